This is an optimization exercise on Yosys and OpenROAD, whose aim is small area, not a production implementation. RTL that was checked went through simulation tests only; none was proved equivalent to the original. The runs stand in the order in which they began. Some may have run side by side, so a run need not build on the results above it, and the first need not be the original design. Not every run is shown, and edits may drop behaviour that the tests do not exercise. No functional check of the RTL was part of runs 3 to 7. The clock cells of runs 11 to 15 and 17 to 20 come from the design's own scripts or RTL, not from TritonCTS. The clock input has no modelled driver; a real chip could not lean on it and would need a root buffer or a full tree. No activity file was given, so power comes from the tool's default toggle rates.

<file path="design.v">
module sevenseg(data, show);
input   [3:0]  data;
output  [6:0]  show;
reg     [6:0]  show;
always @ (*)
begin
  case (data)
  4'd0: show = 7'b100_0000;
  4'd1: show = 7'b111_1001;
  4'd2: show = 7'b010_0100;
  4'd3: show = 7'b011_0000;
  4'd4: show = 7'b001_1001;
  4'd5: show = 7'b001_0010;
  4'd6: show = 7'b000_0010;
  4'd7: show = 7'b111_1000;
  4'd8: show = 7'b000_0000;
  4'd9: show = 7'b001_0000;
  default: show = 7'b111_1111;
  endcase
end
endmodule
module debounce(clk, rst, button, pressed);
input   clk, rst, button;
output  pressed;
reg         pressed;
reg [31:0]  last;
parameter   DELAY=499;
always @ (posedge clk)
begin
  if (rst)
  last <= 32'd0;
  else if (button)
  last <= 32'd0;
  else 
  last <= (last == DELAY) ? 32'd0 : last + 32'd1;
end
always @ (posedge clk)
begin
    if (rst | button | last != DELAY)
    pressed <= 1'b0;
    else 
    pressed <= 1'b1;
end
endmodule
`timescale 1 ns/ 1 ns
module count(clk, rst, key_reset, key_start_pause, key_display, 
                    hex0, hex1, hex2, hex3, hex4, hex5, 
                    led0, led1, led2, led3                  );
input          clk, rst, key_reset, key_start_pause, key_display;
output  [6:0]  hex0, hex1, hex2, hex3, hex4, hex5;
output         led0, led1, led2, led3;
wire [6:0]  hex0, hex1, hex2, hex3, hex4, hex5;
reg         led0, led1, led2;
wire        led3;
reg [31:0] cnt;
reg        pulse;
reg [3:0]  ms_counter_low, ms_counter_high, sec_counter_low, sec_counter_high, min_counter_low, min_counter_high;  
reg [3:0]  ms_display_low, ms_display_high, sec_display_low, sec_display_high, min_display_low, min_display_high;  
reg     working;
reg     counting;
reg     display;
wire     reset_set;
wire     start_set;
wire     display_set;
parameter   COUNTS=24, DELAY=499;
assign led3 = 1'b0;
sevenseg    led8_ms_display_low(.data(ms_display_low), .show(hex0));
sevenseg    led8_ms_display_high(.data(ms_display_high), .show(hex1));
sevenseg    led8_sec_display_low(.data(sec_display_low), .show(hex2));
sevenseg    led8_sec_display_high(.data(sec_display_high), .show(hex3));
sevenseg    led8_min_display_low(.data(min_display_low), .show(hex4));
sevenseg    led8_min_display_high(.data(min_display_high), .show(hex5));
debounce    #(.DELAY(DELAY)) rst_key(.clk(clk), .rst(rst), .button(key_reset), .pressed(reset_set));
debounce    #(.DELAY(DELAY)) stt(.clk(clk), .rst(rst), .button(key_start_pause), .pressed(start_set));
debounce    #(.DELAY(DELAY)) dsp(.clk(clk), .rst(rst), .button(key_display), .pressed(display_set));
always @ (posedge clk)
begin
  if (rst | reset_set) 
  cnt <= 32'd0;
  else 
  begin
    if (working & counting)
	 begin
		cnt <= (cnt == COUNTS) ? 32'd0 : cnt + 1;
	 end
  end
end
always @ (posedge clk)
begin
  if (rst | reset_set)
  begin
    working <= 1'b0;
    led0 <= 1'b0;
  end
  else if (start_set)
  begin
    working <= 1'b1;
    led0 <= 1'b1;
  end
  else
    led0 <= working;
end
always @ (posedge clk)
begin
  if (rst | reset_set)
  begin
    counting <= 1'b0;
    led1 <= 1'b0;
  end
  else if (start_set)
  begin
    counting <= ~counting;
    led1 <= ~counting;
  end
  else
    led1 <= counting;
end
always @ (posedge clk)
begin
  if (rst | reset_set)
  begin
    display <= 1'b0;
    led2 <= 1'b0;
  end
  else if (display_set)
  begin
    display <= ~display;
    led2 <= ~display;
  end
  else 
    led2 <= display;
end
always @ (posedge clk)
begin
    if (rst | reset_set) pulse <= 1'b0;
    else if ((cnt == COUNTS) & working & counting) pulse <= 1'b1;
    else pulse <= 1'b0;
end
always @ (posedge clk)
begin
  if (rst | reset_set) ms_counter_low <= 4'd0;
  else 
  begin
    if (pulse) 
    ms_counter_low <= ((ms_counter_low == 4'd10) ? 4'd0 : ms_counter_low) + 4'd1;
    else if (ms_counter_low == 4'd10)
    ms_counter_low <= 4'd0;
  end
end
always @ (posedge clk)
begin
  if (rst | reset_set) ms_counter_high <= 4'd0;
  else 
  begin
    if (ms_counter_low == 4'd10)
    ms_counter_high <= ((ms_counter_high == 4'd10) ? 4'd0 : ms_counter_high) + 4'd1;
    else if (ms_counter_high == 4'd10)
    ms_counter_high <= 4'd0;
  end
end
always @ (posedge clk)
begin
  if (rst | reset_set) sec_counter_low <= 4'd0;
  else 
  begin
    if (ms_counter_high == 4'd10) 
    sec_counter_low <= ((sec_counter_low == 4'd10) ? 4'd0 : sec_counter_low) + 4'd1;
    else if (sec_counter_low == 4'd10)
    sec_counter_low <= 4'd0;
  end
end
always @ (posedge clk)
begin
  if (rst | reset_set) sec_counter_high <= 4'd0;
  else 
  begin
    if (sec_counter_low == 4'd10)
    sec_counter_high <= ((sec_counter_high == 4'd6) ? 4'd0 : sec_counter_high) + 4'd1;
    else if (sec_counter_high == 4'd6)
    sec_counter_high <= 4'd0;
  end
end
always @ (posedge clk)
begin
  if (rst | reset_set) min_counter_low <= 4'd0;
  else 
  begin
    if (sec_counter_high == 4'd6) 
    min_counter_low <= ((min_counter_low == 4'd10) ? 4'd0 : min_counter_low) + 4'd1;
    else if (min_counter_low == 4'd10)
    min_counter_low <= 4'd0;
  end
end
always @ (posedge clk)
begin
  if (rst | reset_set) min_counter_high <= 4'd0;
  else 
  begin
    if (min_counter_low == 4'd10)
    min_counter_high <= ((min_counter_high == 4'd6) ? 4'd0 : min_counter_high) + 4'd1;
    else if (min_counter_high == 4'd6)
    min_counter_high <= 4'd0;
  end
end
always @ (posedge clk)
begin
  if (rst)
  begin
    ms_display_low <= 4'd0;
    ms_display_high <= 4'd0;
    sec_display_low <= 4'd0;
    sec_display_high <= 4'd0;
    min_display_low <= 4'd0;
    min_display_high <= 4'd0;
  end
  else if (~display) 
  begin
    ms_display_low <= (ms_counter_low == 4'd10) ? 4'd0 : ms_counter_low;
    ms_display_high <= (ms_counter_high == 4'd10) ? 4'd0 : ms_counter_high;
    sec_display_low <= (sec_counter_low == 4'd10) ? 4'd0 : sec_counter_low;
    sec_display_high <= (sec_counter_high == 4'd6) ? 4'd0 : sec_counter_high;
    min_display_low <= (min_counter_low == 4'd10) ? 4'd0 : min_counter_low;
    min_display_high <= (min_counter_high == 4'd6) ? 4'd0 : min_counter_high;
  end
end
endmodule
</file>
<file path="run.sh">
#!/bin/bash
# synth_recipe.tcl (not shown) runs the flow's synth.tcl, then flattens the netlist and writes it again
# the make line also repeats each setting of config.mk as NAME=value (left out here)
make -C /OpenROAD-flow-scripts/flow DESIGN_CONFIG=/design/flow/config.mk WORK_HOME=/design/flow/orfs CLKGATE_MAP_FILE= SYNTH_SCRIPT=/design/flow/synth_recipe.tcl finish
</file>
<file path="config.mk">
export PLATFORM = sky130hd
export DESIGN_NAME = count
export DESIGN_NICKNAME = count
export VERILOG_FILES = /design/flow/design.v
export SDC_FILE = /design/flow/constraint.sdc
export NUM_CORES = 4
export LEC_CHECK = 0
export CAP_MARGIN = 20
export CORE_MARGIN = 2
export CORE_UTILIZATION = 40
export SLEW_MARGIN = 20
</file>
<file path="constraint.sdc">
create_clock -name core_clock -period 5.0 [get_ports {clk}]
set_input_delay 1.0000 -clock core_clock [delete_from_list [all_inputs] [get_ports {clk}]]
set_output_delay 1.0000 -clock core_clock [all_outputs]
set_load 0.01 [all_outputs]
</file>
==> results.toml, run 1 <==
[synthesis]
synth_top_area_cell = "dfxtp_1"
synth-warning-count = 3
syn-num-nets = 1288
ys_types = 58
synth-seq-cells = 225
synth_edf_count = 0
syn_area_um2 = 10750
synth_top_area_frac = 0.4191
synth-seq-area-share = 0.4191
ys_top_cells_by_area = "dfxtp_1 42%, ha_1 4.8%, a21oi_1 4.7%"
avgSynthCellArea_um2 = 8.654
async_flop_share = 0
synthCells = 1242
synth_flop_cell = "dfxtp_1"

[timing]
setup_tns_ps = 0
min_period_ps = 3028
slew_violations = 0
worstMarginPinSlew_ps = 931.8
max_freq_ghz = 0.3303
clock_skew_ps = 9.959
slew_headroom = 0.3771
finalCritPeriodShare = 0.6056
rsz0062_at_grt = "no"
hold_viol = 0
whs_ps = 461.0
setup_violations = 0

[placement]
portBuffers = 49
dp_hpwl_um = 15190
dp.cells = 1569
gp_congestion = 0.8066

[clock_network]
post_cts_resized = 0
cts.sink_count = 225
cts_made_buffers = 26
postCtsSetupRepairBufs = 0
cts_root_buf = "clkbuf_16"
cts_max_level = 1
clk-insertion-delay-late_ps = 530
cts_tree = "built"
clockBufferDepth = 3
clk_pin_slew_ps = 60
hold_buffers = 0

[route]
drt_wl_total_um = 22550
antenna_left = 0
drt_first_pass_iters = 4
vias = 8876
viasPerCell = 5.493
wl_per_cell_um = 13.95
drc = 0
drt_iter0_markers = 555

[global_route]
grt_max_degree = 44
grt_pass1_vias = 8183
track_usage = 0.1587
antenna_found_initial = 0
grt_pass1_wl_um = 38850
grt-ovfl-total = 0

[worst_hold_path]
worstHoldStart = "dsp.last[0]"
hold_class = "register to register"

[setup_path]
crit_path_end_kind = "primary output"
worstSetupPathType = "register to primary output"
cp_max_fo = 26
crit_start = "display"
critPathArrivalTime_ps = 2030
r2r_slack_ps = 2550
cp.required_ps = 4000
rr_startpoint = "display"
start_kind = "register"

[run]
maxCapViolations = 0

[status]
status = "timing/DRC/antenna clean"

[floorplan]
num_io_pins = 51
coreArea_um2 = 26650
rows = 60
die_w_um = 167.9
die_h_um = 167.9
start_util = 0.4033
die_area_um2 = 28200

[layout]
final_nets = 1302
drive_gt1_frac = 0.07137
fillers = 2521
area_growth_pct = 15.39
instances_no_fill = 1616
postLayoutCoreUtil = 0.4654
n_antenna_cell = 0
Yosys cell counts (3+ instances only):
library cell,instances
and3_1,9
ha_1,41
or4_1,44
or3b_2,5
nand2b_1,6
nor2b_1,5
o221ai_1,5
nand3b_1,6
nor4_1,38
or4b_2,4
nor3_1,14
a22oi_1,4
mux2_2,5
nand3_1,50
and4b_1,3
buf_2,5
o31ai_1,44
nor2_1,109
buf_1,5
xnor2_1,36
mux2i_1,34
nor4bb_1,7
xor2_1,29
or3_1,31
nor3b_1,5
o41ai_1,4
nand2_1,67
or2_2,12
and4_1,19
clkbuf_1,62
a21oi_1,102
and2_1,5
nand4_1,47
a21boi_0,6
o21ai_0,65
dfxtp_1,225
nor4b_1,3
inv_1,52
layout make-up:
| type | count | area, µm² | share of cell area |
|---|---|---|---|
| multi-input cells | 892 | 5809 | 0.4684 |
| flip-flops and latches | 225 | 4506 | 0.3633 |
| clock buffers | 38 | 807.0 | 0.06507 |
| repair buffers | 59 | 560.5 | 0.04520 |
| well taps | 341 | 426.7 | 0.03440 |
| inverters | 52 | 195.2 | 0.01574 |
| clock inverters | 9 | 97.59 | 0.007869 |
layout by cell type (no fill, tap or decap), types with 6 or more instances in the layout:
| master | count |
|---|---|
| ha_1 | 41 |
| nor4bb_1 | 7 |
| o31ai_1 | 41 |
| nand4_1 | 47 |
| inv_1 | 52 |
| clkbuf_16 | 27 |
| clkdlybuf4s50_1 | 48 |
| and3_1 | 9 |
| a21oi_1 | 102 |
| o21ai_0 | 64 |
| nor3_1 | 14 |
| or4_1 | 44 |
| a21boi_0 | 6 |
| nor2_1 | 109 |
| buf_4 | 10 |
| xor2_1 | 29 |
| nor4_1 | 38 |
| xnor2_1 | 36 |
| nand3_1 | 50 |
| mux2i_1 | 34 |
| clkinv_2 | 6 |
| nand3b_1 | 6 |
| dfxtp_1 | 224 |
| and4_1 | 19 |
| nand2_1 | 67 |
| clkbuf_8 | 9 |
| or3_1 | 31 |
| or2_2 | 12 |
| nand2b_1 | 6 |
metrics by stage:
stage	setup WS (ps)	instance area [µm²]
3_5_place_dp	2001	11500
5_1_grt	1856	12400
3_3_place_gp	2081	11500
2_1_floorplan	2092	10750
6_report	1972	12400
4_1_cts	1945	12400
sequential cells by signal, summed over array words and instances, names as in the netlist, 7 cells and up:
| register | flops |
|---|---|
| cnt | 32 |
| hex5 | 7 |
| hex3 | 7 |
| rst_key.last | 32 |
| hex4 | 7 |
| stt.last | 32 |
| hex2 | 7 |
| hex0 | 7 |
| hex1 | 7 |
| dsp.last | 32 |
cells by family after synthesis:
kind of cell / Yosys count / share of synthesized area
and+or+nand+nor: 493 / 0.2577
AOI/OAI and AO/OA: 253 / 0.1406
DFF: 225 / 0.4191
buffers and inverters: 125 / 0.04459
xor gates and xnor gates: 65 / 0.05297
adders and majority gates: 41 / 0.04773
muxes: 39 / 0.03690
other: 1 / 0.0003489
metal layers:
layer / GRT usage / vias to the layer above / wire [µm]
met5: 0 / - / 0
met1: 0.2188 / 4150 / 11260
met3: 0.02374 / 36 / 676
met4: 0.04310 / 0 / 493
met2: 0.2596 / 109 / 10120
li1: - / 4581 / -
worst max-delay path: stages (launching register included):
cell	delay [ps]
dfxtp_2	520
buf_4	370
clkdlybuf4s50_1	600
path summary, 6_finish.rpt:
path | end | cells after the start
setup / recovery | led2 | 2
hold / removal | dsp.last[0] | 1
setup reg to reg | hex2[5] | 8
hold reg to reg | dsp.last[0] | 1
Power of run 1 is not shown: the default activity estimate is doubtful for this run.
==> run 2: changes to the inputs <==
==> design.v (replaced) <==
module sevenseg(data, show);
input [3:0] data;
output [6:0] show;
assign show[0] = (data[2] & ~data[1] & ~data[0]) | (~data[3] & ~data[2] & ~data[1] & data[0]);
assign show[1] = (data[2] & data[1] & ~data[0]) | (data[2] & ~data[1] & data[0]);
assign show[2] = (~data[3] & ~data[2] & data[1] & ~data[0]);
assign show[3] = (data[2] & ~data[1] & ~data[0]) | (data[2] & data[1] & data[0]) | (~data[3] & ~data[2] & ~data[1] & data[0]);
assign show[4] = (data[0]) | (data[2] & ~data[1]);
assign show[5] = (data[1] & data[0]) | (~data[3] & ~data[2] & data[0]) | (~data[3] & ~data[2] & data[1]);
assign show[6] = (~data[3] & ~data[2] & ~data[1]) | (data[3] & data[1]) | (data[2] & data[1] & data[0]);
endmodule
module sevenseg6(data, show);
input [2:0] data;
output [6:0] show;
assign show[0] = (~data[2] & ~data[1] & data[0]) | (data[2] & ~data[1] & ~data[0]);
assign show[1] = (data[2] & data[0]);
assign show[2] = (~data[2] & data[1] & ~data[0]);
assign show[3] = (~data[2] & ~data[1] & data[0]) | (data[2] & ~data[1] & ~data[0]);
assign show[4] = (data[0]) | (data[2] & ~data[1]);
assign show[5] = (~data[2] & data[0]) | (~data[2] & data[1]);
assign show[6] = (~data[2] & ~data[1]) | (data[2] & data[1]);
endmodule
module debounce(clk, rst, button, pressed);
input   clk, rst, button;
output  pressed;
reg         pressed;
reg [8:0]   last;
parameter   TERM = 9'd33;    
wire term = (last == TERM);
wire clr  = rst | button | term;
always @ (posedge clk)
begin
  last    <= clr ? 9'd0 : {last[7:0], ~(last[8] ^ last[4])};
  pressed <= ~(rst | button) & term;
end
endmodule
`timescale 1 ns/ 1 ns
module count(clk, rst, key_reset, key_start_pause, key_display,
                    hex0, hex1, hex2, hex3, hex4, hex5,
                    led0, led1, led2, led3                  );
input          clk, rst, key_reset, key_start_pause, key_display;
output  [6:0]  hex0, hex1, hex2, hex3, hex4, hex5;
output         led0, led1, led2, led3;
reg         working, counting, display;
reg         pulse;
reg [4:0]   cnt;
reg [3:0]   d0, d1, d2, d4;
reg [2:0]   d3, d5;
reg [3:0]   s0, s1, s2, s4;
reg [2:0]   s3, s5;
wire reset_set, start_set, display_set;
assign led0 = working;
assign led1 = counting;
assign led2 = display;
assign led3 = 1'b0;
sevenseg led8_0(.data(s0), .show(hex0));
sevenseg led8_1(.data(s1), .show(hex1));
sevenseg led8_2(.data(s2), .show(hex2));
sevenseg6 led8_3(.data(s3), .show(hex3));
sevenseg led8_4(.data(s4), .show(hex4));
sevenseg6 led8_5(.data(s5), .show(hex5));
debounce rst_key(.clk(clk), .rst(rst), .button(key_reset), .pressed(reset_set));
debounce stt(.clk(clk), .rst(rst), .button(key_start_pause), .pressed(start_set));
debounce dsp(.clk(clk), .rst(rst), .button(key_display), .pressed(display_set));
wire clr = rst | reset_set;
wire tterm = (cnt == 5'd20);    
always @ (posedge clk)
begin
  working  <= ~clr & (start_set | working);
  counting <= ~clr & (start_set ^ counting);
  display  <= ~clr & (display_set ^ display);
  pulse    <= ~clr & counting & tterm;
  if (clr | (counting & tterm)) cnt <= 5'd0;
  else if (counting) cnt <= {cnt[3:0], ~(cnt[4] ^ cnt[2])};
end
wire c0 = pulse, c1 = (d0 == 4'd10), c2 = (d1 == 4'd10), c3 = (d2 == 4'd10),
     c4 = (d3 == 3'd6), c5 = (d4 == 4'd10), c6 = (d5 == 3'd6);
always @ (posedge clk)
begin
  if (clr) begin
    d0 <= 0; d1 <= 0; d2 <= 0; d3 <= 0; d4 <= 0; d5 <= 0;
  end else begin
    d0 <= c0 ? d0 + 4'd1 : c1 ? 4'd0 : d0;
    d1 <= c1 ? d1 + 4'd1 : c2 ? 4'd0 : d1;
    d2 <= c2 ? d2 + 4'd1 : c3 ? 4'd0 : d2;
    d3 <= c3 ? d3 + 3'd1 : c4 ? 3'd0 : d3;
    d4 <= c4 ? d4 + 4'd1 : c5 ? 4'd0 : d4;
    d5 <= c5 ? d5 + 3'd1 : c6 ? 3'd0 : d5;
  end
end
always @ (posedge clk)
begin
  if (rst) begin
    s0 <= 0; s1 <= 0; s2 <= 0; s3 <= 0; s4 <= 0; s5 <= 0;
  end else if (~display) begin
    s0 <= d0; s1 <= d1; s2 <= d2; s3 <= d3; s4 <= d4; s5 <= d5;
  end
end
endmodule
--- a/config.mk
+++ b/config.mk
@@ -5,6 +5,8 @@
 export SDC_FILE = /design/flow/constraint.sdc
 export NUM_CORES = 4
 export LEC_CHECK = 0
+export ABC_AREA = 1
+export ABC_CLOCK_PERIOD_IN_PS = 100000
 export CAP_MARGIN = 20
 export CORE_MARGIN = 2
 export CORE_UTILIZATION = 40
==> run 2 against run 1 <==
  * Still clean
  * Utilization up 2.9 points
  * Critical path depth up 3
  * Non-clock buffer count fell by 8
  * Worst hold slack lost 30 ps
  * Synthesized area fell by 65%
  * Sequential share of layout area up 0.20 points
  * Register-to-register slack better by 1200 ps
  * Cell count decreased by 60%
==> results.toml, run 2 <==
[status]
status = "timing/DRC/antenna clean"

[timing]
max_freq_ghz = 0.3549
rsz0062_at_grt = "no"
hold_viol = 0
setup_tns_ps = 0
slew_violations = 0
min_period_ps = 2818
clock_skew_ps = 7.624
setup_violations = 0
finalCritPeriodShare = 0.5635
setup_slack_ps = 2182

[synthesis]
synth_top_area_cell = "dfxtp_1"
synth_xor_xnor_area_share = 0.01860
ys_top_cells_by_count = "99 x nor2_1, 83 x dfxtp_1, 65 x inv_1, 60 x nand2_1, 34 x nand3_1"
synth_flop_cell = "dfxtp_1"
syn_area_um2 = 3766
synth_top_family_by_area = "simple AND/OR/NAND/NOR gates"
synth-adder-area-share = 0.05980
avgSynthCellArea_um2 = 7.717
ys_top_cells_by_area = "dfxtp_1 44%, nor2_1 9.9%, inv_1 6.5%"
ys_types = 32
synth-warning-count = 2
syn-num-nets = 511
async_flop_share = 0
synthCells = 488
synthSimpleGateAreaFrac = 0.2542
synth_edf_count = 0
synth-seq-area-share = 0.4412
synth_most_common_cell = "nor2_1"
synth-seq-cells = 83
synth_top_area_frac = 0.4412
synth_mux_area_frac = 0.007973
synth-compound-area-share = 0.1169

[worst_hold_path]
hold_class = "register to register"
worstHoldStart = "rst_key.last[5]"

[global_route]
grt-ovfl-total = 0
grt_pass1_wl_um = 11970
grtUsageMet3 = 0.02635
grt-busiest-layer = "met2"
use_met1 = 0.1908
antenna_found_initial = 0
grt_pass1_vias = 2814
grtUsageMet2 = 0.2267
track_usage = 0.1431
grt_max_degree = 33

[placement]
placed_area_um2 = 4299
portBuffers = 49
dp_slack_ps = 2552
gp_congestion = 0.8138
dp.cells = 636
dp_hpwl_um = 4959

[setup_path]
cpMaxStageDelayCell = "clkdlybuf4s50_1"
crit_start = "s3[1]"
cp.buffers_inverters = 2
path_delay_family = "buffers and inverters"
worstSetupPathType = "register to primary output"
slowest_delay_ps = 470
cp.required_ps = 4000
start_kind = "register"
cp_max_fo = 3
crit_path_end_kind = "primary output"
cp_cell_sequence = "inv_1 -> ha_1 -> or2_2 -> o21a_1 -> clkdlybuf4s50_1"
rr_startpoint = "d0[0]"
critPathArrivalTime_ps = 1820

[layout]
regArea_um2 = 1662
fin_area_um2 = 4548
top_regs = "dsp.last: 9 flops, rst_key.last: 9 flops, stt.last: 9 flops"
final_nets = 559
instances_no_fill = 652
mostFrequentLayoutCell = "nor2_1"
drive_gt1_frac = 0.07948
fillers = 937
multiInputGateArea_um2 = 1727
n_antenna_cell = 0
layout_common_cells = "99 x nor2_1, 83 x dfxtp_1, 65 x inv_1, 60 x nand2_1, 49 x clkdlybuf4s50_1"
area_growth_pct = 20.76

[floorplan]
die_h_um = 101.0
die_area_um2 = 10210
coreArea_um2 = 9196
num_io_pins = 51
die_w_um = 101.0
start_util = 0.4095
rows = 35

[route]
wl_per_cell_um = 10.38
viasPerCell = 4.626
antenna_left = 0
drt_wl_total_um = 6770
drt_first_pass_iters = 4
drt_iter0_markers = 91
drc = 0
vias = 3016

[power]
p_per_area_nw_per_um2 = 279.4
vdd_ir_drop_max_mv = 0.1690
leakage_nw = 1.828

[clock_network]
clk_pin_slew_ps = 90
cts_tree = "built"
cts_max_level = 3
cts_made_buffers = 9
post_cts_resized = 0
postCtsSetupRepairBufs = 0
clockBufferDepth = 2
cts_root_buf = "clkbuf_8"
cts.sink_count = 83
clk-insertion-delay-late_ps = 350
hold_buffers = 0

[run]
maxCapViolations = 0
[run 2: cell count changes in the layout (fill, tap and decap cells not counted), sizes merged, moves of 41 or more]
cell,change
o31ai,-44
dfxtp,-142
a21oi,-77
o21ai,-41
nand4,-46
or4,-44
[run 2: cell families (layout without fill, tap and decap cells)]
family,count (synthesis),count (layout)
simple gates,218,218
buf+inv,85,138
flops,83,83
compound gates,72,72
fa+ha+maj,18,18
xor+xnor,8,8
mux,3,3
other cells,1,1
[run 2: worst min-delay path: stages, from the launching register on]
cell	delay, ps
dfxtp_1	320
inv_1	50
nor2_1	30
[run 2: stage by stage]
| step | util | power [W] | hold WS [ps] |
|---|---|---|---|
| 6_report | 0.4946 | 0.001271 | 431.4 |
| 5_1_grt | 0.4946 | 0.001313 | 447.9 |
| 4_1_cts | 0.4946 | 0.001289 | 434.8 |
| 3_5_place_dp | 0.4675 | 0.0007019 | 421.1 |
| 3_3_place_gp | 0.4675 | 0.0007017 | 414.0 |
| 2_1_floorplan | - | 0.0006970 | 408.4 |
[run 2: cell type report]
cell class / count / area share
tap: 111 / 0.03054
clock inverter: 6 / 0.02448
timing repair buffer: 51 / 0.1111
inverter: 71 / 0.05860
multi-input combinational: 320 / 0.3796
clock buffer: 10 / 0.03026
sequential: 83 / 0.3653
[run 2: metal layers]
metal,vias to the layer above,wire length (µm)
met4,0,111
met5,-,0
met2,45,2837
li1,1641,-
met1,1318,3578
met3,12,243
[run 2: worst paths after layout]
path / endpoint / slack [ps] / depth (start not counted)
hold reg to reg: rst_key.last[6] / 430 / 2
hold / removal: rst_key.last[6] / 430 / 2
setup reg to reg: d0[1] / 3750 / 4
setup / recovery: hex3[3] / 2180 / 5
[run 2: where the power goes]
| part | total (W) | switching (W) | internal, W |
|---|---|---|---|
| clock network | 0.000585 | 0.000239 | 0.000346 |
| registers | 0.000663 | 0.000000803 | 0.000662 |
| logic | 0.0000223 | 0.0000154 | 0.00000686 |
| total | 0.00127 | 0.000255 | 0.00102 |
==> run 3: changes to the inputs <==
--- a/design.v
+++ b/design.v
@@ -23,15 +23,16 @@
 module debounce(clk, rst, button, pressed);
 input   clk, rst, button;
 output  pressed;
-reg         pressed;
-reg [8:0]   last;
-parameter   TERM = 9'd33;    
-wire term = (last == TERM);
-wire clr  = rst | button | term;
+reg  [8:0]  last;
+parameter   QSTATE = 9'd67;    
+wire q   = (last == QSTATE);
+wire clr = rst | button;
+wire fb  = ~(last[8] ^ last[4]);
+assign pressed = q;
 always @ (posedge clk)
 begin
-  last    <= clr ? 9'd0 : {last[7:0], ~(last[8] ^ last[4])};
-  pressed <= ~(rst | button) & term;
+  last[0]   <= ~clr & (q | fb);
+  last[8:1] <= (clr | q) ? 8'd0 : last[7:0];
 end
 endmodule
 `timescale 1 ns/ 1 ns
@@ -42,7 +43,6 @@
 output  [6:0]  hex0, hex1, hex2, hex3, hex4, hex5;
 output         led0, led1, led2, led3;
 reg         working, counting, display;
-reg         pulse;
 reg [4:0]   cnt;
 reg [3:0]   d0, d1, d2, d4;
 reg [2:0]   d3, d5;
@@ -53,47 +53,72 @@
 assign led1 = counting;
 assign led2 = display;
 assign led3 = 1'b0;
-sevenseg led8_0(.data(s0), .show(hex0));
-sevenseg led8_1(.data(s1), .show(hex1));
-sevenseg led8_2(.data(s2), .show(hex2));
+sevenseg  led8_0(.data(s0), .show(hex0));
+sevenseg  led8_1(.data(s1), .show(hex1));
+sevenseg  led8_2(.data(s2), .show(hex2));
 sevenseg6 led8_3(.data(s3), .show(hex3));
-sevenseg led8_4(.data(s4), .show(hex4));
+sevenseg  led8_4(.data(s4), .show(hex4));
 sevenseg6 led8_5(.data(s5), .show(hex5));
 debounce rst_key(.clk(clk), .rst(rst), .button(key_reset), .pressed(reset_set));
 debounce stt(.clk(clk), .rst(rst), .button(key_start_pause), .pressed(start_set));
 debounce dsp(.clk(clk), .rst(rst), .button(key_display), .pressed(display_set));
 wire clr = rst | reset_set;
-wire tterm = (cnt == 5'd20);    
 always @ (posedge clk)
 begin
   working  <= ~clr & (start_set | working);
   counting <= ~clr & (start_set ^ counting);
   display  <= ~clr & (display_set ^ display);
-  pulse    <= ~clr & counting & tterm;
-  if (clr | (counting & tterm)) cnt <= 5'd0;
-  else if (counting) cnt <= {cnt[3:0], ~(cnt[4] ^ cnt[2])};
 end
-wire c0 = pulse, c1 = (d0 == 4'd10), c2 = (d1 == 4'd10), c3 = (d2 == 4'd10),
-     c4 = (d3 == 3'd6), c5 = (d4 == 4'd10), c6 = (d5 == 3'd6);
+wire pulse = (cnt == 5'd9);
+wire run   = counting;
 always @ (posedge clk)
 begin
-  if (clr) begin
-    d0 <= 0; d1 <= 0; d2 <= 0; d3 <= 0; d4 <= 0; d5 <= 0;
-  end else begin
-    d0 <= c0 ? d0 + 4'd1 : c1 ? 4'd0 : d0;
-    d1 <= c1 ? d1 + 4'd1 : c2 ? 4'd0 : d1;
-    d2 <= c2 ? d2 + 4'd1 : c3 ? 4'd0 : d2;
-    d3 <= c3 ? d3 + 3'd1 : c4 ? 3'd0 : d3;
-    d4 <= c4 ? d4 + 4'd1 : c5 ? 4'd0 : d4;
-    d5 <= c5 ? d5 + 3'd1 : c6 ? 3'd0 : d5;
+  cnt[0]   <= ~clr & (pulse ? run : (run ? ~(cnt[4] ^ cnt[2]) : cnt[0]));
+  cnt[4:1] <= (clr | pulse) ? 4'd0 : (run ? cnt[3:0] : cnt[4:1]);
+end
+wire l0 = d0[3] & d0[1];
+wire l1 = d1[3] & d1[1];
+wire l2 = d2[3] & d2[1];
+wire l3 = d3[2] & d3[1];
+wire l4 = d4[3] & d4[1];
+wire l5 = d5[2] & d5[1];
+function [3:0] dec10;
+  input [3:0] d;
+  input       c, l;
+  begin
+    dec10[0] = d[0] ^ c;
+    dec10[1] = ~l & (d[1] ^ (c & d[0]));
+    dec10[2] = d[2] ^ (c & d[0] & d[1]);
+    dec10[3] = ~l & (d[3] ^ (c & d[0] & d[1] & d[2]));
   end
-end
+endfunction
+function [2:0] dec6;
+  input [2:0] d;
+  input       c, l;
+  begin
+    dec6[0] = d[0] ^ c;
+    dec6[1] = ~l & (d[1] ^ (c & d[0]));
+    dec6[2] = ~l & (d[2] ^ (c & d[0] & d[1]));
+  end
+endfunction
 always @ (posedge clk)
 begin
-  if (rst) begin
-    s0 <= 0; s1 <= 0; s2 <= 0; s3 <= 0; s4 <= 0; s5 <= 0;
-  end else if (~display) begin
-    s0 <= d0; s1 <= d1; s2 <= d2; s3 <= d3; s4 <= d4; s5 <= d5;
-  end
+  d0 <= {4{~clr}} & dec10(d0, pulse, l0);
+  d1 <= {4{~clr}} & dec10(d1, l0, l1);
+  d2 <= {4{~clr}} & dec10(d2, l1, l2);
+  d3 <= {3{~clr}} & dec6(d3, l2, l3);
+  d4 <= {4{~clr}} & dec10(d4, l3, l4);
+  d5 <= {3{~clr}} & dec6(d5, l4, l5);
+end
+wire hold = display & ~rst;
+wire load = ~display & ~rst;
+always @ (posedge clk)
+begin
+  s0 <= (s0 & {4{hold}}) | (d0 & {4{load}});
+  s1 <= (s1 & {4{hold}}) | (d1 & {4{load}});
+  s2 <= (s2 & {4{hold}}) | (d2 & {4{load}});
+  s3 <= (s3 & {3{hold}}) | (d3 & {3{load}});
+  s4 <= (s4 & {4{hold}}) | (d4 & {4{load}});
+  s5 <= (s5 & {3{hold}}) | (d5 & {3{load}});
 end
 endmodule
==> run 3 against run 2 <==
  * Clock skew is 6.9 ps higher
  * Cell area down 8.8%
  * Register-to-register slack got worse by 350 ps
  * Synthesized cell count down 6.4%
  * Clock power decreased by 28%
  * Clock-buffer cell count rose by 1
  * Combinational power down 14%
  * Cell count down 6.0%
==> results.toml, run 3 <==
[synthesis]
synth-seq-area-share = 0.4605
synth_top_area_frac = 0.4605
synth_xor_xnor_area_share = 0
syn-num-nets = 484
synth_mux_area_frac = 0.008743
synth_top_area_cell = "dfxtp_1"
synth-warning-count = 2
synth-adder-area-share = 0.08015
ys_top_cells_by_area = "dfxtp_1 46%, nor2_1 9.2%, ha_1 8.0%"
avgSynthCellArea_um2 = 7.515
synth-seq-cells = 79
synth_top_family_by_area = "simple AND/OR/NAND/NOR gates"
synth_most_common_cell = "nor2_1"
synth_edf_count = 0
synth-compound-area-share = 0.08015
ys_types = 24
ys_top_cells_by_count = "84 x nor2_1, 79 x dfxtp_1, 72 x inv_1, 66 x nand2_1, 54 x nand3_1"
async_flop_share = 0
synth_flop_cell = "dfxtp_1"
syn_area_um2 = 3435
synthCells = 457
synthSimpleGateAreaFrac = 0.2652

[setup_path]
reg2reg_depth = 9
rr_endpoint = "d0[3]"
critPathCapture = "hex3[3]"
cpMaxStageDelayCell = "clkdlybuf4s50_1"
cp_cell_sequence = "inv_1 -> ha_1 -> or2_2 -> o21a_1 -> clkdlybuf4s50_1"
slowest_delay_ps = 470
cp_max_fo = 3
crit_path_end_kind = "primary output"
path_delay_family = "buffers and inverters"
critPathArrivalTime_ps = 1800
r2r_slack_ps = 3400
worst-path-stages = 5
cp.required_ps = 4000
rr_startpoint = "cnt[2]"
start_kind = "register"
worstSetupPathType = "register to primary output"
crit_start = "s3[1]"
cp.buffers_inverters = 2

[route]
viasPerCell = 4.587
drt_wl_total_um = 6121
wl_per_cell_um = 9.985
drt_first_pass_iters = 4
drc = 0
antenna_left = 0
vias = 2812
drt_iter0_markers = 74

[global_route]
track_usage = 0.1365
grt-ovfl-total = 0
grt_pass1_vias = 2554
antenna_found_initial = 0
grt_pass1_wl_um = 10850
grt_max_degree = 34

[layout]
area_growth_pct = 20.73
postLayoutCoreUtil = 0.5021
layout_common_cells = "84 x nor2_1, 79 x dfxtp_1, 72 x inv_1, 66 x nand2_1, 54 x nand3_1"
fillers = 840
n_antenna_cell = 0
multiInputGateArea_um2 = 1495
regArea_um2 = 1582
drive_gt1_frac = 0.04331
top_regs = "dsp.last: 9 flops, rst_key.last: 9 flops, stt.last: 9 flops"
final_nets = 531
mostFrequentLayoutCell = "nor2_1"

[timing]
max_freq_ghz = 0.3569
finalCritPeriodShare = 0.5603
slew_headroom = 0.5266
rsz0062_at_grt = "no"
min_period_ps = 2802
worstMarginPinSlew_ps = 709.4
clock_skew_ps = 14.56
slew_violations = 0
hold_viol = 0
setup_violations = 0
setup_tns_ps = 0

[floorplan]
die_area_um2 = 9343
num_io_pins = 51
coreArea_um2 = 8258
die_w_um = 96.66
rows = 33
die_h_um = 96.66
start_util = 0.4159

[power]
vdd_ir_drop_max_mv = 0.1445
power_w = 0.001073
leakage_nw = 1.786
p_per_area_nw_per_um2 = 258.7

[clock_network]
cts_max_level = 3
hold_buffers = 0
cts.sink_count = 79
cts_tree = "built"
cts_made_buffers = 9
postCtsSetupRepairBufs = 0
clockBufferDepth = 2
cts_root_buf = "clkbuf_8"
post_cts_resized = 0
clk_pin_slew_ps = 80
clk-insertion-delay-late_ps = 340

[worst_hold_path]
hold_class = "register to register"

[placement]
gp_congestion = 0.8106
dp_hpwl_um = 4399
portBuffers = 49

[status]
status = "timing/DRC/antenna clean"

[run]
maxCapViolations = 0
## run 3: cell types whose count changed in the layout (fill, tap and decap cells not counted), sizes merged, moves of 4 or more
cell    before  now
a21oi       25    6
nor2       101   84
dfxtp       83   79
o21ai       24   34
nand3       38   54
a21o         0    5
xor2         5    0
ha          18   22
or2          8    4
a211oi      20    0
## run 3: final cells by class
| class | instances | share of cell area |
|---|---|---|
| well taps | 105 | 0.03168 |
| inverters | 73 | 0.06608 |
| clock inverters | 4 | 0.007845 |
| clock buffers | 11 | 0.03410 |
| multi-input cells | 292 | 0.3606 |
| repair buffers | 49 | 0.1183 |
| flip-flops and latches | 79 | 0.3814 |
## run 3: power by group
part           internal, W  leakage (nW)  total [W]  switching, W
combinational   0.00000572          1.07  0.0000191     0.0000133
clock             0.000193        0.0816   0.000422      0.000228
sequential        0.000631         0.637   0.000632    0.00000112
## run 3: worst min-delay path by stage
| stage | startpoint | endpoint | cells past startpoint |
|---|---|---|---|
| after floorplan | rst_key.last[5] | rst_key.last[6] | 2 |
| after global routing | dsp.last[0] | dsp.last[1] | 2 |
| after global placement | stt.last[2] | stt.last[3] | 2 |
| final | rst_key.last[0] | rst_key.last[1] | 2 |
| after detailed placement | stt.last[0] | stt.last[1] | 2 |
| after CTS | stt.last[0] | stt.last[1] | 2 |
## run 3: cells by family (layout without fill, tap and decap cells)
| group | count (synthesis) | after routing |
|---|---|---|
| and+or+nand+nor | 216 | 216 |
| buffers and inverters | 86 | 137 |
| DFF | 79 | 79 |
| AOI/OAI and AO/OA | 50 | 50 |
| adders and majority gates | 22 | 22 |
| muxes | 3 | 3 |
| other | 1 | 1 |
## run 3: stage by stage
| step | area, µm² | cells | hold slack (ps) | setup WS [ps] |
|---|---|---|---|---|
| 2_1_floorplan | 3435 | 457 | 408.3 | 2846 |
| 3_3_place_gp | 3973 | 598 | 416.0 | 2303 |
| 3_5_place_dp | 3973 | 598 | 417.8 | 2235 |
| 4_1_cts | 4146 | 613 | 425.1 | 2168 |
| 5_1_grt | 4146 | 613 | 445.6 | 2046 |
| 6_report | 4146 | 613 | 421.9 | 2198 |
## run 3: layer usage
layer | part of all wire | track usage | up-vias
met3 | 0.033 | 0.03396 | 6
met1 | 0.50 | 0.1730 | 1234
met2 | 0.45 | 0.2260 | 45
met4 | 0.013 | 0.04875 | 0
li1 | - | - | 1527
met5 | 0 | 0 | -
## run 3: worst register-to-register path, delay by kind of cell (launching register included)
kind                     cells  cell delay (ps)
AO/OA/AOI/OAI                2              260
adder cells (fa/ha/maj)      3              560
buffers and inverters        1               50
flip-flops                   1              380
AND/OR/NAND/NOR              3              220
==> run 4: changes to the inputs <==
--- a/config.mk
+++ b/config.mk
@@ -9,5 +9,8 @@
 export ABC_CLOCK_PERIOD_IN_PS = 100000
 export CAP_MARGIN = 20
 export CORE_MARGIN = 2
-export CORE_UTILIZATION = 40
+export CORE_UTILIZATION = 60
+export CTS_BUF_LIST = sky130_fd_sc_hd__clkbuf_2 sky130_fd_sc_hd__clkbuf_4
+export CTS_CLUSTER_DIAMETER = 100
+export CTS_CLUSTER_SIZE = 40
 export SLEW_MARGIN = 20
==> run 4 against run 3 <==
  * Total power rose by 8.6%
  * Worst hold slack improved by 14 ps
  * Still clean
  * Synthesized area did not move
  * Sequential power barely moved
  * Cell area fell by 0.30%
  * Clock skew fell by 4.0 ps
  * Register-to-register slack barely moved
  * Flip-flop and latch count did not move
==> results.toml, run 4 <==
[setup_path]
cp.buffers_inverters = 2
worst-path-stages = 5
cpMaxStageDelayCell = "clkdlybuf4s50_1"
r2r_slack_ps = 3400
slowest_delay_ps = 480
rr_endpoint = "d0[3]"
start_kind = "register"
worstSetupPathType = "register to primary output"
reg2reg_depth = 9
cp.required_ps = 4000
crit_path_end_kind = "primary output"
critPathArrivalTime_ps = 1950
cp_cell_sequence = "inv_1 -> ha_1 -> or2_2 -> o21a_1 -> clkdlybuf4s50_1"
cp_max_fo = 3
path_delay_family = "buffers and inverters"
rr_startpoint = "cnt[2]"

[synthesis]
synth-seq-cells = 79
synthCells = 457
synth_top_area_cell = "dfxtp_1"
syn-num-nets = 484
ys_types = 24
synth_most_common_cell = "nor2_1"
avgSynthCellArea_um2 = 7.515
syn_area_um2 = 3435
ys_top_cells_by_count = "84 x nor2_1, 79 x dfxtp_1, 72 x inv_1, 66 x nand2_1, 54 x nand3_1"
synth-warning-count = 2
synth_flop_cell = "dfxtp_1"
synth_top_area_frac = 0.4605
ys_top_cells_by_area = "dfxtp_1 46%, nor2_1 9.2%, ha_1 8.0%"
synth_edf_count = 0
synth-seq-area-share = 0.4605
async_flop_share = 0

[clock_network]
clk-insertion-delay-late_ps = 430
cts_tree = "built"
post_cts_resized = 0
hold_buffers = 0
postCtsSetupRepairBufs = 0
cts_root_buf = "clkbuf_4"
cts_made_buffers = 9
clockBufferDepth = 2
cts_max_level = 3
cts.sink_count = 79
clk_pin_slew_ps = 120

[timing]
clock_skew_ps = 10.54
finalCritPeriodShare = 0.5896
hold_viol = 0
setup_violations = 0
slew_violations = 0
rsz0062_at_grt = "no"
setup_tns_ps = 0
worstMarginPinSlew_ps = 659.1
slew_headroom = 0.5601
max_freq_ghz = 0.3392
min_period_ps = 2948

[route]
antenna_left = 0
drc = 0
drt_first_pass_iters = 5
vias = 2893
drt_wl_total_um = 6369
viasPerCell = 4.979
drt_iter0_markers = 157
wl_per_cell_um = 10.96

[floorplan]
coreArea_um2 = 5507
die_area_um2 = 6346
die_h_um = 79.66
num_io_pins = 51
rows = 27
start_util = 0.6237
die_w_um = 79.66

[placement]
gp_congestion = 0.7405
placed_area_um2 = 3931
portBuffers = 49
dp_hpwl_um = 4551

[layout]
top_regs = "dsp.last: 9 flops, rst_key.last: 9 flops, stt.last: 9 flops"
fin_area_um2 = 4134
n_antenna_cell = 0
final_nets = 531
multiInputGateArea_um2 = 1495
layout_common_cells = "84 x nor2_1, 79 x dfxtp_1, 72 x inv_1, 66 x nand2_1, 54 x nand3_1"
fillers = 430
regArea_um2 = 1582
mostFrequentLayoutCell = "nor2_1"
drive_gt1_frac = 0.04322
area_growth_pct = 20.36

[worst_hold_path]
hold_class = "register to register"
hold_end = "dsp.last[2]"
worstHoldStart = "dsp.last[1]"
hold_path_depth = 2

[global_route]
track_usage = 0.2218
grt-ovfl-total = 0
grt_pass1_vias = 2566
grt_max_degree = 34
grtUsageMet2 = 0.3824
use_met1 = 0.2644
grt_pass1_wl_um = 10980
grtUsageMet3 = 0.04638
grt-busiest-layer = "met2"
antenna_found_initial = 0

[run]
maxCapViolations = 0

[power]
leakage_nw = 1.805
p_per_area_nw_per_um2 = 281.7
vdd_ir_drop_max_mv = 0.2276

[status]
status = "timing/DRC/antenna clean"
## run 4: layout make-up
cell class                 instances  share of cell area
sequential                        79              0.3826
multi-input combinational        292              0.3617
timing repair buffer              49              0.1186
inverter                          73             0.06628
clock inverter                     7             0.03269
tap                               72             0.02179
clock buffer                       9             0.01634
## run 4: kinds of logic (layout without fill, tap and decap cells)
group / Yosys count / after routing / synth area share
compound gates: 50 / 50 / 0.08014
fa+ha+maj: 22 / 22 / 0.08014
buf+inv: 86 / 138 / 0.1042
flops: 79 / 79 / 0.4605
mux: 3 / 3 / 0.008744
other cells: 1 / 1 / 0.001092
simple gates: 216 / 216 / 0.2652
## run 4: worst max-delay path by stage
stage	slack, ps	startpoint	to
global route	1960	s3[1]	hex3[0]
floorplan	2850	s3[1]	hex3[3]
global placement	2390	rst	s0[0]
detailed placement	2290	rst	s2[0]
CTS	2050	s5[1]	hex5[3]
finish	2050	s5[1]	hex5[3]
## run 4: where the power goes
| part | internal (W) | switching (W) |
|---|---|---|
| sequential | 0.000631 | 0.00000133 |
| clock | 0.000300 | 0.000212 |
| combinational | 0.00000572 | 0.0000136 |
| total | 0.000937 | 0.000227 |
## run 4: routing by layer
| layer | up-vias | wire (µm) |
|---|---|---|
| li1 | 1530 | - |
| met1 | 1281 | 2934 |
| met2 | 72 | 3023 |
| met3 | 10 | 297 |
| met4 | 0 | 114 |
| met5 | - | 0 |
## run 4: tightest hold or removal path: cells and delay by family (launching register included)
family	cells	cell delay (ps)
DFF	1	330
and+or+nand+nor	1	30
buffers and inverters	1	50
## run 4: metrics by stage
step / power, W / utilization / hold WS [ps] / std cells / setup slack [ps]
3_5_place_dp: 0.0006661 / 0.7139 / 421.7 / 565 / 2286
4_1_cts: 0.001167 / 0.7507 / 435.0 / 581 / 2050
3_3_place_gp: 0.0006657 / 0.7139 / 414.7 / 565 / 2387
6_report: 0.001165 / 0.7507 / 435.6 / 581 / 2052
2_1_floorplan: 0.0006616 / - / 408.3 / 457 / 2846
5_1_grt: 0.001201 / 0.7507 / 454.6 / 581 / 1965
==> run 5: changes to the inputs <==
==> flow/run.sh (new file) <==
#!/bin/bash
# Own layout flow: the standard layout (standard.sh), with
#  - synthesis mapped by ABC for area (my_synth.tcl, area.abc), no adder extraction;
#  - the smallest buffer on the ports;
#  - small clock buffers.
set -euo pipefail
W=$(pwd)
sed -e "s|SYNTH_SCRIPT=[^ ]*|SYNTH_SCRIPT=$W/flow/my_synth.tcl ADDER_MAP_FILE=|" standard.sh > own_standard.sh
bash own_standard.sh \
  "BUFFER_PORTS_ARGS=-buffer_cell sky130_fd_sc_hd__buf_1" \
  finish > make.log 2>&1
==> flow/area.abc (new file) <==
strash
&get -n
&st
&dch -f
&nf -R 1000
&put
topo
==> flow/my_synth.tcl (new file) <==
# Standard synthesis (synth_recipe.tcl), except that ABC maps with the area
# script beside this file and without a delay target.
set my_abc_script [file join [file dirname [file normalize [info script]]] area.abc]
proc synth {args} { yosys synth -nofsm -noshare {*}$args }
proc abc {args} {
  global my_abc_script
  set out {}
  set skip 0
  foreach a $args {
    if {$skip} { set skip 0; continue }
    if {$a eq "-script" || $a eq "-D"} { set skip 1; continue }
    lappend out $a
  }
  yosys abc -script $my_abc_script {*}$out
}
source $::env(SCRIPTS_DIR)/synth.tcl
# left out here: clear keep_hierarchy, flatten, clean up, hide names made inside functions, write 1_2_yosys.v
==> standard.sh (new file) <==
#!/bin/bash
# synth_recipe.tcl (not shown) runs the flow's synth.tcl, then flattens the netlist and writes it again
# the make line also repeats each setting of config.mk as NAME=value (left out here)
make -C /OpenROAD-flow-scripts/flow DESIGN_CONFIG=/design/flow/config.mk WORK_HOME=/design/flow/orfs CLKGATE_MAP_FILE= SYNTH_SCRIPT=/design/flow/synth_recipe.tcl "${@:-finish}"
==> config.mk (replaced) <==
export PLATFORM = sky130hd
export DESIGN_NAME = count
export DESIGN_NICKNAME = count
export VERILOG_FILES = /design/flow/design.v
export SDC_FILE = /design/flow/constraint.sdc
export NUM_CORES = 4
export LEC_CHECK = 0
export CAP_MARGIN = 20
export CORE_MARGIN = 2
export CORE_UTILIZATION = 50
export SLEW_MARGIN = 20
removed: run.sh
==> run 5 against run 4 <==
  * Cell area decreased by 17%
  * Via count decreased by 20%
  * Synthesized area decreased by 14%
  * Register-to-register slack got worse by 440 ps
  * Highest routed layer unchanged
  * Synthesized cell count decreased by 32%
  * First-iteration DRC count decreased by 48%
  * Utilization decreased by 16 points
  * Clock power decreased by 2%
  * Total power decreased by 1.4%
  * Still clean on timing, DRC and antenna
  * Global-route usage decreased by 5.3 points
==> results.toml, run 5 <==
[status]
status = "timing/DRC/antenna clean"

[floorplan]
num_io_pins = 51
rows = 28
coreArea_um2 = 5816
start_util = 0.5086
die_h_um = 80.92
die_area_um2 = 6547
die_w_um = 80.92

[synthesis]
synthCells = 309
synth_most_common_cell = "dfxtp_1"
synth_top_area_frac = 0.5347
ys_top_cells_by_area = "dfxtp_1 53%, a22o_1 6.5%, a21oi_1 5.4%"
synth_top_area_cell = "dfxtp_1"
avgSynthCellArea_um2 = 9.572
synth_edf_count = 0
async_flop_share = 0
syn_area_um2 = 2958
synth-seq-cells = 79
synth-warning-count = 2
ys_types = 31
synth_flop_cell = "dfxtp_1"
syn-num-nets = 314
ys_top_cells_by_count = "79 x dfxtp_1, 32 x a21oi_1, 32 x nor2_1, 23 x and2_0, 22 x a22o_1"
synth-seq-area-share = 0.5347

[layout]
final_nets = 373
top_regs = "dsp.last: 9 flops, rst_key.last: 9 flops, stt.last: 9 flops"
area_growth_pct = 16.33
instances_no_fill = 448
mostFrequentLayoutCell = "dfxtp_1"
n_antenna_cell = 0
layout_common_cells = "79 x dfxtp_1, 49 x buf_1, 32 x nor2_1, 32 x a21oi_1, 23 x and2_0"
drive_gt1_frac = 0.04558

[timing]
max_freq_ghz = 0.4197
rsz0062_at_grt = "no"
worstMarginPinSlew_ps = 947.1
clock_skew_ps = 8.996
setup_tns_ps = 0
slew_headroom = 0.3686
setup_violations = 0
min_period_ps = 2383
hold_viol = 0
finalCritPeriodShare = 0.4765
whs_ps = 450.9
slew_violations = 0

[placement]
dp_hpwl_um = 3428
dp.cells = 432
portBuffers = 49
gp_congestion = 0.7011

[clock_network]
cts.sink_count = 79
cts_made_buffers = 9
postCtsSetupRepairBufs = 0
clk_pin_slew_ps = 80
hold_buffers = 0
clockBufferDepth = 2
cts_tree = "built"
cts_root_buf = "clkbuf_8"
cts_max_level = 3
clk-insertion-delay-late_ps = 340
post_cts_resized = 0

[setup_path]
crit_path_end_kind = "primary output"
worstSetupPathType = "register to primary output"
start_kind = "register"
cp_max_fo = 8
critPathArrivalTime_ps = 1380
cp.required_ps = 4000

[global_route]
track_usage = 0.1693
grt_pass1_wl_um = 8500
grt-ovfl-total = 0
antenna_found_initial = 0
grt_max_degree = 28
grtUsageMet2 = 0.2562
grt-busiest-layer = "met2"
use_met1 = 0.2215
grtUsageMet3 = 0.04000
grt_pass1_vias = 1862

[worst_hold_path]
hold_class = "register to register"

[power]
p_sw_w = 0.0002344
p_per_area_nw_per_um2 = 333.7
p_clk_frac = 0.437
pwr-share-comb = 0.013
seq_power_share = 0.550
vdd_ir_drop_max_mv = 0.2296
p_int_w = 0.0009138
leakage_nw = 1.280
swShare = 0.2041

[route]
drt_iter0_markers = 82
viasPerCell = 5.188
vias = 2324
drc = 0
drt_first_pass_iters = 4
antenna_left = 0
wl_per_cell_um = 11.60
drt_wl_total_um = 5199

[run]
maxCapViolations = 0
==> run 5: final timing paths <==
check                                startpoint               to  depth (start not counted)  slack [ps]
worst max register to register  rst_key.last[3]  rst_key.last[7]                          4        2960
worst min-delay path                stt.last[7]      stt.last[8]                          1         450
worst min register to register      stt.last[7]      stt.last[8]                          1         450
worst max-delay path                      s4[1]          hex4[3]                          4        2620
==> run 5: power by group through the flow <==
stage	registers, W	logic, W	clock network (W)
after detailed placement	0.000647	0.0000154	0
after global routing	0.000632	0.0000173	0.000537
final	0.000632	0.0000149	0.000501
after floorplan	0.000646	0.00000955	0
after global placement	0.000647	0.0000154	0
after CTS	0.000632	0.0000154	0.000514
==> run 5: layout make-up <==
class / count / area (µm²)
timing repair buffer: 51 / 198.9
multi-input combinational: 219 / 1324
tap: 75 / 93.84
clock inverter: 6 / 85.08
fill: 550 / 2375
inverter: 8 / 30.03
clock buffer: 10 / 127.6
sequential: 79 / 1582
==> run 5: stage by stage <==
| step | cell area, µm² | worst slack (ps) | total power (W) | util |
|---|---|---|---|---|
| global placement | 3228 | 2390 | 0.0006621 | 0.5551 |
| detailed placement | 3228 | 2340 | 0.0006620 | 0.5551 |
| global route | 3441 | 2482 | 0.001187 | 0.5917 |
| CTS | 3441 | 2608 | 0.001161 | 0.5917 |
| finish | 3441 | 2617 | 0.001148 | 0.5917 |
| floorplan | 2958 | 2893 | 0.0006559 | - |
==> run 5: per-layer routing <==
layer,share of wire,vias up,wire length [µm]
met1,0.53,1042,2744
met2,0.43,34,2223
met3,0.030,9,157
met5,0,-,0
li1,-,1239,-
met4,0.014,0,74
==> run 5: logic make-up after synthesis <==
| group | Yosys count | synth area share |
|---|---|---|
| other cells | 1 | 0.001268 |
| xor+xnor | 9 | 0.02665 |
| simple gates | 124 | 0.2195 |
| mux | 4 | 0.01354 |
| flops | 79 | 0.5347 |
| fa+ha+maj | 4 | 0.01354 |
| buf+inv | 11 | 0.01777 |
| compound gates | 77 | 0.1730 |
==> run 5: worst max-delay path, stage by stage (launching register included) <==
cell and delay [ps]:
dfxtp_1 380, nor3_1 280, nand2_1 100, o211ai_1 100
buf_1 170
==> run 6: changes to the inputs <==
--- a/flow/run.sh
+++ b/flow/run.sh
@@ -8,4 +8,5 @@
 sed -e "s|SYNTH_SCRIPT=[^ ]*|SYNTH_SCRIPT=$W/flow/my_synth.tcl ADDER_MAP_FILE=|" standard.sh > own_standard.sh
 bash own_standard.sh \
   "BUFFER_PORTS_ARGS=-buffer_cell sky130_fd_sc_hd__buf_1" \
+  "CTS_ARGS=-sink_clustering_enable -repair_clock_nets -buf_list sky130_fd_sc_hd__clkbuf_4 -root_buf sky130_fd_sc_hd__clkbuf_4 -sink_clustering_size 40 -sink_clustering_max_diameter 300 -dont_use_dummy_load" \
   finish > make.log 2>&1
==> run 6 against run 5 <==
  * Still clean
  * Utilization down 2.5 points
  * Clock skew up 25 ps
  * Clock-buffer cell count down 1
  * Synthesized area unchanged
  * First-iteration DRC count up 23%
  * Combinational power about the same
  * Maximum frequency down 2.7%
  * Total power down 21%
  * Die area unchanged
  * Cell area down 4.2%
  * Critical path type unchanged
  * Critical endpoint unchanged
==> results.toml, run 6 <==
[setup_path]
worstSetupPathType = "register to primary output"
reg2reg_depth = 4
start_kind = "register"
rr_startpoint = "rst_key.last[3]"
r2r_slack_ps = 2960
rr_endpoint = "rst_key.last[7]"
crit_start = "s4[1]"
cp_max_fo = 8
crit_path_end_kind = "primary output"
cp.required_ps = 4000
critPathArrivalTime_ps = 1450

[power]
p_sw_w = 0.0001887
leakage_nw = 1.219
seq_power_share = 0.697
vdd_ir_drop_max_mv = 0.1583
p_per_area_nw_per_um2 = 275.3
p_clk_frac = 0.287
pwr-share-comb = 0.016
p_int_w = 0.0007186
swShare = 0.2080

[layout]
n_antenna_cell = 0
top_regs = "dsp.last: 9 flops, rst_key.last: 9 flops, stt.last: 9 flops"
drive_gt1_frac = 0.03005
layout_common_cells = "79 x dfxtp_1, 49 x buf_1, 32 x nor2_1, 32 x a21oi_1, 23 x and2_0"
area_growth_pct = 11.42
fin_area_um2 = 3296
final_nets = 373
postLayoutCoreUtil = 0.5667
mostFrequentLayoutCell = "dfxtp_1"

[synthesis]
synth_most_common_cell = "dfxtp_1"
avgSynthCellArea_um2 = 9.572
synth-seq-area-share = 0.5347
synth_edf_count = 0
async_flop_share = 0
syn-num-nets = 314
synth_top_area_frac = 0.5347
synth_flop_cell = "dfxtp_1"
synth-seq-cells = 79
syn_area_um2 = 2958
ys_types = 31
ys_top_cells_by_area = "dfxtp_1 53%, a22o_1 6.5%, a21oi_1 5.4%"
synth_top_area_cell = "dfxtp_1"
synthCells = 309
synth-warning-count = 2
ys_top_cells_by_count = "79 x dfxtp_1, 32 x a21oi_1, 32 x nor2_1, 23 x and2_0, 22 x a22o_1"

[clock_network]
postCtsSetupRepairBufs = 0
cts_tree = "built"
clk-insertion-delay-late_ps = 400
cts.sink_count = 79
hold_buffers = 0
clk_pin_slew_ps = 120
clockBufferDepth = 2
cts_root_buf = "clkbuf_4"
cts_made_buffers = 9
post_cts_resized = 0
cts_max_level = 3

[route]
drt_first_pass_iters = 4
drt_wl_total_um = 5098
drc = 0
wl_per_cell_um = 11.56
antenna_left = 0
viasPerCell = 5.249
drt_iter0_markers = 101
vias = 2315

[placement]
portBuffers = 49
dp_slack_ps = 2340
dp_hpwl_um = 3428
gp_congestion = 0.7011
placed_area_um2 = 3228

[timing]
setup_slack_ps = 2551
slew_headroom = 0.3757
finalCritPeriodShare = 0.4899
rsz0062_at_grt = "no"
setup_tns_ps = 0
min_period_ps = 2449
slew_violations = 0
setup_violations = 0
worstMarginPinSlew_ps = 936.5
clock_skew_ps = 34.33
whs_ps = 422.6
hold_viol = 0
max_freq_ghz = 0.4083

[floorplan]
die_w_um = 80.92
coreArea_um2 = 5816
start_util = 0.5086
die_h_um = 80.92
rows = 28
num_io_pins = 51
die_area_um2 = 6547

[global_route]
track_usage = 0.1657
grt-ovfl-total = 0
grt_pass1_wl_um = 8397
grt_max_degree = 28
antenna_found_initial = 0
grt_pass1_vias = 1851

[worst_hold_path]
hold_end = "stt.last[8]"
worstHoldStart = "stt.last[7]"
hold_path_depth = 1
hold_class = "register to register"

[status]
status = "timing/DRC/antenna clean"

[run]
maxCapViolations = 0
[run 6: cell types whose count changed in the layout (fill, tap and decap cells not counted)]
cell,delta
clkbuf_4,+9
clkbuf_8,-9
bufinv_16,-2
clkinv_2,-2
clkinvlp_4,-2
clkbuf_1,-1
[run 6: layout make-up]
type	instances	area, µm²
Clock buffer	9	67.56
Timing Repair Buffer	51	198.9
Multi-Input combinational cell	219	1324
Sequential cell	79	1582
Inverter	8	30.03
Fill cell	568	2520
Tap cell	75	93.84
[run 6: critical path: stages (launching register included)]
cell      delay [ps]
dfxtp_1          400
nor3_1           280
nand2_1          100
o211ai_1         100
buf_1            170
[run 6: how the worst max path moves through the flow]
| stage | slack [ps] | to |
|---|---|---|
| global placement | 2390 | rst_key.last[1] |
| CTS | 2530 | hex4[3] |
| floorplan | 2890 | hex5[3] |
| detailed placement | 2340 | rst_key.last[3] |
| finish | 2550 | hex4[3] |
| global route | 2410 | hex4[3] |
[run 6: logic make-up (layout without fill, tap and decap cells)]
| group | Yosys count | count (layout) | synth area share |
|---|---|---|---|
| simple gates | 124 | 124 | 0.2195 |
| flops | 79 | 79 | 0.5347 |
| compound gates | 77 | 77 | 0.1730 |
| buf+inv | 11 | 68 | 0.01777 |
| xor+xnor | 9 | 9 | 0.02665 |
| fa+ha+maj | 4 | 4 | 0.01354 |
| mux | 4 | 4 | 0.01354 |
| other cells | 1 | 1 | 0.001268 |
[run 6: metrics by stage]
stage | total power [W] | cells
after floorplan | 0.0006559 | 309
after global placement | 0.0006621 | 432
after detailed placement | 0.0006620 | 432
after CTS | 0.0009210 | 441
after global routing | 0.0009441 | 441
final | 0.0009074 | 441
[run 6: metal layers]
metal | wire length, µm | track usage | part of all wire | up-vias
li1 | - | - | - | 1231
met1 | 2615 | 0.2208 | 0.51 | 1035
met2 | 2185 | 0.2545 | 0.43 | 40
met3 | 208 | 0.03333 | 0.041 | 9
met4 | 89 | 0.08644 | 0.017 | 0
met5 | 0 | 0 | 0 | -
[run 6: power by group through the flow]
| stage | Clock [W] | Combinational (W) | Sequential (W) |
|---|---|---|---|
| 2_1_floorplan | 0 | 0.00000955 | 0.000646 |
| 3_3_place_gp | 0 | 0.0000154 | 0.000647 |
| 3_5_place_dp | 0 | 0.0000154 | 0.000647 |
| 4_1_cts | 0.000273 | 0.0000154 | 0.000632 |
| 5_1_grt | 0.000294 | 0.0000173 | 0.000633 |
| 6_report | 0.000260 | 0.0000149 | 0.000632 |
==> run 7: changes to the inputs <==
==> flow/run.sh (replaced) <==
#!/bin/bash
# Own layout flow: the standard layout (standard.sh), with
#  - synthesis mapped by ABC for area (my_synth.tcl, area.abc), no adder extraction;
#  - the smallest buffer on the ports;
#  - small clock buffers.
set -euo pipefail
W=$(pwd)
sed -e "s|SYNTH_SCRIPT=[^ ]*|SYNTH_SCRIPT=$W/flow/my_synth.tcl ADDER_MAP_FILE=|" standard.sh > own_standard.sh
bash own_standard.sh \
  "BUFFER_PORTS_ARGS=-buffer_cell sky130_fd_sc_hd__buf_1" \
  "CTS_ARGS=-sink_clustering_enable -repair_clock_nets -buf_list sky130_fd_sc_hd__clkbuf_8 -root_buf sky130_fd_sc_hd__clkbuf_8 -sink_clustering_size 80 -sink_clustering_max_diameter 500 -dont_use_dummy_load" \
  finish > make.log 2>&1
==> run 7 against run 6 <==
  * Largest power group unchanged
  * Utilization rose by 0.97 points
  * Combinational power barely moved
  * First-iteration DRC count fell by 5.9%
  * Maximum frequency rose by 2.9%
  * Critical path type unchanged
  * Via count rose by 0.22%
  * Register-to-register slack barely moved
  * Still clean
  * Clock power rose by 35%
==> results.toml, run 7 <==
[setup_path]
crit_path_end_kind = "primary output"
start_kind = "register"
rr_endpoint = "rst_key.last[7]"
cp.required_ps = 4000
cp_max_fo = 8
reg2reg_depth = 4
r2r_slack_ps = 2950
critPathArrivalTime_ps = 1380
worstSetupPathType = "register to primary output"
rr_startpoint = "rst_key.last[3]"

[layout]
mostFrequentLayoutCell = "dfxtp_1"
top_regs = "dsp.last: 9 flops, rst_key.last: 9 flops, stt.last: 9 flops"
layout_common_cells = "79 x dfxtp_1, 49 x buf_1, 32 x nor2_1, 32 x a21oi_1, 23 x and2_0"
postLayoutCoreUtil = 0.5764
area_growth_pct = 13.32
drive_gt1_frac = 0.03005
fillers = 564
final_nets = 373
n_antenna_cell = 0

[power]
vdd_ir_drop_max_mv = 0.2052
seq_power_share = 0.634
leakage_nw = 1.242
p_per_area_nw_per_um2 = 297.4
pwr-share-comb = 0.015
p_clk_frac = 0.351
p_int_w = 0.0007956
swShare = 0.2020
power_w = 0.0009970
p_sw_w = 0.0002014

[synthesis]
synth-warning-count = 2
synth_top_area_cell = "dfxtp_1"
synth_most_common_cell = "dfxtp_1"
synth_flop_cell = "dfxtp_1"
synth-seq-area-share = 0.5347
synth_mux_area_frac = 0.01354
synth-seq-cells = 79
avgSynthCellArea_um2 = 9.572
synthCells = 309
synth_top_family_by_area = "simple AND/OR/NAND/NOR gates"
async_flop_share = 0
synth-adder-area-share = 0.01354
synthSimpleGateAreaFrac = 0.2195
ys_top_cells_by_count = "79 x dfxtp_1, 32 x a21oi_1, 32 x nor2_1, 23 x and2_0, 22 x a22o_1"
synth_xor_xnor_area_share = 0.02665
synth_edf_count = 0
synth_top_area_frac = 0.5347
ys_types = 31
synth-compound-area-share = 0.1730
ys_top_cells_by_area = "dfxtp_1 53%, a22o_1 6.5%, a21oi_1 5.4%"
syn_area_um2 = 2958
syn-num-nets = 314

[global_route]
grt_pass1_wl_um = 8459
grt-ovfl-total = 0
track_usage = 0.1671
antenna_found_initial = 0
grt_max_degree = 28
grt_pass1_vias = 1856

[timing]
setup_slack_ps = 2620
rsz0062_at_grt = "no"
setup_violations = 0
slew_violations = 0
min_period_ps = 2380
finalCritPeriodShare = 0.4760
setup_tns_ps = 0
clock_skew_ps = 20.29
slew_headroom = 0.3670
worstMarginPinSlew_ps = 949.5
max_freq_ghz = 0.4202
hold_viol = 0

[placement]
dp_hpwl_um = 3428
portBuffers = 49
gp_congestion = 0.7011
dp_slack_ps = 2340

[floorplan]
die_w_um = 80.92
coreArea_um2 = 5816
start_util = 0.5086
rows = 28
die_h_um = 80.92
num_io_pins = 51
die_area_um2 = 6547

[clock_network]
clockBufferDepth = 2
clk_pin_slew_ps = 80
cts_tree = "built"
cts_max_level = 3
hold_buffers = 0
cts_made_buffers = 9
post_cts_resized = 0
postCtsSetupRepairBufs = 0
clk-insertion-delay-late_ps = 340
cts_root_buf = "clkbuf_8"
cts.sink_count = 79

[route]
drt_iter0_markers = 95
vias = 2320
viasPerCell = 5.261
wl_per_cell_um = 11.70
drt_first_pass_iters = 4
drc = 0
drt_wl_total_um = 5158
antenna_left = 0

[worst_hold_path]
hold_end = "stt.last[8]"
worstHoldStart = "stt.last[7]"
hold_class = "register to register"
hold_path_depth = 1

[run]
maxCapViolations = 0

[status]
status = "timing/DRC/antenna clean"
-- run 7: cell counts after synthesis --
No cell type changed its count.
-- run 7: worst max path at each step --
| stage | end | startpoint | cells after the start | slack (ps) |
|---|---|---|---|---|
| floorplan | hex5[3] | s5[0] | 3 | 2890 |
| global placement | rst_key.last[1] | rst | 4 | 2390 |
| detailed placement | rst_key.last[3] | rst | 4 | 2340 |
| CTS | hex4[3] | s4[1] | 4 | 2620 |
| global route | hex4[3] | s4[1] | 4 | 2500 |
| finish | hex4[3] | s4[1] | 4 | 2620 |
-- run 7: kinds of logic (layout without fill, tap and decap cells) --
kind of cell,Yosys count,count (layout)
AND/OR/NAND/NOR,124,124
flip-flops,79,79
multiplexers,4,4
adder cells (fa/ha/maj),4,4
XOR/XNOR,9,9
AO/OA/AOI/OAI,77,77
buffers and inverters,11,68
other,1,1
-- run 7: per-layer routing --
metal,global-route usage,wire [µm]
met3,0.03667,170
met4,0.08644,103
met2,0.2545,2249
met5,0,0
met1,0.2229,2635
-- run 7: worst max-delay path, cell delays in order (launching register included) --
cell      delay [ps]
dfxtp_1          380
nor3_1           280
nand2_1          100
o211ai_1         100
buf_1            170
-- run 7: area by class of cell --
type / count / area [µm²] / area share
inverter: 8 / 30.03 / 0.008959
timing repair buffer: 51 / 198.9 / 0.05935
tap: 75 / 93.84 / 0.02800
sequential: 79 / 1582 / 0.4718
multi-input combinational: 219 / 1324 / 0.3949
clock buffer: 9 / 123.9 / 0.03695
-- run 7: power by group through the flow --
stage	Clock [W]	Combinational, W	Sequential, W
2_1_floorplan	0	0.00000955	0.000646
3_3_place_gp	0	0.0000154	0.000647
3_5_place_dp	0	0.0000154	0.000647
4_1_cts	0.000361	0.0000154	0.000632
5_1_grt	0.000384	0.0000173	0.000632
6_report	0.000350	0.0000150	0.000632
-- run 7: through the flow --
| step | cells | hold WS, ps | area [µm²] |
|---|---|---|---|
| 3_5_place_dp | 432 | 441.8 | 3228 |
| 5_1_grt | 441 | 472.0 | 3352 |
| 6_report | 441 | 434.1 | 3352 |
| 3_3_place_gp | 432 | 437.4 | 3228 |
| 4_1_cts | 441 | 437.4 | 3352 |
| 2_1_floorplan | 309 | 422.4 | 2958 |
==> run 8: changes to the inputs <==
==> design.v (replaced) <==
module sevenseg(data, show);
input   [3:0]  data;
output  [6:0]  show;
assign show[0] = (data[3] & data[2] & data[1]) | (~data[2] & ~data[1] & data[0]);
assign show[1] = (~data[3] & data[2] & data[1]) | (~data[3] & data[2] & data[0]);
assign show[2] = (~data[3] & ~data[2] & data[1] & ~data[0]);
assign show[3] = (~data[3] & ~data[2] & data[0]) | (data[3] & data[2] & data[1]);
assign show[4] = (data[0]);
assign show[5] = (~data[2] & data[0]) | (~data[3] & ~data[2] & data[1]);
assign show[6] = (~data[1] & ~data[0]) | (~data[3] & ~data[2] & data[0]);
endmodule
module sevenseg6(data, show);
input   [2:0]  data;
output  [6:0]  show;
assign show[0] = (data[2] & ~data[0]) | (~data[2] & data[1] & data[0]);
assign show[1] = (data[2] & data[1]);
assign show[2] = (~data[2] & ~data[1] & data[0]);
assign show[3] = (data[2] & ~data[0]) | (~data[2] & data[1] & data[0]);
assign show[4] = (data[2]) | (data[1] & data[0]);
assign show[5] = (~data[1] & data[0]) | (data[2] & ~data[1]);
assign show[6] = (~data[0]);
endmodule
module debounce(clk, rst, button, pressed);
input   clk, rst, button;
output  pressed;
reg  [8:0]  last;
parameter   INV    = 9'b010101010;
parameter   QSTATE = 9'd67;    
wire [8:0] s   = last ^ INV;
wire       q   = (s == QSTATE);
wire       clr = rst | button;
wire       fb  = ~(s[8] ^ s[4]);
wire [8:0] sn;
assign pressed = q;
assign sn[0]   = ~clr & (q | fb);
assign sn[8:1] = (clr | q) ? 8'd0 : s[7:0];
always @ (posedge clk)
  last <= sn ^ INV;
endmodule
`timescale 1 ns/ 1 ns
module count(clk, rst, key_reset, key_start_pause, key_display,
                    hex0, hex1, hex2, hex3, hex4, hex5,
                    led0, led1, led2, led3                  );
input          clk, rst, key_reset, key_start_pause, key_display;
output  [6:0]  hex0, hex1, hex2, hex3, hex4, hex5;
output         led0, led1, led2, led3;
reg         led0, led1, led2;
reg [4:0]   cnt;
reg [3:0]   s0, s1, s2, s4;
reg [2:0]   s3, s5;
wire [3:0]  d0, d1, d2, d4;
wire [2:0]  d3, d5;
wire        l0, l1, l2, l3, l4, l5;
wire reset_set, start_set, display_set;
assign led3 = 1'b0;
sevenseg  led8_0(.data(s0), .show(hex0));
sevenseg  led8_1(.data(s1), .show(hex1));
sevenseg  led8_2(.data(s2), .show(hex2));
sevenseg6 led8_3(.data(s3), .show(hex3));
sevenseg  led8_4(.data(s4), .show(hex4));
sevenseg6 led8_5(.data(s5), .show(hex5));
debounce rst_key(.clk(clk), .rst(rst), .button(key_reset), .pressed(reset_set));
debounce stt(.clk(clk), .rst(rst), .button(key_start_pause), .pressed(start_set));
debounce dsp(.clk(clk), .rst(rst), .button(key_display), .pressed(display_set));
wire clr = rst | reset_set;
always @ (posedge clk)
begin
  led0 <= ~clr & (start_set | led0);
  led1 <= ~clr & (start_set ^ led1);
  led2 <= ~clr & (display_set ^ led2);
end
parameter TINV = 5'b01010;
wire [4:0] t     = cnt ^ TINV;
wire       pulse = (t == 5'd9);
wire       run   = led1;
wire [4:0] tn;
assign tn[0]   = ~clr & (pulse ? run : (run ? ~(t[4] ^ t[2]) : t[0]));
assign tn[4:1] = (clr | pulse) ? 4'd0 : (run ? t[3:0] : t[4:1]);
always @ (posedge clk)
  cnt <= tn ^ TINV;
digit10 dg0(.clk(clk), .clr(clr), .cin(pulse), .d(d0), .isl(l0));
digit10 dg1(.clk(clk), .clr(clr), .cin(l0), .d(d1), .isl(l1));
digit10 dg2(.clk(clk), .clr(clr), .cin(l1), .d(d2), .isl(l2));
digit6  dg3(.clk(clk), .clr(clr), .cin(l2), .d(d3), .isl(l3));
digit10 dg4(.clk(clk), .clr(clr), .cin(l3), .d(d4), .isl(l4));
digit6  dg5(.clk(clk), .clr(clr), .cin(l4), .d(d5), .isl(l5));
wire hold = led2 & ~rst;
wire load = ~led2 & ~rst;
always @ (posedge clk)
begin
  s0 <= (s0 & {4{hold}}) | (d0 & {4{load}});
  s1 <= (s1 & {4{hold}}) | (d1 & {4{load}});
  s2 <= (s2 & {4{hold}}) | (d2 & {4{load}});
  s3 <= (s3 & {3{hold}}) | (d3 & {3{load}});
  s4 <= (s4 & {4{hold}}) | (d4 & {4{load}});
  s5 <= (s5 & {3{hold}}) | (d5 & {3{load}});
end
endmodule
module digit10(clk, clr, cin, d, isl);
input          clk, clr, cin;
output reg [3:0] d;
output         isl;
wire [4:0] x = {cin, d};
assign isl = (d[2] & ~d[1] & ~d[0]);
always @ (posedge clk)
begin
  d[0] <= ~clr & ((~x[4] & x[0]) | (x[4] & ~x[0]) | (x[4] & x[3] & x[1]));
  d[1] <= ~clr & ((~x[4] & x[1]) | (~x[3] & x[1]) | (x[4] & ~x[2] & x[0]) | (x[4] & ~x[3] & x[0]));
  d[2] <= ~clr & ((x[2] & x[0]) | (x[4] & x[3]) | (~x[4] & x[2] & x[1]));
  d[3] <= ~clr & ((x[3] & ~x[2]) | (~x[4] & x[3]) | (x[4] & ~x[2] & x[1]));
end
endmodule
module digit6(clk, clr, cin, d, isl);
input          clk, clr, cin;
output reg [2:0] d;
output         isl;
wire [3:0] x = {cin, d};
assign isl = (d[1] & ~d[0]);
always @ (posedge clk)
begin
  d[0] <= ~clr & ((~x[1] & x[0]) | (~x[2] & x[0]) | (~x[3] & x[0]) | (x[3] & x[2] & ~x[1]));
  d[1] <= ~clr & ((x[1] & x[0]) | (x[3] & x[2] & x[0]));
  d[2] <= ~clr & ((~x[3] & x[2]) | (x[3] & ~x[2]));
end
endmodule
==> run 8 against run 7 <==
  * Still clean on timing, DRC and antenna
  * Register-to-register slack better by 170 ps
  * Combinational power up 16%
  * First-iteration DRC count is 41% higher
  * Clock skew down 9.2 ps
  * Critical path type unchanged
  * Largest power group unchanged
  * Highest routed layer unchanged
==> results.toml, run 8 <==
[worst_hold_path]
hold_class = "register to register"

[layout]
final_nets = 382
drive_gt1_frac = 0.03467
area_growth_pct = 13.08
n_antenna_cell = 0
layout_common_cells = "79 x dfxtp_1, 57 x nor2_1, 49 x buf_1, 34 x nand2_1, 25 x a21oi_1"
mostFrequentLayoutCell = "dfxtp_1"
top_regs = "dsp.last: 9 flops, rst_key.last: 9 flops, stt.last: 9 flops"

[synthesis]
synth_most_common_cell = "dfxtp_1"
avgSynthCellArea_um2 = 8.966
async_flop_share = 0
synth-seq-cells = 79
synth-seq-area-share = 0.5512
synth_top_area_cell = "dfxtp_1"
synth_edf_count = 0
ys_types = 29
syn-num-nets = 325
synth_flop_cell = "dfxtp_1"
synthCells = 320
synth-warning-count = 4
ys_top_cells_by_area = "dfxtp_1 55%, nor2_1 7.5%, a22o_1 6.7%"
syn_area_um2 = 2869
ys_top_cells_by_count = "79 x dfxtp_1, 57 x nor2_1, 34 x nand2_1, 25 x a21oi_1, 22 x a22o_1"
synth_top_area_frac = 0.5512

[floorplan]
rows = 27
die_w_um = 79.75
coreArea_um2 = 5540
die_area_um2 = 6360
num_io_pins = 51
start_util = 0.5178
die_h_um = 79.75

[clock_network]
clockBufferDepth = 2
cts_made_buffers = 9
postCtsSetupRepairBufs = 0
cts_tree = "built"
hold_buffers = 0
clk_pin_slew_ps = 70
cts.sink_count = 79
cts_root_buf = "clkbuf_8"
clk-insertion-delay-late_ps = 330
cts_max_level = 3
post_cts_resized = 0

[global_route]
track_usage = 0.1745
grt-ovfl-total = 0
antenna_found_initial = 0
grt_pass1_vias = 1965
grt_pass1_wl_um = 8638
grt_max_degree = 23

[run]
maxCapViolations = 0

[setup_path]
crit_path_end_kind = "primary output"
critPathArrivalTime_ps = 1480
start_kind = "register"
cp.required_ps = 4000
cp_max_fo = 6
r2r_slack_ps = 3120
worstSetupPathType = "register to primary output"

[timing]
rsz0062_at_grt = "no"
setup_tns_ps = 0
setup_slack_ps = 2517
slew_headroom = 0.5280
clock_skew_ps = 11.04
min_period_ps = 2483
hold_viol = 0
max_freq_ghz = 0.4028
worstMarginPinSlew_ps = 706.5
slew_violations = 0
finalCritPeriodShare = 0.4966
setup_violations = 0

[status]
status = "timing/DRC/antenna clean"

[power]
leakage_nw = 1.175
swShare = 0.2018
pwr-share-comb = 0.017
seq_power_share = 0.634
p_per_area_nw_per_um2 = 307.6
p_sw_w = 0.0002014
p_int_w = 0.0007966
vdd_ir_drop_max_mv = 0.2048
p_clk_frac = 0.349

[route]
vias = 2345
viasPerCell = 5.246
drt_first_pass_iters = 6
wl_per_cell_um = 11.68
drc = 0
drt_iter0_markers = 134
drt_wl_total_um = 5219
antenna_left = 0

[placement]
gp_congestion = 0.7637
portBuffers = 49
dp_slack_ps = 2537
dp_hpwl_um = 3544
==> run 8: kinds of logic after synthesis <==
kind of cell | share of synthesized area
xor gates and xnor gates | 0.01221
other | 0.001307
AOI/OAI and AO/OA | 0.1753
and+or+nand+nor | 0.2281
DFF | 0.5512
muxes | 0.006978
buffers and inverters | 0.02486
==> run 8: worst paths after layout <==
check                        from           to  cells after the start
hold / removal        dsp.last[2]  dsp.last[3]                      1
setup reg to reg  rst_key.last[4]         led1                      7
setup / recovery            s3[2]      hex3[3]                      4
hold reg to reg       dsp.last[2]  dsp.last[3]                      1
==> run 8: through the flow <==
step            power, W  cells  cell area (µm²)  hold WS (ps)    util
6_report       0.0009980    447             3244         385.1  0.5856
2_1_floorplan  0.0006572    320             2869         352.7       -
4_1_cts         0.001013    447             3244         386.4  0.5856
3_3_place_gp   0.0006645    438             3120         368.3  0.5632
3_5_place_dp   0.0006645    438             3120         368.6  0.5632
5_1_grt         0.001034    447             3244         404.0  0.5856
==> run 8: metal layers <==
layer / wire length, µm / GRT usage / up-vias / part of all wire
met5: 0 / 0 / - / 0
met2: 2252 / 0.2630 / 57 / 0.43
met3: 229 / 0.03846 / 11 / 0.044
met4: 128 / 0.1000 / 0 / 0.025
li1: - / - / 1229 / -
met1: 2609 / 0.2307 / 1048 / 0.50
==> run 8: area by class of cell <==
class | instances | area, µm²
clock buffer | 9 | 123.9
timing repair buffer | 53 | 214.0
tap | 72 | 90.09
sequential | 79 | 1582
fill | 532 | 2296
multi-input combinational | 229 | 1216
inverter | 5 | 18.77
==> run 8: critical path: stages, from the launching register on <==
cell	delay, ps
dfxtp_1	420
nor2_1	80
nor2_1	120
a21boi_0	340
buf_1	190
==> run 8: power groups by stage <==
stage / Sequential, W / Combinational [W] / Clock, W
after floorplan: 0.000646 / 0.0000108 / 0
after global routing: 0.000632 / 0.0000199 / 0.000382
after global placement: 0.000647 / 0.0000176 / 0
after detailed placement: 0.000647 / 0.0000176 / 0
after CTS: 0.000632 / 0.0000176 / 0.000363
final: 0.000633 / 0.0000174 / 0.000348
==> run 9: changes to the inputs <==
==> flow/run.sh (replaced) <==
#!/bin/bash
# Own layout flow: the standard layout (standard.sh), with
#  - synthesis mapped by ABC for area (my_synth.tcl, area.abc), no adder extraction;
#  - the smallest buffer on the ports;
#  - a small two-level clock tree built by manual_cts.tcl in place of CTS.
set -euo pipefail
W=$(pwd)
sed -e "s|SYNTH_SCRIPT=[^ ]*|SYNTH_SCRIPT=$W/flow/my_synth.tcl ADDER_MAP_FILE=|" standard.sh > own_standard.sh
bash own_standard.sh \
  "BUFFER_PORTS_ARGS=-buffer_cell sky130_fd_sc_hd__buf_1" \
  "PRE_CTS_TCL=$W/flow/manual_cts.tcl" \
  finish > make.log 2>&1
==> flow/manual_cts.tcl (new file) <==
# PRE_CTS_TCL hook: replaces clock_tree_synthesis by a small two-level clock
# tree. The clock pins are split into manual_cts_groups groups by recursive
# bisection of their positions; each group gets a leaf buffer at its centre,
# and one root buffer, driven by the clock port, drives the leaf buffers.
set manual_cts_root sky130_fd_sc_hd__clkbuf_4
set manual_cts_leaf sky130_fd_sc_hd__clkbuf_4
set manual_cts_groups 8

rename clock_tree_synthesis orfs_clock_tree_synthesis

proc manual_cts_split {sinks k} {
  if {$k <= 1 || [llength $sinks] < 2} { return [list $sinks] }
  set xs {}; set ys {}
  foreach s $sinks { lappend xs [lindex $s 1]; lappend ys [lindex $s 2] }
  set dx [expr {[tcl::mathfunc::max {*}$xs] - [tcl::mathfunc::min {*}$xs]}]
  set dy [expr {[tcl::mathfunc::max {*}$ys] - [tcl::mathfunc::min {*}$ys]}]
  set axis [expr {$dx >= $dy ? 1 : 2}]
  set sorted [lsort -integer -index $axis $sinks]
  set k1 [expr {$k / 2}]
  set h [expr {[llength $sorted] * $k1 / $k}]
  return [concat [manual_cts_split [lrange $sorted 0 [expr {$h - 1}]] $k1] \
                 [manual_cts_split [lrange $sorted $h end] [expr {$k - $k1}]]]
}

proc manual_cts_centre {items} {
  set sx 0; set sy 0
  foreach s $items { set sx [expr {$sx + [lindex $s 1]}]; set sy [expr {$sy + [lindex $s 2]}] }
  set n [llength $items]
  return [list [expr {$sx / $n}] [expr {$sy / $n}]]
}

proc manual_cts_buffer {block master name in_net out_name loc} {
  set buf [odb::dbInst_create $block $master $name]
  set out [odb::dbNet_create $block $out_name]
  $out setSigType CLOCK
  [$buf findITerm A] connect $in_net
  [$buf findITerm X] connect $out
  $buf setLocation [lindex $loc 0] [lindex $loc 1]
  $buf setPlacementStatus PLACED
  return $out
}

proc clock_tree_synthesis {args} {
  global manual_cts_root manual_cts_leaf manual_cts_groups
  set block [ord::get_db_block]
  set db [ord::get_db]
  set root_master [$db findMaster $manual_cts_root]
  set leaf_master [$db findMaster $manual_cts_leaf]
  foreach src [get_property [all_clocks] sources] {
    set name [get_full_name $src]
    set net [$block findNet $name]
    set sinks {}
    foreach it [$net getITerms] {
      set loc [[$it getInst] getLocation]
      lappend sinks [list $it [lindex $loc 0] [lindex $loc 1]]
    }
    set groups [manual_cts_split $sinks $manual_cts_groups]
    set centres {}
    foreach g $groups { lappend centres [concat x [manual_cts_centre $g]] }
    set root_net [manual_cts_buffer $block $root_master clkbuf_root_$name $net \
      clknet_root_$name [manual_cts_centre $centres]]
    set i 0
    foreach g $groups c $centres {
      set leaf_net [manual_cts_buffer $block $leaf_master clkbuf_leaf_${i}_$name $root_net \
        clknet_leaf_${i}_$name [lrange $c 1 2]]
      foreach s $g {
        set it [lindex $s 0]
        $it disconnect
        $it connect $leaf_net
      }
      puts "manual clock tree: leaf $i ($manual_cts_leaf) drives [llength $g] clock pins"
      incr i
    }
  }
  set_propagated_clock [all_clocks]
}
--- a/config.mk
+++ b/config.mk
@@ -7,5 +7,7 @@
 export LEC_CHECK = 0
 export CAP_MARGIN = 20
 export CORE_MARGIN = 2
-export CORE_UTILIZATION = 50
+export CORE_UTILIZATION = 65
+export GPL_TIMING_DRIVEN = 0
+export PLACE_DENSITY = 0.8
 export SLEW_MARGIN = 20
==> run 9 against run 8 <==
  * Synthesized cell count did not move
  * The flow now stops in 4_1_cts
  * Synthesized area did not move
==> results.toml, run 9 <==
[synthesis]
synth_flop_cell = "dfxtp_1"
synth_xor_xnor_area_share = 0.01221
synth_top_area_cell = "dfxtp_1"
async_flop_share = 0
synth-warning-count = 4
synthCells = 320
synth-seq-cells = 79
synthSimpleGateAreaFrac = 0.2281
synth_most_common_cell = "dfxtp_1"
avgSynthCellArea_um2 = 8.966
synth-seq-area-share = 0.5512
synth_mux_area_frac = 0.006978
synth-compound-area-share = 0.1753
syn-num-nets = 325
synth_edf_count = 0
synth_top_area_frac = 0.5512
ys_types = 29
synth-adder-area-share = 0
synth_top_family_by_area = "simple AND/OR/NAND/NOR gates"
ys_top_cells_by_count = "79 x dfxtp_1, 57 x nor2_1, 34 x nand2_1, 25 x a21oi_1, 22 x a22o_1"
ys_top_cells_by_area = "dfxtp_1 55%, nor2_1 7.5%, a22o_1 6.7%"
syn_area_um2 = 2869

[placement]
dp_slack_ps = 2503
dp.cells = 422
dp_hpwl_um = 3630
portBuffers = 49
gp_congestion = 0.8230
placed_area_um2 = 3141

[status]
stop_stage = "4_1_cts"
tool.error = "Error: cts.tcl, 36 can't read \"manual_cts_root\": no such variable"
status = "stopped before the end"

[floorplan]
start_util = 0.6681
rows = 24
num_io_pins = 51
die_h_um = 70.44
die_w_um = 70.44
run 9: cell counts after synthesis:
Identical to the previous run, type by type.
run 9: logic make-up after synthesis:
| kind of cell | count (synthesis) |
|---|---|
| XOR/XNOR | 4 |
| AND/OR/NAND/NOR | 143 |
| buffers and inverters | 12 |
| flip-flops | 79 |
| multiplexers | 2 |
| AO/OA/AOI/OAI | 79 |
| other | 1 |
run 9: power by group through the flow:
stage,Combinational (W),Clock (W),Sequential [W]
global placement,0.0000165,0,0.000647
floorplan,0.0000108,0,0.000646
detailed placement,0.0000179,0,0.000647
run 9: worst min-delay path by stage:
stage                 from     endpoint  slack (ps)  cells past startpoint
2_1_floorplan  dsp.last[2]  dsp.last[3]         350                      1
3_3_place_gp   dsp.last[2]  dsp.last[3]         360                      1
3_5_place_dp   dsp.last[6]  dsp.last[7]         370                      1
run 9: through the flow:
stage | total power (W) | util
after detailed placement | 0.0006647 | 0.7314
after floorplan | 0.0006572 | -
after global placement | 0.0006632 | 0.7261
==> run 10: changes to the inputs <==
--- a/config.mk
+++ b/config.mk
@@ -7,7 +7,6 @@
 export LEC_CHECK = 0
 export CAP_MARGIN = 20
 export CORE_MARGIN = 2
-export CORE_UTILIZATION = 65
+export CORE_UTILIZATION = 50
 export GPL_TIMING_DRIVEN = 0
-export PLACE_DENSITY = 0.8
 export SLEW_MARGIN = 20
==> run 10 against run 9 <==
  * Synthesized cell count unchanged
  * The flow again stops in 4_1_cts
  * Synthesized area unchanged
==> results.toml, run 10 <==
[status]
status = "stopped before the end"
stop_stage = "4_1_cts"
tool.error = "Error: cts.tcl, 36 can't read \"manual_cts_root\": no such variable"

[synthesis]
synth-seq-cells = 79
ys_top_cells_by_count = "79 x dfxtp_1, 57 x nor2_1, 34 x nand2_1, 25 x a21oi_1, 22 x a22o_1"
avgSynthCellArea_um2 = 8.966
ys_types = 29
synth_flop_cell = "dfxtp_1"
ys_top_cells_by_area = "dfxtp_1 55%, nor2_1 7.5%, a22o_1 6.7%"
synth_top_area_frac = 0.5512
async_flop_share = 0
synth_edf_count = 0
syn-num-nets = 325
syn_area_um2 = 2869
synth_most_common_cell = "dfxtp_1"
synth-warning-count = 4
synthCells = 320
synth-seq-area-share = 0.5512
synth_top_area_cell = "dfxtp_1"

[placement]
dp_hpwl_um = 3777
gp_congestion = 0.7898
portBuffers = 49

[floorplan]
num_io_pins = 51
die_h_um = 79.75
rows = 27
start_util = 0.5178
die_w_um = 79.75
[run 10: cell counts after synthesis]
No cell type changed its count.
[run 10: power groups by stage]
stage          Sequential (W)  Combinational (W)  Clock, W
2_1_floorplan        0.000646          0.0000108         0
3_3_place_gp         0.000647          0.0000172         0
3_5_place_dp         0.000647          0.0000198         0
[run 10: worst max path at each step]
stage | from | to | cells after the start
2_1_floorplan | s3[2] | hex3[3] | 4
3_3_place_gp | rst | rst_key.last[7] | 4
3_5_place_dp | rst | dg2.d[3] | 4
[run 10: kinds of logic after synthesis]
logic type,Yosys count,share of synthesized area
other,1,0.001307
xor gates and xnor gates,4,0.01221
AOI/OAI and AO/OA,79,0.1753
muxes,2,0.006978
and+or+nand+nor,143,0.2281
buffers and inverters,12,0.02486
DFF,79,0.5512
[run 10: metrics by stage]
step                      hold WS (ps)  total power (W)  area [µm²]  setup slack (ps)  cells
after global placement           363.7        0.0006640        3143              1758    441
after detailed placement         363.0        0.0006666        3196              2507    444
after floorplan                  352.7        0.0006572        2869              2783    320
==> run 11: changes to the inputs <==
--- a/flow/manual_cts.tcl
+++ b/flow/manual_cts.tcl
@@ -2,9 +2,9 @@
 # tree. The clock pins are split into manual_cts_groups groups by recursive
 # bisection of their positions; each group gets a leaf buffer at its centre,
 # and one root buffer, driven by the clock port, drives the leaf buffers.
-set manual_cts_root sky130_fd_sc_hd__clkbuf_4
-set manual_cts_leaf sky130_fd_sc_hd__clkbuf_4
-set manual_cts_groups 8
+set ::manual_cts_root sky130_fd_sc_hd__clkbuf_4
+set ::manual_cts_leaf sky130_fd_sc_hd__clkbuf_4
+set ::manual_cts_groups 8
 
 rename clock_tree_synthesis orfs_clock_tree_synthesis
 
==> run 11 against run 10 <==
  * Now clean on timing, DRC and antenna
  * Synthesized cell count unchanged
  * Synthesized area unchanged
==> results.toml, run 11 <==
[global_route]
grt-ovfl-total = 0
grt_pass1_vias = 2063
grt_pass1_wl_um = 9087
antenna_found_initial = 0
track_usage = 0.1679
grt_max_degree = 20

[synthesis]
synth_top_area_cell = "dfxtp_1"
synth-warning-count = 4
synth-seq-area-share = 0.5512
avgSynthCellArea_um2 = 8.966
async_flop_share = 0
synth_edf_count = 0
ys_types = 29
synth_top_area_frac = 0.5512
synthCells = 320
syn-num-nets = 325
syn_area_um2 = 2869
synth_most_common_cell = "dfxtp_1"
ys_top_cells_by_area = "dfxtp_1 55%, nor2_1 7.5%, a22o_1 6.7%"
synth-seq-cells = 79
synth_flop_cell = "dfxtp_1"
ys_top_cells_by_count = "79 x dfxtp_1, 57 x nor2_1, 34 x nand2_1, 25 x a21oi_1, 22 x a22o_1"

[clock_network]
clk_pin_slew_ps = 100
hold_buffers = 0
postCtsSetupRepairBufs = 0
post_cts_resized = 0
clk-insertion-delay-late_ps = 410

[route]
drt_first_pass_iters = 4
drt_wl_total_um = 5234
viasPerCell = 5.230
drc = 0
wl_per_cell_um = 11.55
vias = 2369
drt_iter0_markers = 121
antenna_left = 0

[floorplan]
die_h_um = 79.75
start_util = 0.5178
num_io_pins = 51
die_w_um = 79.75
rows = 27
coreArea_um2 = 5540
die_area_um2 = 6360

[setup_path]
cp_max_fo = 6
crit_path_end_kind = "primary output"
reg2reg_depth = 6
r2r_slack_ps = 3100
critPathCapture = "hex3[3]"
worstSetupPathType = "register to primary output"
critPathArrivalTime_ps = 1750
rr_endpoint = "dg2.d[3]"
start_kind = "register"
rr_startpoint = "rst_key.last[4]"
cp.required_ps = 4000
crit_start = "s3[2]"

[power]
leakage_nw = 1.192
vdd_ir_drop_max_mv = 0.1894
p_per_area_nw_per_um2 = 280.1
power_w = 0.0009139

[placement]
dp_hpwl_um = 3777
portBuffers = 49
placed_area_um2 = 3196
gp_congestion = 0.7898

[status]
status = "timing/DRC/antenna clean"

[timing]
slew_violations = 0
setup_tns_ps = 0
worstMarginPinSlew_ps = 843.4
slew_headroom = 0.4330
max_freq_ghz = 0.3643
finalCritPeriodShare = 0.5490
rsz0062_at_grt = "no"
min_period_ps = 2745
clock_skew_ps = 13.35
hold_viol = 0
setup_violations = 0

[layout]
n_antenna_cell = 0
fillers = 531
mostFrequentLayoutCell = "dfxtp_1"
postLayoutCoreUtil = 0.5890
area_growth_pct = 13.74
top_regs = "dsp.last: 9 flops, rst_key.last: 9 flops, stt.last: 9 flops"
fin_area_um2 = 3263
layout_common_cells = "79 x dfxtp_1, 56 x nor2_1, 49 x buf_1, 34 x nand2_1, 25 x a21oi_1"
drive_gt1_frac = 0.05774
final_nets = 388

[run]
maxCapViolations = 0

[worst_hold_path]
hold_class = "register to register"
-- run 11: cell counts after synthesis --
No cell type changed its count.
-- run 11: logic make-up (layout without fill, tap and decap cells) --
kind of cell / count (synthesis) / after routing / share of synthesized area
flops: 79 / 79 / 0.5512
compound gates: 79 / 79 / 0.1753
buf+inv: 12 / 73 / 0.02486
simple gates: 143 / 143 / 0.2281
mux: 2 / 2 / 0.006978
other cells: 1 / 1 / 0.001307
xor+xnor: 4 / 4 / 0.01221
-- run 11: worst max-delay path, cell delays in order, from the launching register on --
cell,delay (ps)
dfxtp_1,450
nor2_1,80
nor2_1,150
a21boi_0,350
buf_4,170
buf_1,140
-- run 11: layout make-up --
type	instances	area (µm²)	share of cell area
Tap cell	72	90.09	0.02761
Sequential cell	79	1582	0.4847
Inverter	5	18.77	0.005752
Multi-Input combinational cell	229	1227	0.3762
Buffer	16	120.1	0.03681
Timing Repair Buffer	52	225.2	0.06902
-- run 11: how the worst min path moves through the flow --
stage | from | endpoint | cells after the start
2_1_floorplan | dsp.last[2] | dsp.last[3] | 1
3_3_place_gp | dsp.last[2] | dsp.last[3] | 1
3_5_place_dp | dsp.last[2] | dsp.last[3] | 1
4_1_cts | dsp.last[2] | dsp.last[3] | 1
5_1_grt | stt.last[6] | stt.last[7] | 1
6_report | stt.last[6] | stt.last[7] | 1
-- run 11: metrics by stage --
step | instances | setup slack [ps] | hold slack [ps]
floorplan | 320 | 2783 | 352.7
global placement | 441 | 1758 | 363.7
detailed placement | 444 | 2507 | 363.0
CTS | 453 | 2229 | 386.3
global route | 453 | 2139 | 402.2
finish | 453 | 2255 | 382.9
-- run 11: report_power, final --
group,switching (W),leakage [nW],internal (W)
Combinational,0.0000135,0.513,0.00000594
Clock,0.000179,0.0414,0.0000837
Sequential,0.00000113,0.638,0.000631
-- run 11: metal layers --
metal | vias up | GRT usage | routed length, µm
met3 | 10 | 0.01244 | 206
met5 | - | 0 | 0
met1 | 1062 | 0.2408 | 2607
met4 | 0 | 0.03390 | 99
li1 | 1245 | - | -
met2 | 52 | 0.2807 | 2320
==> run 12: changes to the inputs <==
--- a/config.mk
+++ b/config.mk
@@ -7,6 +7,7 @@
 export LEC_CHECK = 0
 export CAP_MARGIN = 20
 export CORE_MARGIN = 2
-export CORE_UTILIZATION = 50
+export CORE_UTILIZATION = 65
 export GPL_TIMING_DRIVEN = 0
+export PLACE_DENSITY = 0.8
 export SLEW_MARGIN = 20
==> run 12 against run 11 <==
  * Worst setup slack better by 190 ps
  * Cell area down 1.7%
  * Cell count is 4.9% lower
  * Die area fell by 22%
  * Critical endpoint is now hex5[3]
  * Sequential power about the same
  * Wire length decreased by 5.3%
  * Clock skew fell by 8.1 ps
  * Maximum frequency increased by 7.4%
  * Still clean on timing, DRC and antenna
==> results.toml, run 12 <==
[layout]
area_growth_pct = 11.82
layout_common_cells = "79 x dfxtp_1, 56 x nor2_1, 49 x buf_1, 34 x nand2_1, 25 x a21oi_1"
drive_gt1_frac = 0.05277
fillers = 350
final_nets = 386
n_antenna_cell = 0
mostFrequentLayoutCell = "dfxtp_1"
top_regs = "dsp.last: 9 flops, rst_key.last: 9 flops, stt.last: 9 flops"

[synthesis]
ys_types = 29
synth_edf_count = 0
synth_xor_xnor_area_share = 0.01221
synth-adder-area-share = 0
synth-compound-area-share = 0.1753
syn_area_um2 = 2869
syn-num-nets = 325
synth_top_area_cell = "dfxtp_1"
synth-warning-count = 4
synthCells = 320
synth_top_area_frac = 0.5512
synthSimpleGateAreaFrac = 0.2281
async_flop_share = 0
synth_flop_cell = "dfxtp_1"
avgSynthCellArea_um2 = 8.966
ys_top_cells_by_area = "dfxtp_1 55%, nor2_1 7.5%, a22o_1 6.7%"
synth_top_family_by_area = "simple AND/OR/NAND/NOR gates"
synth_most_common_cell = "dfxtp_1"
ys_top_cells_by_count = "79 x dfxtp_1, 57 x nor2_1, 34 x nand2_1, 25 x a21oi_1, 22 x a22o_1"
synth-seq-area-share = 0.5512
synth_mux_area_frac = 0.006978
synth-seq-cells = 79

[power]
p_clk_frac = 0.280
p_per_area_nw_per_um2 = 281.5
power_w = 0.0009030
p_int_w = 0.0007197
swShare = 0.2030
seq_power_share = 0.700
p_sw_w = 0.0001833
pwr-share-comb = 0.020
leakage_nw = 1.177
vdd_ir_drop_max_mv = 0.2422

[setup_path]
crit_path_end_kind = "primary output"
start_kind = "register"
rr_startpoint = "rst_key.last[4]"
critPathArrivalTime_ps = 1560
r2r_slack_ps = 3150
reg2reg_depth = 7
rr_endpoint = "led1"
worstSetupPathType = "register to primary output"
cp_max_fo = 6
cp.required_ps = 4000

[worst_hold_path]
hold_end = "dsp.last[7]"
hold_path_depth = 1
hold_class = "register to register"
worstHoldStart = "dsp.last[6]"

[route]
drt_first_pass_iters = 4
drt_iter0_markers = 108
drt_wl_total_um = 4955
vias = 2328
drc = 0
wl_per_cell_um = 11.50
viasPerCell = 5.401
antenna_left = 0

[floorplan]
num_io_pins = 51
start_util = 0.6681
coreArea_um2 = 4294
die_w_um = 70.44
die_h_um = 70.44
die_area_um2 = 4961
rows = 24

[global_route]
antenna_found_initial = 0
grt_pass1_wl_um = 8562
track_usage = 0.1998
grt-ovfl-total = 0
grt_pass1_vias = 2031
grt_max_degree = 23

[timing]
setup_tns_ps = 0
hold_viol = 0
setup_violations = 0
worstMarginPinSlew_ps = 902.0
rsz0062_at_grt = "no"
clock_skew_ps = 5.255
slew_headroom = 0.3980
max_freq_ghz = 0.3911
finalCritPeriodShare = 0.5114
min_period_ps = 2557
slew_violations = 0

[status]
status = "timing/DRC/antenna clean"

[clock_network]
clk_pin_slew_ps = 90
postCtsSetupRepairBufs = 0
post_cts_resized = 0
hold_buffers = 0
clk-insertion-delay-late_ps = 380

[placement]
portBuffers = 49
gp_congestion = 0.8230
dp_hpwl_um = 3630

[run]
maxCapViolations = 0
## run 12: changes by cell type in the layout (fill, tap and decap cells not counted)
cell,before,now
buf_8,2,0
## run 12: cells by family (layout without fill, tap and decap cells)
group | count (synthesis) | count (layout)
AND/OR/NAND/NOR | 143 | 143
AO/OA/AOI/OAI | 79 | 79
flip-flops | 79 | 79
buffers and inverters | 12 | 71
XOR/XNOR | 4 | 4
multiplexers | 2 | 2
other | 1 | 1
## run 12: routing by layer
| metal | vias up | track usage | part of all wire |
|---|---|---|---|
| met4 | 0 | 0.02991 | 0.0071 |
| met3 | 4 | 0.01876 | 0.034 |
| li1 | 1235 | - | - |
| met5 | - | 0 | 0 |
| met2 | 38 | 0.3553 | 0.48 |
| met1 | 1051 | 0.2693 | 0.48 |
## run 12: layout make-up
cell class / instances / area (µm²) / share of cell area
flip-flops and latches: 79 / 1582 / 0.4930
multi-input cells: 229 / 1227 / 0.3826
repair buffers: 50 / 195.2 / 0.06084
plain buffers: 16 / 120.1 / 0.03744
well taps: 52 / 65.06 / 0.02028
inverters: 5 / 18.77 / 0.005850
## run 12: power by group through the flow
stage / Clock (W) / Combinational, W / Sequential [W]
after floorplan: 0 / 0.0000108 / 0.000646
after global placement: 0 / 0.0000165 / 0.000647
after detailed placement: 0 / 0.0000179 / 0.000647
after CTS: 0.000260 / 0.0000180 / 0.000632
after global routing: 0.000281 / 0.0000203 / 0.000633
final: 0.000253 / 0.0000180 / 0.000632
## run 12: stage by stage
step / utilization / worst slack (ps) / area [µm²] / hold slack, ps / instances
finish: 0.7471 / 2443 / 3208 / 388.2 / 431
global route: 0.7471 / 2283 / 3208 / 406.7 / 431
CTS: 0.7471 / 2423 / 3208 / 388.9 / 431
detailed placement: 0.7314 / 2503 / 3141 / 366.8 / 422
global placement: 0.7261 / 1900 / 3118 / 357.5 / 421
floorplan: - / 2783 / 2869 / 352.7 / 320
## run 12: how the worst max path moves through the flow
stage                     start         endpoint  slack (ps)  depth (start not counted)
final                     s5[2]          hex5[3]        2440                          5
after CTS                 s5[2]          hex5[3]        2420                          5
after floorplan           s3[2]          hex3[3]        2780                          4
after detailed placement    rst             led1        2500                          5
after global routing      s3[2]          hex3[3]        2280                          5
after global placement      rst  rst_key.last[1]        1900                          4
## run 12: worst max-delay path, stage by stage, from the launching register on
cell,delay (ps)
dfxtp_1,430
nor2_1,90
nor2_1,130
a21boi_0,240
buf_4,140
buf_1,140
==> run 13: changes to the inputs <==
--- a/flow/run.sh
+++ b/flow/run.sh
@@ -8,5 +8,6 @@
 sed -e "s|SYNTH_SCRIPT=[^ ]*|SYNTH_SCRIPT=$W/flow/my_synth.tcl ADDER_MAP_FILE=|" standard.sh > own_standard.sh
 bash own_standard.sh \
   "BUFFER_PORTS_ARGS=-buffer_cell sky130_fd_sc_hd__buf_1" \
+  "SYNTH_INSBUF=0" \
   "PRE_CTS_TCL=$W/flow/manual_cts.tcl" \
   finish > make.log 2>&1
--- a/config.mk
+++ b/config.mk
@@ -5,9 +5,9 @@
 export SDC_FILE = /design/flow/constraint.sdc
 export NUM_CORES = 4
 export LEC_CHECK = 0
-export CAP_MARGIN = 20
+export CAP_MARGIN = 0
 export CORE_MARGIN = 2
 export CORE_UTILIZATION = 65
 export GPL_TIMING_DRIVEN = 0
 export PLACE_DENSITY = 0.8
-export SLEW_MARGIN = 20
+export SLEW_MARGIN = 0
==> run 13 against run 12 <==
  * Die area fell by 1.7%
  * Wire length rose by 6.3%
  * Utilization rose by 2.8 points
  * Clock skew rose by 1.7 ps
  * Via count rose by 1.8%
  * Critical path depth fell by 1
  * Cell area fell by 1.2%
  * Cell count fell by 2.1%
  * Clock power rose by 4%
  * Critical path type unchanged
  * Critical endpoint unchanged
  * Largest cell class unchanged
  * Largest power group unchanged
==> results.toml, run 13 <==
[timing]
finalCritPeriodShare = 0.4933
hold_viol = 0
max_freq_ghz = 0.4054
rsz0062_at_grt = "no"
slew_headroom = 0.3908
min_period_ps = 2467
setup_violations = 0
clock_skew_ps = 6.974
slew_violations = 0
setup_tns_ps = 0
worstMarginPinSlew_ps = 912.8

[route]
drc = 0
drt_first_pass_iters = 4
drt_iter0_markers = 217
viasPerCell = 5.614
vias = 2369
antenna_left = 0
drt_wl_total_um = 5268
wl_per_cell_um = 12.48

[placement]
portBuffers = 49
dp.cells = 413
placed_area_um2 = 3095
gp_congestion = 0.8306
dp_hpwl_um = 3618

[power]
p_clk_frac = 0.288
p_per_area_nw_per_um2 = 288.9
swShare = 0.2131
vdd_ir_drop_max_mv = 0.2893
pwr-share-comb = 0.021
seq_power_share = 0.690
leakage_nw = 1.146
p_int_w = 0.0007205
p_sw_w = 0.0001952

[layout]
fin_area_um2 = 3169
final_nets = 379
fillers = 292
regArea_um2 = 1582
drive_gt1_frac = 0.03495
area_growth_pct = 12.53
layout_common_cells = "79 x dfxtp_1, 56 x nor2_1, 49 x buf_1, 34 x nand2_1, 25 x a21oi_1"
n_antenna_cell = 0
instances_no_fill = 422
mostFrequentLayoutCell = "dfxtp_1"
top_regs = "dsp.last: 9 flops, rst_key.last: 9 flops, stt.last: 9 flops"
multiInputGateArea_um2 = 1227
postLayoutCoreUtil = 0.7756

[setup_path]
cp_common_cell = "nor2_1"
worstSetupPathType = "register to primary output"
cp.required_ps = 4000
start_kind = "register"
cp_max_fo = 6
slowest_delay_ps = 440
critPathArrivalTime_ps = 1470
cpMaxStageDelayCell = "dfxtp_1"
cp_cell_sequence = "nor2_1 -> nor2_1 -> a21boi_0 -> buf_1"
crit_path_end_kind = "primary output"

[synthesis]
synth_most_common_cell = "dfxtp_1"
syn_area_um2 = 2816
synth-seq-cells = 79
ys_top_cells_by_count = "79 x dfxtp_1, 57 x nor2_1, 34 x nand2_1, 25 x a21oi_1, 22 x a22o_1"
synth_flop_cell = "dfxtp_1"
async_flop_share = 0
synthCells = 313
synth_top_area_cell = "dfxtp_1"
synth-seq-area-share = 0.5615
synth-warning-count = 4
ys_types = 28
avgSynthCellArea_um2 = 8.998
syn-num-nets = 318
synth_top_area_frac = 0.5615
ys_top_cells_by_area = "dfxtp_1 56%, nor2_1 7.6%, a22o_1 6.8%"
synth_edf_count = 0

[floorplan]
coreArea_um2 = 4086
num_io_pins = 51
die_h_um = 69.83
die_area_um2 = 4876
start_util = 0.6892
rows = 23
die_w_um = 69.83

[status]
status = "timing/DRC/antenna clean"

[global_route]
grt_max_degree = 29
track_usage = 0.2047
antenna_found_initial = 0
grt-ovfl-total = 0
grt_pass1_vias = 1971
grt_pass1_wl_um = 8652

[clock_network]
post_cts_resized = 0
clk_pin_slew_ps = 100
clk-insertion-delay-late_ps = 410
postCtsSetupRepairBufs = 0
hold_buffers = 0

[worst_hold_path]
hold_class = "register to register"

[run]
maxCapViolations = 0
==> run 13: final timing paths <==
check | from | to | slack, ps | depth (start not counted)
worst max-delay path | s5[2] | hex5[3] | 2530 | 4
worst min-delay path | stt.last[6] | stt.last[7] | 390 | 1
worst max register to register | cnt[2] | cnt[0] | 3380 | 4
worst min register to register | stt.last[6] | stt.last[7] | 390 | 1
==> run 13: worst max-delay path, delay by kind of cell (launching register included) <==
kind,cells,cell delay [ps]
DFF,1,440
buffers and inverters,1,180
AOI/OAI and AO/OA,1,240
and+or+nand+nor,2,190
==> run 13: per-layer routing <==
layer  routed length (µm)  global-route usage  vias to the layer above  part of all wire
li1                     -                   -                     1229                 -
met1                 2502              0.2878                     1063              0.47
met2                 2389              0.3386                       68              0.45
met3                  273             0.01890                        9             0.052
met4                  103             0.05556                        0             0.020
met5                    0                   0                        -                 0
==> run 13: kinds of logic (layout without fill, tap and decap cells) <==
| logic type | Yosys count | after routing | synth area share |
|---|---|---|---|
| flops | 79 | 79 | 0.5615 |
| compound gates | 79 | 79 | 0.1786 |
| xor+xnor | 4 | 4 | 0.01244 |
| other cells | 1 | 1 | 0.001331 |
| simple gates | 143 | 143 | 0.2323 |
| mux | 2 | 2 | 0.007108 |
| buf+inv | 5 | 64 | 0.006664 |
==> run 13: stage by stage <==
stage | worst slack (ps) | power (W) | hold WS [ps]
after floorplan | 2826 | 0.0006566 | 352.7
after global placement | 1893 | 0.0006628 | 357.6
after detailed placement | 2632 | 0.0006663 | 366.3
after CTS | 2526 | 0.0009236 | 390.6
after global routing | 2361 | 0.0009513 | 402.6
final | 2533 | 0.0009157 | 390.1
==> run 13: layout make-up <==
type	instances	area share
inverters	5	0.005922
repair buffers	50	0.06672
flip-flops and latches	79	0.4990
multi-input cells	229	0.3873
plain buffers	9	0.02132
well taps	50	0.01974
==> run 13: power by group through the flow <==
stage | logic (W) | clock network (W) | registers [W]
final | 0.0000194 | 0.000264 | 0.000632
after global routing | 0.0000215 | 0.000297 | 0.000633
after CTS | 0.0000195 | 0.000272 | 0.000632
after detailed placement | 0.0000196 | 0 | 0.000647
after global placement | 0.0000161 | 0 | 0.000647
after floorplan | 0.0000102 | 0 | 0.000646
==> run 14: changes to the inputs <==
--- a/flow/run.sh
+++ b/flow/run.sh
@@ -8,6 +8,6 @@
 sed -e "s|SYNTH_SCRIPT=[^ ]*|SYNTH_SCRIPT=$W/flow/my_synth.tcl ADDER_MAP_FILE=|" standard.sh > own_standard.sh
 bash own_standard.sh \
   "BUFFER_PORTS_ARGS=-buffer_cell sky130_fd_sc_hd__buf_1" \
-  "SYNTH_INSBUF=0" \
+  "MIN_BUF_CELL_AND_PORTS=sky130_fd_sc_hd__buf_1 A X" \
   "PRE_CTS_TCL=$W/flow/manual_cts.tcl" \
   finish > make.log 2>&1
==> run 14 against run 13 <==
  * Sequential share of layout area fell by 0.25 points
  * Clock power down 3%
  * Die area increased by 0.88%
  * Largest power group unchanged
  * Synthesized area rose by 0.93%
  * Sequential power about the same
  * Utilization decreased by 3.4 points
  * Cell area rose by 0.51%
  * First-iteration DRC count fell by 50%
  * Total power shrank 0.88%
==> results.toml, run 14 <==
[status]
status = "timing/DRC/antenna clean"

[global_route]
grt_pass1_vias = 2010
grt_pass1_wl_um = 8611
grt_max_degree = 23
antenna_found_initial = 0
track_usage = 0.2015
grt-ovfl-total = 0

[setup_path]
rr_endpoint = "dg1.d[3]"
slowest_delay_ps = 430
worstSetupPathType = "register to primary output"
cp_cell_sequence = "nor2_1 -> nor2_1 -> a21boi_0 -> buf_1 -> buf_1"
cpMaxStageDelayCell = "dfxtp_1"
critPathCapture = "hex5[3]"
crit_start = "s5[2]"
r2r_slack_ps = 3330
cp_max_fo = 6
cp.required_ps = 4000
reg2reg_depth = 6
critPathArrivalTime_ps = 1510
start_kind = "register"
rr_startpoint = "rst_key.last[4]"
crit_path_end_kind = "primary output"

[power]
seq_power_share = 0.697
leakage_nw = 1.149
vdd_ir_drop_max_mv = 0.2066
swShare = 0.2072
p_int_w = 0.0007196
p_sw_w = 0.0001881
p_clk_frac = 0.284
pwr-share-comb = 0.020
p_per_area_nw_per_um2 = 284.9

[route]
drt_iter0_markers = 108
vias = 2344
drc = 0
antenna_left = 0
drt_wl_total_um = 4944
wl_per_cell_um = 11.47
drt_first_pass_iters = 4
viasPerCell = 5.439

[synthesis]
synth_flop_cell = "dfxtp_1"
syn-num-nets = 325
synth-seq-cells = 79
synth_most_common_cell = "dfxtp_1"
syn_area_um2 = 2843
ys_top_cells_by_area = "dfxtp_1 56%, nor2_1 7.5%, a22o_1 6.8%"
ys_types = 29
synth_edf_count = 0
synthCells = 320
async_flop_share = 0
synth-seq-area-share = 0.5563
avgSynthCellArea_um2 = 8.884
synth_top_area_cell = "dfxtp_1"
ys_top_cells_by_count = "79 x dfxtp_1, 57 x nor2_1, 34 x nand2_1, 25 x a21oi_1, 22 x a22o_1"
synth-warning-count = 4
synth_top_area_frac = 0.5563

[timing]
rsz0062_at_grt = "no"
worstMarginPinSlew_ps = 880.2
setup_tns_ps = 0
max_freq_ghz = 0.3983
min_period_ps = 2511
hold_viol = 0
finalCritPeriodShare = 0.5022
setup_violations = 0
slew_violations = 0
slew_headroom = 0.4125
clock_skew_ps = 7.802

[placement]
gp_congestion = 0.7580
dp_hpwl_um = 3459
placed_area_um2 = 3112
portBuffers = 49

[layout]
mostFrequentLayoutCell = "dfxtp_1"
layout_common_cells = "79 x dfxtp_1, 56 x nor2_1, 56 x buf_1, 34 x nand2_1, 25 x a21oi_1"
fillers = 352
area_growth_pct = 12.06
n_antenna_cell = 0
drive_gt1_frac = 0.03430
top_regs = "dsp.last: 9 flops, rst_key.last: 9 flops, stt.last: 9 flops"
final_nets = 386
fin_area_um2 = 3186
regArea_um2 = 1582
multiInputGateArea_um2 = 1227

[floorplan]
num_io_pins = 51
start_util = 0.6620
die_h_um = 70.13
coreArea_um2 = 4294
die_w_um = 70.13
rows = 24
die_area_um2 = 4918

[worst_hold_path]
worstHoldStart = "dsp.last[6]"
hold_class = "register to register"
hold_path_depth = 1

[clock_network]
clk_pin_slew_ps = 100
hold_buffers = 0
clk-insertion-delay-late_ps = 400
post_cts_resized = 0
postCtsSetupRepairBufs = 0

[run]
maxCapViolations = 0
==> run 14: through the flow <==
stage	hold WS [ps]	setup WS [ps]	std cells	util	total power (W)
after CTS	390.6	2457	431	0.7404	0.0009162
after global routing	408.5	2293	431	0.7418	0.0009398
final	391.1	2489	431	0.7418	0.0009077
after detailed placement	372.3	2610	422	0.7247	0.0006651
after global placement	361.6	1843	421	0.7200	0.0006633
after floorplan	352.7	2799	320	-	0.0006569
==> run 14: worst min path at each step <==
stage                            to  slack, ps
floorplan               dsp.last[3]        350
global placement        dsp.last[7]        360
detailed placement  rst_key.last[3]        370
CTS                     dsp.last[7]        390
global route            dsp.last[1]        410
finish                  dsp.last[7]        390
==> run 14: metal layers <==
metal  vias up  part of all wire  track usage
li1       1241                 -            -
met4         0             0.021      0.04487
met3         8             0.034      0.01587
met1      1048              0.48       0.2932
met5         -                 0            0
met2        47              0.46       0.3312
==> run 14: layout make-up <==
| cell class | instances | area share |
|---|---|---|
| multi-input combinational | 229 | 0.3853 |
| buffer | 16 | 0.02946 |
| timing repair buffer | 50 | 0.06245 |
| tap | 52 | 0.02042 |
| inverter | 5 | 0.005892 |
| sequential | 79 | 0.4965 |
==> run 14: power groups by stage <==
stage,logic [W],clock network [W],registers (W)
6_report,0.0000181,0.000257,0.000632
3_5_place_dp,0.0000183,0,0.000647
2_1_floorplan,0.0000104,0,0.000646
3_3_place_gp,0.0000165,0,0.000647
4_1_cts,0.0000183,0.000266,0.000632
5_1_grt,0.0000203,0.000287,0.000633
==> run 14: kinds of logic after synthesis <==
family,count (synthesis),share of synthesized area
flops,79,0.5563
mux,2,0.007043
buf+inv,12,0.01585
simple gates,143,0.2302
compound gates,79,0.1769
other cells,1,0.001319
xor+xnor,4,0.01233
==> run 14: worst max-delay path, delay by kind of cell (launching register included) <==
family / cells / cell delay (ps)
AO/OA/AOI/OAI: 1 / 240
buffers and inverters: 2 / 260
flip-flops: 1 / 430
AND/OR/NAND/NOR: 2 / 190
==> run 15: changes to the inputs <==
--- a/design.v
+++ b/design.v
@@ -1,13 +1,13 @@
 module sevenseg(data, show);
 input   [3:0]  data;
 output  [6:0]  show;
-assign show[0] = (data[3] & data[2] & data[1]) | (~data[2] & ~data[1] & data[0]);
-assign show[1] = (~data[3] & data[2] & data[1]) | (~data[3] & data[2] & data[0]);
+assign show[0] = (data[2] & ~data[0]) | (~data[3] & ~data[1] & data[0]);
+assign show[1] = (data[2] & data[0]);
 assign show[2] = (~data[3] & ~data[2] & data[1] & ~data[0]);
-assign show[3] = (~data[3] & ~data[2] & data[0]) | (data[3] & data[2] & data[1]);
-assign show[4] = (data[0]);
-assign show[5] = (~data[2] & data[0]) | (~data[3] & ~data[2] & data[1]);
-assign show[6] = (~data[1] & ~data[0]) | (~data[3] & ~data[2] & data[0]);
+assign show[3] = (~data[1] & data[0]) | (data[2] & ~data[0]);
+assign show[4] = (~data[2] & data[0]) | (~data[3] & data[2]);
+assign show[5] = (~data[1] & data[0]) | (~data[3] & ~data[2] & data[1]);
+assign show[6] = (~data[1]);
 endmodule
 module sevenseg6(data, show);
 input   [2:0]  data;
@@ -101,13 +101,13 @@
 output reg [3:0] d;
 output         isl;
 wire [4:0] x = {cin, d};
-assign isl = (d[2] & ~d[1] & ~d[0]);
+assign isl = (d[3] & ~d[1] & ~d[0]);
 always @ (posedge clk)
 begin
-  d[0] <= ~clr & ((~x[4] & x[0]) | (x[4] & ~x[0]) | (x[4] & x[3] & x[1]));
-  d[1] <= ~clr & ((~x[4] & x[1]) | (~x[3] & x[1]) | (x[4] & ~x[2] & x[0]) | (x[4] & ~x[3] & x[0]));
-  d[2] <= ~clr & ((x[2] & x[0]) | (x[4] & x[3]) | (~x[4] & x[2] & x[1]));
-  d[3] <= ~clr & ((x[3] & ~x[2]) | (~x[4] & x[3]) | (x[4] & ~x[2] & x[1]));
+  d[0] <= ~clr & ((~x[4] & x[0]) | (x[4] & ~x[0]) | (x[4] & x[2]));
+  d[1] <= ~clr & ((~x[3] & x[1]) | (~x[4] & x[1]) | (x[4] & ~x[1] & x[0]) | (x[1] & ~x[0]));
+  d[2] <= ~clr & ((~x[3] & x[2]) | (~x[4] & x[2]) | (x[4] & ~x[3] & x[1] & x[0]));
+  d[3] <= ~clr & ((x[3] & x[1]) | (x[3] & x[0]) | (x[4] & x[2] & x[0]));
 end
 endmodule
 module digit6(clk, clr, cin, d, isl);
--- a/flow/run.sh
+++ b/flow/run.sh
@@ -2,6 +2,7 @@
 # Own layout flow: the standard layout (standard.sh), with
 #  - synthesis mapped by ABC for area (my_synth.tcl, area.abc), no adder extraction;
 #  - the smallest buffer on the ports;
+#  - drivers of high-fanout nets upsized before repair_design (upsize.tcl);
 #  - a small two-level clock tree built by manual_cts.tcl in place of CTS.
 set -euo pipefail
 W=$(pwd)
@@ -9,5 +10,6 @@
 bash own_standard.sh \
   "BUFFER_PORTS_ARGS=-buffer_cell sky130_fd_sc_hd__buf_1" \
   "MIN_BUF_CELL_AND_PORTS=sky130_fd_sc_hd__buf_1 A X" \
+  "PRE_RESIZE_TCL=$W/flow/upsize.tcl" \
   "PRE_CTS_TCL=$W/flow/manual_cts.tcl" \
   finish > make.log 2>&1
==> flow/upsize.tcl (new file) <==
# Upsizes the drivers of high-fanout nets to a stronger cell of the same
# function, so that repair_design need not buffer them.
proc my_upsize_fanout {min_fanout} {
  set db [ord::get_db]
  foreach net [[ord::get_db_block] getNets] {
    if {[$net getSigType] ne "SIGNAL"} continue
    set drv ""; set n 0
    foreach it [$net getITerms] {
      if {[$it isOutputSignal]} { set drv $it } else { incr n }
    }
    if {$drv eq "" || $n < $min_fanout} continue
    set inst [$drv getInst]
    set m [[$inst getMaster] getName]
    if {![regexp {^(.*)_([01])$} $m -> base size]} continue
    foreach s {2 4} {
      set new [$db findMaster ${base}_$s]
      if {$new ne "NULL" && $new ne ""} {
        $inst swapMaster $new
        puts "upsized [$inst getName] $m -> ${base}_$s (fanout $n)"
        break
      }
    }
  }
}
my_upsize_fanout 12
==> run 15 against run 14 <==
  * Combinational power is 9% lower
  * Worst hold slack gained 6.1 ps
  * Cell area decreased by 1.3%
  * Register-to-register slack got worse by 50 ps
  * Via count grew 0.13%
  * Maximum frequency shrank 7.4%
  * Wire length grew 6.0%
  * Critical path depth stayed put
  * Utilization is 2.7 points higher
  * Sequential share of layout area increased by 0.67 points
  * Clock skew is 3.2 ps lower
==> results.toml, run 15 <==
[status]
status = "timing/DRC/antenna clean"

[layout]
area_growth_pct = 11.55
final_nets = 378
top_regs = "dsp.last: 9 flops, rst_key.last: 9 flops, stt.last: 9 flops"
mostFrequentLayoutCell = "dfxtp_1"
regArea_um2 = 1582
n_antenna_cell = 0
layout_common_cells = "79 x dfxtp_1, 55 x nor2_1, 52 x buf_1, 35 x nand2_1, 22 x a22o_1"
multiInputGateArea_um2 = 1202
drive_gt1_frac = 0.03504
fillers = 319

[global_route]
use_met1 = 0.2817
grt_pass1_vias = 2051
grt-ovfl-total = 0
grtUsageMet3 = 0.01890
grt_pass1_wl_um = 8818
grt-busiest-layer = "met2"
grtUsageMet2 = 0.3598
antenna_found_initial = 0
grt_max_degree = 31
track_usage = 0.2075

[synthesis]
syn_area_um2 = 2818
async_flop_share = 0
ys_top_cells_by_count = "79 x dfxtp_1, 56 x nor2_1, 35 x nand2_1, 22 x a22o_1, 19 x a21oi_1"
ys_top_cells_by_area = "dfxtp_1 56%, nor2_1 7.5%, a22o_1 6.8%"
avgSynthCellArea_um2 = 9.002
syn-num-nets = 318
synthCells = 313
synth_flop_cell = "dfxtp_1"
synth-seq-cells = 79
synth_most_common_cell = "dfxtp_1"
synth_top_area_frac = 0.5613
ys_types = 31
synth-warning-count = 4
synth-seq-area-share = 0.5613
synth_edf_count = 0
synth_top_area_cell = "dfxtp_1"

[floorplan]
start_util = 0.6895
num_io_pins = 51
rows = 23
die_w_um = 69.84
coreArea_um2 = 4086
die_area_um2 = 4878
die_h_um = 69.84

[route]
antenna_left = 0
drt_iter0_markers = 96
vias = 2347
viasPerCell = 5.575
drc = 0
drt_first_pass_iters = 4
wl_per_cell_um = 12.45
drt_wl_total_um = 5243

[setup_path]
rr_startpoint = "cnt[4]"
critPathArrivalTime_ps = 1710
slowest_delay_ps = 440
cp.required_ps = 4000
start_kind = "register"
cpMaxStageDelayCell = "dfxtp_1"
worstSetupPathType = "register to primary output"
cp_cell_sequence = "nor2_1 -> nor2_1 -> a21boi_0 -> buf_1 -> buf_1"
crit_start = "s3[2]"
crit_path_end_kind = "primary output"
cp_max_fo = 6

[clock_network]
clk-insertion-delay-late_ps = 400
clk_pin_slew_ps = 100
post_cts_resized = 0
postCtsSetupRepairBufs = 0
hold_buffers = 0

[power]
p_per_area_nw_per_um2 = 288.7
leakage_nw = 1.156
vdd_ir_drop_max_mv = 0.2307

[run]
maxCapViolations = 0

[timing]
min_period_ps = 2712
setup_tns_ps = 0
max_freq_ghz = 0.3688
worstMarginPinSlew_ps = 864.7
setup_slack_ps = 2288
slew_violations = 0
hold_viol = 0
clock_skew_ps = 4.574
rsz0062_at_grt = "no"
setup_violations = 0
finalCritPeriodShare = 0.5423
slew_headroom = 0.4210

[placement]
dp_slack_ps = 2649
dp_hpwl_um = 3608
portBuffers = 49
gp_congestion = 0.8286

[worst_hold_path]
hold_class = "register to register"
worstHoldStart = "stt.last[2]"
run 15: cell types whose count changed after synthesis, sizes merged, moves of 4 or more:
cell,delta
a21oi,-6
buf,-4
clkinv,+4
nor2b,-4
o21ai,-7
o22ai,-4
or3,+5
run 15: cell families (layout without fill, tap and decap cells):
group                     Yosys count  in the layout  share of synthesized area
and+or+nand+nor                   147            147                     0.2380
DFF                                79             79                     0.5613
AOI/OAI and AO/OA                  68             68                     0.1639
buffers and inverters              12             70                    0.01598
xor gates and xnor gates            4              4                    0.01244
muxes                               2              2                   0.007105
other                               1              1                   0.001331
run 15: critical path: cells and delay by family, from the launching register on:
family / cells / cell delay [ps]
DFF: 1 / 440
and+or+nand+nor: 2 / 250
buffers and inverters: 2 / 270
AOI/OAI and AO/OA: 1 / 350
run 15: final cells by class:
class,instances,share of cell area
buffer,12,0.02508
tap,50,0.01990
multi-input combinational,222,0.3826
sequential,79,0.5032
inverter,9,0.01075
timing repair buffer,49,0.05852
run 15: final timing paths:
check | end | slack, ps | depth (start not counted)
setup / recovery | hex3[3] | 2290 | 5
hold / removal | stt.last[3] | 400 | 1
setup reg to reg | dg0.d[2] | 3280 | 4
hold reg to reg | stt.last[3] | 400 | 1
run 15: metrics by stage:
step | std cells | cell area [µm²] | power, W | utilization | hold slack (ps)
floorplan | 313 | 2818 | 0.0006569 | - | 357.8
CTS | 421 | 3137 | 0.0009150 | 0.7676 | 394.4
finish | 421 | 3143 | 0.0009073 | 0.7691 | 397.2
detailed placement | 412 | 3069 | 0.0006634 | 0.7511 | 375.2
global placement | 412 | 3064 | 0.0006629 | 0.7498 | 363.5
global route | 421 | 3143 | 0.0009412 | 0.7691 | 410.7
run 15: routing by layer:
| layer | wire, µm | share of wire |
|---|---|---|
| met5 | 0 | 0 |
| met1 | 2472 | 0.47 |
| met3 | 260 | 0.050 |
| met4 | 92 | 0.018 |
| met2 | 2417 | 0.46 |
run 15: power breakdown:
part           internal (W)  switching (W)  total (W)  leakage, nW
logic            0.00000391      0.0000126  0.0000165        0.477
registers          0.000631     0.00000123   0.000632        0.638
clock network     0.0000837       0.000175   0.000259       0.0414
==> run 16: changes to the inputs <==
--- a/config.mk
+++ b/config.mk
@@ -7,7 +7,7 @@
 export LEC_CHECK = 0
 export CAP_MARGIN = 0
 export CORE_MARGIN = 2
-export CORE_UTILIZATION = 65
+export CORE_UTILIZATION = 80
 export GPL_TIMING_DRIVEN = 0
-export PLACE_DENSITY = 0.8
+export PLACE_DENSITY = 0.9
 export SLEW_MARGIN = 0
==> run 16 against run 15 <==
  * Synthesized cell count did not move
  * Synthesized area did not move
  * The run now fails in 3_3_place_gp
==> results.toml, run 16 <==
[synthesis]
synth_top_area_frac = 0.5613
synthCells = 313
ys_types = 31
synth_edf_count = 0
avgSynthCellArea_um2 = 9.002
syn-num-nets = 318
synth_most_common_cell = "dfxtp_1"
synth-seq-cells = 79
synth-warning-count = 4
async_flop_share = 0
ys_top_cells_by_count = "79 x dfxtp_1, 56 x nor2_1, 35 x nand2_1, 22 x a22o_1, 19 x a21oi_1"
ys_top_cells_by_area = "dfxtp_1 56%, nor2_1 7.5%, a22o_1 6.8%"
synth_top_area_cell = "dfxtp_1"
synth_flop_cell = "dfxtp_1"
synth-seq-area-share = 0.5613
syn_area_um2 = 2818

[status]
stop_stage = "3_3_place_gp"
status = "stopped before the end"
tool.error = "[ERROR GPL-0301] Utilization 100.424 % exceeds 100%."

[floorplan]
rows = 21
die_h_um = 63.35
start_util = 0.8378
die_w_um = 63.35
num_io_pins = 51

[placement]
portBuffers = 49
-- run 16: cell counts after synthesis --
Identical to the previous run, type by type.
-- run 16: kinds of logic after synthesis --
logic type             Yosys count  share of synthesized area
other                            1                   0.001331
XOR/XNOR                         4                    0.01244
AO/OA/AOI/OAI                   68                     0.1639
multiplexers                     2                   0.007105
flip-flops                      79                     0.5613
buffers and inverters           12                    0.01598
AND/OR/NAND/NOR                147                     0.2380
==> run 17: changes to the inputs <==
--- a/flow/manual_cts.tcl
+++ b/flow/manual_cts.tcl
@@ -2,9 +2,15 @@
 # tree. The clock pins are split into manual_cts_groups groups by recursive
 # bisection of their positions; each group gets a leaf buffer at its centre,
 # and one root buffer, driven by the clock port, drives the leaf buffers.
+# The number of groups grows from manual_cts_groups until the estimated
+# clock-pin slew is low enough.
 set ::manual_cts_root sky130_fd_sc_hd__clkbuf_4
 set ::manual_cts_leaf sky130_fd_sc_hd__clkbuf_4
-set ::manual_cts_groups 8
+set ::manual_cts_groups 4
+# the first group count whose clock pins all have an estimated slew at most
+# this (ns) is kept
+set ::manual_cts_max_slew 0.105
+set ::manual_cts_max_groups 16
 
 rename clock_tree_synthesis orfs_clock_tree_synthesis
 
@@ -40,12 +46,57 @@
   return $out
 }
 
-proc clock_tree_synthesis {args} {
-  global manual_cts_root manual_cts_leaf manual_cts_groups
+proc manual_cts_build {net name sinks k} {
+  global manual_cts_root manual_cts_leaf
   set block [ord::get_db_block]
   set db [ord::get_db]
-  set root_master [$db findMaster $manual_cts_root]
-  set leaf_master [$db findMaster $manual_cts_leaf]
+  set groups [manual_cts_split $sinks $k]
+  set centres {}
+  foreach g $groups { lappend centres [concat x [manual_cts_centre $g]] }
+  set root_net [manual_cts_buffer $block [$db findMaster $manual_cts_root] clkbuf_root_$name $net \
+    clknet_root_$name [manual_cts_centre $centres]]
+  set made [list [$block findInst clkbuf_root_$name] $root_net]
+  set i 0
+  foreach g $groups c $centres {
+    set leaf_net [manual_cts_buffer $block [$db findMaster $manual_cts_leaf] clkbuf_leaf_${i}_$name \
+      $root_net clknet_leaf_${i}_$name [lrange $c 1 2]]
+    lappend made [$block findInst clkbuf_leaf_${i}_$name] $leaf_net
+    foreach s $g {
+      set it [lindex $s 0]
+      $it disconnect
+      $it connect $leaf_net
+    }
+    incr i
+  }
+  return $made
+}
+
+proc manual_cts_teardown {net sinks made} {
+  foreach s $sinks {
+    set it [lindex $s 0]
+    $it disconnect
+    $it connect $net
+  }
+  foreach {buf out_net} $made {
+    odb::dbInst_destroy $buf
+    odb::dbNet_destroy $out_net
+  }
+}
+
+proc manual_cts_max_slew {} {
+  estimate_parasitics -placement
+  set m 0
+  foreach p [get_pins -hierarchical */CLK] {
+    set s [get_property $p slew_max]
+    if {$s > $m} { set m $s }
+  }
+  return $m
+}
+
+proc clock_tree_synthesis {args} {
+  global manual_cts_groups manual_cts_max_slew manual_cts_max_groups manual_cts_leaf
+  set block [ord::get_db_block]
+  set_propagated_clock [all_clocks]
   foreach src [get_property [all_clocks] sources] {
     set name [get_full_name $src]
     set net [$block findNet $name]
@@ -54,23 +105,12 @@
       set loc [[$it getInst] getLocation]
       lappend sinks [list $it [lindex $loc 0] [lindex $loc 1]]
     }
-    set groups [manual_cts_split $sinks $manual_cts_groups]
-    set centres {}
-    foreach g $groups { lappend centres [concat x [manual_cts_centre $g]] }
-    set root_net [manual_cts_buffer $block $root_master clkbuf_root_$name $net \
-      clknet_root_$name [manual_cts_centre $centres]]
-    set i 0
-    foreach g $groups c $centres {
-      set leaf_net [manual_cts_buffer $block $leaf_master clkbuf_leaf_${i}_$name $root_net \
-        clknet_leaf_${i}_$name [lrange $c 1 2]]
-      foreach s $g {
-        set it [lindex $s 0]
-        $it disconnect
-        $it connect $leaf_net
-      }
-      puts "manual clock tree: leaf $i ($manual_cts_leaf) drives [llength $g] clock pins"
-      incr i
+    for {set k $manual_cts_groups} {1} {incr k} {
+      set made [manual_cts_build $net $name $sinks $k]
+      set slew [manual_cts_max_slew]
+      puts "manual clock tree: $k leaves ($manual_cts_leaf), estimated max clock-pin slew $slew"
+      if {$slew <= $manual_cts_max_slew || $k >= $manual_cts_max_groups} break
+      manual_cts_teardown $net $sinks $made
     }
   }
-  set_propagated_clock [all_clocks]
 }
--- a/config.mk
+++ b/config.mk
@@ -7,7 +7,7 @@
 export LEC_CHECK = 0
 export CAP_MARGIN = 0
 export CORE_MARGIN = 2
-export CORE_UTILIZATION = 80
+export CORE_UTILIZATION = 72
 export GPL_TIMING_DRIVEN = 0
-export PLACE_DENSITY = 0.9
+export PLACE_DENSITY = 0.85
 export SLEW_MARGIN = 0
==> run 17 against run 16 <==
  * The run now finishes clean
  * Synthesized cell count unchanged
  * Synthesized area unchanged
==> results.toml, run 17 <==
[status]
status = "timing/DRC/antenna clean"

[setup_path]
rr_endpoint = "dg0.d[2]"
start_kind = "register"
crit_start = "s3[2]"
crit_path_end_kind = "primary output"
reg2reg_depth = 4
worstSetupPathType = "register to primary output"
cp.required_ps = 4000
rr_startpoint = "cnt[4]"
cp_max_fo = 6
cpMaxStageDelayCell = "dfxtp_1"
slowest_delay_ps = 440
r2r_slack_ps = 3330
cp_cell_sequence = "nor2_1 -> nor2_1 -> a21boi_0 -> buf_1 -> buf_1"
critPathArrivalTime_ps = 1570

[clock_network]
clk-insertion-delay-late_ps = 400
clk_pin_slew_ps = 100
hold_buffers = 0
postCtsSetupRepairBufs = 0
post_cts_resized = 0

[power]
leakage_nw = 1.156
vdd_ir_drop_max_mv = 0.2768
p_per_area_nw_per_um2 = 288.9

[synthesis]
ys_top_cells_by_count = "79 x dfxtp_1, 56 x nor2_1, 35 x nand2_1, 22 x a22o_1, 19 x a21oi_1"
synth_top_area_frac = 0.5613
synth_edf_count = 0
synth_top_area_cell = "dfxtp_1"
ys_top_cells_by_area = "dfxtp_1 56%, nor2_1 7.5%, a22o_1 6.8%"
ys_types = 31
async_flop_share = 0
synth-seq-area-share = 0.5613
synth_most_common_cell = "dfxtp_1"
syn-num-nets = 318
avgSynthCellArea_um2 = 9.002
synth-seq-cells = 79
synth_flop_cell = "dfxtp_1"
syn_area_um2 = 2818
synthCells = 313
synth-warning-count = 4

[floorplan]
die_h_um = 66.56
coreArea_um2 = 3716
rows = 22
die_area_um2 = 4430
num_io_pins = 51
start_util = 0.7582
die_w_um = 66.56

[placement]
gp_congestion = 0.8649
portBuffers = 49
dp.cells = 410
dp_hpwl_um = 3660

[timing]
slew_headroom = 0.3997
min_period_ps = 2566
setup_violations = 0
hold_viol = 0
clock_skew_ps = 9.868
rsz0062_at_grt = "no"
worstMarginPinSlew_ps = 899.5
max_freq_ghz = 0.3897
setup_tns_ps = 0
slew_violations = 0
finalCritPeriodShare = 0.5132

[worst_hold_path]
worstHoldStart = "dsp.last[0]"
hold_end = "dsp.last[1]"
hold_class = "register to register"
hold_path_depth = 1

[route]
antenna_left = 0
wl_per_cell_um = 12.53
drt_wl_total_um = 5252
vias = 2396
viasPerCell = 5.718
drt_iter0_markers = 118
drc = 0
drt_first_pass_iters = 4

[layout]
final_nets = 378
layout_common_cells = "79 x dfxtp_1, 55 x nor2_1, 52 x buf_1, 35 x nand2_1, 22 x a22o_1"
regArea_um2 = 1582
fillers = 243
instances_no_fill = 419
top_regs = "dsp.last: 9 flops, rst_key.last: 9 flops, stt.last: 9 flops"
mostFrequentLayoutCell = "dfxtp_1"
n_antenna_cell = 0
area_growth_pct = 11.46
drive_gt1_frac = 0.03504
multiInputGateArea_um2 = 1202

[global_route]
grt_max_degree = 31
grt-ovfl-total = 0
antenna_found_initial = 0
track_usage = 0.2394
grt_pass1_vias = 2034
grt_pass1_wl_um = 8631

[run]
maxCapViolations = 0
## run 17: cell counts after synthesis
Identical to the previous run, type by type.
## run 17: cell type report
type / count / share of cell area
Buffer: 12 / 0.02510
Inverter: 9 / 0.01076
Multi-Input combinational cell: 222 / 0.3829
Sequential cell: 79 / 0.5036
Tap cell: 48 / 0.01912
Timing Repair Buffer: 49 / 0.05857
## run 17: kinds of logic (layout without fill, tap and decap cells)
family	count (synthesis)	after routing	synth area share
xor+xnor	4	4	0.01244
compound gates	68	68	0.1639
flops	79	79	0.5613
buf+inv	12	70	0.01598
mux	2	2	0.007105
other cells	1	1	0.001331
simple gates	147	147	0.2380
## run 17: how the worst max path moves through the flow
stage	end	slack, ps	cells past startpoint
floorplan	hex3[3]	2800	4
global placement	rst_key.last[7]	1910	4
detailed placement	rst_key.last[5]	2660	4
CTS	hex3[3]	2420	5
global route	hex3[3]	2290	5
finish	hex3[3]	2430	5
## run 17: report_power, final
part	switching (W)	internal (W)	total (W)
clock	0.000174	0.0000837	0.000258
sequential	0.00000117	0.000631	0.000632
combinational	0.0000132	0.00000390	0.0000171
total	0.000189	0.000719	0.000907
## run 17: stage by stage
| step | hold WS [ps] | total power, W | worst slack, ps | util | instance area (µm²) |
|---|---|---|---|---|---|
| after floorplan | 357.8 | 0.0006569 | 2799 | - | 2818 |
| after global placement | 364.2 | 0.0006627 | 1910 | 0.8239 | 3062 |
| after detailed placement | 365.6 | 0.0006638 | 2656 | 0.8253 | 3067 |
| after CTS | 384.9 | 0.0009144 | 2417 | 0.8434 | 3134 |
| after global routing | 406.4 | 0.0009434 | 2293 | 0.8451 | 3141 |
| final | 388.1 | 0.0009074 | 2434 | 0.8451 | 3141 |
## run 17: worst max-delay path: cells and delay by family (launching register included)
family / cells / cell delay, ps
AOI/OAI and AO/OA: 1 / 270
buffers and inverters: 2 / 260
DFF: 1 / 440
and+or+nand+nor: 2 / 200
## run 17: metal layers
metal,vias up,GRT usage,share of wire
li1,1213,-,-
met1,1106,0.3045,0.45
met2,68,0.4325,0.48
met3,9,0.02872,0.049
met4,0,0.05612,0.013
met5,-,0,0
==> run 18: changes to the inputs <==
==> flow/area.abc (replaced) <==
strash
&get -n
&st
&dch -f
&nf -R 1000
&put
strash
dch -f
map -a
strash
&get -n
&st
&dch -f
&nf -R 1000
&put
topo
--- a/flow/manual_cts.tcl
+++ b/flow/manual_cts.tcl
@@ -9,7 +9,7 @@
 set ::manual_cts_groups 4
 # the first group count whose clock pins all have an estimated slew at most
 # this (ns) is kept
-set ::manual_cts_max_slew 0.105
+set ::manual_cts_max_slew 0.115
 set ::manual_cts_max_groups 16
 
 rename clock_tree_synthesis orfs_clock_tree_synthesis
==> run 18 against run 17 <==
  * Clock skew is 3.9 ps higher
  * Utilization is 0.45 points lower
  * Synthesized cell count is 0.64% lower
  * Combinational power is 3% higher
  * Maximum frequency is 0.28% lower
  * Critical path depth stayed put
  * Worst hold slack worse by 1.5 ps
  * Register-to-register slack worse by 280 ps
  * Worst setup slack worse by 7.2 ps
  * Die area is 0.91% lower
  * Global-route usage is 0.48 points higher
  * Cell count is 0.72% lower
==> results.toml, run 18 <==
[route]
antenna_left = 0
vias = 2372
viasPerCell = 5.702
drt_wl_total_um = 5288
drt_iter0_markers = 101
drc = 0
drt_first_pass_iters = 5
wl_per_cell_um = 12.71

[floorplan]
coreArea_um2 = 3689
start_util = 0.7564
die_area_um2 = 4389
num_io_pins = 51
rows = 22
die_h_um = 66.25
die_w_um = 66.25

[synthesis]
synth_top_family_by_area = "simple AND/OR/NAND/NOR gates"
synth_edf_count = 0
synth_top_area_frac = 0.5668
synth-seq-cells = 79
avgSynthCellArea_um2 = 8.972
synth_xor_xnor_area_share = 0.009417
synthCells = 311
synth-warning-count = 4
synth-seq-area-share = 0.5668
synth_mux_area_frac = 0
syn_area_um2 = 2790
syn-num-nets = 316
synth-adder-area-share = 0
ys_types = 29
ys_top_cells_by_area = "dfxtp_1 57%, a22o_1 6.9%, nor2_1 6.9%"
synth-compound-area-share = 0.1780
ys_top_cells_by_count = "79 x dfxtp_1, 51 x nor2_1, 38 x nand2_1, 22 x a21oi_1, 22 x a22o_1"
synth_flop_cell = "dfxtp_1"
synth_top_area_cell = "dfxtp_1"
synth_most_common_cell = "dfxtp_1"
synthSimpleGateAreaFrac = 0.2269
async_flop_share = 0

[power]
p_int_w = 0.0007105
p_sw_w = 0.0001888
p_per_area_nw_per_um2 = 290.0
seq_power_share = 0.703
swShare = 0.2099
pwr-share-comb = 0.020
leakage_nw = 1.152
p_clk_frac = 0.277
vdd_ir_drop_max_mv = 0.2243

[setup_path]
cp.buffers_inverters = 2
critPathArrivalTime_ps = 1570
reg2reg_depth = 4
path_delay_family = "flip-flops"
cp_cell_sequence = "nor2_1 -> nor2_1 -> a21boi_0 -> buf_1 -> buf_1"
rr_startpoint = "cnt[2]"
worst-path-stages = 5
cp.required_ps = 4000
r2r_slack_ps = 3050
crit_path_end_kind = "primary output"
cp_max_fo = 6
cpMaxStageDelayCell = "dfxtp_1"
rr_endpoint = "dg0.d[2]"
worstSetupPathType = "register to primary output"
critPathCapture = "hex3[3]"
start_kind = "register"
slowest_delay_ps = 440
crit_start = "s3[2]"

[layout]
top_regs = "dsp.last: 9 flops, rst_key.last: 9 flops, stt.last: 9 flops"
area_growth_pct = 11.12
multiInputGateArea_um2 = 1165
n_antenna_cell = 0
regArea_um2 = 1583
fillers = 232
drive_gt1_frac = 0.03261
final_nets = 375
layout_common_cells = "78 x dfxtp_1, 52 x buf_1, 50 x nor2_1, 38 x nand2_1"
mostFrequentLayoutCell = "dfxtp_1"

[placement]
gp_congestion = 0.8156
portBuffers = 49
dp_slack_ps = 2689
dp_hpwl_um = 3708

[global_route]
antenna_found_initial = 0
grt_pass1_wl_um = 8638
grt-ovfl-total = 0
grt_max_degree = 31
grt_pass1_vias = 2086
track_usage = 0.2442

[timing]
setup_tns_ps = 0
setup_slack_ps = 2427
slew_violations = 0
slew_headroom = 0.3156
finalCritPeriodShare = 0.5146
clock_skew_ps = 13.74
rsz0062_at_grt = "no"
setup_violations = 0
max_freq_ghz = 0.3886
min_period_ps = 2573
hold_viol = 0
worstMarginPinSlew_ps = 1017

[clock_network]
postCtsSetupRepairBufs = 0
clk_pin_slew_ps = 120
hold_buffers = 0
clk-insertion-delay-late_ps = 410
post_cts_resized = 0

[status]
status = "timing/DRC/antenna clean"

[run]
maxCapViolations = 0

[worst_hold_path]
hold_class = "register to register"
run 18: how the worst min path moves through the flow:
| stage | end | slack [ps] | from | cells after the start |
|---|---|---|---|---|
| 2_1_floorplan | stt.last[1] | 350 | stt.last[0] | 1 |
| 3_3_place_gp | stt.last[3] | 370 | stt.last[2] | 1 |
| 3_5_place_dp | stt.last[7] | 370 | stt.last[6] | 1 |
| 4_1_cts | rst_key.last[3] | 390 | rst_key.last[2] | 1 |
| 5_1_grt | stt.last[7] | 410 | stt.last[6] | 1 |
| 6_report | rst_key.last[3] | 390 | rst_key.last[2] | 1 |
run 18: cell families after synthesis:
| family | after synthesis |
|---|---|
| simple gates | 140 |
| flops | 79 |
| compound gates | 75 |
| buf+inv | 13 |
| xor+xnor | 3 |
| other cells | 1 |
run 18: layer usage:
| metal | wire (µm) | part of all wire | GRT usage | up-vias |
|---|---|---|---|---|
| li1 | - | - | - | 1199 |
| met1 | 2272 | 0.43 | 0.2796 | 1093 |
| met5 | 0 | 0 | 0 | - |
| met4 | 96 | 0.018 | 0.07653 | 0 |
| met3 | 264 | 0.050 | 0.02555 | 15 |
| met2 | 2654 | 0.50 | 0.4688 | 65 |
run 18: metrics by stage:
| stage | power [W] | utilization | instance area [µm²] | hold slack (ps) | std cells |
|---|---|---|---|---|---|
| after floorplan | 0.0006578 | - | 2790 | 353.1 | 311 |
| after global placement | 0.0006632 | 0.8226 | 3034 | 365.2 | 408 |
| after detailed placement | 0.0006645 | 0.8243 | 3040 | 370.8 | 408 |
| after CTS | 0.0009067 | 0.8406 | 3100 | 389.0 | 416 |
| after global routing | 0.0009294 | 0.8406 | 3100 | 414.1 | 416 |
| final | 0.0008992 | 0.8406 | 3100 | 386.5 | 416 |
run 18: layout make-up:
| class | count | area share |
|---|---|---|
| plain buffers | 11 | 0.02300 |
| well taps | 48 | 0.01937 |
| inverters | 10 | 0.01211 |
| flip-flops and latches | 79 | 0.5105 |
| repair buffers | 49 | 0.05932 |
| multi-input cells | 219 | 0.3757 |
run 18: worst reg2reg max path: stages, from the launching register on:
cell	delay, ps
dfxtp_1	360
nor4_1	870
and2_0	350
a21oi_1	100
a211oi_1	200
run 18: power by group through the flow:
stage | clock network, W | registers (W) | logic, W
2_1_floorplan | 0 | 0.000646 | 0.0000114
3_3_place_gp | 0 | 0.000647 | 0.0000164
3_5_place_dp | 0 | 0.000647 | 0.0000176
4_1_cts | 0.000257 | 0.000633 | 0.0000176
5_1_grt | 0.000277 | 0.000633 | 0.0000198
6_report | 0.000249 | 0.000633 | 0.0000176
==> run 19: changes to the inputs <==
--- a/design.v
+++ b/design.v
@@ -1,12 +1,12 @@
 module sevenseg(data, show);
 input   [3:0]  data;
 output  [6:0]  show;
-assign show[0] = (data[2] & ~data[0]) | (~data[3] & ~data[1] & data[0]);
+assign show[0] = (~data[3] & ~data[1] & data[0]) | (~data[3] & data[2] & ~data[0]);
 assign show[1] = (data[2] & data[0]);
 assign show[2] = (~data[3] & ~data[2] & data[1] & ~data[0]);
-assign show[3] = (~data[1] & data[0]) | (data[2] & ~data[0]);
-assign show[4] = (~data[2] & data[0]) | (~data[3] & data[2]);
-assign show[5] = (~data[1] & data[0]) | (~data[3] & ~data[2] & data[1]);
+assign show[3] = (data[2] & ~data[1]) | (~data[1] & data[0]) | (data[2] & ~data[0]);
+assign show[4] = (~data[3] & data[0]) | (~data[2] & data[0]) | (~data[3] & data[2]);
+assign show[5] = (data[2] & ~data[1]) | (~data[1] & data[0]) | (~data[3] & ~data[2] & data[1]);
 assign show[6] = (~data[1]);
 endmodule
 module sevenseg6(data, show);
@@ -17,7 +17,7 @@
 assign show[2] = (~data[2] & ~data[1] & data[0]);
 assign show[3] = (data[2] & ~data[0]) | (~data[2] & data[1] & data[0]);
 assign show[4] = (data[2]) | (data[1] & data[0]);
-assign show[5] = (~data[1] & data[0]) | (data[2] & ~data[1]);
+assign show[5] = (data[2] & ~data[1]) | (~data[1] & data[0]);
 assign show[6] = (~data[0]);
 endmodule
 module debounce(clk, rst, button, pressed);
--- a/flow/manual_cts.tcl
+++ b/flow/manual_cts.tcl
@@ -9,7 +9,7 @@
 set ::manual_cts_groups 4
 # the first group count whose clock pins all have an estimated slew at most
 # this (ns) is kept
-set ::manual_cts_max_slew 0.115
+set ::manual_cts_max_slew 0.105
 set ::manual_cts_max_groups 16
 
 rename clock_tree_synthesis orfs_clock_tree_synthesis
==> run 19 against run 18 <==
  * Via count is 2.4% lower
  * Clock skew is 1.4 ps higher
  * Total power up 1.0%
  * Die area shrank 0.84%
  * Critical path depth stayed put
  * Critical endpoint unchanged
  * Worst setup slack gained 23 ps
  * Critical path type unchanged
  * Wire length is 1.7% lower
  * Worst hold slack worse by 16 ps
  * Synthesized area shrank 0.90%
  * Flip-flop and latch count is the same
  * Highest routed layer unchanged
  * Clock power increased by 4%
  * Synthesized cell count fell by 2.6%
==> results.toml, run 19 <==
[floorplan]
die_area_um2 = 4352
die_h_um = 65.97
coreArea_um2 = 3689
rows = 22
num_io_pins = 51
die_w_um = 65.97
start_util = 0.7497

[synthesis]
ys_top_cells_by_count = "79 x dfxtp_1, 51 x nor2_1, 26 x a21oi_1, 26 x nand2_1, 22 x a22o_1"
synth-seq-area-share = 0.5719
ys_types = 29
synth-seq-cells = 79
syn-num-nets = 308
async_flop_share = 0
syn_area_um2 = 2765
synth_top_area_frac = 0.5719
synth-warning-count = 4
synth_flop_cell = "dfxtp_1"
synth_top_area_cell = "dfxtp_1"
synthCells = 303
ys_top_cells_by_area = "dfxtp_1 57%, a22o_1 7.0%, nor2_1 6.9%"
synth_edf_count = 0
avgSynthCellArea_um2 = 9.126
synth_most_common_cell = "dfxtp_1"

[layout]
n_antenna_cell = 0
layout_common_cells = "78 x dfxtp_1, 52 x buf_1, 50 x nor2_1, 26 x nand2_1, 26 x a21oi_1"
top_regs = "dsp.last: 9 flops, rst_key.last: 9 flops, stt.last: 9 flops"
area_growth_pct = 11.49
postLayoutCoreUtil = 0.8358
mostFrequentLayoutCell = "dfxtp_1"
drive_gt1_frac = 0.03601
fin_area_um2 = 3083
final_nets = 368

[timing]
rsz0062_at_grt = "no"
setup_violations = 0
slew_violations = 0
finalCritPeriodShare = 0.5100
setup_tns_ps = 0
clock_skew_ps = 15.15
hold_viol = 0
slew_headroom = 0.3284
worstMarginPinSlew_ps = 998.2
setup_slack_ps = 2450
min_period_ps = 2550
max_freq_ghz = 0.3921

[setup_path]
critPathCapture = "hex3[3]"
rr_endpoint = "dg0.d[2]"
cp_max_fo = 6
slowest_delay_ps = 430
crit_start = "s3[2]"
start_kind = "register"
cp_cell_sequence = "nor2_1 -> nor2_1 -> a21boi_0 -> buf_1 -> buf_1"
crit_path_end_kind = "primary output"
r2r_slack_ps = 3070
critPathArrivalTime_ps = 1550
cp.required_ps = 4000
rr_startpoint = "cnt[2]"
worstSetupPathType = "register to primary output"
reg2reg_depth = 4
cpMaxStageDelayCell = "dfxtp_1"

[route]
drt-met1-wl_um = 2230
antenna_left = 0
vias = 2315
top_layer = "met4"
dr_wl_met3_um = 235
dr_wl_met2_um = 2662
drt_first_pass_iters = 4
drt_wl_total_um = 5199
viasPerCell = 5.660
drt_iter0_markers = 108
drc = 0
wl_per_cell_um = 12.71

[clock_network]
post_cts_resized = 0
hold_buffers = 0
clk_pin_slew_ps = 110
clk-insertion-delay-late_ps = 400
postCtsSetupRepairBufs = 0

[global_route]
grt_pass1_wl_um = 8576
grt-ovfl-total = 0
track_usage = 0.2426
grt_pass1_vias = 2071
grt_max_degree = 31
antenna_found_initial = 0

[status]
status = "timing/DRC/antenna clean"

[placement]
portBuffers = 49
dp_hpwl_um = 3652
gp_congestion = 0.8283
placed_area_um2 = 3015
dp_slack_ps = 2656

[worst_hold_path]
hold_path_depth = 1
hold_class = "register to register"

[power]
p_per_area_nw_per_um2 = 294.7
p_clk_frac = 0.285
swShare = 0.2083
p_sw_w = 0.0001892
pwr-share-comb = 0.019
leakage_nw = 1.117
seq_power_share = 0.696
p_int_w = 0.0007193
vdd_ir_drop_max_mv = 0.3083

[run]
maxCapViolations = 0
-- run 19: changes by cell type in the layout (fill, tap and decap cells not counted), sizes merged --
cell,before,now
nor2b,5,9
clkbuf,8,9
nand2,38,26
a21oi,22,26
nand2b,6,2
-- run 19: worst max-delay path, delay by kind of cell (launching register included) --
family | cells | cell delay [ps]
AO/OA/AOI/OAI | 1 | 260
buffers and inverters | 2 | 270
flip-flops | 1 | 430
AND/OR/NAND/NOR | 2 | 200
-- run 19: layout make-up --
class	instances	area (µm²)
Tap cell	48	60.06
Buffer	12	78.83
Timing Repair Buffer	49	183.9
Multi-Input combinational cell	211	1140
Fill cell	243	605.6
Inverter	10	37.54
Sequential cell	79	1583
-- run 19: worst min-delay path by stage --
stage	startpoint	slack, ps	to
after floorplan	stt.last[0]	350	stt.last[1]
after detailed placement	rst_key.last[0]	370	rst_key.last[1]
final	rst_key.last[0]	370	rst_key.last[1]
after CTS	rst_key.last[0]	380	rst_key.last[1]
after global placement	stt.last[0]	360	stt.last[1]
after global routing	rst_key.last[0]	390	rst_key.last[1]
-- run 19: routing by layer --
layer,vias to the layer above,track usage
met3,8,0.02555
met1,1063,0.2940
met4,0,0.06888
li1,1184,-
met2,60,0.4533
met5,-,0
-- run 19: kinds of logic after synthesis --
kind of cell	synth area share
compound gates	0.1869
simple gates	0.2127
other cells	0.001356
xor+xnor	0.009504
flops	0.5719
buf+inv	0.01765
-- run 19: power groups by stage --
stage               clock, W  combinational, W  sequential, W
floorplan                  0         0.0000114       0.000646
global placement           0         0.0000165       0.000647
detailed placement         0         0.0000174       0.000647
CTS                 0.000264         0.0000175       0.000632
global route        0.000291         0.0000193       0.000633
finish              0.000259         0.0000174       0.000632
-- run 19: per-stage QoR --
| step | power, W | instances | hold slack [ps] |
|---|---|---|---|
| final | 0.0009085 | 409 | 370.7 |
| after global routing | 0.0009435 | 409 | 392.8 |
| after CTS | 0.0009134 | 409 | 383.7 |
| after detailed placement | 0.0006643 | 400 | 367.4 |
| after global placement | 0.0006632 | 400 | 360.9 |
| after floorplan | 0.0006578 | 303 | 353.1 |
==> run 20: changes to the inputs <==
--- a/design.v
+++ b/design.v
@@ -25,11 +25,11 @@
 output  pressed;
 reg  [8:0]  last;
 parameter   INV    = 9'b010101010;
-parameter   QSTATE = 9'd67;    
+parameter   QSTATE = 9'd135;   
 wire [8:0] s   = last ^ INV;
 wire       q   = (s == QSTATE);
 wire       clr = rst | button;
-wire       fb  = ~(s[8] ^ s[4]);
+wire       fb  = ~(s[8] ^ s[3]);
 wire [8:0] sn;
 assign pressed = q;
 assign sn[0]   = ~clr & (q | fb);
==> run 20 against run 19 <==
  * Synthesized cell count is 0.66% lower
  * Sequential power hardly changed
  * Clock skew is 9.3 ps lower
  * Sequential share of layout area is 0.083 points lower
  * Cell count is 0.49% lower
  * Cell area is 0.16% higher
  * Clock power is 2% lower
  * Utilization is 0.14 points higher
  * Global-route usage is 0.55 points higher
  * Critical path depth stayed put
  * Die area is 0.17% higher
  * Worst hold slack better by 17 ps
  * Critical endpoint unchanged
  * Largest cell class unchanged
==> results.toml, run 20 <==
[global_route]
track_usage = 0.2481
grt_pass1_vias = 2141
antenna_found_initial = 0
grt-ovfl-total = 0
grt_max_degree = 31
grt_pass1_wl_um = 8832

[synthesis]
synth_edf_count = 0
ys_top_cells_by_area = "dfxtp_1 57%, a22o_1 7.0%, nor2_1 6.8%"
synth_top_family_by_area = "simple AND/OR/NAND/NOR gates"
synth_most_common_cell = "dfxtp_1"
synth-adder-area-share = 0
synth-seq-cells = 79
async_flop_share = 0
avgSynthCellArea_um2 = 9.203
synth_flop_cell = "dfxtp_1"
synth_top_area_cell = "dfxtp_1"
syn-num-nets = 306
ys_types = 31
synth_top_area_frac = 0.5709
synth-seq-area-share = 0.5709
syn_area_um2 = 2770
synth_xor_xnor_area_share = 0.01265
synthCells = 301
synth-compound-area-share = 0.1847
ys_top_cells_by_count = "79 x dfxtp_1, 50 x nor2_1, 26 x a21oi_1, 24 x nand2_1, 22 x a22o_1"
synthSimpleGateAreaFrac = 0.2114
synth-warning-count = 4
synth_mux_area_frac = 0

[placement]
gp_congestion = 0.7774
portBuffers = 49
dp_slack_ps = 2625
dp_hpwl_um = 3584

[route]
drt_wl_total_um = 5140
drt_first_pass_iters = 4
wl_per_cell_um = 12.63
vias = 2278
antenna_left = 0
drc = 0
drt_iter0_markers = 130
viasPerCell = 5.597

[clock_network]
clk-insertion-delay-late_ps = 390
post_cts_resized = 0
clk_pin_slew_ps = 100
postCtsSetupRepairBufs = 0
hold_buffers = 0

[layout]
multiInputGateArea_um2 = 1141
area_growth_pct = 11.47
top_regs = "dsp.last: 9 flops, rst_key.last: 9 flops, stt.last: 9 flops"
drive_gt1_frac = 0.03621
mostFrequentLayoutCell = "dfxtp_1"
final_nets = 366
layout_common_cells = "78 x dfxtp_1, 52 x buf_1, 49 x nor2_1, 26 x a21oi_1, 24 x nand2_1"
n_antenna_cell = 0
fillers = 228
regArea_um2 = 1583

[timing]
setup_violations = 0
setup_tns_ps = 0
clock_skew_ps = 5.878
rsz0062_at_grt = "no"
min_period_ps = 2617
hold_viol = 0
slew_headroom = 0.3135
slew_violations = 0
setup_slack_ps = 2383
whs_ps = 388.1
worstMarginPinSlew_ps = 1020
finalCritPeriodShare = 0.5234
max_freq_ghz = 0.3821

[setup_path]
crit_path_end_kind = "primary output"
critPathArrivalTime_ps = 1620
slowest_delay_ps = 430
cpMaxStageDelayCell = "dfxtp_1"
cp_cell_sequence = "nor2_1 -> nor2_1 -> a21boi_0 -> buf_1 -> buf_1"
start_kind = "register"
worstSetupPathType = "register to primary output"
cp_max_fo = 6
cp.required_ps = 4000

[floorplan]
die_w_um = 66.03
num_io_pins = 51
start_util = 0.7510
coreArea_um2 = 3689
die_h_um = 66.03
die_area_um2 = 4359
rows = 22

[power]
power_w = 0.0009035
leakage_nw = 1.098
vdd_ir_drop_max_mv = 0.2162
p_per_area_nw_per_um2 = 292.6

[worst_hold_path]
hold_class = "register to register"

[run]
maxCapViolations = 0

[status]
status = "timing/DRC/antenna clean"
[run 20: final timing paths]
check                                     start         endpoint  slack [ps]  depth (start not counted)
worst min register to register  rst_key.last[2]  rst_key.last[3]         390                          1
worst min-delay path            rst_key.last[2]  rst_key.last[3]         390                          1
worst max register to register           cnt[2]         dg0.d[2]        2980                          4
worst max-delay path                      s3[2]          hex3[3]        2380                          5
[run 20: cell type report]
class                           instances  share of cell area
Tap cell                               48             0.01945
Inverter                               11             0.01337
Multi-Input combinational cell        208              0.3695
Timing Repair Buffer                   49             0.05956
Sequential cell                        79              0.5126
Buffer                                 12             0.02553
[run 20: metal layers]
layer  up-vias  global-route usage  share of wire
li1       1171                   -              -
met1      1016              0.3062           0.44
met2        79              0.4646           0.50
met3        12             0.01874          0.046
met4         0             0.06633          0.019
met5         -                   0              0
[run 20: metrics by stage]
step                utilization  instance area [µm²]  cells
global route             0.8372                 3088    407
global placement         0.8172                 3014    398
floorplan                     -                 2770    301
detailed placement       0.8189                 3020    398
finish                   0.8372                 3088    407
CTS                      0.8372                 3088    407
[run 20: power breakdown]
group / internal [W] / switching (W) / total, W
sequential: 0.000631 / 0.00000121 / 0.000632
combinational: 0.00000409 / 0.0000131 / 0.0000172
clock: 0.0000838 / 0.000170 / 0.000254
[run 20: worst max-delay path, delay by kind of cell, from the launching register on]
| kind | cells | cell delay (ps) |
|---|---|---|
| AOI/OAI and AO/OA | 1 | 240 |
| DFF | 1 | 430 |
| buffers and inverters | 2 | 340 |
| and+or+nand+nor | 2 | 220 |
[run 20: cell families (layout without fill, tap and decap cells)]
logic type / Yosys count / in the layout
flops: 79 / 79
xor+xnor: 4 / 4
other cells: 1 / 1
simple gates: 125 / 125
buf+inv: 14 / 72
compound gates: 78 / 78

## port drivers added, routing unchanged
In the flow no input, the clock included, has a driving cell. The finished layouts below were timed again as built, in two steps.
Step 1, drivers: a clkbuf_16 drives clk and a buf_2 each remaining input, both assumed.
Step 2 also shifts input and output timing later by t, the mid clock arrival at the registers, as if the neighbouring blocks saw the same clock.
a / b / c = ideal / step 1 / step 2; a / b = the first two.
run	t, ns	slack for setup (ns)	worst hold slack (ns)	worst register clock-pin slew, ns
run 1	0.571	1.972 / 1.924 / 1.990	0.461 / 0.461 / 0.461	0.06 / 0.06
run 2	0.374	2.182 / 2.153 / 2.527	0.431 / 0.431 / 0.431	0.09 / 0.09
run 3	0.363	2.198 / 2.169 / 2.268	0.422 / 0.422 / 0.422	0.09 / 0.09
run 4	0.452	2.052 / 2.027 / 2.339	0.436 / 0.436 / 0.436	0.12 / 0.12
run 5	0.365	2.617 / 2.590 / 2.409	0.451 / 0.451 / 0.451	0.08 / 0.08
run 6	0.410	2.551 / 2.525 / 2.430	0.423 / 0.423 / 0.423	0.12 / 0.12
run 7	0.360	2.620 / 2.593 / 2.387	0.434 / 0.434 / 0.434	0.08 / 0.08
run 8	0.357	2.517 / 2.487 / 2.524	0.385 / 0.385 / 0.385	0.07 / 0.07
run 11	0.425	2.255 / 2.230 / 2.540	0.383 / 0.383 / 0.383	0.10 / 0.10
run 12	0.404	2.443 / 2.421 / 2.511	0.388 / 0.388 / 0.388	0.10 / 0.10
run 13	0.432	2.533 / 2.508 / 2.655	0.390 / 0.390 / 0.390	0.10 / 0.10
run 14	0.416	2.489 / 2.466 / 2.628	0.391 / 0.391 / 0.391	0.10 / 0.10
run 15	0.420	2.288 / 2.264 / 2.684	0.397 / 0.397 / 0.397	0.10 / 0.10
run 17	0.423	2.434 / 2.409 / 2.629	0.388 / 0.388 / 0.388	0.10 / 0.10
run 18	0.423	2.427 / 2.404 / 2.681	0.387 / 0.387 / 0.387	0.12 / 0.12
run 19	0.417	2.450 / 2.426 / 2.650	0.371 / 0.371 / 0.371	0.11 / 0.11
run 20	0.412	2.383 / 2.358 / 2.639	0.388 / 0.388 / 0.388	0.10 / 0.10
After both steps every run listed still meets setup and hold. For run 7, which loses most, drivers alone change the setup slack by -0.027 ns; drivers and shift together by -0.233 ns.
